From an optimization exercise on the open Yosys and OpenROAD flow, aimed at small area; shortcuts taken in it are not production practice.
Where RTL was checked, it was by simulation tests only, not by an equivalence proof against the original.
The runs stand in the order in which they began. Some may have run side by side, so a run need not build on the results above it, and the first need not be the original design.
The series may have gaps, and a smaller design here may also do less where the tests do not look.
Only the layout flow was run in runs 2 to 5, 14 and 16 to 21; the RTL was not checked for function there.
Power is estimated from default activity; no workload was simulated.

$ cat config.mk
export PLATFORM = sky130hd
export DESIGN_NAME = floating_point_adder
export DESIGN_NICKNAME = floating_point_adder
export VERILOG_FILES = /design/flow/design.v
export SDC_FILE = /design/flow/constraint.sdc
export NUM_CORES = 4
export LEC_CHECK = 0
export CAP_MARGIN = 20
export CORE_MARGIN = 2
export CORE_UTILIZATION = 40
export SLEW_MARGIN = 20
$ cat constraint.sdc
create_clock -name core_clock -period 6.0 [get_ports {clk}]
set_input_delay 1.2000 -clock core_clock [delete_from_list [all_inputs] [get_ports {clk}]]
set_output_delay 1.2000 -clock core_clock [all_outputs]
set_load 0.01 [all_outputs]
$ cat design.v
module floating_point_adder (f_in1, f_in2, f_out, clk);
input [63:0] f_in1, f_in2;
output reg [63:0] f_out;
input clk;
wire swap = f_in2[62:0] > f_in1[62:0];
wire [63:0] opl = swap ? f_in2 : f_in1;
wire [63:0] ops = swap ? f_in1 : f_in2;
wire [10:0] d = opl[62:52] - ops[62:52];
wire [5:0] shamt = d[5:0] | {6{|d[10:6]}};
reg [51:0] s1_ml, s1_ms;
reg [10:0] s1_el;
reg [5:0] s1_sh;
reg s1_sl, s1_sub;
always @(posedge clk) begin
  s1_ml <= opl[51:0];
  s1_ms <= ops[51:0];
  s1_el <= opl[62:52];
  s1_sh <= shamt;
  s1_sl <= opl[63];
  s1_sub <= opl[63] ^ ops[63];
end
wire [52:0] a = {1'b1, s1_ml};
wire [52:0] b = {1'b1, s1_ms} >> s1_sh;
wire [52:0] bx = b ^ {53{s1_sub}};
wire [54:0] sum = {1'b0, a, s1_sub} + {1'b0, bx, s1_sub};
wire [53:0] r = {sum[54] ^ s1_sub, sum[53:1]};
reg [53:0] s2_r;
reg [10:0] s2_el;
reg s2_sl;
always @(posedge clk) begin
  s2_r <= r;
  s2_el <= s1_el;
  s2_sl <= s1_sl;
end
reg [51:0] mant;
reg [10:0] ex;
always @(*) begin
  if (s2_r[53]) begin
    mant = s2_r[52:1];
    ex = s2_el + 11'd1;
  end else if (s2_r[52]) begin
    mant = s2_r[51:0];
    ex = s2_el;
  end else begin
    mant = {s2_r[50:0], 1'b0};
    ex = s2_el - 11'd1;
  end
end
wire nz = |s2_r;
always @(posedge clk)
  f_out <= {s2_sl & nz, ex & {11{nz}}, mant};
endmodule
$ cat run.sh
#!/bin/bash
# synth_recipe.tcl (not shown) runs the flow's synth.tcl, then flattens the netlist and writes it again
# the make line also repeats each setting of config.mk as NAME=value (left out here)
make -C /OpenROAD-flow-scripts/flow DESIGN_CONFIG=/design/flow/config.mk WORK_HOME=/design/flow/orfs CLKGATE_MAP_FILE= SYNTH_SCRIPT=/design/flow/synth_recipe.tcl finish
==> results of run 1 <==
## through the flow
| stage | hold WS (ns) | std cells | cell area (um^2) | utilization [%] |
|---|---|---|---|---|
| global placement | 0.311 | 2692 | 19700 | 48.3 |
| floorplan | 0.310 | 1954 | 16600 | - |
| global route | 0.331 | 2745 | 20700 | 50.6 |
| CTS | 0.324 | 2743 | 20600 | 50.6 |
| finish | 0.327 | 2745 | 20700 | 50.6 |
| detailed placement | 0.312 | 2692 | 19700 | 48.3 |
## worst paths after layout
kind,start,endpoint,slack [ns]
hold / removal,s1_el[2],s2_el[2],0.33
setup / recovery,s1_sh[3],s2_r[51],0.26
setup reg to reg,s1_sh[3],s2_r[51],0.26
hold reg to reg,s1_el[2],s2_el[2],0.33
## kinds of logic after synthesis
kind of cell | synth area share, %
xor+xnor | 6.44
buf+inv | 4.53
compound gates | 18.6
fa+ha+maj | 8.91
mux | 16.2
flops | 30.5
simple gates | 14.8
## registers in the layout (all words and copies together) (netlist names), 6 cells and up
register,cells
s2_el,11
s1_ms,52
s1_el,11
s2_r,54
s1_sh,6
s1_ml,52
f_out,64
## layout by cell type, fill, tap and decap left out, types with 18 or more instances in the layout
master,instances
a211oi_1,19
a21o_1,41
a21oi_1,125
a31oi_1,18
buf_4,111
clkbuf_16,28
clkdlybuf4s50_1,192
dfxtp_1,246
ha_1,118
inv_1,90
mux2_2,73
mux2i_1,103
mux4_2,30
nand2_1,262
nand3_1,25
nand4_1,22
nor2_1,133
nor3_1,18
nor4_1,19
o21ai_0,180
o22ai_1,23
xnor2_1,47
xor2_1,75
## layer usage
layer  global-route usage [%]  vias up
li1                         -     7462
met2                     39.4      337
met5                        0        -
met4                     7.41        2
met1                     33.2     6889
met3                     2.21       67
## cell type report
cell class	count	area [um^2]
Inverter	93	349
Fill cell	3956	20200
Antenna cell	2	5.00
Timing Repair Buffer	307	2840
Clock inverter	14	180
Sequential cell	253	5080
Clock buffer	37	764
Tap cell	532	666
Multi-Input combinational cell	1507	10800
## power by group
part / total (W) / internal, W / leakage (nW) / switching, W
Combinational: 0.00299 / 0.00148 / 6.43 / 0.00151
Clock: 0.00174 / 0.00103 / 0.450 / 0.000709
Sequential: 0.00265 / 0.00223 / 2.13 / 0.000425
## cells in the mapped netlist (25+ instances only)
| cell type | count |
|---|---|
| mux4_2 | 30 |
| inv_1 | 90 |
| o21ai_0 | 180 |
| dfxtp_1 | 253 |
| nor2_1 | 133 |
| xor2_1 | 75 |
| clkbuf_1 | 68 |
| buf_1 | 28 |
| a21oi_1 | 125 |
| a21o_1 | 41 |
| nand3_1 | 25 |
| mux2i_1 | 103 |
| nand2_1 | 262 |
| mux2_2 | 73 |
| ha_1 | 118 |
| xnor2_1 | 47 |
## repair_timing
action,in CTS,in global routing
gates resized for setup,0,2
setup endpoints to repair,0,3
setup buffers,0,0
## worst register-to-register path, stage by stage, from the launching register on
cell,delay [ns]
dfxtp_1,0.60
clkinv_1,0.52
buf_4,0.33
nand2_1,0.05
o21ai_0,0.08
a21oi_1,0.39
inv_1,0.09
o22ai_1,0.27
xor2_1,0.28
ha_1,0.32
a21oi_1,0.17
o21bai_1,0.10
a211oi_1,0.35
nor3b_1,0.11
a21boi_0,0.14
buf_4,0.16
a211oi_2,0.27
nor4_2,0.09
buf_4,0.15
o22ai_2,0.27
o41ai_4,0.15
a221oi_4,0.36
o21ai_2,0.09
xor2_1,0.28
==> results.sh, run 1 <==
export IMPL_outcome="no timing/DRC/antenna violations"
export IMPL_overflow=0
export IMPL_finalCritPeriodShare_pct=95.6
export IMPL_cts_tree="built"
export IMPL_cts_buffers=28
export IMPL_crit_path_end_kind="flip-flop"
export IMPL_drc=0
export IMPL_cts_root_buf="clkbuf_16"
export IMPL_synth_area_leaders="dfxtp_1 31%, ha_1 8.9%, mux2i_1 6.2%, nand2_1 5.9%, o21ai_0 5.4%"
export IMPL_cap_violations=0
export IMPL_synth_cell_area_mm2=0.0166
export IMPL_rsz0062_at_grt="no"
export IMPL_htree_levels=1
export IMPL_avgSynthCellArea_um2=8.48
export IMPL_critPathMaxStageDelay_ns=0.60
export IMPL_dp_hpwl_um=43800
export IMPL_synth_edf_count=0
export IMPL_syn_to_final_growth_pct=24.6
export IMPL_dr_wl_met3_um=2010
export IMPL_start_util_pct=40.6
export IMPL_synth_distinct_cells=77
export IMPL_worstPathRequired_ns=6.45
export IMPL_nets=2437
export IMPL_io_pins=193
export IMPL_insertion_delay_ns=0.58
export IMPL_cp_arrival_ns=6.19
export IMPL_viasPerCell=5.38
export IMPL_gp_congestion=0.978
export IMPL_fp_dieH_um=208
export IMPL_cts_sinks=253
export IMPL_layout_setup_ws_ns=0.261
export IMPL_tightestPinTransition_ns=1.04
export IMPL_ys_warn_count=1
export IMPL_route_antenna_remaining_nets=0
export IMPL_worstSetupPathType="reg2reg"
export IMPL_die_area_mm2=0.0431
export IMPL_crit_chain="clkinv_1 -> buf_4 -> nand2_1 -> o21ai_0 -> a21oi_1 -> inv_1 -> o22ai_1 -> xor2_1 -> ha_1 -> a21oi_1 -> o21bai_1 -> a211oi_1 -> nor3b_1 -> a21boi_0 -> buf_4 -> a211oi_2 -> nor4_2 -> buf_4 -> o22ai_2 -> o41ai_4 -> a221oi_4 -> o21ai_2 -> xor2_1"
export IMPL_synth_top_area_share_pct=30.5
export IMPL_grt_max_degree=112
export IMPL_hold_buffers=0
export IMPL_fmax_mhz=174
export IMPL_grt_pass1_wl_um=81000
export IMPL_ys_seq_area_share_pct=30.5
export IMPL_p_leak_nw=9.01
export IMPL_std_cell_rows=74
export IMPL_maxSlewHeadroom_pct=30.8
export IMPL_hold_path_class="reg2reg"
export IMPL_highest_layer="met5"
export IMPL_core_area_mm2=0.0408
export IMPL_place_ws_ns=-0.110
export IMPL_antenna_found_initial=3
export IMPL_drive_gt1_share_pct=13.3
export IMPL_syn_inst=1954
export IMPL_ir_drop_uv=207
export IMPL_met2WireLength_um=24600
export IMPL_synth_area_leader_cell="dfxtp_1"
export IMPL_cp_top_family="compound AO/OA/AOI/OAI gates"
export IMPL_grt_usage_pct=23.9
export IMPL_drv_slew=0
export IMPL_setup_viol=0
export IMPL_cp_depth=23
export IMPL_clockBufferDepth=3
export IMPL_grt_pass1_vias=14100
export IMPL_min_period_ns=5.74
export IMPL_clkTransAtPathRegs_ns=0.07
export IMPL_cpMostUsedCell="buf_4"
export IMPL_power_w=0.00738
export IMPL_cp_start_kind="flip-flop"
export IMPL_num_vias=14800
export IMPL_power_density_mw_per_mm2=357
export IMPL_synth_seq_cells=253
export IMPL_crit_fanout=13
export IMPL_fin_skew_ns=0.0421
export IMPL_syn_nets=2201
export IMPL_post_drt_wl_per_cell_um=19.4
export IMPL_finalWirelength_um=53100
export IMPL_hold_viol=0
export IMPL_reg2reg_depth=23
export IMPL_tns_ns=0
export IMPL_drtPass1Iterations=5
export IMPL_min_path_cells=0
export IMPL_met1_length_um=24900
export IMPL_synth_ff_type="dfxtp_1"
export IMPL_die_w_um=208
export IMPL_crit_buf_inv=5
export IMPL_cpMaxStageDelayCell="dfxtp_1"
export IMPL_port_buffers=192
export IMPL_drt_iter0_markers=1067
export IMPL_synthArstFlopShare_pct=0
==> inputs of run 2 (changes only) <==
==> design.v (replaced) <==
module fa_imux (input x0, x1, s, sn, output y);    
  assign y = ~((x0 | s) & (x1 | sn));
endmodule
module fa_mux (input x0, x1, s, sn, output y);     
  assign y = (x0 | s) & (x1 | sn);
endmodule
module fa_nand2 (input a, b, output y);
  assign y = ~(a & b);
endmodule
module fa_nor2 (input a, b, output y);
  assign y = ~(a | b);
endmodule
module fa_xnor2 (input a, b, output y);
  assign y = ~(a ^ b);
endmodule
module fa_xor2 (input a, b, output y);
  assign y = a ^ b;
endmodule
module fa_aoi22 (input a1, a2, b1, b2, output y);
  assign y = ~((a1 & a2) | (b1 & b2));
endmodule
module fa_aoi222 (input a1, a2, b1, b2, c1, c2, output y);
  assign y = ~((a1 & a2) | (b1 & b2) | (c1 & c2));
endmodule
module fa_aoi221 (input a1, a2, b1, b2, c, output y);
  assign y = ~((a1 & a2) | (b1 & b2) | c);
endmodule
module fa_half (input a, b, output s, c);
  assign s = a ^ b;
  assign c = a & b;
endmodule
module fa_full (input a, b, ci, output s, co);
  assign s = a ^ b ^ ci;
  assign co = (a & b) | (ci & (a ^ b));
endmodule
module fa_exp1 (
  input [10:0] e1, e2,
  input s1, s2,
  output gt, gtn,
  output [4:0] s, sn,        
  output sela, selb,         
  output [10:0] el,
  output sl, sub
);
  wire [10:0] g = e1 & ~e2;
  wire [10:0] p = e1 | ~e2;
  wire [10:0] h = ~(e1 ^ e2);
  wire [11:0] c;
  assign c[0] = 1'b0;
  genvar i;
  generate
    for (i = 0; i < 6; i = i + 1) begin : lo
      assign c[i + 1] = g[i] | (p[i] & c[i]);
    end
  endgenerate
  wire g76 = g[7] | (p[7] & g[6]);
  wire p76 = p[7] & p[6];
  wire g98 = g[9] | (p[9] & g[8]);
  wire p98 = p[9] & p[8];
  wire g96 = g98 | (p98 & g76);
  wire p96 = p98 & p76;
  wire g106 = g[10] | (p[10] & g96);
  wire p106 = p[10] & p96;
  wire g10 = g[1] | (p[1] & g[0]);
  wire g32 = g[3] | (p[3] & g[2]);
  wire p32 = p[3] & p[2];
  wire g54 = g[5] | (p[5] & g[4]);
  wire p54 = p[5] & p[4];
  wire g50 = g54 | (p54 & (g32 | (p32 & g10)));
  assign gt = g106 | (p106 & g50);
  assign gtn = ~gt;
  assign c[7] = g[6] | (p[6] & g50);
  generate
    for (i = 7; i < 11; i = i + 1) begin : hi
      assign c[i + 1] = g[i] | (p[i] & c[i]);
    end
  endgenerate
  wire [10:0] dd = (h ^ c[10:0]) ^ {11{gtn}};
  wire sat = |dd[10:6];
  assign s = dd[4:0];
  assign sn = ~dd[4:0];
  assign sela = ~sat & ~dd[5];
  assign selb = ~sat & dd[5];
  assign el = gt ? e1 : e2;
  assign sl = gt ? s1 : s2;
  assign sub = s1 ^ s2;
endmodule
module fa_ctl3 #(parameter NB = 5, parameter [6*8-1:0] LOS = 0) (
  input [52:0] u,
  input [NB-1:0] bc,
  input sub,
  output [NB-1:0] cin,
  output neg, hi, mid, lo, zero
);
  function integer LO;
    input integer j;
    LO = LOS[j * 8 +: 8];
  endfunction
  wire [NB-1:0] ones;
  wire [NB:0] k, c;
  genvar j;
  generate
    for (j = 0; j < NB; j = j + 1) begin : blk
      assign ones[j] = &u[LO(j + 1) - 1:LO(j)];
      assign k[j + 1] = bc[j] | (ones[j] & k[j]);
      assign c[j + 1] = bc[j] | (ones[j] & c[j]);
      assign cin[j] = c[j];
    end
  endgenerate
  assign k[0] = 1'b0;
  assign c[0] = sub & k[NB];
  assign neg = sub & ~k[NB];
  wire r53 = ~sub & k[NB];
  wire t52 = c[NB - 1] & (&u[51:LO(NB - 1)]);
  wire r52 = u[52] ^ t52 ^ neg;
  assign hi = r53;
  assign mid = ~r53 & r52;
  assign lo = ~r53 & ~r52;
  assign zero = sub & (&ones) & ~(|bc);
endmodule
module fa_exp3 (
  input [10:0] el,
  input sl, neg, hi, mid, lo, zero,
  output [11:0] o
);
  wire [10:0] ex = hi ? el + 11'd1 : mid ? el : el - 11'd1;
  assign o = {(sl ^ neg) & ~zero, ex & {11{~zero}}};
endmodule
module floating_point_adder (f_in1, f_in2, f_out, clk);
input [63:0] f_in1, f_in2;
output reg [63:0] f_out;
input clk;
genvar i, j;
localparam NB = 5;
localparam [6*8-1:0] LOS = {8'd53, 8'd43, 8'd33, 8'd22, 8'd11, 8'd0};
function integer LO;
  input integer j;
  LO = LOS[j * 8 +: 8];
endfunction
wire gt, gtn, sela, selb, sl, sub;
wire [4:0] s, sn;
wire [10:0] el;
fa_exp1 ux (.e1(f_in1[62:52]), .e2(f_in2[62:52]), .s1(f_in1[63]), .s2(f_in2[63]),
            .gt(gt), .gtn(gtn), .s(s), .sn(sn), .sela(sela), .selb(selb),
            .el(el), .sl(sl), .sub(sub));
wire [51:0] ml;
generate
  for (i = 0; i < 52; i = i + 1) begin : amux
    fa_mux g (.x0(f_in2[i]), .x1(f_in1[i]), .s(gt), .sn(gtn), .y(ml[i]));
  end
endgenerate
wire [52:0] y0;
assign y0[52] = gt;
fa_nor2 uy51 (.a(gt), .b(f_in1[51]), .y(y0[51]));
generate
  for (i = 0; i < 51; i = i + 1) begin : ymux
    fa_imux g (.x0(f_in1[i]), .x1(f_in2[i + 1]), .s(gt), .sn(gtn), .y(y0[i]));
  end
endgenerate
wire [52:0] y1, y2, y3, y4, y5;
generate
  for (i = 0; i < 53; i = i + 1) begin : shl
    if (i + 1 < 53) begin : a0
      fa_imux g (.x0(y0[i]), .x1(y0[i + 1]), .s(s[0]), .sn(sn[0]), .y(y1[i]));
    end else begin : b0
      fa_nor2 g (.a(s[0]), .b(y0[i]), .y(y1[i]));
    end
    if (i + 2 < 53) begin : a1
      fa_imux g (.x0(y1[i]), .x1(y1[i + 2]), .s(s[1]), .sn(sn[1]), .y(y2[i]));
    end else begin : b1
      fa_nand2 g (.a(sn[1]), .b(y1[i]), .y(y2[i]));
    end
    if (i + 4 < 53) begin : a2
      fa_imux g (.x0(y2[i]), .x1(y2[i + 4]), .s(s[2]), .sn(sn[2]), .y(y3[i]));
    end else begin : b2
      fa_nor2 g (.a(s[2]), .b(y2[i]), .y(y3[i]));
    end
    if (i + 8 < 53) begin : a3
      fa_imux g (.x0(y3[i]), .x1(y3[i + 8]), .s(s[3]), .sn(sn[3]), .y(y4[i]));
    end else begin : b3
      fa_nand2 g (.a(sn[3]), .b(y3[i]), .y(y4[i]));
    end
    if (i + 16 < 53) begin : a4
      fa_imux g (.x0(y4[i]), .x1(y4[i + 16]), .s(s[4]), .sn(sn[4]), .y(y5[i]));
    end else begin : b4
      fa_nor2 g (.a(s[4]), .b(y4[i]), .y(y5[i]));
    end
  end
endgenerate
wire [52:0] bsn;
generate
  for (i = 0; i < 53; i = i + 1) begin : sh5
    if (i + 32 < 53) begin : a
      fa_aoi22 g (.a1(y5[i]), .a2(sela), .b1(y5[i + 32]), .b2(selb), .y(bsn[i]));
    end else begin : b
      fa_nand2 g (.a(y5[i]), .b(sela), .y(bsn[i]));
    end
  end
endgenerate
reg [51:0] s1_ml;
reg [52:0] s1_bsn;
reg [10:0] s1_el;
reg s1_sl, s1_sub;
always @(posedge clk) begin
  s1_ml <= ml;
  s1_bsn <= bsn;
  s1_el <= el;
  s1_sl <= sl;
  s1_sub <= sub;
end
wire [52:0] b;
generate
  for (i = 0; i < 53; i = i + 1) begin : bx
    fa_xnor2 g (.a(s1_bsn[i]), .b(s1_sub), .y(b[i]));
  end
endgenerate
wire [52:0] a = {1'b1, s1_ml};
wire [52:0] u;
wire [53:0] cy;
wire [NB-1:0] bc;
generate
  for (j = 0; j < NB; j = j + 1) begin : blk
    for (i = LO(j); i < LO(j + 1); i = i + 1) begin : ad
      if (i == LO(j)) begin : h
        fa_half g (.a(a[i]), .b(b[i]), .s(u[i]), .c(cy[i + 1]));
      end else begin : f
        fa_full g (.a(a[i]), .b(b[i]), .ci(cy[i]), .s(u[i]), .co(cy[i + 1]));
      end
    end
    assign bc[j] = cy[LO(j + 1)];
  end
endgenerate
reg [52:0] s2_u;
reg [NB-1:0] s2_bc;
reg [10:0] s2_el;
reg s2_sl, s2_sub;
always @(posedge clk) begin
  s2_u <= u;
  s2_bc <= bc;
  s2_el <= s1_el;
  s2_sl <= s1_sl;
  s2_sub <= s1_sub;
end
wire [NB-1:0] cin;
wire neg, hi, mid, lo, zero;
fa_ctl3 #(.NB(NB), .LOS(LOS)) uc (.u(s2_u), .bc(s2_bc), .sub(s2_sub), .cin(cin),
                                  .neg(neg), .hi(hi), .mid(mid), .lo(lo), .zero(zero));
wire [52:0] sm, rn;
wire [52:0] t;
generate
  for (j = 0; j < NB; j = j + 1) begin : inc
    assign t[LO(j)] = cin[j];
    for (i = LO(j); i < LO(j + 1); i = i + 1) begin : b
      if (i + 1 < LO(j + 1)) begin : h
        fa_half g (.a(s2_u[i]), .b(t[i]), .s(sm[i]), .c(t[i + 1]));
      end else begin : e
        fa_xor2 g (.a(s2_u[i]), .b(t[i]), .y(sm[i]));
      end
      fa_xnor2 x (.a(sm[i]), .b(neg), .y(rn[i]));
    end
  end
endgenerate
wire [51:0] mant;
fa_aoi221 um0 (.a1(hi), .a2(rn[1]), .b1(mid), .b2(rn[0]), .c(lo), .y(mant[0]));
generate
  for (i = 1; i < 52; i = i + 1) begin : nrm
    fa_aoi222 g (.a1(hi), .a2(rn[i + 1]), .b1(mid), .b2(rn[i]), .c1(lo), .c2(rn[i - 1]),
                 .y(mant[i]));
  end
endgenerate
wire [11:0] se;
fa_exp3 ue (.el(s2_el), .sl(s2_sl), .neg(neg), .hi(hi), .mid(mid), .lo(lo), .zero(zero), .o(se));
always @(posedge clk)
  f_out <= {se, mant};
endmodule
==> flow/run.sh (new file) <==
#!/bin/bash
# The standard layout (standard.sh), with these changes to how it is made:
#  - every port still gets its own buffer, a small one (buf_1);
#  - optional extra make settings in flow/extra.args (one per line) are passed to make.
set -euo pipefail
cp -r "$FLOW_HOME/scripts" ./scripts_own
cp flow/abc_area.script scripts_own/abc_area.script
extra=()
if [[ -f flow/extra.args ]]; then
  while IFS= read -r line; do [[ -n "$line" ]] && extra+=("$line"); done < flow/extra.args
fi
bash standard.sh SCRIPTS_DIR="$PWD/scripts_own" \
  BUFFER_PORTS_ARGS="-buffer_cell sky130_fd_sc_hd__buf_1" "${extra[@]}" finish \
  > make_finish.log 2>&1
test -s out/final.def
==> flow/abc_area.script (new file) <==
strash
dc2
dch
amap
topo
stime -c
==> standard.sh (new file) <==
#!/bin/bash
# synth_recipe.tcl (not shown) runs the flow's synth.tcl, then flattens the netlist and writes it again
# the make line also repeats each setting of config.mk as NAME=value (left out here)
make -C /OpenROAD-flow-scripts/flow DESIGN_CONFIG=/design/flow/config.mk WORK_HOME=/design/flow/orfs CLKGATE_MAP_FILE= SYNTH_SCRIPT=/design/flow/synth_recipe.tcl "${@:-finish}"
--- a/config.mk
+++ b/config.mk
@@ -5,7 +5,10 @@
 export SDC_FILE = /design/flow/constraint.sdc
 export NUM_CORES = 4
 export LEC_CHECK = 0
+export ABC_AREA = 1
 export CAP_MARGIN = 20
 export CORE_MARGIN = 2
 export CORE_UTILIZATION = 40
+export GPL_TIMING_DRIVEN = 0
 export SLEW_MARGIN = 20
+export SYNTH_HIERARCHICAL = 1
removed: run.sh
==> run 2 against run 1 <==
Net effect: sequential power is 11% lower; core utilization fell by 0.63 points; first-iteration DRC count fell by 18%; global-route usage down 1.3 points; final cell count shrank 30%; clock power is 8% lower; largest power group unchanged; sequential share of layout area is 9.4 points higher; still clean on timing, DRC and antenna; clock skew shrank 0.021 ns; count of clock-buffer cells in the layout is the same; final area fell by 28%; worst hold slack worse by 0.00099 ns.
==> results.sh, run 2 <==
export IMPL_outcome="no timing/DRC/antenna violations"
export IMPL_crit_buf_inv=7
export IMPL_multi_input_area_mm2=0.00717
export IMPL_ys_warn_count=7
export IMPL_drive_gt1_share_pct=6.49
export IMPL_critPathLaunch="f_in2[52]"
export IMPL_regMostFlops="f_out"
export IMPL_syn_nets=1542
export IMPL_viasPerCell=5.86
export IMPL_antenna_found_initial=3
export IMPL_drv_slew=0
export IMPL_drtPass1Iterations=7
export IMPL_cts_sinks=253
export IMPL_yosysMostFrequentCell="o22ai_1"
export IMPL_worstPathRequired_ns=6.42
export IMPL_ff_latch_area_mm2=0.00507
export IMPL_setup_viol=0
export IMPL_synth_cell_area_mm2=0.0122
export IMPL_power_density_mw_per_mm2=441
export IMPL_core_area_mm2=0.0299
export IMPL_rsz0062_at_grt="yes"
export IMPL_finalCritPeriodShare_pct=95.6
export IMPL_cp_depth=32
export IMPL_start_util_pct=40.9
export IMPL_final_common_cell="o22ai_1"
export IMPL_reg2reg_depth=13
export IMPL_r2r_start="s1_sub"
export IMPL_gp_congestion=0.870
export IMPL_maxSlewHeadroom_pct=27.8
export IMPL_crit_fanout=71
export IMPL_cts_buffers=27
export IMPL_syn_to_final_growth_pct=22.2
export IMPL_drc=0
export IMPL_cpMaxStageDelayCell="a22oi_2"
export IMPL_synth_seq_cells=253
export IMPL_finalWirelength_um=37100
export IMPL_avgSynthCellArea_um2=9.53
export IMPL_fmax_mhz=174
export IMPL_cap_violations=0
export IMPL_critPathMaxStageDelay_ns=0.38
export IMPL_route_antenna_remaining_nets=0
export IMPL_fin_skew_ns=0.0214
export IMPL_final_cell_mix="290 x o22ai_1, 252 x dfxtp_1, 192 x buf_1"
export IMPL_tightestPinTransition_ns=1.08
export IMPL_tns_ns=0
export IMPL_p_leak_nw=5.49
export IMPL_clockBufferDepth=3
export IMPL_io_pins=193
export IMPL_post_drt_wl_per_cell_um=19.2
export IMPL_port_buffers=192
export IMPL_met2WireLength_um=16900
export IMPL_dp_hpwl_um=28600
export IMPL_crit_path_end="s1_bsn[16]"
export IMPL_grt_usage_pct=22.6
export IMPL_place_inst=1881
export IMPL_r2r_end="s2_u[32]"
export IMPL_nets=1786
export IMPL_synth_area_leader_cell="dfxtp_1"
export IMPL_ir_drop_uv=229
export IMPL_htree_levels=1
export IMPL_dr_wl_met3_um=2200
export IMPL_grt_pass1_vias=10300
export IMPL_crit_path_end_kind="flip-flop"
export IMPL_largest_reg_flops=64
export IMPL_grt_pass1_wl_um=56000
export IMPL_cpMostUsedCell="nor2_1"
export IMPL_syn_inst=1283
export IMPL_min_period_ns=5.74
export IMPL_fillerInstances=2869
export IMPL_drt_iter0_markers=870
export IMPL_synth_edf_count=0
export IMPL_cts_root_buf="clkbuf_16"
export IMPL_hold_path_class="reg2reg"
export IMPL_synthArstFlopShare_pct=0
export IMPL_std_cell_rows=63
export IMPL_cts_tree="built"
export IMPL_hold_buffers=0
export IMPL_num_vias=11300
export IMPL_cp_start_kind="input pin"
export IMPL_highest_layer="met5"
export IMPL_ys_seq_area_share_pct=41.4
export IMPL_die_area_mm2=0.0320
export IMPL_synth_distinct_cells=29
export IMPL_synth_top_area_share_pct=41.4
export IMPL_cp_arrival_ns=6.16
export IMPL_r2r_setup_slack_ns=0.59
export IMPL_synth_area_leaders="dfxtp_1 41%, o22ai_1 15%, fa_1 9.2%, ha_1 7.6%, nand2_1 4.8%"
export IMPL_met1_length_um=17200
export IMPL_cp_top_family="compound AO/OA/AOI/OAI gates"
export IMPL_synthTopCellsByCount="299 x o22ai_1, 253 x dfxtp_1, 155 x nand2_1"
export IMPL_overflow=0
export IMPL_fp_dieH_um=179
export IMPL_insertion_delay_ns=0.55
export IMPL_synth_ff_type="dfxtp_1"
export IMPL_clkTransAtPathRegs_ns=0.06
export IMPL_fin_cells=1931
export IMPL_grt_max_degree=110
export IMPL_reg_top3="f_out: 64 flops, s1_bsn: 53 flops, s2_u: 53 flops"
export IMPL_worstSetupPathType="in2reg"
export IMPL_hold_viol=0
export IMPL_die_w_um=179
run 2: cell count changes in the layout (fill, tap and decap cells not counted), moves of 73 or more:
cell	delta
mux2i_1	-103
inv_1	-90
mux2_2	-73
nand2_1	-107
buf_4	-103
buf_1	+192
clkdlybuf4s50_1	-192
a21oi_1	-115
o22ai_1	+267
xor2_1	-75
run 2: cell type report:
class	instances	share of cell area (%)
multi-input combinational	980	48.0
sequential	253	33.9
timing repair buffer	215	7.53
clock buffer	37	5.18
tap	390	3.27
inverter	50	1.61
clock inverter	5	0.411
antenna	1	0.0168
run 2: worst min path at each step:
| stage | endpoint | cells after the start | slack (ns) | startpoint |
|---|---|---|---|---|
| 2_1_floorplan | s2_el[0] | 0 | 0.31 | s1_el[0] |
| 3_3_place_gp | s2_el[0] | 0 | 0.31 | s1_el[0] |
| 3_5_place_dp | s2_el[9] | 0 | 0.31 | s1_el[9] |
| 4_1_cts | s2_sl | 0 | 0.33 | s1_sl |
| 5_1_grt | s2_sl | 0 | 0.33 | s1_sl |
| 6_report | s2_el[8] | 0 | 0.33 | s1_el[8] |
run 2: kinds of logic after synthesis:
family          after synthesis  synth area share (%)
simple gates                282                  9.46
other cells                   1                0.0307
buf+inv                      50                  1.54
fa+ha+maj                   130                  16.7
compound gates              567                  30.8
flops                       253                  41.4
run 2: modules after synthesis, one instance, submodules excluded, excerpt:
module,flip-flops and latches,cells
fa_half,0,1
fa_imux,0,1
fa_aoi221,0,1
fa_mux,0,1
fa_nand2,0,1
fa_aoi222,0,1
fa_full,0,1
fa_exp1,0,110
fa_nor2,0,1
fa_exp3,0,66
fa_xor2,0,2
floating_point_adder,253,254
fa_xnor2,0,2
fa_aoi22,0,1
run 2: metal layers:
layer | global-route usage [%] | vias up
li1 | - | 5598
met1 | 31.9 | 5280
met2 | 37.2 | 374
met3 | 2.57 | 57
met4 | 5.22 | 2
met5 | 0 | -
run 2: through the flow:
step / hold WS, ns / instance area, um^2 / total power (W) / setup WS [ns] / util, %
2_1_floorplan: 0.310 / 12300 / 0.00400 / -6.45 / -
3_3_place_gp: 0.310 / 13500 / 0.00482 / -11.30 / 45.1
3_5_place_dp: 0.312 / 13900 / 0.00492 / -1.56 / 46.6
4_1_cts: 0.327 / 14800 / 0.00656 / 0.00217 / 49.7
5_1_grt: 0.328 / 14900 / 0.00702 / -0.0570 / 50.0
6_report: 0.326 / 14900 / 0.00659 / 0.264 / 50.0
run 2: what timing repair did:
| action | in CTS | in global routing |
|---|---|---|
| endpoints found under the hold margin | 0 | 0 |
| endpoints found under the setup margin | 53 | 53 |
| pin swaps | 4 | 1 |
| buffers inserted | 7 | 0 |
| resized for setup | 6 | 16 |
| gates cloned | 0 | 0 |
run 2: report_power, final:
| part | switching (W) | leakage [nW] | internal (W) |
|---|---|---|---|
| Clock | 0.000665 | 0.412 | 0.000933 |
| Sequential | 0.000233 | 2.12 | 0.00213 |
| Combinational | 0.00164 | 2.97 | 0.000985 |
| Total | 0.00254 | 5.49 | 0.00405 |
==> inputs of run 3 (changes only) <==
==> flow/extra.args (new file) <==
CTS_ARGS=-sink_clustering_enable -repair_clock_nets -dont_use_dummy_load -buf_list sky130_fd_sc_hd__clkbuf_8 -sink_clustering_size 14 -sink_clustering_max_diameter 60
--- a/config.mk
+++ b/config.mk
@@ -8,7 +8,7 @@
 export ABC_AREA = 1
 export CAP_MARGIN = 20
 export CORE_MARGIN = 2
-export CORE_UTILIZATION = 40
+export CORE_UTILIZATION = 60
 export GPL_TIMING_DRIVEN = 0
 export SLEW_MARGIN = 20
 export SYNTH_HIERARCHICAL = 1
==> run 3 against run 2 <==
Net effect: die area fell by 33%; synthesized cell count did not move; combinational power rose by 3%; final area is 4.0% lower; total power shrank 10%; largest cell class unchanged; largest power group unchanged.
==> results.sh, run 3 <==
export IMPL_synth_cell_area_mm2=0.0122
export IMPL_viasPerCell=6.57
export IMPL_die_w_um=147
export IMPL_synth_top_family_by_area="compound AO/OA/AOI/OAI gates"
export IMPL_worstSetupPathType="in2reg"
export IMPL_r2r_setup_slack_ns=0.68
export IMPL_min_from="s1_el[3]"
export IMPL_hold_buffers=0
export IMPL_r2r_start="s1_sub"
export IMPL_cts_buffers=22
export IMPL_fin_util_pct=71.3
export IMPL_worstPathRequired_ns=6.35
export IMPL_p_leak_nw=5.27
export IMPL_r2r_end="s2_u[32]"
export IMPL_clkTransAtPathRegs_ns=0.08
export IMPL_io_pins=193
export IMPL_avgSynthCellArea_um2=9.53
export IMPL_syn_nets=1542
export IMPL_finalWirelength_um=36800
export IMPL_nets=1781
export IMPL_hold_viol=0
export IMPL_synthArstFlopShare_pct=0
export IMPL_drt_iter0_markers=1325
export IMPL_timing_hold_ws_ns=0.332
export IMPL_antenna_found_initial=0
export IMPL_port_buffers=192
export IMPL_final_common_cell="o22ai_1"
export IMPL_start_util_pct=60.8
export IMPL_drv_slew=0
export IMPL_min_period_ns=5.67
export IMPL_synth_area_leader_cell="dfxtp_1"
export IMPL_syn_inst=1283
export IMPL_finalCritPeriodShare_pct=94.5
export IMPL_reg2reg_depth=13
export IMPL_yosysMostFrequentCell="o22ai_1"
export IMPL_critPathMaxStageDelay_ns=0.35
export IMPL_post_drt_wl_per_cell_um=20.6
export IMPL_fin_skew_ns=0.0251
export IMPL_ir_drop_uv=214
export IMPL_synth_ff_type="dfxtp_1"
export IMPL_synth_xor_area_share_pct=0
export IMPL_insertion_delay_ns=0.55
export IMPL_overflow=0
export IMPL_cp_start_kind="input pin"
export IMPL_cap_violations=0
export IMPL_synth_area_leaders="dfxtp_1 41%, o22ai_1 15%, fa_1 9.2%, ha_1 7.6%, nand2_1 4.8%"
export IMPL_ys_warn_count=7
export IMPL_fp_dieH_um=147
export IMPL_power_density_mw_per_mm2=413
export IMPL_setup_viol=0
export IMPL_synth_seq_cells=253
export IMPL_fillerInstances=1617
export IMPL_cts_tree="built"
export IMPL_grt_max_degree=110
export IMPL_route_antenna_remaining_nets=0
export IMPL_crit_buf_inv=7
export IMPL_die_area_mm2=0.0215
export IMPL_std_cell_rows=52
export IMPL_synth_edf_count=0
export IMPL_gp_congestion=0.906
export IMPL_num_vias=11800
export IMPL_cpMostUsedCell="nor2_1"
export IMPL_core_area_mm2=0.0201
export IMPL_syn_to_final_growth_pct=17.2
export IMPL_cpMaxStageDelayCell="fa_2"
export IMPL_diodes=0
export IMPL_synth_compound_area_share_pct=30.8
export IMPL_critPathLaunch="f_in2[52]"
export IMPL_drtPass1Iterations=10
export IMPL_outcome="no timing/DRC/antenna violations"
export IMPL_grt_usage_pct=32.7
export IMPL_tightestPinTransition_ns=0.932
export IMPL_crit_path_end_kind="flip-flop"
export IMPL_cts_sinks=253
export IMPL_fmax_mhz=176
export IMPL_synth_distinct_cells=29
export IMPL_cp_arrival_ns=6.01
export IMPL_cp_top_family="simple AND/OR/NAND/NOR gates"
export IMPL_crit_fanout=73
export IMPL_synth_mux_area_share_pct=0
export IMPL_htree_levels=1
export IMPL_largest_reg_flops=64
export IMPL_grt_pass1_vias=10600
export IMPL_power_w=0.00592
export IMPL_min_to="s2_el[3]"
export IMPL_reg_top3="f_out: 64 flops, s1_bsn: 53 flops, s2_u: 53 flops"
export IMPL_grt_pass1_wl_um=55600
export IMPL_synth_simple_area_share_pct=9.46
export IMPL_min_path_cells=0
export IMPL_regMostFlops="f_out"
export IMPL_ys_seq_area_share_pct=41.4
export IMPL_maxSlewHeadroom_pct=37.8
export IMPL_hold_path_class="reg2reg"
export IMPL_clockBufferDepth=3
export IMPL_synthTopCellsByCount="299 x o22ai_1, 253 x dfxtp_1, 155 x nand2_1"
export IMPL_drive_gt1_share_pct=5.79
export IMPL_synth_top_area_share_pct=41.4
export IMPL_drc=0
export IMPL_final_cell_mix="286 x o22ai_1, 252 x dfxtp_1, 192 x buf_1"
export IMPL_dp_hpwl_um=27400
export IMPL_rsz0062_at_grt="yes"
export IMPL_synth_fa_ha_area_share_pct=16.7
export IMPL_cts_root_buf="clkbuf_8"
[run 3: through the flow]
| stage | area (um^2) | TNS, ns | setup WS (ns) | cells |
|---|---|---|---|---|
| floorplan | 12300 | -415.99 | -6.45 | 1283 |
| global placement | 13300 | -831.39 | -10.74 | 1745 |
| detailed placement | 13800 | -79.28 | -1.71 | 1760 |
| CTS | 14200 | 0 | 0.116 | 1788 |
| global route | 14300 | -0.0120 | -0.00447 | 1790 |
| finish | 14300 | 0 | 0.331 | 1790 |
[run 3: per-module statistics from Yosys (local to each module, per instance), excerpt]
module / copies in the design / cell area (um^2) / cells / flip-flops and latches
fa_nand2: 42 / 3.75 / 1 / 0
fa_full: 48 / 20.0 / 1 / 0
fa_nor2: 22 / 3.75 / 1 / 0
fa_xor2: 5 / 8.76 / 2 / 0
fa_aoi222: 51 / 10.0 / 1 / 0
fa_exp3: 1 / 350 / 66 / 0
fa_mux: 52 / 8.76 / 1 / 0
floating_point_adder: 1 / 5070 / 254 / 253
fa_imux: 285 / 6.26 / 1 / 0
fa_aoi221: 1 / 8.76 / 1 / 0
fa_xnor2: 106 / 8.76 / 2 / 0
fa_exp1: 1 / 767 / 110 / 0
fa_half: 53 / 12.5 / 1 / 0
[run 3: worst reg2reg max path, cell delays in order, from the launching register on]
cell     delay (ns)
dfxtp_4        0.54
buf_16         0.30
o21ai_0        0.16
ha_1           0.21
fa_1           0.38
fa_1           0.40
fa_1           0.41
fa_1           0.40
fa_1           0.39
fa_1           0.38
fa_1           0.39
fa_1           0.40
fa_1           0.39
fa_1           0.46
[run 3: worst max-delay path by stage]
stage	endpoint	slack (ns)	depth (start not counted)
final	s1_bsn[7]	0.33	32
after global routing	s1_bsn[16]	-0.004	30
after CTS	s1_bsn[3]	0.12	32
after detailed placement	s1_bsn[3]	-1.71	30
after global placement	s1_bsn[3]	-10.74	28
after floorplan	s1_bsn[14]	-6.45	27
[run 3: logic make-up (layout without fill, tap and decap cells)]
family / after synthesis / count (layout)
and+or+nand+nor: 282 / 282
AOI/OAI and AO/OA: 567 / 569
adders and majority gates: 130 / 130
DFF: 253 / 253
buffers and inverters: 50 / 285
other: 1 / 1
[run 3: report_power, final]
| group | leakage (nW) | internal, W | total [W] | switching (W) |
|---|---|---|---|---|
| clock | 0.158 | 0.000328 | 0.000856 | 0.000528 |
| combinational | 2.99 | 0.00102 | 0.00271 | 0.00169 |
| sequential | 2.12 | 0.00213 | 0.00236 | 0.000235 |
| total | 5.27 | 0.00347 | 0.00592 | 0.00245 |
[run 3: cell type report]
cell class | instances | area, um^2 | area share [%]
clock buffer | 22 | 303 | 2.11
inverter | 50 | 253 | 1.76
multi-input combinational | 982 | 7210 | 50.3
sequential | 253 | 5070 | 35.4
tap | 270 | 338 | 2.36
timing repair buffer | 213 | 1160 | 8.10
[run 3: layer usage]
| layer | vias up | part of all wire [%] | global-route usage (%) |
|---|---|---|---|
| met4 | 0 | 3.1 | 10.4 |
| met5 | - | 0 | 0 |
| met3 | 84 | 8.8 | 5.03 |
| met1 | 5489 | 42 | 45.7 |
| li1 | 5568 | - | - |
| met2 | 615 | 46 | 52.6 |
[run 3: what timing repair did]
action	4_1_cts	5_1_grt
resized for setup	7	21
cloned	2	0
endpoints found under the setup margin	53	50
buffers inserted	4	2
pin swaps	4	3
==> inputs of run 4 (changes only) <==
--- a/config.mk
+++ b/config.mk
@@ -6,9 +6,9 @@
 export NUM_CORES = 4
 export LEC_CHECK = 0
 export ABC_AREA = 1
-export CAP_MARGIN = 20
+export CAP_MARGIN = 0
 export CORE_MARGIN = 2
-export CORE_UTILIZATION = 60
+export CORE_UTILIZATION = 40
 export GPL_TIMING_DRIVEN = 0
-export SLEW_MARGIN = 20
+export SLEW_MARGIN = 0
 export SYNTH_HIERARCHICAL = 1
==> run 4 against run 3 <==
Net effect: first-iteration DRC count is 36% lower; non-clock buffer count is 2 higher; final area increased by 1.1%; sequential share of layout area shrank 0.37 points; synthesized cell count stayed put; core utilization fell by 23 points; sequential power is essentially flat; worst setup slack got worse by 0.041 ns; synthesized area did not move; maximum frequency is 0.71% lower; critical path depth unchanged.
==> results.sh, run 4 <==
export IMPL_globalRouteMet3Util_pct=2.74
export IMPL_hold_viol=0
export IMPL_dp_hpwl_um=28500
export IMPL_cap_violations=0
export IMPL_grt_max_degree=110
export IMPL_place_inst=1879
export IMPL_finalCritPeriodShare_pct=95.2
export IMPL_cpMostUsedCell="nor2_1"
export IMPL_fp_dieH_um=179
export IMPL_cp_top_family="simple AND/OR/NAND/NOR gates"
export IMPL_crit_path_end_kind="flip-flop"
export IMPL_clkTransAtPathRegs_ns=0.08
export IMPL_p_int_w=0.00349
export IMPL_synth_edf_count=0
export IMPL_drv_slew=0
export IMPL_clockBufferDepth=3
export IMPL_final_cell_mix="285 x o22ai_1, 252 x dfxtp_1, 192 x buf_1"
export IMPL_synth_distinct_cells=29
export IMPL_drtPass1Iterations=7
export IMPL_min_period_ns=5.71
export IMPL_yosysMostFrequentCell="o22ai_1"
export IMPL_crit_buf_inv=7
export IMPL_viasPerCell=5.89
export IMPL_synthArstFlopShare_pct=0
export IMPL_reg_top3="f_out: 64 flops, s1_bsn: 53 flops, s2_u: 53 flops"
export IMPL_synth_area_leader_cell="dfxtp_1"
export IMPL_fin_skew_ns=0.0551
export IMPL_grt_usage_pct=22.7
export IMPL_synth_top_area_share_pct=41.4
export IMPL_port_buffers=192
export IMPL_synth_seq_cells=253
export IMPL_overflow=0
export IMPL_io_pins=193
export IMPL_num_vias=11300
export IMPL_cts_root_buf="clkbuf_8"
export IMPL_ys_warn_count=7
export IMPL_grt_pass1_wl_um=56200
export IMPL_core_area_mm2=0.0299
export IMPL_synthTopCellsByCount="299 x o22ai_1, 253 x dfxtp_1, 155 x nand2_1"
export IMPL_die_w_um=179
export IMPL_drt_iter0_markers=851
export IMPL_final_common_cell="o22ai_1"
export IMPL_regMostFlops="f_out"
export IMPL_start_util_pct=40.9
export IMPL_p_switching_w=0.00244
export IMPL_setup_viol=0
export IMPL_cp_arrival_ns=6.17
export IMPL_synth_ff_type="dfxtp_1"
export IMPL_antenna_found_initial=1
export IMPL_tightestPinTransition_ns=1.11
export IMPL_ir_drop_uv=149
export IMPL_syn_to_final_growth_pct=18.5
export IMPL_clockPowerShare_pct=15.5
export IMPL_nets=1785
export IMPL_htree_levels=1
export IMPL_place_ws_ns=-2.44
export IMPL_grt_busiest_layer="met2"
export IMPL_gp_congestion=0.870
export IMPL_syn_inst=1283
export IMPL_critPathMaxStageDelay_ns=0.37
export IMPL_drive_gt1_share_pct=6.10
export IMPL_fmax_mhz=175
export IMPL_cp_start_kind="input pin"
export IMPL_p_leak_nw=5.27
export IMPL_synth_cell_area_mm2=0.0122
export IMPL_largest_reg_flops=64
export IMPL_fin_cells=1915
export IMPL_place_area_mm2=0.0139
export IMPL_cts_tree="built"
export IMPL_cts_buffers=25
export IMPL_worstPathRequired_ns=6.46
export IMPL_maxSlewHeadroom_pct=26.1
export IMPL_worstSetupPathType="in2reg"
export IMPL_finalWirelength_um=37500
export IMPL_crit_fanout=71
export IMPL_syn_nets=1542
export IMPL_std_cell_rows=63
export IMPL_avgSynthCellArea_um2=9.53
export IMPL_hold_path_class="reg2reg"
export IMPL_design_area_mm2=0.0145
export IMPL_route_antenna_remaining_nets=0
export IMPL_synth_area_leaders="dfxtp_1 41%, o22ai_1 15%, fa_1 9.2%, ha_1 7.6%, nand2_1 4.8%"
export IMPL_cts_sinks=253
export IMPL_combPwrFrac_pct=44.6
export IMPL_use_met1_pct=32.2
export IMPL_insertion_delay_ns=0.57
export IMPL_layout_setup_ws_ns=0.290
export IMPL_ys_seq_area_share_pct=41.4
export IMPL_switching_share_pct=41.1
export IMPL_post_drt_wl_per_cell_um=19.6
export IMPL_grt_pass1_vias=10300
export IMPL_power_density_mw_per_mm2=410
export IMPL_cpMaxStageDelayCell="fa_2"
export IMPL_outcome="no timing/DRC/antenna violations"
export IMPL_met2_usage_pct=37.3
export IMPL_seqPwrFrac_pct=39.9
export IMPL_drc=0
export IMPL_die_area_mm2=0.0320
==> run 4: cell counts after synthesis <==
Identical to the previous run, type by type.
==> run 4: cells by family after synthesis <==
logic type	count (synthesis)	share of synthesized area, %
buffers and inverters	50	1.54
other	1	0.0307
and+or+nand+nor	282	9.46
AOI/OAI and AO/OA	567	30.8
DFF	253	41.4
adders and majority gates	130	16.7
==> run 4: repair_timing <==
item,CTS,global route
hold buffers,0,0
gates resized for setup,13,20
buffers inserted,7,1
pin swaps,4,1
endpoints found under the setup margin,53,53
cloned,1,1
==> run 4: power by group through the flow <==
stage,Combinational [W],Clock (W),Sequential [W]
2_1_floorplan,0.00157,0,0.00243
3_3_place_gp,0.00242,0,0.00240
3_5_place_dp,0.00252,0,0.00241
4_1_cts,0.00256,0.000955,0.00237
5_1_grt,0.00293,0.00102,0.00242
6_report,0.00265,0.000918,0.00237
==> run 4: cell type report <==
type                    count  area, um^2
diodes                      1        2.50
clock buffers              25         344
fillers                  2937       15400
inverters                  50         253
multi-input cells         981        7210
flip-flops and latches    253        5070
well taps                 390         488
repair buffers            215        1110
==> run 4: metrics by stage <==
step                total power, W  setup TNS (ns)  hold WS (ns)  util [%]
global placement           0.00482         -931.00         0.310      45.1
CTS                        0.00589               0         0.330      48.0
finish                     0.00593               0         0.326      48.5
floorplan                  0.00400         -415.99         0.310         -
global route               0.00636        -0.00307         0.336      48.5
detailed placement         0.00492         -120.41         0.312      46.5
==> run 4: routing by layer <==
layer	wire, um	share of wire [%]
met1	17700	47
met2	17200	46
met3	2050	5.5
met4	553	1.5
met5	0	0
==> run 4: worst paths after layout <==
| kind | slack, ns | startpoint | depth (start not counted) | endpoint |
|---|---|---|---|---|
| max | 0.29 | f_in2[52] | 32 | s1_bsn[18] |
| min | 0.33 | s1_el[3] | 0 | s2_el[3] |
| max reg2reg | 0.34 | s1_sub | 12 | s2_u[10] |
| min reg2reg | 0.33 | s1_el[3] | 0 | s2_el[3] |
==> run 4: per-module statistics from Yosys, one instance, submodules excluded, a selection <==
module	flip-flops and latches	times used	cells	cell area (um^2)
fa_aoi22	0	21	1	7.51
fa_exp1	0	1	110	767
fa_exp3	0	1	66	350
fa_full	0	48	1	20.0
fa_half	0	53	1	12.5
fa_mux	0	52	1	8.76
fa_nand2	0	42	1	3.75
fa_nor2	0	22	1	3.75
floating_point_adder	253	1	254	5070
==> inputs of run 5 (changes only) <==
--- a/design.v
+++ b/design.v
@@ -39,49 +39,48 @@
   output gt, gtn,
   output [4:0] s, sn,        
   output sela, selb,         
-  output [10:0] el,
   output sl, sub
 );
   wire [10:0] g = e1 & ~e2;
-  wire [10:0] p = e1 | ~e2;
   wire [10:0] h = ~(e1 ^ e2);
   wire [11:0] c;
   assign c[0] = 1'b0;
   genvar i;
   generate
     for (i = 0; i < 6; i = i + 1) begin : lo
-      assign c[i + 1] = g[i] | (p[i] & c[i]);
+      assign c[i + 1] = g[i] | (h[i] & c[i]);
     end
   endgenerate
-  wire g76 = g[7] | (p[7] & g[6]);
-  wire p76 = p[7] & p[6];
-  wire g98 = g[9] | (p[9] & g[8]);
-  wire p98 = p[9] & p[8];
-  wire g96 = g98 | (p98 & g76);
-  wire p96 = p98 & p76;
-  wire g106 = g[10] | (p[10] & g96);
-  wire p106 = p[10] & p96;
-  wire g10 = g[1] | (p[1] & g[0]);
-  wire g32 = g[3] | (p[3] & g[2]);
-  wire p32 = p[3] & p[2];
-  wire g54 = g[5] | (p[5] & g[4]);
-  wire p54 = p[5] & p[4];
-  wire g50 = g54 | (p54 & (g32 | (p32 & g10)));
-  assign gt = g106 | (p106 & g50);
+  wire g10 = g[1] | (h[1] & g[0]);
+  wire h10 = h[1] & h[0];
+  wire g32 = g[3] | (h[3] & g[2]);
+  wire h32 = h[3] & h[2];
+  wire g54 = g[5] | (h[5] & g[4]);
+  wire h54 = h[5] & h[4];
+  wire g76 = g[7] | (h[7] & g[6]);
+  wire h76 = h[7] & h[6];
+  wire g98 = g[9] | (h[9] & g[8]);
+  wire h98 = h[9] & h[8];
+  wire g50 = g54 | (h54 & (g32 | (h32 & g10)));
+  wire g96 = g98 | (h98 & g76);
+  wire h96 = h98 & h76;
+  wire g106 = g[10] | (h[10] & g96);
+  wire h106 = h[10] & h96;
+  assign gt = g106 | (h106 & g50);
   assign gtn = ~gt;
-  assign c[7] = g[6] | (p[6] & g50);
+  assign c[7] = g[6] | (h[6] & g50);
   generate
     for (i = 7; i < 11; i = i + 1) begin : hi
-      assign c[i + 1] = g[i] | (p[i] & c[i]);
+      assign c[i + 1] = g[i] | (h[i] & c[i]);
     end
   endgenerate
-  wire [10:0] dd = (h ^ c[10:0]) ^ {11{gtn}};
-  wire sat = |dd[10:6];
+  wire [10:0] dsum = h ^ c[10:0];           
+  wire [5:0] dd = dsum[5:0] ^ {6{gtn}};
+  wire sat = gt ? |dsum[10:6] : ~&dsum[10:6];
   assign s = dd[4:0];
   assign sn = ~dd[4:0];
   assign sela = ~sat & ~dd[5];
   assign selb = ~sat & dd[5];
-  assign el = gt ? e1 : e2;
   assign sl = gt ? s1 : s2;
   assign sub = s1 ^ s2;
 endmodule
@@ -119,10 +118,11 @@
   assign zero = sub & (&ones) & ~(|bc);
 endmodule
 module fa_exp3 (
-  input [10:0] el,
+  input [10:0] eln,
   input sl, neg, hi, mid, lo, zero,
   output [11:0] o
 );
+  wire [10:0] el = ~eln;
   wire [10:0] ex = hi ? el + 11'd1 : mid ? el : el - 11'd1;
   assign o = {(sl ^ neg) & ~zero, ex & {11{~zero}}};
 endmodule
@@ -139,10 +139,15 @@
 endfunction
 wire gt, gtn, sela, selb, sl, sub;
 wire [4:0] s, sn;
-wire [10:0] el;
 fa_exp1 ux (.e1(f_in1[62:52]), .e2(f_in2[62:52]), .s1(f_in1[63]), .s2(f_in2[63]),
             .gt(gt), .gtn(gtn), .s(s), .sn(sn), .sela(sela), .selb(selb),
-            .el(el), .sl(sl), .sub(sub));
+            .sl(sl), .sub(sub));
+wire [10:0] eln;
+generate
+  for (i = 0; i < 11; i = i + 1) begin : emux
+    fa_imux g (.x0(f_in2[52 + i]), .x1(f_in1[52 + i]), .s(gt), .sn(gtn), .y(eln[i]));
+  end
+endgenerate
 wire [51:0] ml;
 generate
   for (i = 0; i < 52; i = i + 1) begin : amux
@@ -199,12 +204,12 @@
 endgenerate
 reg [51:0] s1_ml;
 reg [52:0] s1_bsn;
-reg [10:0] s1_el;
+reg [10:0] s1_eln;
 reg s1_sl, s1_sub;
 always @(posedge clk) begin
   s1_ml <= ml;
   s1_bsn <= bsn;
-  s1_el <= el;
+  s1_eln <= eln;
   s1_sl <= sl;
   s1_sub <= sub;
 end
@@ -232,12 +237,12 @@
 endgenerate
 reg [52:0] s2_u;
 reg [NB-1:0] s2_bc;
-reg [10:0] s2_el;
+reg [10:0] s2_eln;
 reg s2_sl, s2_sub;
 always @(posedge clk) begin
   s2_u <= u;
   s2_bc <= bc;
-  s2_el <= s1_el;
+  s2_eln <= s1_eln;
   s2_sl <= s1_sl;
   s2_sub <= s1_sub;
 end
@@ -269,7 +274,7 @@
   end
 endgenerate
 wire [11:0] se;
-fa_exp3 ue (.el(s2_el), .sl(s2_sl), .neg(neg), .hi(hi), .mid(mid), .lo(lo), .zero(zero), .o(se));
+fa_exp3 ue (.eln(s2_eln), .sl(s2_sl), .neg(neg), .hi(hi), .mid(mid), .lo(lo), .zero(zero), .o(se));
 always @(posedge clk)
   f_out <= {se, mant};
 endmodule
==> run 5 against run 4 <==
Net effect: synthesized cell count fell by 1.6%; sequential cell count did not move; wire length rose by 2.3%; count of clock-buffer cells in the layout rose by 1; via count rose by 0.73%; die area fell by 1.1%; final cell count fell by 1.1%; critical path type unchanged; largest cell class unchanged.
==> results.sh, run 5 <==
export IMPL_fin_util_pct=48.3
export IMPL_drt_iter0_markers=1047
export IMPL_syn_nets=1513
export IMPL_hold_viol=0
export IMPL_tightestPinTransition_ns=1.17
export IMPL_nets=1756
export IMPL_cts_sinks=253
export IMPL_insertion_delay_ns=0.56
export IMPL_final_common_cell="o22ai_1"
export IMPL_hold_buffers=0
export IMPL_cap_violations=0
export IMPL_die_w_um=178
export IMPL_ys_seq_area_share_pct=41.9
export IMPL_std_cell_rows=63
export IMPL_cts_buffers=26
export IMPL_overflow=0
export IMPL_multi_input_area_mm2=0.00717
export IMPL_syn_to_final_growth_pct=18.8
export IMPL_hold_path_class="reg2reg"
export IMPL_crit_fanout=130
export IMPL_grt_pass1_vias=10400
export IMPL_viasPerCell=6.00
export IMPL_syn_inst=1263
export IMPL_route_antenna_remaining_nets=0
export IMPL_synth_top_area_share_pct=41.9
export IMPL_fmax_mhz=176
export IMPL_cp_start_kind="input pin"
export IMPL_gp_congestion=0.913
export IMPL_post_drt_wl_per_cell_um=20.2
export IMPL_p_leak_nw=5.20
export IMPL_worstPathRequired_ns=6.45
export IMPL_synth_edf_count=0
export IMPL_clockBufferDepth=3
export IMPL_cts_tree="built"
export IMPL_rsz0062_at_grt="no"
export IMPL_grt_pass1_wl_um=58400
export IMPL_grt_max_degree=131
export IMPL_drtPass1Iterations=10
export IMPL_start_util_pct=40.7
export IMPL_drv_slew=0
export IMPL_yosysMostFrequentCell="o22ai_1"
export IMPL_synthArstFlopShare_pct=0
export IMPL_antenna_found_initial=1
export IMPL_cp_arrival_ns=6.14
export IMPL_regMostFlops="f_out"
export IMPL_largest_reg_flops=64
export IMPL_synth_cell_area_mm2=0.0121
export IMPL_ys_warn_count=7
export IMPL_synth_seq_cells=253
export IMPL_core_area_mm2=0.0297
export IMPL_dp_hpwl_um=28700
export IMPL_min_period_ns=5.69
export IMPL_fillerInstances=2880
export IMPL_cts_root_buf="clkbuf_8"
export IMPL_drive_gt1_share_pct=6.85
export IMPL_io_pins=193
export IMPL_crit_path_end_kind="flip-flop"
export IMPL_final_cell_mix="285 x o22ai_1, 252 x dfxtp_1, 191 x buf_1"
export IMPL_reg_top3="f_out: 64 flops, s1_bsn: 53 flops, s2_u: 53 flops"
export IMPL_power_density_mw_per_mm2=415
export IMPL_avgSynthCellArea_um2=9.57
export IMPL_port_buffers=192
export IMPL_htree_levels=1
export IMPL_outcome="no timing/DRC/antenna violations"
export IMPL_fp_dieH_um=178
export IMPL_worstSetupPathType="in2reg"
export IMPL_layout_setup_ws_ns=0.313
export IMPL_power_w=0.00596
export IMPL_clkTransAtPathRegs_ns=0.08
export IMPL_tns_ns=0
export IMPL_synthTopCellsByCount="299 x o22ai_1, 253 x dfxtp_1, 160 x nand2_1"
export IMPL_diodes=0
export IMPL_setup_viol=0
export IMPL_grt_usage_pct=23.8
export IMPL_place_ws_ns=-2.81
export IMPL_synth_area_leader_cell="dfxtp_1"
export IMPL_finalCritPeriodShare_pct=94.8
export IMPL_maxSlewHeadroom_pct=21.7
export IMPL_synth_distinct_cells=31
export IMPL_synth_area_leaders="dfxtp_1 42%, o22ai_1 15%, fa_1 9.3%, ha_1 6.7%, nand2_1 5.0%"
export IMPL_drc=0
export IMPL_num_vias=11400
export IMPL_ir_drop_uv=150
export IMPL_die_area_mm2=0.0316
export IMPL_fin_skew_ns=0.0468
export IMPL_timing_hold_ws_ns=0.332
export IMPL_ff_latch_area_mm2=0.00507
export IMPL_synth_ff_type="dfxtp_1"
export IMPL_finalWirelength_um=38400
[run 5: path summary, 6_finish.rpt]
path	startpoint	slack, ns	endpoint	cells after the start
setup reg to reg	s1_sub	0.35	s2_bc[0]	11
setup / recovery	f_in2[52]	0.31	s1_bsn[6]	26
hold / removal	s1_eln[1]	0.33	s2_eln[1]	0
hold reg to reg	s1_eln[1]	0.33	s2_eln[1]	0
[run 5: per-stage QoR]
stage / cell area (um^2) / instances
after floorplan: 12100 / 1263
after global placement: 13300 / 1845
after detailed placement: 13700 / 1858
after CTS: 14200 / 1892
after global routing: 14400 / 1894
final: 14400 / 1894
[run 5: repair_timing]
item                       in CTS  in global routing
buffers inserted                5                  2
cloned                          3                  0
pin swaps                       4                  3
gates resized for setup        11                 29
setup endpoints to repair      53                 47
[run 5: critical path, cell delays in order]
cell	delay [ns]
clkbuf_2	0.17
clkinv_8	0.06
ha_4	0.16
fa_2	0.39
a21o_1	0.19
a21o_1	0.15
a21o_1	0.15
a21o_1	0.16
a21oi_2	0.16
clkinv_1	0.08
a21oi_1	0.16
nor2_1	0.07
a211oi_2	0.21
nor2_2	0.14
nor2_4	0.18
clkinv_4	0.08
buf_16	0.23
a21oi_4	0.27
buf_6	0.22
buf_16	0.20
o22ai_1	0.13
o22ai_1	0.31
o22ai_1	0.19
o22ai_1	0.29
nor2_1	0.15
a22oi_2	0.30
[run 5: modules after synthesis, one instance, submodules excluded, a selection]
| module | area [um^2] | copies in the design |
|---|---|---|
| fa_exp1 | 562 | 1 |
| fa_exp3 | 353 | 1 |
| fa_aoi222 | 10.0 | 51 |
| fa_aoi221 | 8.76 | 1 |
| fa_full | 20.0 | 48 |
| fa_imux | 6.26 | 296 |
| fa_nand2 | 3.75 | 42 |
| fa_xnor2 | 8.76 | 106 |
| fa_mux | 8.76 | 52 |
| fa_half | 12.5 | 53 |
[run 5: logic make-up (layout without fill, tap and decap cells)]
kind of cell | after synthesis | count (layout) | share of synthesized area, %
other cells | 1 | 1 | 0.0310
simple gates | 276 | 277 | 9.33
fa+ha+maj | 121 | 121 | 16.0
compound gates | 573 | 575 | 31.5
buf+inv | 39 | 277 | 1.21
flops | 253 | 253 | 41.9
[run 5: cell type report]
class / count / area share, %
timing repair buffer: 212 / 7.63
inverter: 39 / 1.32
tap: 390 / 3.40
sequential: 253 / 35.3
multi-input combinational: 974 / 49.9
clock buffer: 26 / 2.49
[run 5: metal layers]
layer	wire (um)	track usage, %	share of wire, %
met5	11	0	0.029
met3	2910	4.16	7.6
met4	697	4.61	1.8
met1	17800	34.7	46
met2	16900	37.0	44
[run 5: power breakdown]
group	switching (W)	leakage (nW)	internal, W
Sequential	0.000214	2.12	0.00212
Clock	0.000544	0.187	0.000383
Combinational	0.00170	2.90	0.000995
==> inputs of run 6 (changes only) <==
--- a/design.v
+++ b/design.v
@@ -1,20 +1,32 @@
 module fa_imux (input x0, x1, s, sn, output y);    
   assign y = ~((x0 | s) & (x1 | sn));
 endmodule
-module fa_mux (input x0, x1, s, sn, output y);     
-  assign y = (x0 | s) & (x1 | sn);
-endmodule
 module fa_nand2 (input a, b, output y);
   assign y = ~(a & b);
 endmodule
 module fa_nor2 (input a, b, output y);
   assign y = ~(a | b);
 endmodule
+module fa_xor2 (input a, b, output y);
+  assign y = a ^ b;
+endmodule
+module fa_inv (input a, output y);
+  assign y = ~a;
+endmodule
+module fa_andn (input a, b, output y);             
+  assign y = a & ~b;
+endmodule
 module fa_xnor2 (input a, b, output y);
   assign y = ~(a ^ b);
 endmodule
-module fa_xor2 (input a, b, output y);
-  assign y = a ^ b;
+module fa_aoi21 (input a1, a2, b, output y);
+  assign y = ~((a1 & a2) | b);
+endmodule
+module fa_oai21 (input a1, a2, b, output y);
+  assign y = ~((a1 | a2) & b);
+endmodule
+module fa_ao21 (input a1, a2, b, output y);
+  assign y = (a1 & a2) | b;
 endmodule
 module fa_aoi22 (input a1, a2, b1, b2, output y);
   assign y = ~((a1 & a2) | (b1 & b2));
@@ -39,50 +51,66 @@
   output gt, gtn,
   output [4:0] s, sn,        
   output sela, selb,         
-  output sl, sub
+  output sl, sub, subn
 );
-  wire [10:0] g = e1 & ~e2;
-  wire [10:0] h = ~(e1 ^ e2);
-  wire [11:0] c;
-  assign c[0] = 1'b0;
   genvar i;
+  wire [10:0] g, h;
   generate
-    for (i = 0; i < 6; i = i + 1) begin : lo
-      assign c[i + 1] = g[i] | (h[i] & c[i]);
+    for (i = 0; i < 11; i = i + 1) begin : lf
+      fa_andn ug (.a(e1[i]), .b(e2[i]), .y(g[i]));
+      fa_xnor2 uh (.a(e1[i]), .b(e2[i]), .y(h[i]));
     end
   endgenerate
-  wire g10 = g[1] | (h[1] & g[0]);
-  wire h10 = h[1] & h[0];
-  wire g32 = g[3] | (h[3] & g[2]);
-  wire h32 = h[3] & h[2];
-  wire g54 = g[5] | (h[5] & g[4]);
-  wire h54 = h[5] & h[4];
-  wire g76 = g[7] | (h[7] & g[6]);
-  wire h76 = h[7] & h[6];
-  wire g98 = g[9] | (h[9] & g[8]);
-  wire h98 = h[9] & h[8];
-  wire g50 = g54 | (h54 & (g32 | (h32 & g10)));
-  wire g96 = g98 | (h98 & g76);
-  wire h96 = h98 & h76;
-  wire g106 = g[10] | (h[10] & g96);
-  wire h106 = h[10] & h96;
-  assign gt = g106 | (h106 & g50);
-  assign gtn = ~gt;
-  assign c[7] = g[6] | (h[6] & g50);
+  wire gn10, hn10, gn32, hn32, gn54, hn54, gn76, hn76, gn98, hn98;
+  fa_aoi21 t0 (.a1(h[1]), .a2(g[0]), .b(g[1]), .y(gn10));
+  fa_nand2 t1 (.a(h[1]), .b(h[0]), .y(hn10));
+  fa_aoi21 t2 (.a1(h[3]), .a2(g[2]), .b(g[3]), .y(gn32));
+  fa_nand2 t3 (.a(h[3]), .b(h[2]), .y(hn32));
+  fa_aoi21 t4 (.a1(h[5]), .a2(g[4]), .b(g[5]), .y(gn54));
+  fa_nand2 t5 (.a(h[5]), .b(h[4]), .y(hn54));
+  fa_aoi21 t6 (.a1(h[7]), .a2(g[6]), .b(g[7]), .y(gn76));
+  fa_nand2 t7 (.a(h[7]), .b(h[6]), .y(hn76));
+  fa_aoi21 t8 (.a1(h[9]), .a2(g[8]), .b(g[9]), .y(gn98));
+  fa_nand2 t9 (.a(h[9]), .b(h[8]), .y(hn98));
+  wire g30, h30, g74, h74, gn70, gn90, g90;
+  fa_oai21 t10 (.a1(hn32), .a2(gn10), .b(gn32), .y(g30));
+  fa_nor2 t11 (.a(hn32), .b(hn10), .y(h30));
+  fa_oai21 t12 (.a1(hn76), .a2(gn54), .b(gn76), .y(g74));
+  fa_nor2 t13 (.a(hn76), .b(hn54), .y(h74));
+  fa_aoi21 t14 (.a1(h74), .a2(g30), .b(g74), .y(gn70));
+  fa_oai21 t15 (.a1(hn98), .a2(gn70), .b(gn98), .y(g90));
+  fa_ao21 t16 (.a1(h[10]), .a2(g90), .b(g[10]), .y(gt));
+  fa_aoi21 t17 (.a1(h[10]), .a2(g90), .b(g[10]), .y(gtn));
+  wire [10:0] c;
+  assign c[1] = g[0];
   generate
-    for (i = 7; i < 11; i = i + 1) begin : hi
-      assign c[i + 1] = g[i] | (h[i] & c[i]);
+    for (i = 1; i < 10; i = i + 1) begin : rc
+      fa_ao21 u (.a1(h[i]), .a2(c[i]), .b(g[i]), .y(c[i + 1]));
     end
   endgenerate
-  wire [10:0] dsum = h ^ c[10:0];           
-  wire [5:0] dd = dsum[5:0] ^ {6{gtn}};
+  wire [10:0] dsum;
+  assign dsum[0] = h[0];
+  generate
+    for (i = 1; i < 11; i = i + 1) begin : ds
+      fa_xor2 u (.a(h[i]), .b(c[i]), .y(dsum[i]));
+    end
+    for (i = 0; i < 5; i = i + 1) begin : sel
+      fa_xnor2 u (.a(dsum[i]), .b(gt), .y(s[i]));
+      fa_inv v (.a(s[i]), .y(sn[i]));
+    end
+  endgenerate
+  fa_exp1s us (.dsum(dsum[10:5]), .gt(gt), .sela(sela), .selb(selb));
+  wire sln;
+  fa_imux usl (.x0(s2), .x1(s1), .s(gt), .sn(gtn), .y(sln));
+  fa_inv usl2 (.a(sln), .y(sl));
+  fa_xor2 usb (.a(s1), .b(s2), .y(sub));
+  fa_xnor2 usbn (.a(s1), .b(s2), .y(subn));
+endmodule
+module fa_exp1s (input [10:5] dsum, input gt, output sela, selb);
+  wire d5 = dsum[5] ^ ~gt;
   wire sat = gt ? |dsum[10:6] : ~&dsum[10:6];
-  assign s = dd[4:0];
-  assign sn = ~dd[4:0];
-  assign sela = ~sat & ~dd[5];
-  assign selb = ~sat & dd[5];
-  assign sl = gt ? s1 : s2;
-  assign sub = s1 ^ s2;
+  assign sela = ~sat & ~d5;
+  assign selb = ~sat & d5;
 endmodule
 module fa_ctl3 #(parameter NB = 5, parameter [6*8-1:0] LOS = 0) (
   input [52:0] u,
@@ -108,10 +136,10 @@
   endgenerate
   assign k[0] = 1'b0;
   assign c[0] = sub & k[NB];
-  assign neg = sub & ~k[NB];
-  wire r53 = ~sub & k[NB];
+  assign neg = sub & k[NB];
+  wire r53 = ~sub & ~k[NB];
   wire t52 = c[NB - 1] & (&u[51:LO(NB - 1)]);
-  wire r52 = u[52] ^ t52 ^ neg;
+  wire r52 = ~(u[52] ^ t52 ^ neg);
   assign hi = r53;
   assign mid = ~r53 & r52;
   assign lo = ~r53 & ~r52;
@@ -137,21 +165,21 @@
   input integer j;
   LO = LOS[j * 8 +: 8];
 endfunction
-wire gt, gtn, sela, selb, sl, sub;
+wire gt, gtn, sela, selb, sl, sub, subn;
 wire [4:0] s, sn;
 fa_exp1 ux (.e1(f_in1[62:52]), .e2(f_in2[62:52]), .s1(f_in1[63]), .s2(f_in2[63]),
             .gt(gt), .gtn(gtn), .s(s), .sn(sn), .sela(sela), .selb(selb),
-            .sl(sl), .sub(sub));
+            .sl(sl), .sub(sub), .subn(subn));
 wire [10:0] eln;
 generate
   for (i = 0; i < 11; i = i + 1) begin : emux
     fa_imux g (.x0(f_in2[52 + i]), .x1(f_in1[52 + i]), .s(gt), .sn(gtn), .y(eln[i]));
   end
 endgenerate
-wire [51:0] ml;
+wire [51:0] mln;
 generate
   for (i = 0; i < 52; i = i + 1) begin : amux
-    fa_mux g (.x0(f_in2[i]), .x1(f_in1[i]), .s(gt), .sn(gtn), .y(ml[i]));
+    fa_imux g (.x0(f_in2[i]), .x1(f_in1[i]), .s(gt), .sn(gtn), .y(mln[i]));
   end
 endgenerate
 wire [52:0] y0;
@@ -202,31 +230,39 @@
     end
   end
 endgenerate
-reg [51:0] s1_ml;
+reg [51:0] s1_mln;
 reg [52:0] s1_bsn;
 reg [10:0] s1_eln;
-reg s1_sl, s1_sub;
+reg s1_sl, s1_sub, s1_subn;
 always @(posedge clk) begin
-  s1_ml <= ml;
+  s1_mln <= mln;
   s1_bsn <= bsn;
   s1_eln <= eln;
   s1_sl <= sl;
   s1_sub <= sub;
+  s1_subn <= subn;
 end
 wire [52:0] b;
 generate
   for (i = 0; i < 53; i = i + 1) begin : bx
-    fa_xnor2 g (.a(s1_bsn[i]), .b(s1_sub), .y(b[i]));
-  end
-endgenerate
-wire [52:0] a = {1'b1, s1_ml};
+    if (i % 2 == 0) begin : e
+      fa_xor2 g (.a(s1_bsn[i]), .b(s1_sub), .y(b[i]));
+    end else begin : o
+      fa_xnor2 g (.a(s1_bsn[i]), .b(s1_subn), .y(b[i]));
+    end
+  end
+endgenerate
+wire [52:0] a = {1'b0, s1_mln};
+wire addc = ~s1_sub;
 wire [52:0] u;
 wire [53:0] cy;
 wire [NB-1:0] bc;
 generate
   for (j = 0; j < NB; j = j + 1) begin : blk
     for (i = LO(j); i < LO(j + 1); i = i + 1) begin : ad
-      if (i == LO(j)) begin : h
+      if (i == 0) begin : c
+        fa_full g (.a(a[i]), .b(b[i]), .ci(addc), .s(u[i]), .co(cy[i + 1]));
+      end else if (i == LO(j)) begin : h
         fa_half g (.a(a[i]), .b(b[i]), .s(u[i]), .c(cy[i + 1]));
       end else begin : f
         fa_full g (.a(a[i]), .b(b[i]), .ci(cy[i]), .s(u[i]), .co(cy[i + 1]));
@@ -261,7 +297,7 @@
       end else begin : e
         fa_xor2 g (.a(s2_u[i]), .b(t[i]), .y(sm[i]));
       end
-      fa_xnor2 x (.a(sm[i]), .b(neg), .y(rn[i]));
+      fa_xor2 x (.a(sm[i]), .b(neg), .y(rn[i]));
     end
   end
 endgenerate
==> run 6 against run 5 <==
Net effect: still clean; die area shrank 0.79%; total power shrank 7.6%; worst setup slack lost 0.052 ns; clock skew grew 0.0032 ns; final cell count grew 1.8%; final area shrank 2.2%; count of clock-buffer cells in the layout shrank 1; synthesized cell count grew 3.1%; sequential share of layout area grew 1.0 points; critical path type is now reg2reg.
==> results.sh, run 6 <==
export IMPL_outcome="no timing/DRC/antenna violations"
export IMPL_maxSlewHeadroom_pct=8.14
export IMPL_drc=0
export IMPL_fin_cells=1929
export IMPL_finalCritPeriodShare_pct=95.6
export IMPL_hold_viol=0
export IMPL_num_vias=11600
export IMPL_crit_chain="o21ai_0 -> ha_1 -> fa_1 -> fa_1 -> fa_1 -> fa_1 -> fa_1 -> fa_1 -> fa_1 -> fa_1 -> fa_1 -> fa_1"
export IMPL_ys_seq_area_share_pct=42.4
export IMPL_synthArstFlopShare_pct=0
export IMPL_gp_congestion=0.940
export IMPL_cp_arrival_ns=6.16
export IMPL_synth_edf_count=0
export IMPL_ir_drop_uv=161
export IMPL_die_w_um=177
export IMPL_syn_to_final_growth_pct=17.1
export IMPL_cpMostUsedCell="fa_1"
export IMPL_drt_iter0_markers=1212
export IMPL_cp_top_family="adder cells"
export IMPL_cts_setup_buffers=0
export IMPL_grt_busiest_layer="met2"
export IMPL_cpMaxStageDelayCell="dfxtp_2"
export IMPL_finalWirelength_um=39000
export IMPL_reg2reg_depth=12
export IMPL_cts_buffers=25
export IMPL_ys_warn_count=7
export IMPL_min_to="s2_eln[6]"
export IMPL_crit_fanout=52
export IMPL_synth_area_leaders="dfxtp_1 42%, o22ai_1 18%, fa_1 8.2%, ha_1 5.6%, nor2_1 4.7%"
export IMPL_worstPathRequired_ns=6.42
export IMPL_synth_cell_area_mm2=0.0120
export IMPL_viasPerCell=6.03
export IMPL_route_antenna_remaining_nets=0
export IMPL_multi_input_area_mm2=0.00692
export IMPL_hold_path_class="reg2reg"
export IMPL_p_leak_nw=5.13
export IMPL_use_met1_pct=35.3
export IMPL_hold_buffers=0
export IMPL_place_ws_ns=-1.07
export IMPL_rsz0062_at_grt="no"
export IMPL_fmax_mhz=174
export IMPL_reg_top3="f_out: 64 flops, s1_bsn: 53 flops, s2_u: 53 flops"
export IMPL_core_area_mm2=0.0296
export IMPL_htree_levels=1
export IMPL_worstSetupPathType="reg2reg"
export IMPL_io_pins=193
export IMPL_min_from="s1_eln[6]"
export IMPL_regMostFlops="f_out"
export IMPL_fillerInstances=2962
export IMPL_cp_start_kind="flip-flop"
export IMPL_place_inst=1900
export IMPL_clkTransAtPathRegs_ns=0.09
export IMPL_met2_usage_pct=37.6
export IMPL_fp_dieH_um=177
export IMPL_synth_area_leader_cell="dfxtp_1"
export IMPL_min_path_cells=0
export IMPL_grt_max_degree=66
export IMPL_synth_top_area_share_pct=42.4
export IMPL_cts_sinks=254
export IMPL_grt_pass1_vias=10400
export IMPL_cts_tree="built"
export IMPL_yosysMostFrequentCell="o22ai_1"
export IMPL_clockBufferDepth=3
export IMPL_syn_nets=1534
export IMPL_drv_slew=0
export IMPL_min_period_ns=5.74
export IMPL_port_buffers=192
export IMPL_overflow=0
export IMPL_synth_seq_cells=254
export IMPL_globalRouteMet3Util_pct=2.32
export IMPL_power_density_mw_per_mm2=392
export IMPL_r2r_start="s1_subn"
export IMPL_dp_hpwl_um=29400
export IMPL_post_drt_wl_per_cell_um=20.2
export IMPL_synth_ff_type="dfxtp_1"
export IMPL_drive_gt1_share_pct=4.68
export IMPL_grt_usage_pct=24.2
export IMPL_drtPass1Iterations=10
export IMPL_critPathMaxStageDelay_ns=0.90
export IMPL_r2r_end="s2_u[21]"
export IMPL_std_cell_rows=63
export IMPL_crit_path_end_kind="flip-flop"
export IMPL_antenna_found_initial=3
export IMPL_nets=1772
export IMPL_cts_root_buf="clkbuf_8"
export IMPL_grt_pass1_wl_um=59000
export IMPL_insertion_delay_ns=0.55
export IMPL_setup_viol=0
export IMPL_final_common_cell="o22ai_1"
export IMPL_cp_depth=12
export IMPL_layout_setup_ws_ns=0.261
export IMPL_die_area_mm2=0.0314
export IMPL_synthTopCellsByCount="351 x o22ai_1, 254 x dfxtp_1, 151 x nor2_1"
export IMPL_synth_distinct_cells=31
export IMPL_largest_reg_flops=64
export IMPL_tightestPinTransition_ns=1.38
export IMPL_ff_latch_area_mm2=0.00510
export IMPL_syn_inst=1302
export IMPL_crit_buf_inv=0
export IMPL_r2r_setup_slack_ns=0.26
export IMPL_avgSynthCellArea_um2=9.21
export IMPL_final_cell_mix="350 x o22ai_1, 245 x dfxtp_1, 192 x buf_1"
export IMPL_fin_skew_ns=0.0501
export IMPL_start_util_pct=40.6
export IMPL_cap_violations=0
export IMPL_power_w=0.00551
-- run 6: cell count changes after synthesis, sizes merged, moves of 9 or more --
cell and change:
clkinv -9, nand2 -62, o22a -52, ha -11, nor2 +75, a21oi +93
o21ai -54, nor2b +12, o22ai +52
-- run 6: Yosys stat by module (local to each module, per instance), a selection --
module    times used  cells inside
fa_andn           11             1
fa_ao21           10             1
fa_aoi21           7             1
fa_aoi22          21             1
fa_exp3            1            69
fa_full           49             1
fa_imux          349             1
fa_inv             6             1
fa_nor2           23             1
fa_oai21           3             1
fa_xor2           96             2
-- run 6: worst register-to-register path, stage by stage, from the launching register on --
cell	delay [ns]
dfxtp_2	0.90
o21ai_0	0.31
ha_1	0.25
fa_1	0.38
fa_1	0.49
fa_1	0.42
fa_1	0.41
fa_1	0.40
fa_1	0.39
fa_1	0.42
fa_1	0.41
fa_1	0.40
fa_1	0.43
-- run 6: worst max-delay path by stage --
stage          slack, ns      start    endpoint
2_1_floorplan      -0.24   s2_u[28]   f_out[59]
3_3_place_gp       -2.51  f_in2[55]   s1_bsn[0]
3_5_place_dp       -1.07  f_in2[55]   s1_bsn[0]
4_1_cts             0.11  f_in2[55]  s1_bsn[17]
5_1_grt             0.03    s1_subn    s2_u[21]
6_report            0.26    s1_subn    s2_u[21]
-- run 6: what timing repair did --
item                       in CTS  in global routing
gates cloned                    2                  0
setup endpoints to repair      49                 16
resized for setup               2                  3
-- run 6: per-layer routing --
layer  vias up  part of all wire (%)
li1       5680                     -
met4         0                   2.7
met1      5392                    46
met2       503                    44
met3        64                   7.2
met5         -                     0
-- run 6: cells by family after synthesis --
kind of cell	synth area share, %
AND/OR/NAND/NOR	10.4
adder cells (fa/ha/maj)	13.8
AO/OA/AOI/OAI	32.3
other	0.0313
flip-flops	42.4
buffers and inverters	1.00
-- run 6: per-stage QoR --
stage	hold WS, ns	TNS [ns]	area [um^2]	utilization, %
2_1_floorplan	0.310	-1.22	12000	-
3_3_place_gp	0.314	-255.58	13300	44.8
3_5_place_dp	0.312	-43.86	13700	46.2
4_1_cts	0.306	0	14000	47.5
5_1_grt	0.315	0	14000	47.5
6_report	0.307	0	14000	47.5
-- run 6: final cells by class --
type | count | share of cell area, %
Inverter | 30 | 0.891
Sequential cell | 254 | 36.3
Timing Repair Buffer | 209 | 7.54
Multi-Input combinational cell | 1019 | 49.3
Buffer | 1 | 0.0534
Tap cell | 390 | 3.47
Antenna cell | 1 | 0.0178
Clock buffer | 25 | 2.45
-- run 6: power breakdown --
part / switching [W] / internal (W) / leakage [nW]
sequential: 0.000214 / 0.00211 / 2.12
combinational: 0.00144 / 0.000837 / 2.82
clock: 0.000535 / 0.000370 / 0.180
total: 0.00219 / 0.00332 / 5.13
==> inputs of run 7 (changes only) <==
--- a/design.v
+++ b/design.v
@@ -9,24 +9,6 @@
 endmodule
 module fa_xor2 (input a, b, output y);
   assign y = a ^ b;
-endmodule
-module fa_inv (input a, output y);
-  assign y = ~a;
-endmodule
-module fa_andn (input a, b, output y);             
-  assign y = a & ~b;
-endmodule
-module fa_xnor2 (input a, b, output y);
-  assign y = ~(a ^ b);
-endmodule
-module fa_aoi21 (input a1, a2, b, output y);
-  assign y = ~((a1 & a2) | b);
-endmodule
-module fa_oai21 (input a1, a2, b, output y);
-  assign y = ~((a1 | a2) & b);
-endmodule
-module fa_ao21 (input a1, a2, b, output y);
-  assign y = (a1 & a2) | b;
 endmodule
 module fa_aoi22 (input a1, a2, b1, b2, output y);
   assign y = ~((a1 & a2) | (b1 & b2));
@@ -51,66 +33,50 @@
   output gt, gtn,
   output [4:0] s, sn,        
   output sela, selb,         
-  output sl, sub, subn
+  output sl, sub
 );
+  wire [10:0] g = e1 & ~e2;
+  wire [10:0] h = ~(e1 ^ e2);
+  wire [11:0] c;
+  assign c[0] = 1'b0;
   genvar i;
-  wire [10:0] g, h;
   generate
-    for (i = 0; i < 11; i = i + 1) begin : lf
-      fa_andn ug (.a(e1[i]), .b(e2[i]), .y(g[i]));
-      fa_xnor2 uh (.a(e1[i]), .b(e2[i]), .y(h[i]));
+    for (i = 0; i < 6; i = i + 1) begin : lo
+      assign c[i + 1] = g[i] | (h[i] & c[i]);
     end
   endgenerate
-  wire gn10, hn10, gn32, hn32, gn54, hn54, gn76, hn76, gn98, hn98;
-  fa_aoi21 t0 (.a1(h[1]), .a2(g[0]), .b(g[1]), .y(gn10));
-  fa_nand2 t1 (.a(h[1]), .b(h[0]), .y(hn10));
-  fa_aoi21 t2 (.a1(h[3]), .a2(g[2]), .b(g[3]), .y(gn32));
-  fa_nand2 t3 (.a(h[3]), .b(h[2]), .y(hn32));
-  fa_aoi21 t4 (.a1(h[5]), .a2(g[4]), .b(g[5]), .y(gn54));
-  fa_nand2 t5 (.a(h[5]), .b(h[4]), .y(hn54));
-  fa_aoi21 t6 (.a1(h[7]), .a2(g[6]), .b(g[7]), .y(gn76));
-  fa_nand2 t7 (.a(h[7]), .b(h[6]), .y(hn76));
-  fa_aoi21 t8 (.a1(h[9]), .a2(g[8]), .b(g[9]), .y(gn98));
-  fa_nand2 t9 (.a(h[9]), .b(h[8]), .y(hn98));
-  wire g30, h30, g74, h74, gn70, gn90, g90;
-  fa_oai21 t10 (.a1(hn32), .a2(gn10), .b(gn32), .y(g30));
-  fa_nor2 t11 (.a(hn32), .b(hn10), .y(h30));
-  fa_oai21 t12 (.a1(hn76), .a2(gn54), .b(gn76), .y(g74));
-  fa_nor2 t13 (.a(hn76), .b(hn54), .y(h74));
-  fa_aoi21 t14 (.a1(h74), .a2(g30), .b(g74), .y(gn70));
-  fa_oai21 t15 (.a1(hn98), .a2(gn70), .b(gn98), .y(g90));
-  fa_ao21 t16 (.a1(h[10]), .a2(g90), .b(g[10]), .y(gt));
-  fa_aoi21 t17 (.a1(h[10]), .a2(g90), .b(g[10]), .y(gtn));
-  wire [10:0] c;
-  assign c[1] = g[0];
+  wire g10 = g[1] | (h[1] & g[0]);
+  wire h10 = h[1] & h[0];
+  wire g32 = g[3] | (h[3] & g[2]);
+  wire h32 = h[3] & h[2];
+  wire g54 = g[5] | (h[5] & g[4]);
+  wire h54 = h[5] & h[4];
+  wire g76 = g[7] | (h[7] & g[6]);
+  wire h76 = h[7] & h[6];
+  wire g98 = g[9] | (h[9] & g[8]);
+  wire h98 = h[9] & h[8];
+  wire g50 = g54 | (h54 & (g32 | (h32 & g10)));
+  wire g96 = g98 | (h98 & g76);
+  wire h96 = h98 & h76;
+  wire g106 = g[10] | (h[10] & g96);
+  wire h106 = h[10] & h96;
+  assign gt = g106 | (h106 & g50);
+  assign gtn = ~gt;
+  assign c[7] = g[6] | (h[6] & g50);
   generate
-    for (i = 1; i < 10; i = i + 1) begin : rc
-      fa_ao21 u (.a1(h[i]), .a2(c[i]), .b(g[i]), .y(c[i + 1]));
+    for (i = 7; i < 11; i = i + 1) begin : hi
+      assign c[i + 1] = g[i] | (h[i] & c[i]);
     end
   endgenerate
-  wire [10:0] dsum;
-  assign dsum[0] = h[0];
-  generate
-    for (i = 1; i < 11; i = i + 1) begin : ds
-      fa_xor2 u (.a(h[i]), .b(c[i]), .y(dsum[i]));
-    end
-    for (i = 0; i < 5; i = i + 1) begin : sel
-      fa_xnor2 u (.a(dsum[i]), .b(gt), .y(s[i]));
-      fa_inv v (.a(s[i]), .y(sn[i]));
-    end
-  endgenerate
-  fa_exp1s us (.dsum(dsum[10:5]), .gt(gt), .sela(sela), .selb(selb));
-  wire sln;
-  fa_imux usl (.x0(s2), .x1(s1), .s(gt), .sn(gtn), .y(sln));
-  fa_inv usl2 (.a(sln), .y(sl));
-  fa_xor2 usb (.a(s1), .b(s2), .y(sub));
-  fa_xnor2 usbn (.a(s1), .b(s2), .y(subn));
-endmodule
-module fa_exp1s (input [10:5] dsum, input gt, output sela, selb);
-  wire d5 = dsum[5] ^ ~gt;
+  wire [10:0] dsum = h ^ c[10:0];           
+  wire [5:0] dd = dsum[5:0] ^ {6{gtn}};
   wire sat = gt ? |dsum[10:6] : ~&dsum[10:6];
-  assign sela = ~sat & ~d5;
-  assign selb = ~sat & d5;
+  assign s = dd[4:0];
+  assign sn = ~dd[4:0];
+  assign sela = ~sat & ~dd[5];
+  assign selb = ~sat & dd[5];
+  assign sl = gt ? s1 : s2;
+  assign sub = s1 ^ s2;
 endmodule
 module fa_ctl3 #(parameter NB = 5, parameter [6*8-1:0] LOS = 0) (
   input [52:0] u,
@@ -165,11 +131,11 @@
   input integer j;
   LO = LOS[j * 8 +: 8];
 endfunction
-wire gt, gtn, sela, selb, sl, sub, subn;
+wire gt, gtn, sela, selb, sl, sub;
 wire [4:0] s, sn;
 fa_exp1 ux (.e1(f_in1[62:52]), .e2(f_in2[62:52]), .s1(f_in1[63]), .s2(f_in2[63]),
             .gt(gt), .gtn(gtn), .s(s), .sn(sn), .sela(sela), .selb(selb),
-            .sl(sl), .sub(sub), .subn(subn));
+            .sl(sl), .sub(sub));
 wire [10:0] eln;
 generate
   for (i = 0; i < 11; i = i + 1) begin : emux
@@ -233,23 +199,18 @@
 reg [51:0] s1_mln;
 reg [52:0] s1_bsn;
 reg [10:0] s1_eln;
-reg s1_sl, s1_sub, s1_subn;
+reg s1_sl, s1_sub;
 always @(posedge clk) begin
   s1_mln <= mln;
   s1_bsn <= bsn;
   s1_eln <= eln;
   s1_sl <= sl;
   s1_sub <= sub;
-  s1_subn <= subn;
 end
 wire [52:0] b;
 generate
   for (i = 0; i < 53; i = i + 1) begin : bx
-    if (i % 2 == 0) begin : e
-      fa_xor2 g (.a(s1_bsn[i]), .b(s1_sub), .y(b[i]));
-    end else begin : o
-      fa_xnor2 g (.a(s1_bsn[i]), .b(s1_subn), .y(b[i]));
-    end
+    fa_xor2 g (.a(s1_bsn[i]), .b(s1_sub), .y(b[i]));
   end
 endgenerate
 wire [52:0] a = {1'b0, s1_mln};
==> run 7 against run 6 <==
Net effect: still clean; non-clock buffer count is 6 higher; register-to-register slack better by 0.26 ns; global-route usage is 0.69 points lower; clock skew is 0.0033 ns lower; core utilization is 0.66 points higher; count of clock-buffer cells in the layout is 1 higher; sequential share of layout area is 0.68 points lower; worst hold slack better by 0.026 ns; maximum frequency is 0.73% lower; die area hardly changed; critical endpoint is now s1_bsn[5].
==> results.sh, run 7 <==
export IMPL_largest_reg_flops=64
export IMPL_port_buffers=192
export IMPL_globalRouteMet3Util_pct=2.88
export IMPL_drv_slew=0
export IMPL_met2_usage_pct=35.8
export IMPL_finalWirelength_um=38500
export IMPL_htree_levels=1
export IMPL_route_antenna_remaining_nets=0
export IMPL_cts_sinks=253
export IMPL_antenna_found_initial=3
export IMPL_insertion_delay_ns=0.58
export IMPL_place_ws_ns=-3.18
export IMPL_synth_seq_cells=253
export IMPL_grt_usage_pct=23.5
export IMPL_place_inst=1864
export IMPL_r2r_start="s1_sub"
export IMPL_syn_nets=1517
export IMPL_overflow=0
export IMPL_std_cell_rows=63
export IMPL_core_area_mm2=0.0296
export IMPL_use_met1_pct=35.4
export IMPL_cp_start_kind="input pin"
export IMPL_power_density_mw_per_mm2=424
export IMPL_power_w=0.00604
export IMPL_syn_inst=1267
export IMPL_min_path_cells=0
export IMPL_syn_to_final_growth_pct=18.8
export IMPL_synth_edf_count=0
export IMPL_dp_hpwl_um=28600
export IMPL_ys_warn_count=7
export IMPL_cts_tree="built"
export IMPL_ys_seq_area_share_pct=42.3
export IMPL_io_pins=193
export IMPL_layout_setup_ws_ns=0.220
export IMPL_critPathLaunch="f_in2[52]"
export IMPL_synth_area_leaders="dfxtp_1 42%, o22ai_1 18%, fa_1 9.5%, ha_1 6.7%, nor2_1 5.7%"
export IMPL_min_to="s2_eln[4]"
export IMPL_crit_buf_inv=7
export IMPL_grt_pass1_vias=10300
export IMPL_final_common_cell="o22ai_1"
export IMPL_crit_fanout=65
export IMPL_setup_viol=0
export IMPL_final_cell_mix="350 x o22ai_1, 251 x dfxtp_1, 192 x buf_1"
export IMPL_fmax_mhz=173
export IMPL_worstPathRequired_ns=6.36
export IMPL_hold_viol=0
export IMPL_start_util_pct=40.6
export IMPL_die_area_mm2=0.0314
export IMPL_critPathMaxStageDelay_ns=0.39
export IMPL_tns_ns=0
export IMPL_cts_root_buf="clkbuf_8"
export IMPL_cts_buffers=26
export IMPL_rsz0062_at_grt="no"
export IMPL_cp_top_family="compound AO/OA/AOI/OAI gates"
export IMPL_regMostFlops="f_out"
export IMPL_clockBufferDepth=3
export IMPL_r2r_end="s2_bc[0]"
export IMPL_hold_path_class="reg2reg"
export IMPL_crit_path_end_kind="flip-flop"
export IMPL_avgSynthCellArea_um2=9.46
export IMPL_post_drt_wl_per_cell_um=20.2
export IMPL_ff_latch_area_mm2=0.00507
export IMPL_outcome="no timing/DRC/antenna violations"
export IMPL_p_leak_nw=5.15
export IMPL_fp_dieH_um=177
export IMPL_grt_max_degree=130
export IMPL_cpMaxStageDelayCell="fa_2"
export IMPL_cp_arrival_ns=6.14
export IMPL_synthArstFlopShare_pct=0
export IMPL_num_vias=11400
export IMPL_finalCritPeriodShare_pct=96.3
export IMPL_min_period_ns=5.78
export IMPL_ir_drop_uv=162
export IMPL_drc=0
export IMPL_reg_top3="f_out: 64 flops, s1_bsn: 53 flops, s2_u: 53 flops"
export IMPL_r2r_setup_slack_ns=0.52
export IMPL_multi_input_area_mm2=0.00695
export IMPL_nets=1763
export IMPL_drt_iter0_markers=1244
export IMPL_die_w_um=177
export IMPL_synth_ff_type="dfxtp_1"
export IMPL_tightestPinTransition_ns=1.03
export IMPL_fin_cells=1902
export IMPL_synthTopCellsByCount="352 x o22ai_1, 253 x dfxtp_1, 183 x nor2_1"
export IMPL_hold_buffers=0
export IMPL_cap_violations=0
export IMPL_gp_congestion=0.936
export IMPL_fin_skew_ns=0.0468
export IMPL_synth_distinct_cells=31
export IMPL_synth_cell_area_mm2=0.0120
export IMPL_grt_pass1_wl_um=57300
export IMPL_min_from="s1_eln[4]"
export IMPL_fillerInstances=2937
export IMPL_worstSetupPathType="in2reg"
export IMPL_grt_busiest_layer="met2"
export IMPL_viasPerCell=6.00
export IMPL_reg2reg_depth=12
export IMPL_yosysMostFrequentCell="o22ai_1"
export IMPL_drtPass1Iterations=9
export IMPL_synth_top_area_share_pct=42.3
export IMPL_drive_gt1_share_pct=5.76
export IMPL_maxSlewHeadroom_pct=31.2
export IMPL_synth_area_leader_cell="dfxtp_1"
export IMPL_timing_hold_ws_ns=0.332
export IMPL_clkTransAtPathRegs_ns=0.08
-- run 7: cell count changes in the layout (fill, tap and decap cells not counted), sizes merged, moves of 11 or more --
cell   delta
o21ai    -52
nand2    -46
nor2     +33
a21oi    +15
nor2b    -11
-- run 7: worst max-delay path by stage --
stage          cells after the start         end
6_report                          27   s1_bsn[5]
5_1_grt                           26  s1_bsn[19]
4_1_cts                           25   s1_bsn[0]
3_5_place_dp                      24   s1_bsn[0]
3_3_place_gp                      24   s1_bsn[5]
2_1_floorplan                     23  s1_bsn[15]
-- run 7: final cells by class --
| class | count | area share [%] |
|---|---|---|
| Antenna cell | 1 | 0.0176 |
| Buffer | 1 | 0.0527 |
| Clock buffer | 26 | 2.51 |
| Inverter | 40 | 1.51 |
| Multi-Input combinational cell | 975 | 48.8 |
| Sequential cell | 253 | 35.6 |
| Tap cell | 390 | 3.43 |
| Timing Repair Buffer | 215 | 8.00 |
| Timing Repair inverter | 1 | 0.0791 |
-- run 7: cell families (layout without fill, tap and decap cells) --
| logic type | after synthesis | in the layout | share of synthesized area [%] |
|---|---|---|---|
| other | 1 | 2 | 0.0313 |
| buffers and inverters | 41 | 283 | 1.32 |
| AO/OA/AOI/OAI | 573 | 574 | 30.7 |
| adder cells (fa/ha/maj) | 121 | 121 | 16.2 |
| flip-flops | 253 | 253 | 42.3 |
| AND/OR/NAND/NOR | 278 | 279 | 9.54 |
-- run 7: metrics by stage --
stage               util [%]  instance area (um^2)
finish                  48.2                 14200
global route            48.2                 14200
detailed placement      46.4                 13700
floorplan                  -                 12100
CTS                     48.0                 14200
global placement        44.9                 13300
-- run 7: Yosys stat by module, one instance, submodules excluded, excerpt --
| module | cells | area, um^2 | copies in the design | flops+latches |
|---|---|---|---|---|
| fa_aoi221 | 1 | 8.76 | 1 | 0 |
| fa_aoi222 | 1 | 10.0 | 51 | 0 |
| fa_exp1 | 79 | 562 | 1 | 0 |
| fa_exp3 | 66 | 353 | 1 | 0 |
| fa_half | 1 | 12.5 | 52 | 0 |
| fa_imux | 1 | 6.26 | 348 | 0 |
| fa_nand2 | 1 | 3.75 | 42 | 0 |
| fa_xor2 | 2 | 8.76 | 111 | 0 |
| floating_point_adder | 255 | 5070 | 1 | 253 |
-- run 7: metal layers --
metal / part of all wire [%] / up-vias
li1: - / 5563
met1: 48 / 5380
met2: 44 / 419
met3: 6.8 / 48
met4: 1.7 / 0
met5: 0 / -
-- run 7: report_power, final --
group	total (W)	internal (W)	leakage [nW]	switching [W]
clock	0.000950	0.000384	0.187	0.000566
combinational	0.00275	0.00101	2.85	0.00174
sequential	0.00234	0.00213	2.12	0.000211
total	0.00604	0.00353	5.15	0.00252
-- run 7: worst register-to-register path: stages, from the launching register on --
cell     delay (ns)
dfxtp_4        0.63
a21oi_1        0.20
fa_1           0.43
fa_1           0.39
fa_1           0.40
fa_1           0.41
fa_1           0.40
fa_1           0.39
fa_1           0.40
fa_1           0.39
fa_1           0.39
fa_1           0.40
fa_1           0.48
-- run 7: repair_timing --
| action | 4_1_cts | 5_1_grt |
|---|---|---|
| gates cloned | 2 | 1 |
| pin swaps | 4 | 2 |
| setup buffers | 6 | 2 |
| resized for setup | 10 | 7 |
| endpoints found under the setup margin | 53 | 31 |
==> inputs of run 8 (changes only) <==
==> design.v: back to that of run 6 <==
==> flow/extra.args (replaced) <==
CTS_ARGS=-sink_clustering_enable -repair_clock_nets -dont_use_dummy_load -buf_list sky130_fd_sc_hd__clkbuf_16 -sink_clustering_size 30 -sink_clustering_max_diameter 100
==> run 8 against run 7 <==
Net effect: still clean on timing, DRC and antenna; combinational power fell by 17%; sequential share of layout area up 0.68 points; final cell count up 0.84%; synthesized cell count rose by 2.8%; core utilization fell by 0.66 points; worst hold slack gained 0.0011 ns; critical path depth down 14; register-to-register slack got worse by 0.23 ns; first-iteration DRC count shrank 2.0%; clock power shrank 4.8%; maximum frequency rose by 1.3%; critical endpoint is now s1_bsn[0]; largest power group is now sequential cells; highest routed layer unchanged.
==> results.sh, run 8 <==
export IMPL_met2_usage_pct=36.7
export IMPL_p_int_w=0.00334
export IMPL_cts_root_buf="clkbuf_16"
export IMPL_num_vias=11600
export IMPL_cts_tree="built"
export IMPL_grt_pass1_wl_um=58300
export IMPL_fin_cells=1918
export IMPL_fin_skew_ns=0.0429
export IMPL_tightestPinTransition_ns=1.16
export IMPL_std_cell_rows=63
export IMPL_largest_reg_flops=64
export IMPL_clkTransAtPathRegs_ns=0.11
export IMPL_drt_iter0_markers=1219
export IMPL_avgSynthCellArea_um2=9.21
export IMPL_finalWirelength_um=39000
export IMPL_clockBufferDepth=3
export IMPL_yosysMostFrequentCell="o22ai_1"
export IMPL_reg_top3="f_out: 64 flops, s1_bsn: 53 flops, s2_u: 53 flops"
export IMPL_synth_cell_area_mm2=0.0120
export IMPL_ys_warn_count=7
export IMPL_synth_seq_cells=254
export IMPL_cts_setup_buffers=0
export IMPL_syn_nets=1534
export IMPL_io_pins=193
export IMPL_cts_buffers=13
export IMPL_synth_mux_area_share_pct=0
export IMPL_synth_top_family_by_area="compound AO/OA/AOI/OAI gates"
export IMPL_power_density_mw_per_mm2=392
export IMPL_cp_start_kind="input pin"
export IMPL_clockPowerShare_pct=16.4
export IMPL_synth_xor_area_share_pct=0
export IMPL_insertion_delay_ns=0.50
export IMPL_ir_drop_uv=172
export IMPL_gp_congestion=0.940
export IMPL_port_buffers=192
export IMPL_syn_inst=1302
export IMPL_crit_fanout=37
export IMPL_nets=1761
export IMPL_viasPerCell=6.06
export IMPL_die_w_um=177
export IMPL_regMostFlops="f_out"
export IMPL_p_leak_nw=5.12
export IMPL_fmax_mhz=175
export IMPL_grt_busiest_layer="met2"
export IMPL_crit_path_end_kind="flip-flop"
export IMPL_rsz0062_at_grt="no"
export IMPL_fillerInstances=2948
export IMPL_core_area_mm2=0.0296
export IMPL_worstSetupPathType="in2reg"
export IMPL_ff_latch_area_mm2=0.00510
export IMPL_place_inst=1900
export IMPL_dp_hpwl_um=29400
export IMPL_globalRouteMet3Util_pct=2.26
export IMPL_final_cell_mix="350 x o22ai_1, 245 x dfxtp_1, 192 x buf_1"
export IMPL_drive_gt1_share_pct=3.99
export IMPL_place_ws_ns=-1.07
export IMPL_r2r_start="s1_subn"
export IMPL_maxSlewHeadroom_pct=22.0
export IMPL_drc=0
export IMPL_use_met1_pct=35.0
export IMPL_antenna_found_initial=3
export IMPL_seqPwrFrac_pct=42.2
export IMPL_die_area_mm2=0.0314
export IMPL_min_from="s1_eln[10]"
export IMPL_combPwrFrac_pct=41.4
export IMPL_switching_share_pct=39.3
export IMPL_grt_usage_pct=23.8
export IMPL_grt_max_degree=66
export IMPL_synth_area_leaders="dfxtp_1 42%, o22ai_1 18%, fa_1 8.2%, ha_1 5.6%, nor2_1 4.7%"
export IMPL_synth_area_leader_cell="dfxtp_1"
export IMPL_synth_fa_ha_area_share_pct=13.8
export IMPL_post_drt_wl_per_cell_um=20.3
export IMPL_design_area_mm2=0.0140
export IMPL_synthArstFlopShare_pct=0
export IMPL_setup_viol=0
export IMPL_hold_viol=0
export IMPL_synth_top_area_share_pct=42.4
export IMPL_finalCritPeriodShare_pct=95.1
export IMPL_place_area_mm2=0.0137
export IMPL_ys_seq_area_share_pct=42.4
export IMPL_route_antenna_remaining_nets=0
export IMPL_drtPass1Iterations=9
export IMPL_synth_compound_area_share_pct=32.3
export IMPL_synth_edf_count=0
export IMPL_drv_slew=0
export IMPL_cts_sinks=254
export IMPL_final_common_cell="o22ai_1"
export IMPL_synthTopCellsByCount="351 x o22ai_1, 254 x dfxtp_1, 151 x nor2_1"
export IMPL_grt_pass1_vias=10300
export IMPL_synth_simple_area_share_pct=10.4
export IMPL_htree_levels=1
export IMPL_overflow=0
export IMPL_cap_violations=0
export IMPL_fp_dieH_um=177
export IMPL_start_util_pct=40.6
export IMPL_synth_ff_type="dfxtp_1"
export IMPL_worstPathRequired_ns=6.26
export IMPL_hold_path_class="reg2reg"
export IMPL_multi_input_area_mm2=0.00692
export IMPL_syn_to_final_growth_pct=17.2
export IMPL_critPathLaunch="f_in2[55]"
export IMPL_p_switching_w=0.00217
export IMPL_layout_setup_ws_ns=0.292
export IMPL_outcome="no timing/DRC/antenna violations"
export IMPL_cp_arrival_ns=5.96
export IMPL_synth_distinct_cells=31
export IMPL_min_period_ns=5.71
## run 8: routing by layer
layer	routed length [um]	vias to the layer above
met2	17500	479
met1	17900	5410
li1	-	5669
met5	0	-
met3	2590	60
met4	1010	0
## run 8: layout make-up
cell class              instances  share of cell area [%]
repair buffers                210                    7.68
plain buffers                   1                  0.0534
inverters                      30                   0.891
flip-flops and latches        254                    36.3
diodes                          1                  0.0178
multi-input cells            1019                    49.3
well taps                     390                    3.47
clock buffers                  13                    2.32
## run 8: worst paths after layout
| check | to | slack (ns) | depth (start not counted) |
|---|---|---|---|
| worst max register to register | s2_u[21] | 0.29 | 12 |
| worst min register to register | s2_eln[10] | 0.33 | 0 |
| worst min-delay path | s2_eln[10] | 0.33 | 0 |
| worst max-delay path | s1_bsn[0] | 0.29 | 13 |
## run 8: through the flow
stage          TNS (ns)  total power (W)  utilization, %  hold WS (ns)
6_report              0          0.00551            47.5         0.333
5_1_grt               0          0.00586            47.5         0.334
4_1_cts               0          0.00550            47.4         0.336
3_5_place_dp     -43.86          0.00458            46.2         0.312
3_3_place_gp    -255.58          0.00449            44.8         0.314
2_1_floorplan     -1.22          0.00376               -         0.310
## run 8: power groups by stage
stage                     Clock [W]  Sequential, W  Combinational, W
after floorplan                   0        0.00241           0.00136
after detailed placement          0        0.00236           0.00221
after CTS                  0.000936        0.00233           0.00224
after global routing       0.000985        0.00236           0.00252
after global placement            0        0.00237           0.00212
final                      0.000904        0.00232           0.00228
## run 8: logic make-up after synthesis
group / after synthesis
adder cells (fa/ha/maj): 103
AND/OR/NAND/NOR: 301
buffers and inverters: 31
other: 1
AO/OA/AOI/OAI: 612
flip-flops: 254
## run 8: Yosys stat by module, one instance, submodules excluded, excerpt
module | flip-flops and latches | cells
fa_full | 0 | 1
fa_xor2 | 0 | 2
fa_exp3 | 0 | 69
fa_aoi22 | 0 | 1
fa_aoi222 | 0 | 1
fa_inv | 0 | 1
fa_aoi21 | 0 | 1
fa_nor2 | 0 | 1
fa_exp1s | 0 | 11
floating_point_adder | 254 | 256
fa_andn | 0 | 1
fa_nand2 | 0 | 1
fa_imux | 0 | 1
fa_ao21 | 0 | 1
fa_xnor2 | 0 | 2
fa_aoi221 | 0 | 1
## run 8: repair_timing
action,4_1_cts,5_1_grt
hold buffers,0,0
resized for setup,4,1
setup endpoints to repair,49,44
cloned,1,1
## run 8: worst max-delay path: stages
cell and delay (ns):
buf_1 0.12, o21ai_0 0.47, nand2_1 0.10, o21ai_0 0.24, a21oi_1 0.13, o21ai_1 0.54, a21o_4 0.53, nand2_1 0.18
o21ai_4 0.29, buf_12 0.27, clkinv_1 0.89, o22ai_1 0.75, a22oi_1 0.21
==> inputs of run 9 (changes only) <==
==> flow/extra.args (replaced) <==
CTS_ARGS=-sink_clustering_enable -repair_clock_nets -dont_use_dummy_load -buf_list sky130_fd_sc_hd__clkbuf_8 -sink_clustering_size 14 -sink_clustering_max_diameter 60
RECOVER_POWER=100
==> run 9 against run 8 <==
Net effect: now fails the layout checks on max-capacitance violations, max-slew violations; clock skew up 0.0090 ns; maximum frequency down 0.83%; wire length about the same; critical path depth unchanged; final cell count up 0.63%; sequential power about the same; total power down 0.23%; die area unchanged; first-iteration DRC count down 4.2%; clock power about the same; synthesized cell count unchanged; combinational power about the same.
==> results.sh, run 9 <==
export IMPL_outcome="complete, but fails checks"
export IMPL_so_violations="max-capacitance violations, max-slew violations"
export IMPL_synth_top_area_share_pct=42.4
export IMPL_syn_nets=1534
export IMPL_synth_area_leaders="dfxtp_1 42%, o22ai_1 18%, fa_1 8.2%, ha_1 5.6%, nor2_1 4.7%"
export IMPL_ys_warn_count=7
export IMPL_clockBufferDepth=3
export IMPL_worstPathRequired_ns=6.33
export IMPL_crit_buf_inv=3
export IMPL_crit_fanout=37
export IMPL_finalWirelength_um=39000
export IMPL_drv_slew=66
export IMPL_grt_pass1_wl_um=59000
export IMPL_cts_sinks=254
export IMPL_rsz0062_at_grt="no"
export IMPL_die_w_um=177
export IMPL_fin_util_pct=47.4
export IMPL_antenna_found_initial=3
export IMPL_io_pins=193
export IMPL_final_common_cell="o22ai_1"
export IMPL_setup_viol=0
export IMPL_hold_viol=0
export IMPL_cpMaxStageDelayCell="clkinv_1"
export IMPL_largest_reg_flops=64
export IMPL_crit_chain="buf_1 -> o21ai_0 -> nand2_1 -> o21ai_0 -> a21oi_1 -> o21ai_1 -> a21o_4 -> nand2_1 -> o21ai_2 -> buf_12 -> clkinv_1 -> o22ai_1 -> a22oi_1"
export IMPL_final_cell_mix="351 x o22ai_1, 246 x dfxtp_1, 192 x buf_1"
export IMPL_reg_top3="f_out: 64 flops, s1_bsn: 53 flops, s2_u: 53 flops"
export IMPL_ys_seq_area_share_pct=42.4
export IMPL_hold_path_class="reg2reg"
export IMPL_worstSetupPathType="in2reg"
export IMPL_synthTopCellsByCount="351 x o22ai_1, 254 x dfxtp_1, 151 x nor2_1"
export IMPL_crit_path_end_kind="flip-flop"
export IMPL_std_cell_rows=63
export IMPL_drc=0
export IMPL_gp_congestion=0.940
export IMPL_route_antenna_remaining_nets=0
export IMPL_yosysMostFrequentCell="o22ai_1"
export IMPL_drive_gt1_share_pct=4.36
export IMPL_post_drt_wl_per_cell_um=20.2
export IMPL_synth_ff_type="dfxtp_1"
export IMPL_synth_cell_area_mm2=0.0120
export IMPL_fin_skew_ns=0.0520
export IMPL_grt_usage_pct=24.2
export IMPL_htree_levels=1
export IMPL_clkTransAtPathRegs_ns=0.08
export IMPL_maxSlewHeadroom_pct=-59.3
export IMPL_cap_violations=1
export IMPL_timing_hold_ws_ns=0.306
export IMPL_fmax_mhz=174
export IMPL_fillerInstances=2972
export IMPL_syn_to_final_growth_pct=16.8
export IMPL_power_density_mw_per_mm2=392
export IMPL_cts_tree="built"
export IMPL_tightestPinTransition_ns=2.39
export IMPL_synth_area_leader_cell="dfxtp_1"
export IMPL_critPathLaunch="f_in2[55]"
export IMPL_critPathMaxStageDelay_ns=0.89
export IMPL_num_vias=11600
export IMPL_fp_dieH_um=177
export IMPL_grt_pass1_vias=10400
export IMPL_drt_iter0_markers=1168
export IMPL_avgSynthCellArea_um2=9.21
export IMPL_ir_drop_uv=162
export IMPL_tns_ns=0
export IMPL_cp_top_family="compound AO/OA/AOI/OAI gates"
export IMPL_drtPass1Iterations=8
export IMPL_synth_distinct_cells=31
export IMPL_insertion_delay_ns=0.55
export IMPL_regMostFlops="f_out"
export IMPL_synthArstFlopShare_pct=0
export IMPL_min_from="s1_eln[6]"
export IMPL_r2r_start="s1_subn"
export IMPL_die_area_mm2=0.0314
export IMPL_viasPerCell=6.02
export IMPL_cts_root_buf="clkbuf_8"
export IMPL_min_period_ns=5.76
export IMPL_dp_hpwl_um=29400
export IMPL_syn_inst=1302
export IMPL_port_buffers=192
export IMPL_cp_start_kind="input pin"
export IMPL_synth_seq_cells=254
export IMPL_cp_arrival_ns=6.08
export IMPL_start_util_pct=40.6
export IMPL_core_area_mm2=0.0296
export IMPL_finalCritPeriodShare_pct=95.9
export IMPL_p_leak_nw=5.11
export IMPL_grt_max_degree=66
export IMPL_overflow=0
export IMPL_nets=1772
export IMPL_cts_buffers=25
export IMPL_synth_edf_count=0
run 9: cell type report:
class	count	area, um^2	share of cell area [%]
Sequential cell	254	5090	36.4
Timing Repair Buffer	209	1040	7.45
Clock buffer	25	344	2.46
Buffer	1	7.51	0.0536
Antenna cell	2	5.00	0.0357
Inverter	30	125	0.894
Multi-Input combinational cell	1019	6890	49.2
Tap cell	390	488	3.48
run 9: report_power, final:
part,switching (W),internal [W],leakage (nW)
sequential,0.000214,0.00211,2.13
clock,0.000537,0.000370,0.180
combinational,0.00144,0.000826,2.81
run 9: cells by family (layout without fill, tap and decap cells):
kind of cell	after synthesis	in the layout	synth area share, %
fa+ha+maj	103	103	13.8
flops	254	254	42.4
other cells	1	3	0.0313
compound gates	612	614	32.3
buf+inv	31	265	1.00
simple gates	301	301	10.4
run 9: what timing repair did:
item,in CTS,in global routing
hold buffers,0,0
buffers inserted,0,0
endpoints found under the setup margin,49,16
cloned,2,0
pin swaps,0,0
gates resized for setup,2,3
run 9: routing by layer:
layer	share of wire, %	global-route usage (%)	routed length [um]
met2	45	37.6	17500
met1	46	35.3	17800
met4	2.5	7.47	976
met5	0	0	0
met3	7.0	2.32	2740
run 9: per-module statistics from Yosys, one instance, submodules excluded, a selection:
module / flops+latches / area [um^2]
fa_aoi22: 0 / 7.51
fa_aoi221: 0 / 8.76
floating_point_adder: 254 / 5090
fa_andn: 0 / 6.26
fa_half: 0 / 12.5
fa_exp3: 0 / 359
fa_ao21: 0 / 7.51
fa_imux: 0 / 6.26
run 9: final timing paths:
kind / slack [ns] / end / depth (start not counted)
max: 0.24 / s1_bsn[0] / 13
min: 0.31 / s2_eln[6] / 0
max reg2reg: 0.27 / s2_u[21] / 12
min reg2reg: 0.31 / s2_eln[6] / 0
run 9: metrics by stage:
stage,instance area [um^2],setup WS [ns],instances,power [W]
3_3_place_gp,13300,-2.51,1884,0.00449
3_5_place_dp,13700,-1.07,1900,0.00458
2_1_floorplan,12000,-0.242,1302,0.00376
5_1_grt,14000,0.0298,1929,0.00585
6_report,14000,0.244,1930,0.00549
4_1_cts,14000,0.106,1927,0.00550
==> inputs of run 10 (changes only) <==
==> flow/extra.args (replaced) <==
CTS_ARGS=-sink_clustering_enable -repair_clock_nets -dont_use_dummy_load -buf_list sky130_fd_sc_hd__clkbuf_8 -sink_clustering_size 14 -sink_clustering_max_diameter 60
DONT_USE_CELLS=sky130_fd_sc_hd__probe_p_8 sky130_fd_sc_hd__probec_p_8 sky130_fd_sc_hd__lpflow_bleeder_1 sky130_fd_sc_hd__lpflow_clkbufkapwr_1 sky130_fd_sc_hd__lpflow_clkbufkapwr_16 sky130_fd_sc_hd__lpflow_clkbufkapwr_2 sky130_fd_sc_hd__lpflow_clkbufkapwr_4 sky130_fd_sc_hd__lpflow_clkbufkapwr_8 sky130_fd_sc_hd__lpflow_clkinvkapwr_1 sky130_fd_sc_hd__lpflow_clkinvkapwr_16 sky130_fd_sc_hd__lpflow_clkinvkapwr_2 sky130_fd_sc_hd__lpflow_clkinvkapwr_4 sky130_fd_sc_hd__lpflow_clkinvkapwr_8 sky130_fd_sc_hd__lpflow_decapkapwr_12 sky130_fd_sc_hd__lpflow_decapkapwr_3 sky130_fd_sc_hd__lpflow_decapkapwr_4 sky130_fd_sc_hd__lpflow_decapkapwr_6 sky130_fd_sc_hd__lpflow_decapkapwr_8 sky130_fd_sc_hd__lpflow_inputiso0n_1 sky130_fd_sc_hd__lpflow_inputiso0p_1 sky130_fd_sc_hd__lpflow_inputiso1n_1 sky130_fd_sc_hd__lpflow_inputiso1p_1 sky130_fd_sc_hd__lpflow_inputisolatch_1 sky130_fd_sc_hd__lpflow_isobufsrc_1 sky130_fd_sc_hd__lpflow_isobufsrc_16 sky130_fd_sc_hd__lpflow_isobufsrc_2 sky130_fd_sc_hd__lpflow_isobufsrc_4 sky130_fd_sc_hd__lpflow_isobufsrc_8 sky130_fd_sc_hd__lpflow_isobufsrckapwr_16 sky130_fd_sc_hd__lpflow_lsbuf_lh_hl_isowell_tap_1 sky130_fd_sc_hd__lpflow_lsbuf_lh_hl_isowell_tap_2 sky130_fd_sc_hd__lpflow_lsbuf_lh_hl_isowell_tap_4 sky130_fd_sc_hd__lpflow_lsbuf_lh_isowell_4 sky130_fd_sc_hd__lpflow_lsbuf_lh_isowell_tap_1 sky130_fd_sc_hd__lpflow_lsbuf_lh_isowell_tap_2 sky130_fd_sc_hd__lpflow_lsbuf_lh_isowell_tap_4 sky130_fd_sc_hd__buf_6 sky130_fd_sc_hd__buf_8 sky130_fd_sc_hd__buf_12 sky130_fd_sc_hd__buf_16 sky130_fd_sc_hd__bufbuf_8 sky130_fd_sc_hd__bufbuf_16 sky130_fd_sc_hd__bufinv_8 sky130_fd_sc_hd__bufinv_16 sky130_fd_sc_hd__clkbuf_16 sky130_fd_sc_hd__inv_6 sky130_fd_sc_hd__inv_8 sky130_fd_sc_hd__inv_12 sky130_fd_sc_hd__inv_16 sky130_fd_sc_hd__clkinv_8 sky130_fd_sc_hd__clkinv_16
==> run 10 against run 9 <==
Net effect: now clean on timing, DRC and antenna; worst hold slack better by 0.014 ns; clock power increased by 3.3%; sequential power about the same; die area did not move; worst setup slack lost 0.0077 ns; total power about the same; wire length rose by 0.28%; critical endpoint is now s2_u[21]; synthesized area stayed put; critical path type is now reg2reg; clock skew decreased by 0.0013 ns; sequential share of layout area up 0.45 points.
==> results.sh, run 10 <==
export IMPL_gp_congestion=0.940
export IMPL_setup_viol=0
export IMPL_crit_path_end_kind="flip-flop"
export IMPL_syn_nets=1534
export IMPL_largest_reg_flops=64
export IMPL_synth_area_leader_cell="dfxtp_1"
export IMPL_place_inst=1899
export IMPL_avgSynthCellArea_um2=9.21
export IMPL_cp_top_family="adder cells"
export IMPL_rsz0062_at_grt="no"
export IMPL_htree_levels=1
export IMPL_num_vias=11500
export IMPL_dp_hpwl_um=29300
export IMPL_drv_slew=0
export IMPL_nets=1771
export IMPL_io_pins=193
export IMPL_fp_dieH_um=177
export IMPL_antenna_found_initial=4
export IMPL_ir_drop_uv=195
export IMPL_regMostFlops="f_out"
export IMPL_min_path_cells=0
export IMPL_crit_path_end="s2_u[21]"
export IMPL_final_cell_mix="350 x o22ai_1, 245 x dfxtp_1, 192 x buf_1"
export IMPL_synth_area_leaders="dfxtp_1 42%, o22ai_1 18%, fa_1 8.2%, ha_1 5.6%, nor2_1 4.7%"
export IMPL_syn_inst=1302
export IMPL_r2r_setup_slack_ns=0.24
export IMPL_worstSetupPathType="reg2reg"
export IMPL_drc=0
export IMPL_finalCritPeriodShare_pct=96.1
export IMPL_ys_seq_area_share_pct=42.4
export IMPL_cp_arrival_ns=6.18
export IMPL_r2r_end="s2_u[21]"
export IMPL_grt_pass1_vias=10500
export IMPL_synth_distinct_cells=31
export IMPL_fin_skew_ns=0.0507
export IMPL_die_area_mm2=0.0314
export IMPL_tns_ns=0
export IMPL_port_buffers=192
export IMPL_reg_top3="f_out: 64 flops, s1_bsn: 53 flops, s2_u: 53 flops"
export IMPL_crit_fanout=52
export IMPL_cts_setup_buffers=0
export IMPL_outcome="no timing/DRC/antenna violations"
export IMPL_critPathMaxStageDelay_ns=0.91
export IMPL_cp_start_kind="flip-flop"
export IMPL_cts_buffers=26
export IMPL_clkTransAtPathRegs_ns=0.09
export IMPL_cts_sinks=254
export IMPL_crit_buf_inv=0
export IMPL_cpMaxStageDelayCell="dfxtp_2"
export IMPL_grt_busiest_layer="met2"
export IMPL_synth_cell_area_mm2=0.0120
export IMPL_syn_to_final_growth_pct=15.4
export IMPL_cpMostUsedCell="fa_1"
export IMPL_cap_violations=0
export IMPL_yosysMostFrequentCell="o22ai_1"
export IMPL_met2_usage_pct=37.3
export IMPL_power_w=0.00549
export IMPL_grt_usage_pct=24.1
export IMPL_grt_pass1_wl_um=59000
export IMPL_finalWirelength_um=39100
export IMPL_tightestPinTransition_ns=1.43
export IMPL_fmax_mhz=174
export IMPL_p_leak_nw=5.05
export IMPL_ys_warn_count=7
export IMPL_cts_root_buf="clkbuf_8"
export IMPL_die_w_um=177
export IMPL_synth_seq_cells=254
export IMPL_start_util_pct=40.6
export IMPL_drtPass1Iterations=9
export IMPL_power_density_mw_per_mm2=397
export IMPL_reg2reg_depth=12
export IMPL_use_met1_pct=35.3
export IMPL_critPathLaunch="s1_subn"
export IMPL_post_drt_wl_per_cell_um=20.3
export IMPL_clockBufferDepth=3
export IMPL_synthArstFlopShare_pct=0
export IMPL_core_area_mm2=0.0296
export IMPL_insertion_delay_ns=0.55
export IMPL_r2r_start="s1_subn"
export IMPL_cp_depth=12
export IMPL_viasPerCell=5.98
export IMPL_hold_path_class="reg2reg"
export IMPL_cts_tree="built"
export IMPL_globalRouteMet3Util_pct=2.62
export IMPL_synth_edf_count=0
export IMPL_grt_max_degree=66
export IMPL_final_common_cell="o22ai_1"
export IMPL_crit_chain="o21ai_0 -> ha_1 -> fa_1 -> fa_1 -> fa_1 -> fa_1 -> fa_1 -> fa_1 -> fa_1 -> fa_1 -> fa_1 -> fa_1"
export IMPL_worstPathRequired_ns=6.42
export IMPL_synthTopCellsByCount="351 x o22ai_1, 254 x dfxtp_1, 151 x nor2_1"
export IMPL_std_cell_rows=63
export IMPL_hold_buffers=0
export IMPL_synth_top_area_share_pct=42.4
export IMPL_drt_iter0_markers=1252
export IMPL_synth_ff_type="dfxtp_1"
export IMPL_hold_viol=0
export IMPL_overflow=0
export IMPL_fin_cells=1930
export IMPL_maxSlewHeadroom_pct=4.71
export IMPL_drive_gt1_share_pct=4.68
export IMPL_min_period_ns=5.76
export IMPL_route_antenna_remaining_nets=0
[run 10: final cells by class]
cell class	instances	area, um^2
well taps	390	488
plain buffers	1	7.51
clock buffers	26	358
flip-flops and latches	254	5100
inverters	30	124
fillers	2968	15700
diodes	3	7.51
multi-input cells	1018	6920
repair buffers	208	838
[run 10: worst min-delay path by stage]
stage / startpoint / to / slack, ns
global route: s1_eln[8] / s2_eln[8] / 0.33
detailed placement: s1_eln[0] / s2_eln[0] / 0.31
floorplan: s1_eln[0] / s2_eln[0] / 0.31
global placement: s1_eln[7] / s2_eln[7] / 0.31
finish: s1_eln[8] / s2_eln[8] / 0.32
CTS: s1_eln[1] / s2_eln[1] / 0.33
[run 10: where the power goes]
group / internal (W) / switching (W) / total, W
Sequential: 0.00211 / 0.000214 / 0.00232
Clock: 0.000383 / 0.000554 / 0.000937
Combinational: 0.000793 / 0.00143 / 0.00223
Total: 0.00329 / 0.00220 / 0.00549
[run 10: logic make-up (layout without fill, tap and decap cells)]
group | after synthesis | after routing | synth area share [%]
fa+ha+maj | 103 | 103 | 13.8
flops | 254 | 254 | 42.4
simple gates | 301 | 301 | 10.4
buf+inv | 31 | 265 | 1.00
other cells | 1 | 4 | 0.0313
compound gates | 612 | 613 | 32.3
[run 10: metal layers]
layer / up-vias / routed length (um)
met5: - / 0
met4: 0 / 977
met3: 63 / 2720
met2: 453 / 17300
met1: 5344 / 18200
li1: 5685 / -
[run 10: worst reg2reg max path, cell delays in order (launching register included)]
cell     delay, ns
dfxtp_2       0.91
o21ai_0       0.31
ha_1          0.26
fa_1          0.38
fa_1          0.49
fa_1          0.42
fa_1          0.41
fa_1          0.40
fa_1          0.39
fa_1          0.43
fa_1          0.41
fa_1          0.40
fa_1          0.43
[run 10: repair_timing]
item / in CTS / in global routing
setup endpoints to repair: 49 / 43
gates cloned: 1 / 0
resized for setup: 3 / 3
[run 10: metrics by stage]
stage / utilization [%] / instance area [um^2] / setup WS [ns] / hold slack (ns)
detailed placement: 45.5 / 13400 / -1.06 / 0.313
CTS: 46.7 / 13800 / 0.118 / 0.326
global placement: 44.8 / 13300 / -2.51 / 0.314
finish: 46.8 / 13800 / 0.236 / 0.319
global route: 46.8 / 13800 / 0.0202 / 0.328
floorplan: - / 12000 / -0.242 / 0.310
[run 10: modules after synthesis, one instance, submodules excluded, excerpt]
module | area [um^2] | copies in the design
fa_andn | 6.26 | 11
fa_ao21 | 7.51 | 10
fa_aoi21 | 5.00 | 7
fa_aoi22 | 7.51 | 21
fa_aoi221 | 8.76 | 1
fa_exp1s | 51.3 | 1
fa_exp3 | 359 | 1
fa_full | 20.0 | 49
fa_half | 12.5 | 52
fa_imux | 6.26 | 349
fa_nand2 | 3.75 | 46
fa_nor2 | 3.75 | 23
fa_oai21 | 5.00 | 3
fa_xnor2 | 8.76 | 43
fa_xor2 | 8.76 | 96
floating_point_adder | 5090 | 1
==> inputs of run 11 (changes only) <==
==> flow/extra.args (replaced) <==
CTS_ARGS=-sink_clustering_enable -repair_clock_nets -dont_use_dummy_load -buf_list sky130_fd_sc_hd__clkbuf_8 -sink_clustering_size 20 -sink_clustering_max_diameter 50
==> run 11 against run 10 <==
Net effect: still clean on timing, DRC and antenna; clock skew is 0.0070 ns higher; final cell count is essentially flat; final area is 1.7% higher; sequential power hardly changed; synthesized cell count unchanged; critical path type unchanged; critical endpoint unchanged.
==> results.sh, run 11 <==
export IMPL_insertion_delay_ns=0.59
export IMPL_overflow=0
export IMPL_synth_area_leader_cell="dfxtp_1"
export IMPL_place_area_mm2=0.0137
export IMPL_synth_cell_area_mm2=0.0120
export IMPL_syn_to_final_growth_pct=17.4
export IMPL_tightestPinTransition_ns=1.37
export IMPL_grt_usage_pct=24.2
export IMPL_grt_pass1_vias=10500
export IMPL_drtPass1Iterations=9
export IMPL_synth_seq_cells=254
export IMPL_io_pins=193
export IMPL_fp_dieH_um=177
export IMPL_drt_iter0_markers=1306
export IMPL_drv_slew=0
export IMPL_synth_ff_type="dfxtp_1"
export IMPL_hold_path_class="reg2reg"
export IMPL_cts_tree="built"
export IMPL_r2r_setup_slack_ns=0.24
export IMPL_maxSlewHeadroom_pct=8.91
export IMPL_synthArstFlopShare_pct=0
export IMPL_post_drt_wl_per_cell_um=20.2
export IMPL_route_antenna_remaining_nets=0
export IMPL_final_cell_mix="350 x o22ai_1, 245 x dfxtp_1, 192 x buf_1"
export IMPL_std_cell_rows=63
export IMPL_htree_levels=1
export IMPL_cts_root_buf="clkbuf_8"
export IMPL_num_vias=11600
export IMPL_die_w_um=177
export IMPL_nets=1774
export IMPL_avgSynthCellArea_um2=9.21
export IMPL_hold_buffers=0
export IMPL_outcome="no timing/DRC/antenna violations"
export IMPL_crit_chain="o21ai_0 -> ha_1 -> fa_1 -> fa_1 -> fa_1 -> fa_1 -> fa_1 -> fa_1 -> fa_1 -> fa_1 -> fa_1 -> fa_1"
export IMPL_place_inst=1900
export IMPL_viasPerCell=6.02
export IMPL_gp_congestion=0.940
export IMPL_regMostFlops="f_out"
export IMPL_dp_hpwl_um=29400
export IMPL_syn_nets=1534
export IMPL_largest_reg_flops=64
export IMPL_cts_sinks=254
export IMPL_clkTransAtPathRegs_ns=0.10
export IMPL_fin_skew_ns=0.0577
export IMPL_finalWirelength_um=39000
export IMPL_ys_seq_area_share_pct=42.4
export IMPL_synth_distinct_cells=31
export IMPL_drc=0
export IMPL_cp_start_kind="flip-flop"
export IMPL_clockBufferDepth=3
export IMPL_p_leak_nw=5.14
export IMPL_cp_top_family="adder cells"
export IMPL_power_density_mw_per_mm2=394
export IMPL_cp_arrival_ns=6.20
export IMPL_ir_drop_uv=151
export IMPL_antenna_found_initial=3
export IMPL_ys_warn_count=7
export IMPL_worstPathRequired_ns=6.44
export IMPL_design_area_mm2=0.0141
export IMPL_cap_violations=0
export IMPL_fin_cells=1931
export IMPL_synth_top_area_share_pct=42.4
export IMPL_cpMaxStageDelayCell="dfxtp_2"
export IMPL_synthTopCellsByCount="351 x o22ai_1, 254 x dfxtp_1, 151 x nor2_1"
export IMPL_finalCritPeriodShare_pct=96.0
export IMPL_fin_util_pct=47.6
export IMPL_hold_viol=0
export IMPL_worstSetupPathType="reg2reg"
export IMPL_synth_edf_count=0
export IMPL_crit_fanout=52
export IMPL_rsz0062_at_grt="no"
export IMPL_grt_max_degree=66
export IMPL_reg_top3="f_out: 64 flops, s1_bsn: 53 flops, s2_u: 53 flops"
export IMPL_fmax_mhz=174
export IMPL_cts_buffers=27
export IMPL_cpMostUsedCell="fa_1"
export IMPL_cts_setup_buffers=0
export IMPL_core_area_mm2=0.0296
export IMPL_drive_gt1_share_pct=4.81
export IMPL_setup_viol=0
export IMPL_die_area_mm2=0.0314
export IMPL_grt_pass1_wl_um=59000
export IMPL_crit_buf_inv=0
export IMPL_port_buffers=192
export IMPL_crit_path_end_kind="flip-flop"
export IMPL_final_common_cell="o22ai_1"
export IMPL_start_util_pct=40.6
export IMPL_synth_area_leaders="dfxtp_1 42%, o22ai_1 18%, fa_1 8.2%, ha_1 5.6%, nor2_1 4.7%"
export IMPL_critPathMaxStageDelay_ns=0.91
export IMPL_min_period_ns=5.76
export IMPL_syn_inst=1302
export IMPL_yosysMostFrequentCell="o22ai_1"
run 11: layout make-up:
| class | instances | area (um^2) |
|---|---|---|
| fill | 2956 | 15500 |
| multi-input combinational | 1019 | 6920 |
| sequential | 254 | 5100 |
| timing repair buffer | 209 | 1060 |
| tap | 390 | 488 |
| clock buffer | 27 | 372 |
| inverter | 30 | 125 |
| buffer | 1 | 7.51 |
| antenna | 1 | 2.50 |
run 11: modules after synthesis (local to each module, per instance), a selection:
module,flip-flops and latches,cell area [um^2]
fa_imux,0,6.26
fa_xnor2,0,8.76
fa_andn,0,6.26
fa_exp1s,0,51.3
fa_nor2,0,3.75
floating_point_adder,254,5090
fa_half,0,12.5
fa_aoi21,0,5.00
fa_ao21,0,7.51
fa_aoi221,0,8.76
fa_aoi222,0,10.0
run 11: where the power goes:
part / switching [W] / internal (W) / total, W
Clock: 0.000540 / 0.000398 / 0.000938
Sequential: 0.000213 / 0.00211 / 0.00232
Combinational: 0.00144 / 0.000838 / 0.00228
run 11: repair_timing:
action / in CTS / in global routing
resized for setup: 2 / 3
pin swaps: 0 / 0
endpoints found under the setup margin: 49 / 15
cloned: 2 / 0
run 11: final timing paths:
| path | end | start | depth (start not counted) |
|---|---|---|---|
| hold reg to reg | s2_eln[6] | s1_eln[6] | 0 |
| setup reg to reg | s2_u[21] | s1_subn | 12 |
| setup / recovery | s2_u[21] | s1_subn | 12 |
| hold / removal | s2_eln[6] | s1_eln[6] | 0 |
run 11: worst register-to-register path: cells and delay by family (launching register included):
| family | cells | cell delay [ns] |
|---|---|---|
| flip-flops | 1 | 0.91 |
| adder cells (fa/ha/maj) | 11 | 4.39 |
| AO/OA/AOI/OAI | 1 | 0.31 |
run 11: cells by family after synthesis:
logic type / count (synthesis) / synth area share, %
AO/OA/AOI/OAI: 612 / 32.3
AND/OR/NAND/NOR: 301 / 10.4
flip-flops: 254 / 42.4
adder cells (fa/ha/maj): 103 / 13.8
buffers and inverters: 31 / 1.00
other: 1 / 0.0313
run 11: routing by layer:
layer	global-route usage [%]	part of all wire, %
met5	0	0
met4	7.20	2.7
met3	2.53	7.1
met2	37.6	45
met1	35.4	46
run 11: metrics by stage:
step           setup TNS [ns]  hold WS [ns]  total power [W]  setup WS, ns
4_1_cts                     0         0.254          0.00554         0.126
5_1_grt                     0         0.260          0.00591        0.0102
2_1_floorplan           -1.22         0.310          0.00376        -0.242
3_3_place_gp          -255.58         0.314          0.00449         -2.51
3_5_place_dp           -43.86         0.312          0.00458         -1.07
6_report                    0         0.255          0.00554         0.243
==> inputs of run 12 (changes only) <==
==> flow/extra.args (replaced) <==
CTS_ARGS=-sink_clustering_enable -repair_clock_nets -dont_use_dummy_load -buf_list sky130_fd_sc_hd__clkbuf_4 -sink_clustering_size 10 -sink_clustering_max_diameter 40
==> run 12 against run 11 <==
Net effect: still clean; sequential cell count stayed put; total power is 1.5% lower; non-clock buffer count stayed put; synthesized area stayed put; critical path type unchanged.
==> results.sh, run 12 <==
export IMPL_critPathLaunch="s1_subn"
export IMPL_seqPwrFrac_pct=42.6
export IMPL_synth_distinct_cells=31
export IMPL_fin_cells=1946
export IMPL_p_switching_w=0.00220
export IMPL_ys_seq_area_share_pct=42.4
export IMPL_power_density_mw_per_mm2=389
export IMPL_avgSynthCellArea_um2=9.21
export IMPL_finalCritPeriodShare_pct=95.8
export IMPL_outcome="no timing/DRC/antenna violations"
export IMPL_grt_max_degree=66
export IMPL_fillerInstances=2974
export IMPL_place_inst=1900
export IMPL_htree_levels=2
export IMPL_drtPass1Iterations=9
export IMPL_place_ws_ns=-1.07
export IMPL_worstSetupPathType="reg2reg"
export IMPL_setup_viol=0
export IMPL_synth_area_leader_cell="dfxtp_1"
export IMPL_synth_edf_count=0
export IMPL_overflow=0
export IMPL_synth_ff_type="dfxtp_1"
export IMPL_syn_nets=1534
export IMPL_core_area_mm2=0.0296
export IMPL_largest_reg_flops=64
export IMPL_drt_iter0_markers=1254
export IMPL_drc=0
export IMPL_maxSlewHeadroom_pct=7.68
export IMPL_cp_start_kind="flip-flop"
export IMPL_hold_viol=0
export IMPL_io_pins=193
export IMPL_crit_path_end="s2_u[21]"
export IMPL_syn_to_final_growth_pct=16.8
export IMPL_ys_warn_count=7
export IMPL_start_util_pct=40.6
export IMPL_min_period_ns=5.75
export IMPL_grt_pass1_vias=10600
export IMPL_tightestPinTransition_ns=1.38
export IMPL_fmax_mhz=174
export IMPL_drv_slew=0
export IMPL_worstPathRequired_ns=6.53
export IMPL_cts_tree="built"
export IMPL_crit_path_end_kind="flip-flop"
export IMPL_grt_pass1_wl_um=58700
export IMPL_synth_cell_area_mm2=0.0120
export IMPL_p_leak_nw=5.13
export IMPL_r2r_setup_slack_ns=0.25
export IMPL_finalWirelength_um=39200
export IMPL_synth_area_leaders="dfxtp_1 42%, o22ai_1 18%, fa_1 8.2%, ha_1 5.6%, nor2_1 4.7%"
export IMPL_drive_gt1_share_pct=5.60
export IMPL_clkTransAtPathRegs_ns=0.10
export IMPL_route_antenna_remaining_nets=0
export IMPL_synthArstFlopShare_pct=0
export IMPL_regMostFlops="f_out"
export IMPL_switching_share_pct=40.4
export IMPL_rsz0062_at_grt="no"
export IMPL_crit_fanout=52
export IMPL_final_common_cell="o22ai_1"
export IMPL_reg_top3="f_out: 64 flops, s1_bsn: 53 flops, s2_u: 53 flops"
export IMPL_r2r_start="s1_subn"
export IMPL_die_w_um=177
export IMPL_combPwrFrac_pct=41.8
export IMPL_yosysMostFrequentCell="o22ai_1"
export IMPL_cts_buffers=40
export IMPL_std_cell_rows=63
export IMPL_num_vias=11800
export IMPL_port_buffers=192
export IMPL_fp_dieH_um=177
export IMPL_synth_seq_cells=254
export IMPL_synthTopCellsByCount="351 x o22ai_1, 254 x dfxtp_1, 151 x nor2_1"
export IMPL_fin_skew_ns=0.112
export IMPL_reg2reg_depth=12
export IMPL_cp_arrival_ns=6.28
export IMPL_antenna_found_initial=4
export IMPL_cts_sinks=254
export IMPL_dp_hpwl_um=29400
export IMPL_layout_setup_ws_ns=0.252
export IMPL_cap_violations=0
export IMPL_gp_congestion=0.940
export IMPL_cts_root_buf="clkbuf_4"
export IMPL_die_area_mm2=0.0314
export IMPL_viasPerCell=6.06
export IMPL_hold_path_class="reg2reg"
export IMPL_clockBufferDepth=3
export IMPL_syn_inst=1302
export IMPL_insertion_delay_ns=0.66
export IMPL_final_cell_mix="350 x o22ai_1, 245 x dfxtp_1, 192 x buf_1"
export IMPL_clockPowerShare_pct=15.7
export IMPL_post_drt_wl_per_cell_um=20.2
export IMPL_p_int_w=0.00325
export IMPL_synth_top_area_share_pct=42.4
export IMPL_nets=1787
export IMPL_grt_usage_pct=24.1
export IMPL_r2r_end="s2_u[21]"
export IMPL_ir_drop_uv=140
-- run 12: cell counts after synthesis --
No cell type changed its count.
-- run 12: layout make-up --
type	instances	area, um^2	share of cell area, %
diodes	3	7.51	0.0536
multi-input cells	1019	6920	49.4
repair buffers	209	1060	7.56
well taps	390	488	3.48
clock buffers	40	300	2.14
flip-flops and latches	254	5100	36.4
inverters	30	125	0.893
plain buffers	1	7.51	0.0536
-- run 12: timing repair --
item | in CTS | in global routing
endpoints found under the setup margin | 48 | 32
hold buffers | 0 | 0
pin swaps | 0 | 0
gates resized for setup | 2 | 3
gates cloned | 1 | 1
buffers inserted | 0 | 0
-- run 12: worst min path at each step --
stage	from	endpoint	cells past startpoint
CTS	s1_eln[6]	s2_eln[6]	0
finish	s1_eln[6]	s2_eln[6]	0
floorplan	s1_eln[0]	s2_eln[0]	0
global placement	s1_eln[7]	s2_eln[7]	0
detailed placement	s1_eln[6]	s2_eln[6]	0
global route	s1_eln[6]	s2_eln[6]	0
-- run 12: critical path: stages, from the launching register on --
cell and delay, ns:
dfxtp_2 0.91, o21ai_0 0.26, ha_1 0.25, fa_1 0.38, fa_1 0.49, fa_1 0.42, fa_1 0.41, fa_1 0.40
fa_1 0.39, fa_1 0.42, fa_1 0.41, fa_1 0.40, fa_1 0.43
-- run 12: through the flow --
stage	util, %	instance area, um^2	hold slack, ns	setup TNS, ns	total power (W)
finish	47.4	14000	0.283	0	0.00545
global route	47.4	14000	0.283	0	0.00582
CTS	47.3	14000	0.266	0	0.00545
detailed placement	46.2	13700	0.312	-43.86	0.00458
global placement	44.8	13300	0.314	-255.58	0.00449
floorplan	-	12000	0.310	-1.22	0.00376
-- run 12: Yosys stat by module, one instance, submodules excluded, a selection --
module,cells,cell area (um^2),times used,flip-flops and latches
floating_point_adder,256,5090,1,254
fa_exp3,69,359,1,0
fa_full,1,20.0,49,0
fa_half,1,12.5,52,0
fa_xnor2,2,8.76,43,0
fa_nor2,1,3.75,23,0
fa_nand2,1,3.75,46,0
-- run 12: cells by family (layout without fill, tap and decap cells) --
logic type / count (synthesis) / count (layout) / synth area share [%]
buf+inv: 31 / 280 / 1.00
compound gates: 612 / 614 / 32.3
flops: 254 / 254 / 42.4
fa+ha+maj: 103 / 103 / 13.8
simple gates: 301 / 301 / 10.4
other cells: 1 / 4 / 0.0313
-- run 12: routing by layer --
layer,wire (um),share of wire (%),GRT usage [%]
met4,1190,3.0,9.19
met3,2700,6.9,2.99
met2,17400,44,36.8
met1,17900,46,34.8
met5,0,0,0
-- run 12: power by group through the flow --
| stage | Clock [W] | Combinational (W) | Sequential, W |
|---|---|---|---|
| 2_1_floorplan | 0 | 0.00136 | 0.00241 |
| 3_3_place_gp | 0 | 0.00212 | 0.00237 |
| 3_5_place_dp | 0 | 0.00221 | 0.00236 |
| 4_1_cts | 0.000894 | 0.00223 | 0.00233 |
| 5_1_grt | 0.000947 | 0.00251 | 0.00236 |
| 6_report | 0.000855 | 0.00228 | 0.00232 |
==> inputs of run 13 (changes only) <==
==> flow/extra.args (replaced) <==
CTS_ARGS=-sink_clustering_enable -repair_clock_nets -dont_use_dummy_load -buf_list sky130_fd_sc_hd__clkbuf_8 -sink_clustering_size 14 -sink_clustering_max_diameter 60
DONT_USE_CELLS=sky130_fd_sc_hd__probe_p_8 sky130_fd_sc_hd__probec_p_8 sky130_fd_sc_hd__lpflow_bleeder_1 sky130_fd_sc_hd__lpflow_clkbufkapwr_1 sky130_fd_sc_hd__lpflow_clkbufkapwr_16 sky130_fd_sc_hd__lpflow_clkbufkapwr_2 sky130_fd_sc_hd__lpflow_clkbufkapwr_4 sky130_fd_sc_hd__lpflow_clkbufkapwr_8 sky130_fd_sc_hd__lpflow_clkinvkapwr_1 sky130_fd_sc_hd__lpflow_clkinvkapwr_16 sky130_fd_sc_hd__lpflow_clkinvkapwr_2 sky130_fd_sc_hd__lpflow_clkinvkapwr_4 sky130_fd_sc_hd__lpflow_clkinvkapwr_8 sky130_fd_sc_hd__lpflow_decapkapwr_12 sky130_fd_sc_hd__lpflow_decapkapwr_3 sky130_fd_sc_hd__lpflow_decapkapwr_4 sky130_fd_sc_hd__lpflow_decapkapwr_6 sky130_fd_sc_hd__lpflow_decapkapwr_8 sky130_fd_sc_hd__lpflow_inputiso0n_1 sky130_fd_sc_hd__lpflow_inputiso0p_1 sky130_fd_sc_hd__lpflow_inputiso1n_1 sky130_fd_sc_hd__lpflow_inputiso1p_1 sky130_fd_sc_hd__lpflow_inputisolatch_1 sky130_fd_sc_hd__lpflow_isobufsrc_1 sky130_fd_sc_hd__lpflow_isobufsrc_16 sky130_fd_sc_hd__lpflow_isobufsrc_2 sky130_fd_sc_hd__lpflow_isobufsrc_4 sky130_fd_sc_hd__lpflow_isobufsrc_8 sky130_fd_sc_hd__lpflow_isobufsrckapwr_16 sky130_fd_sc_hd__lpflow_lsbuf_lh_hl_isowell_tap_1 sky130_fd_sc_hd__lpflow_lsbuf_lh_hl_isowell_tap_2 sky130_fd_sc_hd__lpflow_lsbuf_lh_hl_isowell_tap_4 sky130_fd_sc_hd__lpflow_lsbuf_lh_isowell_4 sky130_fd_sc_hd__lpflow_lsbuf_lh_isowell_tap_1 sky130_fd_sc_hd__lpflow_lsbuf_lh_isowell_tap_2 sky130_fd_sc_hd__lpflow_lsbuf_lh_isowell_tap_4 sky130_fd_sc_hd__buf_6 sky130_fd_sc_hd__buf_8 sky130_fd_sc_hd__buf_12 sky130_fd_sc_hd__buf_16 sky130_fd_sc_hd__bufbuf_8 sky130_fd_sc_hd__bufbuf_16 sky130_fd_sc_hd__bufinv_8 sky130_fd_sc_hd__bufinv_16 sky130_fd_sc_hd__clkbuf_16 sky130_fd_sc_hd__inv_6 sky130_fd_sc_hd__inv_8 sky130_fd_sc_hd__inv_12 sky130_fd_sc_hd__inv_16 sky130_fd_sc_hd__clkinv_8 sky130_fd_sc_hd__clkinv_16
--- a/config.mk
+++ b/config.mk
@@ -8,7 +8,7 @@
 export ABC_AREA = 1
 export CAP_MARGIN = 0
 export CORE_MARGIN = 2
-export CORE_UTILIZATION = 40
+export CORE_UTILIZATION = 50
 export GPL_TIMING_DRIVEN = 0
 export SLEW_MARGIN = 0
 export SYNTH_HIERARCHICAL = 1
==> run 13 against run 12 <==
Net effect: still clean on timing, DRC and antenna; global-route usage is 3.9 points higher; count of clock-buffer cells in the layout shrank 17; wire length shrank 6.5%; first-iteration DRC count rose by 16%; maximum frequency rose by 0.61%; total power down 1.1%; non-clock buffer count decreased by 3; clock skew is 0.052 ns lower; critical path depth is the same; critical path type unchanged; critical endpoint unchanged; largest power group unchanged.
==> results.sh, run 13 <==
export IMPL_outcome="no timing/DRC/antenna violations"
export IMPL_cts_root_buf="clkbuf_8"
export IMPL_die_w_um=159
export IMPL_diodes=0
export IMPL_grt_pass1_vias=10400
export IMPL_fmax_mhz=175
export IMPL_port_buffers=192
export IMPL_min_period_ns=5.71
export IMPL_synth_area_leaders="dfxtp_1 42%, o22ai_1 18%, fa_1 8.2%, ha_1 5.6%, nor2_1 4.7%"
export IMPL_largest_reg_flops=64
export IMPL_drt_iter0_markers=1458
export IMPL_clockBufferDepth=3
export IMPL_syn_to_final_growth_pct=14.2
export IMPL_crit_chain="o21ai_0 -> ha_1 -> fa_1 -> fa_1 -> fa_1 -> fa_1 -> fa_1 -> fa_1 -> fa_1 -> fa_1 -> fa_1 -> fa_1"
export IMPL_met2WireLength_um=16400
export IMPL_drtPass1Iterations=6
export IMPL_drv_slew=0
export IMPL_highest_layer="met4"
export IMPL_io_pins=193
export IMPL_synth_compound_area_share_pct=32.3
export IMPL_layout_setup_ws_ns=0.287
export IMPL_combPwrFrac_pct=40.9
export IMPL_fp_dieH_um=159
export IMPL_fin_skew_ns=0.0600
export IMPL_hold_viol=0
export IMPL_crit_path_end_kind="flip-flop"
export IMPL_post_drt_wl_per_cell_um=19.8
export IMPL_crit_fanout=52
export IMPL_cts_sinks=254
export IMPL_yosysMostFrequentCell="o22ai_1"
export IMPL_synth_xor_area_share_pct=0
export IMPL_maxSlewHeadroom_pct=11.4
export IMPL_final_common_cell="o22ai_1"
export IMPL_antenna_found_initial=0
export IMPL_switching_share_pct=39.9
export IMPL_overflow=0
export IMPL_rsz0062_at_grt="no"
export IMPL_drive_gt1_share_pct=4.44
export IMPL_synth_fa_ha_area_share_pct=13.8
export IMPL_cp_start_kind="flip-flop"
export IMPL_core_area_mm2=0.0235
export IMPL_synthTopCellsByCount="351 x o22ai_1, 254 x dfxtp_1, 151 x nor2_1"
export IMPL_synth_top_area_share_pct=42.4
export IMPL_synth_edf_count=0
export IMPL_cp_depth=12
export IMPL_reg2reg_depth=12
export IMPL_finalCritPeriodShare_pct=95.2
export IMPL_ys_seq_area_share_pct=42.4
export IMPL_syn_inst=1302
export IMPL_htree_levels=1
export IMPL_dr_wl_met3_um=2880
export IMPL_cap_violations=0
export IMPL_drc=0
export IMPL_gp_congestion=0.921
export IMPL_avgSynthCellArea_um2=9.21
export IMPL_synthArstFlopShare_pct=0
export IMPL_std_cell_rows=56
export IMPL_p_int_w=0.00325
export IMPL_p_leak_nw=5.03
export IMPL_cp_arrival_ns=6.15
export IMPL_final_cell_mix="350 x o22ai_1, 245 x dfxtp_1, 192 x buf_1"
export IMPL_hold_path_class="reg2reg"
export IMPL_clkTransAtPathRegs_ns=0.09
export IMPL_nets=1767
export IMPL_route_antenna_remaining_nets=0
export IMPL_power_density_mw_per_mm2=394
export IMPL_ir_drop_uv=172
export IMPL_finalWirelength_um=36700
export IMPL_synth_top_family_by_area="compound AO/OA/AOI/OAI gates"
export IMPL_met1_length_um=16300
export IMPL_design_area_mm2=0.0137
export IMPL_ys_warn_count=7
export IMPL_regMostFlops="f_out"
export IMPL_p_switching_w=0.00215
export IMPL_grt_pass1_wl_um=56500
export IMPL_worstPathRequired_ns=6.44
export IMPL_synth_area_leader_cell="dfxtp_1"
export IMPL_insertion_delay_ns=0.57
export IMPL_synth_distinct_cells=31
export IMPL_synth_mux_area_share_pct=0
export IMPL_start_util_pct=51.1
export IMPL_die_area_mm2=0.0252
export IMPL_cts_setup_buffers=0
export IMPL_place_area_mm2=0.0133
export IMPL_cpMaxStageDelayCell="dfxtp_2"
export IMPL_synth_simple_area_share_pct=10.4
export IMPL_synth_ff_type="dfxtp_1"
export IMPL_dp_hpwl_um=27200
export IMPL_cts_tree="built"
export IMPL_cp_top_family="adder cells"
export IMPL_synth_seq_cells=254
export IMPL_clockPowerShare_pct=16.1
export IMPL_num_vias=11500
export IMPL_critPathMaxStageDelay_ns=0.94
export IMPL_worstSetupPathType="reg2reg"
export IMPL_reg_top3="f_out: 64 flops, s1_bsn: 53 flops, s2_u: 53 flops"
export IMPL_grt_usage_pct=28.1
export IMPL_cts_buffers=23
export IMPL_setup_viol=0
export IMPL_grt_max_degree=66
export IMPL_tightestPinTransition_ns=1.33
export IMPL_min_path_cells=0
export IMPL_seqPwrFrac_pct=43.1
export IMPL_cpMostUsedCell="fa_1"
export IMPL_synth_cell_area_mm2=0.0120
export IMPL_crit_buf_inv=0
export IMPL_syn_nets=1534
export IMPL_place_ws_ns=-0.976
export IMPL_viasPerCell=6.20
-- run 13: cell counts after synthesis --
Identical to the previous run, type by type.
-- run 13: cell families after synthesis --
kind of cell | after synthesis
adder cells (fa/ha/maj) | 103
AND/OR/NAND/NOR | 301
buffers and inverters | 31
flip-flops | 254
other | 1
AO/OA/AOI/OAI | 612
-- run 13: path summary, 6_finish.rpt --
kind / start / end / slack, ns
max: s1_subn / s2_u[21] / 0.29
min: s1_eln[0] / s2_eln[0] / 0.32
max reg2reg: s1_subn / s2_u[21] / 0.29
min reg2reg: s1_eln[0] / s2_eln[0] / 0.32
-- run 13: final cells by class --
class | instances | area, um^2
Multi-Input combinational cell | 1019 | 6920
Tap cell | 319 | 399
Clock buffer | 23 | 317
Fill cell | 2184 | 9780
Buffer | 1 | 7.51
Timing Repair Buffer | 206 | 826
Sequential cell | 254 | 5100
Inverter | 30 | 124
-- run 13: modules after synthesis (local to each module, per instance), a selection --
module	flip-flops and latches	area, um^2
fa_aoi21	0	5.00
fa_aoi221	0	8.76
fa_aoi222	0	10.0
fa_full	0	20.0
fa_exp3	0	359
fa_nand2	0	3.75
fa_nor2	0	3.75
fa_xor2	0	8.76
fa_imux	0	6.26
-- run 13: repair_timing --
item | CTS | global route
hold buffers | 0 | 0
resized for setup | 4 | 2
cloned | 1 | 1
endpoints found under the setup margin | 48 | 42
-- run 13: metrics by stage --
stage / cells / util (%) / total power (W) / TNS (ns) / hold slack, ns
2_1_floorplan: 1302 / - / 0.00376 / -1.22 / 0.310
3_3_place_gp: 1813 / 56.1 / 0.00447 / -217.85 / 0.312
5_1_grt: 1852 / 58.3 / 0.00576 / 0 / 0.336
6_report: 1852 / 58.3 / 0.00540 / 0 / 0.325
3_5_place_dp: 1827 / 56.9 / 0.00449 / -37.25 / 0.312
4_1_cts: 1851 / 58.3 / 0.00538 / 0 / 0.325
-- run 13: routing by layer --
metal	vias up	track usage, %
met4	0	8.14
met2	483	44.6
li1	5672	-
met1	5264	39.3
met5	-	0
met3	71	4.86
-- run 13: power groups by stage --
stage / registers (W) / clock network [W] / logic (W)
after floorplan: 0.00241 / 0 / 0.00136
after global placement: 0.00236 / 0 / 0.00210
after detailed placement: 0.00236 / 0 / 0.00213
after CTS: 0.00233 / 0.000901 / 0.00215
after global routing: 0.00237 / 0.000960 / 0.00244
final: 0.00232 / 0.000868 / 0.00220
==> inputs of run 14 (changes only) <==
--- a/design.v
+++ b/design.v
@@ -112,7 +112,7 @@
   assign sela = ~sat & ~d5;
   assign selb = ~sat & d5;
 endmodule
-module fa_ctl3 #(parameter NB = 5, parameter [6*8-1:0] LOS = 0) (
+module fa_ctl3 #(parameter NB = 5, parameter [6*8-1:0] LOS = {8'd53, 8'd43, 8'd33, 8'd22, 8'd11, 8'd0}) (
   input [52:0] u,
   input [NB-1:0] bc,
   input sub,
==> flow/extra.args (replaced) <==
CTS_ARGS=-sink_clustering_enable -repair_clock_nets -dont_use_dummy_load -buf_list sky130_fd_sc_hd__clkbuf_4 -sink_clustering_size 10 -sink_clustering_max_diameter 40
DONT_USE_CELLS=sky130_fd_sc_hd__probe_p_8 sky130_fd_sc_hd__probec_p_8 sky130_fd_sc_hd__lpflow_bleeder_1 sky130_fd_sc_hd__lpflow_clkbufkapwr_1 sky130_fd_sc_hd__lpflow_clkbufkapwr_16 sky130_fd_sc_hd__lpflow_clkbufkapwr_2 sky130_fd_sc_hd__lpflow_clkbufkapwr_4 sky130_fd_sc_hd__lpflow_clkbufkapwr_8 sky130_fd_sc_hd__lpflow_clkinvkapwr_1 sky130_fd_sc_hd__lpflow_clkinvkapwr_16 sky130_fd_sc_hd__lpflow_clkinvkapwr_2 sky130_fd_sc_hd__lpflow_clkinvkapwr_4 sky130_fd_sc_hd__lpflow_clkinvkapwr_8 sky130_fd_sc_hd__lpflow_decapkapwr_12 sky130_fd_sc_hd__lpflow_decapkapwr_3 sky130_fd_sc_hd__lpflow_decapkapwr_4 sky130_fd_sc_hd__lpflow_decapkapwr_6 sky130_fd_sc_hd__lpflow_decapkapwr_8 sky130_fd_sc_hd__lpflow_inputiso0n_1 sky130_fd_sc_hd__lpflow_inputiso0p_1 sky130_fd_sc_hd__lpflow_inputiso1n_1 sky130_fd_sc_hd__lpflow_inputiso1p_1 sky130_fd_sc_hd__lpflow_inputisolatch_1 sky130_fd_sc_hd__lpflow_isobufsrc_1 sky130_fd_sc_hd__lpflow_isobufsrc_16 sky130_fd_sc_hd__lpflow_isobufsrc_2 sky130_fd_sc_hd__lpflow_isobufsrc_4 sky130_fd_sc_hd__lpflow_isobufsrc_8 sky130_fd_sc_hd__lpflow_isobufsrckapwr_16 sky130_fd_sc_hd__lpflow_lsbuf_lh_hl_isowell_tap_1 sky130_fd_sc_hd__lpflow_lsbuf_lh_hl_isowell_tap_2 sky130_fd_sc_hd__lpflow_lsbuf_lh_hl_isowell_tap_4 sky130_fd_sc_hd__lpflow_lsbuf_lh_isowell_4 sky130_fd_sc_hd__lpflow_lsbuf_lh_isowell_tap_1 sky130_fd_sc_hd__lpflow_lsbuf_lh_isowell_tap_2 sky130_fd_sc_hd__lpflow_lsbuf_lh_isowell_tap_4 sky130_fd_sc_hd__buf_6 sky130_fd_sc_hd__buf_8 sky130_fd_sc_hd__buf_12 sky130_fd_sc_hd__buf_16 sky130_fd_sc_hd__bufbuf_8 sky130_fd_sc_hd__bufbuf_16 sky130_fd_sc_hd__bufinv_8 sky130_fd_sc_hd__bufinv_16 sky130_fd_sc_hd__clkbuf_16 sky130_fd_sc_hd__inv_6 sky130_fd_sc_hd__inv_8 sky130_fd_sc_hd__inv_12 sky130_fd_sc_hd__inv_16 sky130_fd_sc_hd__clkinv_8 sky130_fd_sc_hd__clkinv_16
==> run 14 against run 13 <==
Net effect: still clean; critical path depth stayed put; sequential cell count stayed put; clock skew increased by 0.011 ns.
==> results.sh, run 14 <==
export IMPL_crit_path_end_kind="flip-flop"
export IMPL_crit_chain="o21ai_0 -> ha_1 -> fa_1 -> fa_1 -> fa_1 -> fa_1 -> fa_1 -> fa_1 -> fa_1 -> fa_1 -> fa_1 -> fa_1"
export IMPL_r2r_end="s2_u[21]"
export IMPL_cap_violations=0
export IMPL_overflow=0
export IMPL_synth_xor_area_share_pct=0
export IMPL_synth_distinct_cells=31
export IMPL_core_area_mm2=0.0235
export IMPL_ys_warn_count=7
export IMPL_num_vias=11600
export IMPL_rsz0062_at_grt="no"
export IMPL_synthArstFlopShare_pct=0
export IMPL_syn_inst=1302
export IMPL_synth_area_leaders="dfxtp_1 42%, o22ai_1 18%, fa_1 8.2%, ha_1 5.6%, nor2_1 4.7%"
export IMPL_die_area_mm2=0.0252
export IMPL_gp_congestion=0.921
export IMPL_setup_viol=0
export IMPL_min_path_cells=0
export IMPL_fin_skew_ns=0.0711
export IMPL_min_from="s1_eln[8]"
export IMPL_crit_fanout=52
export IMPL_cp_start_kind="flip-flop"
export IMPL_cts_tree="built"
export IMPL_synth_area_leader_cell="dfxtp_1"
export IMPL_clockBufferDepth=3
export IMPL_largest_reg_flops=64
export IMPL_finalWirelength_um=36700
export IMPL_regMostFlops="f_out"
export IMPL_fmax_mhz=176
export IMPL_maxSlewHeadroom_pct=11.6
export IMPL_finalCritPeriodShare_pct=94.7
export IMPL_grt_pass1_vias=10600
export IMPL_hold_path_class="reg2reg"
export IMPL_timing_hold_ws_ns=0.329
export IMPL_synth_cell_area_mm2=0.0120
export IMPL_min_period_ns=5.68
export IMPL_grt_max_degree=66
export IMPL_antenna_found_initial=1
export IMPL_io_pins=193
export IMPL_cpMaxStageDelayCell="dfxtp_2"
export IMPL_synth_top_area_share_pct=42.4
export IMPL_drt_iter0_markers=1392
export IMPL_reg2reg_depth=12
export IMPL_synth_seq_cells=254
export IMPL_final_common_cell="o22ai_1"
export IMPL_r2r_start="s1_subn"
export IMPL_syn_nets=1534
export IMPL_p_leak_nw=5.04
export IMPL_route_antenna_remaining_nets=0
export IMPL_start_util_pct=51.1
export IMPL_cts_root_buf="clkbuf_4"
export IMPL_synth_compound_area_share_pct=32.3
export IMPL_synth_simple_area_share_pct=10.4
export IMPL_drc=0
export IMPL_drive_gt1_share_pct=5.36
export IMPL_synth_edf_count=0
export IMPL_std_cell_rows=56
export IMPL_outcome="no timing/DRC/antenna violations"
export IMPL_avgSynthCellArea_um2=9.21
export IMPL_dp_hpwl_um=27200
export IMPL_ys_seq_area_share_pct=42.4
export IMPL_cp_arrival_ns=6.22
export IMPL_fp_dieH_um=159
export IMPL_worstPathRequired_ns=6.54
export IMPL_grt_usage_pct=28.2
export IMPL_synth_top_family_by_area="compound AO/OA/AOI/OAI gates"
export IMPL_power_density_mw_per_mm2=392
export IMPL_hold_viol=0
export IMPL_yosysMostFrequentCell="o22ai_1"
export IMPL_synth_mux_area_share_pct=0
export IMPL_htree_levels=2
export IMPL_insertion_delay_ns=0.65
export IMPL_drtPass1Iterations=8
export IMPL_min_to="s2_eln[8]"
export IMPL_synthTopCellsByCount="351 x o22ai_1, 254 x dfxtp_1, 151 x nor2_1"
export IMPL_port_buffers=192
export IMPL_r2r_setup_slack_ns=0.32
export IMPL_tns_ns=0
export IMPL_post_drt_wl_per_cell_um=19.7
export IMPL_synth_fa_ha_area_share_pct=13.8
export IMPL_cts_sinks=254
export IMPL_clkTransAtPathRegs_ns=0.10
export IMPL_critPathMaxStageDelay_ns=0.95
export IMPL_syn_to_final_growth_pct=14.0
export IMPL_reg_top3="f_out: 64 flops, s1_bsn: 53 flops, s2_u: 53 flops"
export IMPL_viasPerCell=6.19
export IMPL_worstSetupPathType="reg2reg"
export IMPL_cpMostUsedCell="fa_1"
export IMPL_die_w_um=159
export IMPL_ir_drop_uv=168
export IMPL_final_cell_mix="350 x o22ai_1, 245 x dfxtp_1, 192 x buf_1"
export IMPL_nets=1782
export IMPL_cts_buffers=38
export IMPL_tightestPinTransition_ns=1.33
export IMPL_grt_pass1_wl_um=56700
export IMPL_synth_ff_type="dfxtp_1"
export IMPL_drv_slew=0
run 14: cell counts after synthesis:
No cell type changed its count.
run 14: how the worst max path moves through the flow:
stage,start,to,slack [ns]
after floorplan,s2_u[28],f_out[59],-0.24
after global placement,f_in2[55],s1_bsn[2],-2.29
after detailed placement,f_in2[55],s1_bsn[3],-0.98
after CTS,f_in2[57],s1_bsn[2],0.04
after global routing,s1_subn,s2_u[21],0.05
final,s1_subn,s2_u[21],0.32
run 14: power by group:
part	internal, W	total [W]	switching [W]	leakage (nW)
Combinational	0.000795	0.00220	0.00140	2.74
Sequential	0.00211	0.00232	0.000215	2.12
Clock	0.000291	0.000829	0.000538	0.175
run 14: cell type report:
| type | count | area (um^2) |
|---|---|---|
| Multi-Input combinational cell | 1019 | 6920 |
| Sequential cell | 254 | 5100 |
| Antenna cell | 2 | 5.00 |
| Inverter | 30 | 125 |
| Fill cell | 2205 | 9800 |
| Clock buffer | 38 | 285 |
| Tap cell | 319 | 399 |
| Buffer | 1 | 7.51 |
| Timing Repair Buffer | 206 | 826 |
run 14: per-module statistics from Yosys (local to each module, per instance), a selection:
module / cell area (um^2) / cells
fa_imux: 6.26 / 1
fa_aoi221: 8.76 / 1
fa_half: 12.5 / 1
fa_oai21: 5.00 / 1
fa_xnor2: 8.76 / 2
fa_inv: 3.75 / 1
fa_aoi22: 7.51 / 1
floating_point_adder: 5090 / 256
fa_nand2: 3.75 / 1
fa_exp1s: 51.3 / 11
fa_xor2: 8.76 / 2
fa_ao21: 7.51 / 1
fa_exp3: 359 / 69
fa_aoi222: 10.0 / 1
fa_aoi21: 5.00 / 1
fa_nor2: 3.75 / 1
run 14: routing by layer:
layer  vias to the layer above  wire length [um]  global-route usage, %
met5                         -                 0                      0
met4                         0              1170                   9.17
met3                        86              2910                   5.12
met2                       481             16400                   44.5
met1                      5267             16300                   39.5
li1                       5736                 -                      -
run 14: kinds of logic after synthesis:
group | after synthesis
compound gates | 612
other cells | 1
simple gates | 301
buf+inv | 31
flops | 254
fa+ha+maj | 103
run 14: what timing repair did:
| item | 4_1_cts | 5_1_grt |
|---|---|---|
| hold buffers | 0 | 0 |
| gates cloned | 1 | 1 |
| endpoints found under the setup margin | 40 | 39 |
| hold endpoints to repair | 0 | 0 |
| resized for setup | 2 | 2 |
| setup buffers | 0 | 0 |
| pin swaps | 0 | 0 |
run 14: stage by stage:
stage	util [%]	area (um^2)	power (W)	setup slack, ns	instances
after floorplan	-	12000	0.00376	-0.242	1302
after global placement	56.1	13200	0.00447	-2.29	1813
after detailed placement	56.9	13300	0.00449	-0.976	1827
after CTS	58.1	13600	0.00533	0.0442	1866
after global routing	58.2	13700	0.00573	0.0472	1868
final	58.2	13700	0.00535	0.317	1869
run 14: critical path: cells and delay by family (launching register included):
kind	cells	cell delay (ns)
compound gates	1	0.22
fa+ha+maj	11	4.38
flops	1	0.95
==> inputs of run 15 (changes only) <==
--- a/design.v
+++ b/design.v
@@ -112,7 +112,7 @@
   assign sela = ~sat & ~d5;
   assign selb = ~sat & d5;
 endmodule
-module fa_ctl3 #(parameter NB = 5, parameter [6*8-1:0] LOS = {8'd53, 8'd43, 8'd33, 8'd22, 8'd11, 8'd0}) (
+module fa_ctl3 #(parameter NB = 5, parameter [6*8-1:0] LOS = 0) (
   input [52:0] u,
   input [NB-1:0] bc,
   input sub,
--- a/config.mk
+++ b/config.mk
@@ -8,7 +8,7 @@
 export ABC_AREA = 1
 export CAP_MARGIN = 0
 export CORE_MARGIN = 2
-export CORE_UTILIZATION = 50
+export CORE_UTILIZATION = 40
 export GPL_TIMING_DRIVEN = 0
 export SLEW_MARGIN = 0
 export SYNTH_HIERARCHICAL = 1
==> run 15 against run 14 <==
Net effect: clock power is 2.9% higher; synthesized area is the same; register-to-register slack got worse by 0.09 ns; critical path depth is the same; clock skew grew 0.022 ns; count of clock-buffer cells in the layout is 2 higher; global-route usage decreased by 3.7 points; first-iteration DRC count decreased by 10%; critical endpoint unchanged; wire length rose by 7.1%; die area increased by 24%; sequential cell count stayed put.
==> results.sh, run 15 <==
export IMPL_synth_ff_type="dfxtp_1"
export IMPL_place_area_mm2=0.0134
export IMPL_layout_setup_ws_ns=0.229
export IMPL_gp_congestion=0.940
export IMPL_clockBufferDepth=3
export IMPL_synth_area_leader_cell="dfxtp_1"
export IMPL_regMostFlops="f_out"
export IMPL_ys_seq_area_share_pct=42.4
export IMPL_synth_seq_cells=254
export IMPL_worstPathRequired_ns=6.53
export IMPL_synth_cell_area_mm2=0.0120
export IMPL_syn_to_final_growth_pct=15.0
export IMPL_htree_levels=2
export IMPL_crit_chain="o21ai_0 -> ha_1 -> fa_1 -> fa_1 -> fa_1 -> fa_1 -> fa_1 -> fa_1 -> fa_1 -> fa_1 -> fa_1 -> fa_1"
export IMPL_die_area_mm2=0.0314
export IMPL_antenna_found_initial=5
export IMPL_rsz0062_at_grt="no"
export IMPL_fmax_mhz=173
export IMPL_design_area_mm2=0.0138
export IMPL_r2r_start="s1_subn"
export IMPL_synth_area_leaders="dfxtp_1 42%, o22ai_1 18%, fa_1 8.2%, ha_1 5.6%, nor2_1 4.7%"
export IMPL_grt_max_degree=66
export IMPL_largest_reg_flops=64
export IMPL_cts_buffers=40
export IMPL_min_from="s1_eln[8]"
export IMPL_clkTransAtPathRegs_ns=0.10
export IMPL_overflow=0
export IMPL_reg2reg_depth=12
export IMPL_synth_edf_count=0
export IMPL_hold_path_class="reg2reg"
export IMPL_io_pins=193
export IMPL_cts_sinks=254
export IMPL_dp_hpwl_um=29300
export IMPL_drtPass1Iterations=9
export IMPL_insertion_delay_ns=0.67
export IMPL_crit_fanout=52
export IMPL_fillerInstances=3006
export IMPL_num_vias=11700
export IMPL_power_density_mw_per_mm2=392
export IMPL_cp_start_kind="flip-flop"
export IMPL_ys_warn_count=7
export IMPL_avgSynthCellArea_um2=9.21
export IMPL_cts_tree="built"
export IMPL_r2r_setup_slack_ns=0.23
export IMPL_core_area_mm2=0.0296
export IMPL_drt_iter0_markers=1246
export IMPL_syn_inst=1302
export IMPL_synth_distinct_cells=31
export IMPL_finalWirelength_um=39300
export IMPL_drv_slew=0
export IMPL_viasPerCell=6.03
export IMPL_route_antenna_remaining_nets=0
export IMPL_crit_buf_inv=0
export IMPL_min_to="s2_eln[8]"
export IMPL_r2r_end="s2_u[21]"
export IMPL_multi_input_area_mm2=0.00693
export IMPL_cp_arrival_ns=6.31
export IMPL_min_period_ns=5.77
export IMPL_min_path_cells=0
export IMPL_place_ws_ns=-1.06
export IMPL_p_leak_nw=5.05
export IMPL_synthArstFlopShare_pct=0
export IMPL_yosysMostFrequentCell="o22ai_1"
export IMPL_crit_path_end_kind="flip-flop"
export IMPL_maxSlewHeadroom_pct=10.6
export IMPL_worstSetupPathType="reg2reg"
export IMPL_ir_drop_uv=124
export IMPL_fin_skew_ns=0.0935
export IMPL_port_buffers=192
export IMPL_cp_top_family="adder cells"
export IMPL_die_w_um=177
export IMPL_hold_buffers=0
export IMPL_syn_nets=1534
export IMPL_drive_gt1_share_pct=5.61
export IMPL_drc=0
export IMPL_outcome="no timing/DRC/antenna violations"
export IMPL_hold_viol=0
export IMPL_cts_root_buf="clkbuf_4"
export IMPL_nets=1785
export IMPL_cpMaxStageDelayCell="dfxtp_2"
export IMPL_synthTopCellsByCount="351 x o22ai_1, 254 x dfxtp_1, 151 x nor2_1"
export IMPL_critPathMaxStageDelay_ns=0.92
export IMPL_cp_depth=12
export IMPL_cap_violations=0
export IMPL_tightestPinTransition_ns=1.34
export IMPL_grt_pass1_vias=10700
export IMPL_fp_dieH_um=177
export IMPL_finalCritPeriodShare_pct=96.2
export IMPL_std_cell_rows=63
export IMPL_grt_pass1_wl_um=59600
export IMPL_final_common_cell="o22ai_1"
export IMPL_cpMostUsedCell="fa_1"
export IMPL_final_cell_mix="350 x o22ai_1, 245 x dfxtp_1, 192 x buf_1"
export IMPL_grt_usage_pct=24.5
export IMPL_reg_top3="f_out: 64 flops, s1_bsn: 53 flops, s2_u: 53 flops"
export IMPL_start_util_pct=40.6
export IMPL_post_drt_wl_per_cell_um=20.2
export IMPL_ff_latch_area_mm2=0.00510
export IMPL_synth_top_area_share_pct=42.4
export IMPL_setup_viol=0
export IMPL_timing_hold_ws_ns=0.255
==> run 15: cell counts after synthesis <==
Identical to the previous run, type by type.
==> run 15: routing by layer <==
layer / GRT usage [%] / vias up / share of wire (%)
met3: 3.33 / 73 / 7.3
met2: 37.9 / 497 / 44
met1: 35.4 / 5427 / 46
met5: 0 / - / 0
li1: - / 5735 / -
met4: 7.78 / 0 / 2.5
==> run 15: how the worst max path moves through the flow <==
stage                     startpoint   endpoint  slack [ns]
after floorplan             s2_u[28]  f_out[59]       -0.24
final                        s1_subn   s2_u[21]        0.23
after global placement     f_in2[55]  s1_bsn[0]       -2.51
after CTS                  f_in2[55]  s1_bsn[2]        0.17
after detailed placement   f_in2[55]  s1_bsn[0]       -1.06
after global routing         s1_subn   s2_u[21]        0.03
==> run 15: cell families after synthesis <==
logic type	count (synthesis)	synth area share, %
AO/OA/AOI/OAI	612	32.3
AND/OR/NAND/NOR	301	10.4
flip-flops	254	42.4
adder cells (fa/ha/maj)	103	13.8
buffers and inverters	31	1.00
other	1	0.0313
==> run 15: timing repair <==
action / CTS / global route
endpoints found under the setup margin: 47 / 35
pin swaps: 0 / 0
gates cloned: 2 / 0
gates resized for setup: 2 / 3
setup buffers: 0 / 0
==> run 15: per-stage QoR <==
step | util [%] | cells | TNS, ns | total power (W)
floorplan | - | 1302 | -1.22 | 0.00376
global placement | 44.8 | 1884 | -255.58 | 0.00449
detailed placement | 45.5 | 1899 | -41.59 | 0.00452
CTS | 46.6 | 1941 | 0 | 0.00540
global route | 46.6 | 1944 | 0 | 0.00579
finish | 46.6 | 1945 | 0 | 0.00541
==> run 15: worst reg2reg max path: cells and delay by family (launching register included) <==
| family | cells | cell delay (ns) |
|---|---|---|
| flip-flops | 1 | 0.92 |
| AO/OA/AOI/OAI | 1 | 0.31 |
| adder cells (fa/ha/maj) | 11 | 4.40 |
==> run 15: per-module statistics from Yosys, one instance, submodules excluded, excerpt <==
| module | cells | copies in the design | flip-flops and latches | area [um^2] |
|---|---|---|---|---|
| fa_ao21 | 1 | 10 | 0 | 7.51 |
| fa_aoi21 | 1 | 7 | 0 | 5.00 |
| fa_aoi22 | 1 | 21 | 0 | 7.51 |
| fa_aoi221 | 1 | 1 | 0 | 8.76 |
| fa_aoi222 | 1 | 51 | 0 | 10.0 |
| fa_exp1s | 11 | 1 | 0 | 51.3 |
| fa_exp3 | 69 | 1 | 0 | 359 |
| fa_full | 1 | 49 | 0 | 20.0 |
| fa_imux | 1 | 349 | 0 | 6.26 |
| fa_nand2 | 1 | 46 | 0 | 3.75 |
| fa_nor2 | 1 | 23 | 0 | 3.75 |
| fa_oai21 | 1 | 3 | 0 | 5.00 |
| fa_xnor2 | 2 | 43 | 0 | 8.76 |
| fa_xor2 | 2 | 96 | 0 | 8.76 |
| floating_point_adder | 256 | 1 | 254 | 5090 |
==> run 15: power by group <==
part,internal (W),switching [W],leakage (nW)
clock network,0.000306,0.000547,0.184
logic,0.000794,0.00144,2.74
registers,0.00211,0.000214,2.12
==> run 15: layout make-up <==
class	count	area share, %
flip-flops and latches	254	37.0
well taps	390	3.54
multi-input cells	1019	50.3
diodes	4	0.0726
repair buffers	207	6.04
plain buffers	1	0.0544
inverters	30	0.898
clock buffers	40	2.18
==> inputs of run 16 (changes only) <==
--- a/design.v
+++ b/design.v
@@ -112,7 +112,7 @@
   assign sela = ~sat & ~d5;
   assign selb = ~sat & d5;
 endmodule
-module fa_ctl3 #(parameter NB = 5, parameter [6*8-1:0] LOS = 0) (
+module fa_ctl3 #(parameter NB = 5, parameter [6*8-1:0] LOS = {8'd53, 8'd43, 8'd33, 8'd22, 8'd11, 8'd0}) (
   input [52:0] u,
   input [NB-1:0] bc,
   input sub,
--- a/config.mk
+++ b/config.mk
@@ -8,7 +8,8 @@
 export ABC_AREA = 1
 export CAP_MARGIN = 0
 export CORE_MARGIN = 2
-export CORE_UTILIZATION = 40
+export CORE_UTILIZATION = 50
 export GPL_TIMING_DRIVEN = 0
+export PLACE_DENSITY = 0.75
 export SLEW_MARGIN = 0
 export SYNTH_HIERARCHICAL = 1
==> run 16 against run 15 <==
Net effect: still clean on timing, DRC and antenna; sequential power is essentially flat; die area is 20% lower; sequential cell count unchanged; register-to-register slack better by 0.24 ns; global-route usage rose by 4.3 points; sequential share of layout area rose by 0.26 points; count of clock-buffer cells in the layout unchanged; largest power group unchanged; highest routed layer unchanged.
==> results.sh, run 16 <==
export IMPL_min_period_ns=5.72
export IMPL_switching_share_pct=40.5
export IMPL_syn_nets=1534
export IMPL_yosysMostFrequentCell="o22ai_1"
export IMPL_p_leak_nw=5.05
export IMPL_cts_root_buf="clkbuf_4"
export IMPL_die_w_um=159
export IMPL_drc=0
export IMPL_combPwrFrac_pct=41.2
export IMPL_finalCritPeriodShare_pct=95.4
export IMPL_synth_cell_area_mm2=0.0120
export IMPL_final_cell_mix="350 x o22ai_1, 245 x dfxtp_1, 192 x buf_1"
export IMPL_cpMostUsedCell="o22ai_1"
export IMPL_fp_dieH_um=159
export IMPL_design_area_mm2=0.0137
export IMPL_place_ws_ns=-1.35
export IMPL_core_area_mm2=0.0235
export IMPL_nets=1785
export IMPL_grt_pass1_wl_um=58200
export IMPL_critPathMaxStageDelay_ns=0.60
export IMPL_layout_setup_ws_ns=0.277
export IMPL_synth_area_leader_cell="dfxtp_1"
export IMPL_cts_setup_buffers=0
export IMPL_cp_start_kind="input pin"
export IMPL_grt_max_degree=66
export IMPL_synth_seq_cells=254
export IMPL_seqPwrFrac_pct=43.0
export IMPL_power_density_mw_per_mm2=393
export IMPL_htree_levels=2
export IMPL_finalWirelength_um=37800
export IMPL_overflow=0
export IMPL_syn_to_final_growth_pct=14.2
export IMPL_synthArstFlopShare_pct=0
export IMPL_gp_congestion=0.931
export IMPL_port_buffers=192
export IMPL_dp_hpwl_um=28100
export IMPL_worstPathRequired_ns=6.41
export IMPL_multi_input_area_mm2=0.00692
export IMPL_insertion_delay_ns=0.66
export IMPL_clockPowerShare_pct=15.8
export IMPL_fillerInstances=2159
export IMPL_synth_ff_type="dfxtp_1"
export IMPL_ff_latch_area_mm2=0.00510
export IMPL_cap_violations=0
export IMPL_ir_drop_uv=155
export IMPL_ys_warn_count=7
export IMPL_synth_edf_count=0
export IMPL_drv_slew=0
export IMPL_synthTopCellsByCount="351 x o22ai_1, 254 x dfxtp_1, 151 x nor2_1"
export IMPL_num_vias=11800
export IMPL_cp_top_family="compound AO/OA/AOI/OAI gates"
export IMPL_clockBufferDepth=3
export IMPL_drive_gt1_share_pct=5.54
export IMPL_hold_path_class="reg2reg"
export IMPL_worstSetupPathType="in2reg"
export IMPL_avgSynthCellArea_um2=9.21
export IMPL_post_drt_wl_per_cell_um=20.2
export IMPL_synth_area_leaders="dfxtp_1 42%, o22ai_1 18%, fa_1 8.2%, ha_1 5.6%, nor2_1 4.7%"
export IMPL_tightestPinTransition_ns=1.13
export IMPL_route_antenna_remaining_nets=0
export IMPL_grt_pass1_vias=10800
export IMPL_p_int_w=0.00320
export IMPL_crit_path_end_kind="flip-flop"
export IMPL_die_area_mm2=0.0252
export IMPL_grt_usage_pct=28.9
export IMPL_reg_top3="f_out: 64 flops, s1_bsn: 53 flops, s2_u: 53 flops"
export IMPL_fin_skew_ns=0.0856
export IMPL_hold_viol=0
export IMPL_crit_chain="buf_1 -> o21ai_0 -> nand2_1 -> o21ai_0 -> a21oi_1 -> o21ai_1 -> a21o_4 -> nand2_1 -> o21ai_4 -> buf_4 -> clkinv_2 -> o22ai_1 -> o22ai_1 -> o22ai_1 -> a22oi_1"
export IMPL_drtPass1Iterations=8
export IMPL_regMostFlops="f_out"
export IMPL_ys_seq_area_share_pct=42.4
export IMPL_cp_arrival_ns=6.14
export IMPL_cts_tree="built"
export IMPL_place_area_mm2=0.0134
export IMPL_viasPerCell=6.30
export IMPL_cpMaxStageDelayCell="clkinv_2"
export IMPL_final_common_cell="o22ai_1"
export IMPL_std_cell_rows=56
export IMPL_crit_buf_inv=3
export IMPL_p_switching_w=0.00218
export IMPL_largest_reg_flops=64
export IMPL_maxSlewHeadroom_pct=24.1
export IMPL_syn_inst=1302
export IMPL_cts_buffers=40
export IMPL_setup_viol=0
export IMPL_io_pins=193
export IMPL_crit_fanout=49
export IMPL_cts_sinks=254
export IMPL_synth_top_area_share_pct=42.4
export IMPL_clkTransAtPathRegs_ns=0.09
export IMPL_start_util_pct=51.1
export IMPL_synth_distinct_cells=31
export IMPL_fmax_mhz=175
export IMPL_antenna_found_initial=3
export IMPL_rsz0062_at_grt="no"
export IMPL_outcome="no timing/DRC/antenna violations"
export IMPL_drt_iter0_markers=1543
export IMPL_timing_hold_ws_ns=0.312
## run 16: cell counts after synthesis
No cell type changed its count.
## run 16: metal layers
layer / part of all wire [%] / wire, um / global-route usage [%]
met1: 44 / 16700 / 41.0
met2: 45 / 17000 / 45.6
met3: 8.2 / 3120 / 4.00
met4: 2.8 / 1050 / 9.42
met5: 0 / 0 / 0
## run 16: through the flow
step	total power [W]	std cells	setup TNS, ns	util [%]
finish	0.00538	1871	0	58.3
CTS	0.00534	1868	0	58.2
detailed placement	0.00448	1827	-55.41	56.9
floorplan	0.00376	1302	-1.22	-
global placement	0.00444	1813	-229.65	56.1
global route	0.00574	1871	0	58.3
## run 16: per-module statistics from Yosys, one instance, submodules excluded, a selection
module	times used	cells
fa_andn	11	1
fa_nand2	46	1
fa_imux	349	1
fa_nor2	23	1
fa_oai21	3	1
fa_aoi21	7	1
fa_xnor2	43	2
fa_aoi221	1	1
fa_half	52	1
floating_point_adder	1	256
fa_full	49	1
fa_inv	6	1
fa_aoi222	51	1
fa_xor2	96	2
## run 16: what timing repair did
item                                    CTS  global route
endpoints found under the setup margin   49            44
gates resized for setup                   3             3
hold buffers                              0             0
gates cloned                              1             1
endpoints found under the hold margin     0             0
## run 16: final timing paths
kind	from	depth (start not counted)	slack, ns	endpoint
worst max-delay path	f_in2[55]	15	0.28	s1_bsn[0]
worst min-delay path	s1_eln[9]	0	0.31	s2_eln[9]
worst max register to register	s1_subn	11	0.47	s2_u[10]
worst min register to register	s1_eln[9]	0	0.31	s2_eln[9]
## run 16: cell families (layout without fill, tap and decap cells)
| group | Yosys count | count (layout) | share of synthesized area [%] |
|---|---|---|---|
| AOI/OAI and AO/OA | 612 | 614 | 32.3 |
| and+or+nand+nor | 301 | 301 | 10.4 |
| DFF | 254 | 254 | 42.4 |
| adders and majority gates | 103 | 103 | 13.8 |
| buffers and inverters | 31 | 278 | 1.00 |
| other | 1 | 2 | 0.0313 |
## run 16: power groups by stage
stage | Combinational (W) | Sequential (W) | Clock (W)
after detailed placement | 0.00213 | 0.00235 | 0
after CTS | 0.00215 | 0.00231 | 0.000871
final | 0.00222 | 0.00231 | 0.000851
after global placement | 0.00209 | 0.00235 | 0
after global routing | 0.00243 | 0.00236 | 0.000947
after floorplan | 0.00136 | 0.00241 | 0
## run 16: cell type report
class / instances / share of cell area (%)
diodes: 1 / 0.0183
repair buffers: 207 / 6.13
inverters: 30 / 0.905
well taps: 319 / 2.91
flip-flops and latches: 254 / 37.2
clock buffers: 40 / 2.19
multi-input cells: 1019 / 50.6
plain buffers: 1 / 0.0548
==> inputs of run 17 (changes only) <==
==> flow/extra.args (replaced) <==
CTS_ARGS=-sink_clustering_enable -repair_clock_nets -dont_use_dummy_load -buf_list sky130_fd_sc_hd__clkbuf_4 -sink_clustering_size 13 -sink_clustering_max_diameter 45
DONT_USE_CELLS=sky130_fd_sc_hd__probe_p_8 sky130_fd_sc_hd__probec_p_8 sky130_fd_sc_hd__lpflow_bleeder_1 sky130_fd_sc_hd__lpflow_clkbufkapwr_1 sky130_fd_sc_hd__lpflow_clkbufkapwr_16 sky130_fd_sc_hd__lpflow_clkbufkapwr_2 sky130_fd_sc_hd__lpflow_clkbufkapwr_4 sky130_fd_sc_hd__lpflow_clkbufkapwr_8 sky130_fd_sc_hd__lpflow_clkinvkapwr_1 sky130_fd_sc_hd__lpflow_clkinvkapwr_16 sky130_fd_sc_hd__lpflow_clkinvkapwr_2 sky130_fd_sc_hd__lpflow_clkinvkapwr_4 sky130_fd_sc_hd__lpflow_clkinvkapwr_8 sky130_fd_sc_hd__lpflow_decapkapwr_12 sky130_fd_sc_hd__lpflow_decapkapwr_3 sky130_fd_sc_hd__lpflow_decapkapwr_4 sky130_fd_sc_hd__lpflow_decapkapwr_6 sky130_fd_sc_hd__lpflow_decapkapwr_8 sky130_fd_sc_hd__lpflow_inputiso0n_1 sky130_fd_sc_hd__lpflow_inputiso0p_1 sky130_fd_sc_hd__lpflow_inputiso1n_1 sky130_fd_sc_hd__lpflow_inputiso1p_1 sky130_fd_sc_hd__lpflow_inputisolatch_1 sky130_fd_sc_hd__lpflow_isobufsrc_1 sky130_fd_sc_hd__lpflow_isobufsrc_16 sky130_fd_sc_hd__lpflow_isobufsrc_2 sky130_fd_sc_hd__lpflow_isobufsrc_4 sky130_fd_sc_hd__lpflow_isobufsrc_8 sky130_fd_sc_hd__lpflow_isobufsrckapwr_16 sky130_fd_sc_hd__lpflow_lsbuf_lh_hl_isowell_tap_1 sky130_fd_sc_hd__lpflow_lsbuf_lh_hl_isowell_tap_2 sky130_fd_sc_hd__lpflow_lsbuf_lh_hl_isowell_tap_4 sky130_fd_sc_hd__lpflow_lsbuf_lh_isowell_4 sky130_fd_sc_hd__lpflow_lsbuf_lh_isowell_tap_1 sky130_fd_sc_hd__lpflow_lsbuf_lh_isowell_tap_2 sky130_fd_sc_hd__lpflow_lsbuf_lh_isowell_tap_4 sky130_fd_sc_hd__buf_6 sky130_fd_sc_hd__buf_8 sky130_fd_sc_hd__buf_12 sky130_fd_sc_hd__buf_16 sky130_fd_sc_hd__bufbuf_8 sky130_fd_sc_hd__bufbuf_16 sky130_fd_sc_hd__bufinv_8 sky130_fd_sc_hd__bufinv_16 sky130_fd_sc_hd__clkbuf_16 sky130_fd_sc_hd__inv_6 sky130_fd_sc_hd__inv_8 sky130_fd_sc_hd__inv_12 sky130_fd_sc_hd__inv_16 sky130_fd_sc_hd__clkinv_8 sky130_fd_sc_hd__clkinv_16
--- a/config.mk
+++ b/config.mk
@@ -10,6 +10,5 @@
 export CORE_MARGIN = 2
 export CORE_UTILIZATION = 50
 export GPL_TIMING_DRIVEN = 0
-export PLACE_DENSITY = 0.75
 export SLEW_MARGIN = 0
 export SYNTH_HIERARCHICAL = 1
==> run 17 against run 16 <==
Net effect: synthesized cell count unchanged; sequential power about the same; critical path type is now reg2reg; critical endpoint is now s2_u[21]; count of clock-buffer cells in the layout decreased by 10; still clean; largest cell class unchanged.
==> results.sh, run 17 <==
export IMPL_regMostFlops="f_out"
export IMPL_gp_congestion=0.921
export IMPL_cts_sinks=254
export IMPL_nets=1773
export IMPL_post_drt_wl_per_cell_um=19.6
export IMPL_avgSynthCellArea_um2=9.21
export IMPL_min_to="s2_eln[10]"
export IMPL_min_path_cells=0
export IMPL_syn_to_final_growth_pct=13.4
export IMPL_rsz0062_at_grt="no"
export IMPL_fmax_mhz=177
export IMPL_crit_fanout=52
export IMPL_worstSetupPathType="reg2reg"
export IMPL_r2r_setup_slack_ns=0.34
export IMPL_cts_root_buf="clkbuf_4"
export IMPL_p_leak_nw=4.99
export IMPL_crit_path_end_kind="flip-flop"
export IMPL_grt_usage_pct=28.0
export IMPL_place_area_mm2=0.0133
export IMPL_fin_util_pct=57.9
export IMPL_grt_pass1_vias=10500
export IMPL_synth_area_leaders="dfxtp_1 42%, o22ai_1 18%, fa_1 8.2%, ha_1 5.6%, nor2_1 4.7%"
export IMPL_r2r_end="s2_u[21]"
export IMPL_design_area_mm2=0.0136
export IMPL_largest_reg_flops=64
export IMPL_fin_skew_ns=0.0866
export IMPL_io_pins=193
export IMPL_r2r_start="s1_subn"
export IMPL_hold_path_class="reg2reg"
export IMPL_drc=0
export IMPL_reg_top3="f_out: 64 flops, s1_bsn: 53 flops, s2_u: 53 flops"
export IMPL_highest_layer="met4"
export IMPL_synthTopCellsByCount="351 x o22ai_1, 254 x dfxtp_1, 151 x nor2_1"
export IMPL_dr_wl_met3_um=2690
export IMPL_start_util_pct=51.1
export IMPL_synth_distinct_cells=31
export IMPL_cts_buffers=30
export IMPL_reg2reg_depth=12
export IMPL_outcome="no timing/DRC/antenna violations"
export IMPL_antenna_found_initial=1
export IMPL_setup_viol=0
export IMPL_final_cell_mix="350 x o22ai_1, 245 x dfxtp_1, 192 x buf_1"
export IMPL_htree_levels=1
export IMPL_port_buffers=192
export IMPL_insertion_delay_ns=0.73
export IMPL_die_area_mm2=0.0252
export IMPL_die_w_um=159
export IMPL_synthArstFlopShare_pct=0
export IMPL_overflow=0
export IMPL_ir_drop_uv=169
export IMPL_grt_pass1_wl_um=56600
export IMPL_dp_hpwl_um=27200
export IMPL_synth_ff_type="dfxtp_1"
export IMPL_hold_buffers=0
export IMPL_num_vias=11500
export IMPL_synth_area_leader_cell="dfxtp_1"
export IMPL_drtPass1Iterations=8
export IMPL_cp_start_kind="flip-flop"
export IMPL_drv_slew=0
export IMPL_core_area_mm2=0.0235
export IMPL_synth_seq_cells=254
export IMPL_finalCritPeriodShare_pct=94.4
export IMPL_std_cell_rows=56
export IMPL_syn_inst=1302
export IMPL_route_antenna_remaining_nets=0
export IMPL_worstPathRequired_ns=6.62
export IMPL_hold_viol=0
export IMPL_finalWirelength_um=36500
export IMPL_synth_cell_area_mm2=0.0120
export IMPL_min_period_ns=5.66
export IMPL_yosysMostFrequentCell="o22ai_1"
export IMPL_grt_max_degree=66
export IMPL_viasPerCell=6.20
export IMPL_min_from="s1_eln[10]"
export IMPL_fp_dieH_um=159
export IMPL_clockBufferDepth=3
export IMPL_synth_top_area_share_pct=42.4
export IMPL_ys_seq_area_share_pct=42.4
export IMPL_maxSlewHeadroom_pct=12.1
export IMPL_drt_iter0_markers=1383
export IMPL_syn_nets=1534
export IMPL_cap_violations=0
export IMPL_met1_length_um=16500
export IMPL_final_common_cell="o22ai_1"
export IMPL_cp_arrival_ns=6.28
export IMPL_power_density_mw_per_mm2=387
export IMPL_tightestPinTransition_ns=1.32
export IMPL_cts_tree="built"
export IMPL_synth_edf_count=0
export IMPL_clkTransAtPathRegs_ns=0.12
export IMPL_ys_warn_count=7
export IMPL_timing_hold_ws_ns=0.321
export IMPL_met2WireLength_um=16100
export IMPL_drive_gt1_share_pct=4.81
==> run 17: area by class of cell <==
class / instances / area, um^2
Buffer: 1 / 7.51
Fill cell: 2205 / 9880
Antenna cell: 1 / 2.50
Clock buffer: 30 / 225
Timing Repair Buffer: 206 / 826
Tap cell: 319 / 399
Multi-Input combinational cell: 1018 / 6920
Sequential cell: 254 / 5100
Inverter: 30 / 123
==> run 17: kinds of logic (layout without fill, tap and decap cells) <==
family | Yosys count | count (layout) | synth area share [%]
flops | 254 | 254 | 42.4
compound gates | 612 | 613 | 32.3
fa+ha+maj | 103 | 103 | 13.8
simple gates | 301 | 301 | 10.4
buf+inv | 31 | 267 | 1.00
other cells | 1 | 2 | 0.0313
==> run 17: worst max-delay path, cell delays in order, from the launching register on <==
cell and delay, ns:
dfxtp_2 0.94, o21ai_0 0.22, ha_1 0.24, fa_1 0.38, fa_1 0.48, fa_1 0.43
fa_1 0.39, fa_1 0.41, fa_1 0.40, fa_1 0.41, fa_1 0.41, fa_1 0.40
fa_1 0.44
==> run 17: repair_timing <==
item / 4_1_cts / 5_1_grt
endpoints found under the setup margin: 20 / 50
gates cloned: 1 / 0
resized for setup: 1 / 3
setup buffers: 0 / 0
==> run 17: report_power, final <==
part	total [W]	leakage, nW	switching [W]	internal [W]
Combinational	0.00219	2.73	0.00140	0.000795
Sequential	0.00232	2.12	0.000216	0.00211
Clock	0.000744	0.138	0.000516	0.000228
==> run 17: through the flow <==
| stage | std cells | power, W | setup slack, ns | TNS (ns) |
|---|---|---|---|---|
| after floorplan | 1302 | 0.00376 | -0.242 | -1.22 |
| after global placement | 1813 | 0.00447 | -2.29 | -217.85 |
| after detailed placement | 1827 | 0.00449 | -0.976 | -37.25 |
| after CTS | 1858 | 0.00525 | 0.0350 | 0 |
| after global routing | 1859 | 0.00564 | 0.0299 | 0 |
| final | 1859 | 0.00526 | 0.339 | 0 |
==> run 17: per-layer routing <==
metal  global-route usage, %  up-vias
li1                        -     5702
met5                       0        -
met4                    8.31        0
met2                    44.3      491
met3                    5.04       82
met1                    39.4     5252
==> run 17: how the worst max path moves through the flow <==
stage | from | to | slack [ns] | cells past startpoint
2_1_floorplan | s2_u[28] | f_out[59] | -0.24 | 26
3_3_place_gp | f_in2[55] | s1_bsn[2] | -2.29 | 14
3_5_place_dp | f_in2[55] | s1_bsn[3] | -0.98 | 14
4_1_cts | f_in2[57] | s1_bsn[2] | 0.04 | 16
5_1_grt | f_in2[57] | s1_bsn[14] | 0.03 | 16
6_report | s1_subn | s2_u[21] | 0.34 | 12
==> run 17: Yosys stat by module (local to each module, per instance), a selection <==
module / cell area [um^2] / flops+latches
fa_full: 20.0 / 0
fa_imux: 6.26 / 0
fa_xor2: 8.76 / 0
fa_andn: 6.26 / 0
fa_aoi222: 10.0 / 0
fa_nand2: 3.75 / 0
fa_exp3: 359 / 0
fa_oai21: 5.00 / 0
fa_xnor2: 8.76 / 0
fa_aoi221: 8.76 / 0
fa_ao21: 7.51 / 0
fa_inv: 3.75 / 0
fa_half: 12.5 / 0
fa_aoi22: 7.51 / 0
==> inputs of run 18 (changes only) <==
--- a/design.v
+++ b/design.v
@@ -51,7 +51,7 @@
   output gt, gtn,
   output [4:0] s, sn,        
   output sela, selb,         
-  output sl, sub, subn
+  output sl, sub
 );
   genvar i;
   wire [10:0] g, h;
@@ -104,7 +104,6 @@
   fa_imux usl (.x0(s2), .x1(s1), .s(gt), .sn(gtn), .y(sln));
   fa_inv usl2 (.a(sln), .y(sl));
   fa_xor2 usb (.a(s1), .b(s2), .y(sub));
-  fa_xnor2 usbn (.a(s1), .b(s2), .y(subn));
 endmodule
 module fa_exp1s (input [10:5] dsum, input gt, output sela, selb);
   wire d5 = dsum[5] ^ ~gt;
@@ -165,11 +164,11 @@
   input integer j;
   LO = LOS[j * 8 +: 8];
 endfunction
-wire gt, gtn, sela, selb, sl, sub, subn;
+wire gt, gtn, sela, selb, sl, sub;
 wire [4:0] s, sn;
 fa_exp1 ux (.e1(f_in1[62:52]), .e2(f_in2[62:52]), .s1(f_in1[63]), .s2(f_in2[63]),
             .gt(gt), .gtn(gtn), .s(s), .sn(sn), .sela(sela), .selb(selb),
-            .sl(sl), .sub(sub), .subn(subn));
+            .sl(sl), .sub(sub));
 wire [10:0] eln;
 generate
   for (i = 0; i < 11; i = i + 1) begin : emux
@@ -233,23 +232,18 @@
 reg [51:0] s1_mln;
 reg [52:0] s1_bsn;
 reg [10:0] s1_eln;
-reg s1_sl, s1_sub, s1_subn;
+reg s1_sl, s1_sub;
 always @(posedge clk) begin
   s1_mln <= mln;
   s1_bsn <= bsn;
   s1_eln <= eln;
   s1_sl <= sl;
   s1_sub <= sub;
-  s1_subn <= subn;
 end
 wire [52:0] b;
 generate
   for (i = 0; i < 53; i = i + 1) begin : bx
-    if (i % 2 == 0) begin : e
-      fa_xor2 g (.a(s1_bsn[i]), .b(s1_sub), .y(b[i]));
-    end else begin : o
-      fa_xnor2 g (.a(s1_bsn[i]), .b(s1_subn), .y(b[i]));
-    end
+    fa_xor2 g (.a(s1_bsn[i]), .b(s1_sub), .y(b[i]));
   end
 endgenerate
 wire [52:0] a = {1'b0, s1_mln};
@@ -264,6 +258,8 @@
         fa_full g (.a(a[i]), .b(b[i]), .ci(addc), .s(u[i]), .co(cy[i + 1]));
       end else if (i == LO(j)) begin : h
         fa_half g (.a(a[i]), .b(b[i]), .s(u[i]), .c(cy[i + 1]));
+      end else if (i == 52) begin : t       
+        fa_half g (.a(b[i]), .b(cy[i]), .s(u[i]), .c(cy[i + 1]));
       end else begin : f
         fa_full g (.a(a[i]), .b(b[i]), .ci(cy[i]), .s(u[i]), .co(cy[i + 1]));
       end
==> flow/extra.args (replaced) <==
CTS_ARGS=-sink_clustering_enable -repair_clock_nets -dont_use_dummy_load -buf_list sky130_fd_sc_hd__clkbuf_4 -sink_clustering_size 11 -sink_clustering_max_diameter 42
DONT_USE_CELLS=sky130_fd_sc_hd__probe_p_8 sky130_fd_sc_hd__probec_p_8 sky130_fd_sc_hd__lpflow_bleeder_1 sky130_fd_sc_hd__lpflow_clkbufkapwr_1 sky130_fd_sc_hd__lpflow_clkbufkapwr_16 sky130_fd_sc_hd__lpflow_clkbufkapwr_2 sky130_fd_sc_hd__lpflow_clkbufkapwr_4 sky130_fd_sc_hd__lpflow_clkbufkapwr_8 sky130_fd_sc_hd__lpflow_clkinvkapwr_1 sky130_fd_sc_hd__lpflow_clkinvkapwr_16 sky130_fd_sc_hd__lpflow_clkinvkapwr_2 sky130_fd_sc_hd__lpflow_clkinvkapwr_4 sky130_fd_sc_hd__lpflow_clkinvkapwr_8 sky130_fd_sc_hd__lpflow_decapkapwr_12 sky130_fd_sc_hd__lpflow_decapkapwr_3 sky130_fd_sc_hd__lpflow_decapkapwr_4 sky130_fd_sc_hd__lpflow_decapkapwr_6 sky130_fd_sc_hd__lpflow_decapkapwr_8 sky130_fd_sc_hd__lpflow_inputiso0n_1 sky130_fd_sc_hd__lpflow_inputiso0p_1 sky130_fd_sc_hd__lpflow_inputiso1n_1 sky130_fd_sc_hd__lpflow_inputiso1p_1 sky130_fd_sc_hd__lpflow_inputisolatch_1 sky130_fd_sc_hd__lpflow_isobufsrc_1 sky130_fd_sc_hd__lpflow_isobufsrc_16 sky130_fd_sc_hd__lpflow_isobufsrc_2 sky130_fd_sc_hd__lpflow_isobufsrc_4 sky130_fd_sc_hd__lpflow_isobufsrc_8 sky130_fd_sc_hd__lpflow_isobufsrckapwr_16 sky130_fd_sc_hd__lpflow_lsbuf_lh_hl_isowell_tap_1 sky130_fd_sc_hd__lpflow_lsbuf_lh_hl_isowell_tap_2 sky130_fd_sc_hd__lpflow_lsbuf_lh_hl_isowell_tap_4 sky130_fd_sc_hd__lpflow_lsbuf_lh_isowell_4 sky130_fd_sc_hd__lpflow_lsbuf_lh_isowell_tap_1 sky130_fd_sc_hd__lpflow_lsbuf_lh_isowell_tap_2 sky130_fd_sc_hd__lpflow_lsbuf_lh_isowell_tap_4 sky130_fd_sc_hd__buf_6 sky130_fd_sc_hd__buf_8 sky130_fd_sc_hd__buf_12 sky130_fd_sc_hd__buf_16 sky130_fd_sc_hd__bufbuf_8 sky130_fd_sc_hd__bufbuf_16 sky130_fd_sc_hd__bufinv_8 sky130_fd_sc_hd__bufinv_16 sky130_fd_sc_hd__clkbuf_16 sky130_fd_sc_hd__inv_6 sky130_fd_sc_hd__inv_8 sky130_fd_sc_hd__inv_12 sky130_fd_sc_hd__inv_16 sky130_fd_sc_hd__clkinv_8 sky130_fd_sc_hd__clkinv_16
==> run 18 against run 17 <==
Net effect: still clean on timing, DRC and antenna; first-iteration DRC count is 5.9% higher; clock skew is 0.026 ns higher; core utilization is 0.18 points higher; die area is 0.33% lower; largest cell class unchanged; largest power group unchanged.
==> results.sh, run 18 <==
export IMPL_cts_root_buf="clkbuf_4"
export IMPL_syn_inst=1298
export IMPL_fp_dieH_um=159
export IMPL_synth_seq_cells=253
export IMPL_drt_iter0_markers=1465
export IMPL_grt_pass1_wl_um=55000
export IMPL_worstPathRequired_ns=6.53
export IMPL_drive_gt1_share_pct=5.31
export IMPL_synth_xor_area_share_pct=0
export IMPL_num_vias=11600
export IMPL_p_leak_nw=5.00
export IMPL_largest_reg_flops=64
export IMPL_overflow=0
export IMPL_nets=1778
export IMPL_drc=0
export IMPL_hold_path_class="reg2reg"
export IMPL_insertion_delay_ns=0.66
export IMPL_antenna_found_initial=4
export IMPL_maxSlewHeadroom_pct=12.2
export IMPL_r2r_start="s1_sub"
export IMPL_synth_mux_area_share_pct=0
export IMPL_grt_max_degree=80
export IMPL_drv_slew=0
export IMPL_synth_distinct_cells=30
export IMPL_fin_skew_ns=0.112
export IMPL_multi_input_area_mm2=0.00691
export IMPL_grt_pass1_vias=10400
export IMPL_core_area_mm2=0.0235
export IMPL_synth_area_leaders="dfxtp_1 42%, o22ai_1 18%, fa_1 8.0%, ha_1 5.8%, a21oi_1 5.7%"
export IMPL_ys_warn_count=7
export IMPL_synth_top_family_by_area="compound AO/OA/AOI/OAI gates"
export IMPL_start_util_pct=50.9
export IMPL_finalWirelength_um=36600
export IMPL_drtPass1Iterations=6
export IMPL_critPathMaxStageDelay_ns=0.64
export IMPL_r2r_end="s2_u[32]"
export IMPL_post_drt_wl_per_cell_um=19.6
export IMPL_fin_cells=1869
export IMPL_die_w_um=159
export IMPL_cpMostUsedCell="fa_1"
export IMPL_grt_usage_pct=28.4
export IMPL_cp_top_family="adder cells"
export IMPL_final_common_cell="o22ai_1"
export IMPL_min_period_ns=5.71
export IMPL_outcome="no timing/DRC/antenna violations"
export IMPL_cap_violations=0
export IMPL_htree_levels=2
export IMPL_regMostFlops="f_out"
export IMPL_cp_start_kind="flip-flop"
export IMPL_crit_buf_inv=1
export IMPL_yosysMostFrequentCell="o22ai_1"
export IMPL_reg2reg_depth=13
export IMPL_cp_arrival_ns=6.24
export IMPL_fin_util_pct=58.1
export IMPL_syn_nets=1530
export IMPL_crit_fanout=79
export IMPL_rsz0062_at_grt="no"
export IMPL_cts_tree="built"
export IMPL_ff_latch_area_mm2=0.00508
export IMPL_tightestPinTransition_ns=1.32
export IMPL_hold_buffers=0
export IMPL_synth_cell_area_mm2=0.0120
export IMPL_io_pins=193
export IMPL_cpMaxStageDelayCell="buf_4"
export IMPL_min_from="s1_eln[10]"
export IMPL_synth_top_area_share_pct=42.4
export IMPL_worstSetupPathType="reg2reg"
export IMPL_synth_compound_area_share_pct=32.4
export IMPL_reg_top3="f_out: 64 flops, s1_bsn: 53 flops, s2_u: 53 flops"
export IMPL_synth_ff_type="dfxtp_1"
export IMPL_synth_fa_ha_area_share_pct=13.8
export IMPL_hold_viol=0
export IMPL_std_cell_rows=56
export IMPL_crit_chain="buf_4 -> a21oi_1 -> ha_1 -> fa_1 -> fa_1 -> fa_1 -> fa_1 -> fa_1 -> fa_1 -> fa_1 -> fa_1 -> fa_1 -> fa_1"
export IMPL_fillerInstances=2213
export IMPL_ir_drop_uv=197
export IMPL_viasPerCell=6.22
export IMPL_gp_congestion=0.991
export IMPL_power_density_mw_per_mm2=384
export IMPL_die_area_mm2=0.0252
export IMPL_port_buffers=192
export IMPL_synth_area_leader_cell="dfxtp_1"
export IMPL_place_inst=1823
export IMPL_cts_sinks=253
export IMPL_fmax_mhz=175
export IMPL_route_antenna_remaining_nets=0
export IMPL_syn_to_final_growth_pct=14.1
export IMPL_min_to="s2_eln[10]"
export IMPL_dp_hpwl_um=27000
export IMPL_r2r_setup_slack_ns=0.29
export IMPL_synth_simple_area_share_pct=10.4
export IMPL_final_cell_mix="350 x o22ai_1, 245 x dfxtp_1, 192 x buf_1"
export IMPL_min_path_cells=0
export IMPL_ys_seq_area_share_pct=42.4
export IMPL_synthTopCellsByCount="351 x o22ai_1, 253 x dfxtp_1, 177 x nor2_1"
export IMPL_synthArstFlopShare_pct=0
export IMPL_setup_viol=0
export IMPL_clockBufferDepth=3
export IMPL_crit_path_end_kind="flip-flop"
export IMPL_cts_buffers=37
export IMPL_avgSynthCellArea_um2=9.21
export IMPL_finalCritPeriodShare_pct=95.2
export IMPL_clkTransAtPathRegs_ns=0.10
export IMPL_synth_edf_count=0
run 18: how the worst max path moves through the flow:
stage	end	depth (start not counted)	startpoint
global placement	s1_bsn[0]	14	f_in2[55]
finish	s2_u[32]	13	s1_sub
detailed placement	s1_bsn[0]	15	f_in2[55]
floorplan	f_out[61]	26	s2_u[28]
CTS	s1_bsn[0]	16	f_in2[53]
global route	s2_u[32]	13	s1_sub
run 18: kinds of logic after synthesis:
logic type,Yosys count
AND/OR/NAND/NOR,300
flip-flops,253
adder cells (fa/ha/maj),103
AO/OA/AOI/OAI,611
buffers and inverters,31
run 18: cell type report:
type | count | area share (%)
diodes | 6 | 0.110
plain buffers | 1 | 0.0551
clock buffers | 37 | 2.04
inverters | 30 | 0.908
multi-input cells | 1017 | 50.7
flip-flops and latches | 253 | 37.2
well taps | 319 | 2.93
repair buffers | 206 | 6.06
run 18: per-layer routing:
layer,vias to the layer above,routed length (um),track usage (%)
met3,83,2780,4.55
met5,-,0,0
met2,493,16700,45.3
met1,5330,16000,39.8
met4,0,1060,8.41
li1,5721,-,-
run 18: timing repair:
action,CTS,global route
pin swaps,0,1
gates resized for setup,2,4
cloned,1,2
endpoints found under the setup margin,49,49
buffers inserted,0,0
run 18: per-stage QoR:
stage	instance area (um^2)	TNS (ns)	setup WS [ns]	power [W]	hold slack [ns]
2_1_floorplan	12000	-1.24	-0.265	0.00368	0.310
3_3_place_gp	13100	-222.13	-2.27	0.00436	0.313
3_5_place_dp	13300	-50.87	-1.23	0.00438	0.313
4_1_cts	13600	0	0.112	0.00520	0.336
5_1_grt	13600	0	0.0502	0.00562	0.341
6_report	13600	0	0.290	0.00523	0.338
run 18: report_power, final:
group | switching, W | internal (W) | leakage, nW
registers | 0.000211 | 0.00209 | 2.12
logic | 0.00135 | 0.000764 | 2.71
clock network | 0.000526 | 0.000284 | 0.170
total | 0.00209 | 0.00314 | 5.00
run 18: per-module statistics from Yosys, one instance, submodules excluded, a selection:
module                cell area [um^2]  cells inside  flip-flops and latches  times used
fa_nor2                           3.75             1                       0          23
fa_aoi21                          5.00             1                       0           7
fa_aoi22                          7.51             1                       0          21
fa_inv                            3.75             1                       0           6
fa_xnor2                          8.76             2                       0          16
fa_oai21                          5.00             1                       0           3
fa_exp1s                          51.3            11                       0           1
floating_point_adder              5070           254                     253           1
fa_nand2                          3.75             1                       0          46
fa_aoi221                         8.76             1                       0           1
fa_half                           12.5             1                       0          53
fa_imux                           6.26             1                       0         349
fa_andn                           6.26             1                       0          11
fa_xor2                           8.76             2                       0         122
fa_ao21                           7.51             1                       0          10
==> inputs of run 19 (changes only) <==
==> flow/extra.args (replaced) <==
CTS_ARGS=-sink_clustering_enable -repair_clock_nets -dont_use_dummy_load -buf_list sky130_fd_sc_hd__clkbuf_4 -sink_clustering_size 12 -sink_clustering_max_diameter 38
DONT_USE_CELLS=sky130_fd_sc_hd__probe_p_8 sky130_fd_sc_hd__probec_p_8 sky130_fd_sc_hd__lpflow_bleeder_1 sky130_fd_sc_hd__lpflow_clkbufkapwr_1 sky130_fd_sc_hd__lpflow_clkbufkapwr_16 sky130_fd_sc_hd__lpflow_clkbufkapwr_2 sky130_fd_sc_hd__lpflow_clkbufkapwr_4 sky130_fd_sc_hd__lpflow_clkbufkapwr_8 sky130_fd_sc_hd__lpflow_clkinvkapwr_1 sky130_fd_sc_hd__lpflow_clkinvkapwr_16 sky130_fd_sc_hd__lpflow_clkinvkapwr_2 sky130_fd_sc_hd__lpflow_clkinvkapwr_4 sky130_fd_sc_hd__lpflow_clkinvkapwr_8 sky130_fd_sc_hd__lpflow_decapkapwr_12 sky130_fd_sc_hd__lpflow_decapkapwr_3 sky130_fd_sc_hd__lpflow_decapkapwr_4 sky130_fd_sc_hd__lpflow_decapkapwr_6 sky130_fd_sc_hd__lpflow_decapkapwr_8 sky130_fd_sc_hd__lpflow_inputiso0n_1 sky130_fd_sc_hd__lpflow_inputiso0p_1 sky130_fd_sc_hd__lpflow_inputiso1n_1 sky130_fd_sc_hd__lpflow_inputiso1p_1 sky130_fd_sc_hd__lpflow_inputisolatch_1 sky130_fd_sc_hd__lpflow_isobufsrc_1 sky130_fd_sc_hd__lpflow_isobufsrc_16 sky130_fd_sc_hd__lpflow_isobufsrc_2 sky130_fd_sc_hd__lpflow_isobufsrc_4 sky130_fd_sc_hd__lpflow_isobufsrc_8 sky130_fd_sc_hd__lpflow_isobufsrckapwr_16 sky130_fd_sc_hd__lpflow_lsbuf_lh_hl_isowell_tap_1 sky130_fd_sc_hd__lpflow_lsbuf_lh_hl_isowell_tap_2 sky130_fd_sc_hd__lpflow_lsbuf_lh_hl_isowell_tap_4 sky130_fd_sc_hd__lpflow_lsbuf_lh_isowell_4 sky130_fd_sc_hd__lpflow_lsbuf_lh_isowell_tap_1 sky130_fd_sc_hd__lpflow_lsbuf_lh_isowell_tap_2 sky130_fd_sc_hd__lpflow_lsbuf_lh_isowell_tap_4 sky130_fd_sc_hd__buf_6 sky130_fd_sc_hd__buf_8 sky130_fd_sc_hd__buf_12 sky130_fd_sc_hd__buf_16 sky130_fd_sc_hd__bufbuf_8 sky130_fd_sc_hd__bufbuf_16 sky130_fd_sc_hd__bufinv_8 sky130_fd_sc_hd__bufinv_16 sky130_fd_sc_hd__clkbuf_16 sky130_fd_sc_hd__inv_6 sky130_fd_sc_hd__inv_8 sky130_fd_sc_hd__inv_12 sky130_fd_sc_hd__inv_16 sky130_fd_sc_hd__clkinv_8 sky130_fd_sc_hd__clkinv_16
==> run 19 against run 18 <==
Net effect: count of clock-buffer cells in the layout up 1; sequential share of layout area about the same; sequential cell count unchanged; register-to-register slack worse by 0.02 ns; critical path depth unchanged; global-route usage up 0.13 points; synthesized cell count unchanged; worst setup slack worse by 0.015 ns; total power up 0.26%; die area unchanged; final cell count about the same; maximum frequency down 0.27%.
==> results.sh, run 19 <==
export IMPL_outcome="no timing/DRC/antenna violations"
export IMPL_cp_arrival_ns=6.24
export IMPL_largest_reg_flops=64
export IMPL_clkTransAtPathRegs_ns=0.11
export IMPL_synth_distinct_cells=30
export IMPL_crit_path_end_kind="flip-flop"
export IMPL_avgSynthCellArea_um2=9.21
export IMPL_cts_tree="built"
export IMPL_synth_edf_count=0
export IMPL_worstSetupPathType="reg2reg"
export IMPL_power_density_mw_per_mm2=385
export IMPL_synthArstFlopShare_pct=0
export IMPL_syn_to_final_growth_pct=14.1
export IMPL_synth_xor_area_share_pct=0
export IMPL_synth_simple_area_share_pct=10.4
export IMPL_synth_fa_ha_area_share_pct=13.8
export IMPL_post_drt_wl_per_cell_um=19.6
export IMPL_rsz0062_at_grt="no"
export IMPL_fmax_mhz=175
export IMPL_grt_max_degree=80
export IMPL_synth_compound_area_share_pct=32.4
export IMPL_cap_violations=0
export IMPL_synth_ff_type="dfxtp_1"
export IMPL_antenna_found_initial=4
export IMPL_synth_seq_cells=253
export IMPL_ys_seq_area_share_pct=42.4
export IMPL_regMostFlops="f_out"
export IMPL_synth_area_leader_cell="dfxtp_1"
export IMPL_setup_viol=0
export IMPL_gp_congestion=0.991
export IMPL_final_cell_mix="350 x o22ai_1, 245 x dfxtp_1, 192 x buf_1"
export IMPL_overflow=0
export IMPL_ir_drop_uv=167
export IMPL_synth_top_area_share_pct=42.4
export IMPL_start_util_pct=50.9
export IMPL_synth_mux_area_share_pct=0
export IMPL_syn_nets=1530
export IMPL_nets=1779
export IMPL_drive_gt1_share_pct=5.31
export IMPL_p_leak_nw=5.00
export IMPL_fin_util_pct=58.1
export IMPL_timing_hold_ws_ns=0.324
export IMPL_drv_slew=0
export IMPL_grt_pass1_wl_um=55300
export IMPL_fillerInstances=2208
export IMPL_port_buffers=192
export IMPL_ys_warn_count=7
export IMPL_cts_buffers=38
export IMPL_yosysMostFrequentCell="o22ai_1"
export IMPL_insertion_delay_ns=0.66
export IMPL_crit_fanout=79
export IMPL_hold_viol=0
export IMPL_tightestPinTransition_ns=1.34
export IMPL_synth_area_leaders="dfxtp_1 42%, o22ai_1 18%, fa_1 8.0%, ha_1 5.8%, a21oi_1 5.7%"
export IMPL_route_antenna_remaining_nets=0
export IMPL_min_period_ns=5.73
export IMPL_std_cell_rows=56
export IMPL_finalCritPeriodShare_pct=95.4
export IMPL_cp_start_kind="flip-flop"
export IMPL_htree_levels=2
export IMPL_maxSlewHeadroom_pct=10.7
export IMPL_drtPass1Iterations=9
export IMPL_hold_buffers=0
export IMPL_fp_dieH_um=159
export IMPL_core_area_mm2=0.0235
export IMPL_cts_sinks=253
export IMPL_die_area_mm2=0.0252
export IMPL_syn_inst=1298
export IMPL_drc=0
export IMPL_synth_top_family_by_area="compound AO/OA/AOI/OAI gates"
export IMPL_synth_cell_area_mm2=0.0120
export IMPL_hold_path_class="reg2reg"
export IMPL_synthTopCellsByCount="351 x o22ai_1, 253 x dfxtp_1, 177 x nor2_1"
export IMPL_dp_hpwl_um=27000
export IMPL_clockBufferDepth=3
export IMPL_reg2reg_depth=13
export IMPL_fin_skew_ns=0.0668
export IMPL_drt_iter0_markers=1441
export IMPL_worstPathRequired_ns=6.51
export IMPL_viasPerCell=6.19
export IMPL_finalWirelength_um=36600
export IMPL_grt_usage_pct=28.5
export IMPL_num_vias=11600
export IMPL_final_common_cell="o22ai_1"
export IMPL_io_pins=193
export IMPL_reg_top3="f_out: 64 flops, s1_bsn: 53 flops, s2_u: 53 flops"
export IMPL_cts_root_buf="clkbuf_4"
export IMPL_grt_pass1_vias=10400
export IMPL_min_path_cells=0
export IMPL_die_w_um=159
## run 19: stage by stage
step           instances  power, W  worst slack (ns)  area [um^2]  setup TNS [ns]
2_1_floorplan       1298   0.00368            -0.265        12000           -1.24
3_3_place_gp        1809   0.00436             -2.27        13100         -222.13
3_5_place_dp        1823   0.00438             -1.23        13300          -50.87
4_1_cts             1862   0.00521            0.0832        13600               0
5_1_grt             1868   0.00563            0.0451        13600               0
6_report            1868   0.00524             0.274        13600               0
## run 19: kinds of logic (layout without fill, tap and decap cells)
logic type	after synthesis	after routing
other	0	4
AO/OA/AOI/OAI	611	613
buffers and inverters	31	275
adder cells (fa/ha/maj)	103	103
flip-flops	253	253
AND/OR/NAND/NOR	300	301
## run 19: path summary, 6_finish.rpt
path / to / slack [ns] / startpoint
worst max register to register: s2_u[32] / 0.27 / s1_sub
worst min-delay path: s2_sl / 0.32 / s1_sl
worst min register to register: s2_sl / 0.32 / s1_sl
worst max-delay path: s2_u[32] / 0.27 / s1_sub
## run 19: final cells by class
cell class                      instances  area, um^2  area share (%)
Multi-Input combinational cell       1017        6910            50.7
Sequential cell                       253        5080            37.2
Timing Repair Buffer                  206         826            6.06
Inverter                               30         120           0.881
Clock buffer                           38         285            2.09
Buffer                                  1        7.51          0.0551
Antenna cell                            4        10.0          0.0734
Tap cell                              319         399            2.93
## run 19: report_power, final
group | total [W] | switching [W] | internal, W
clock network | 0.000825 | 0.000533 | 0.000292
logic | 0.00211 | 0.00135 | 0.000764
registers | 0.00231 | 0.000212 | 0.00209
total | 0.00524 | 0.00209 | 0.00315
## run 19: worst max-delay path, cell delays in order, from the launching register on
cell and delay [ns]:
dfxtp_4 0.56, buf_4 0.63, a21oi_1 0.15, ha_1 0.23
fa_1 0.37, fa_1 0.41, fa_1 0.39, fa_1 0.38
fa_1 0.38, fa_1 0.38, fa_1 0.39, fa_1 0.40
fa_1 0.40, fa_1 0.47
## run 19: what timing repair did
action,CTS,global route
pin swaps,0,1
endpoints found under the setup margin,49,49
resized for setup,2,3
cloned,1,2
setup buffers,0,0
## run 19: Yosys stat by module, one instance, submodules excluded, excerpt
module | times used | flops+latches
fa_oai21 | 3 | 0
fa_exp1s | 1 | 0
fa_half | 53 | 0
fa_xor2 | 122 | 0
fa_aoi222 | 51 | 0
fa_aoi22 | 21 | 0
fa_full | 48 | 0
fa_ao21 | 10 | 0
fa_imux | 349 | 0
## run 19: layer usage
metal	GRT usage (%)	up-vias	wire length, um
met3	5.39	82	2970
met1	39.5	5265	15900
met5	0	-	0
met2	45.4	508	16600
li1	-	5712	-
met4	8.75	0	1110
==> inputs of run 20 (changes only) <==
--- a/design.v
+++ b/design.v
@@ -28,6 +28,21 @@
 module fa_ao21 (input a1, a2, b, output y);
   assign y = (a1 & a2) | b;
 endmodule
+module fa_and2 (input a, b, output y);
+  assign y = a & b;
+endmodule
+module fa_nand3 (input a, b, c, output y);
+  assign y = ~(a & b & c);
+endmodule
+module fa_nand4 (input a, b, c, d, output y);
+  assign y = ~(a & b & c & d);
+endmodule
+module fa_nor3 (input a, b, c, output y);
+  assign y = ~(a | b | c);
+endmodule
+module fa_nor4 (input a, b, c, d, output y);
+  assign y = ~(a | b | c | d);
+endmodule
 module fa_aoi22 (input a1, a2, b1, b2, output y);
   assign y = ~((a1 & a2) | (b1 & b2));
 endmodule
@@ -111,38 +126,66 @@
   assign sela = ~sat & ~d5;
   assign selb = ~sat & d5;
 endmodule
-module fa_ctl3 #(parameter NB = 5, parameter [6*8-1:0] LOS = {8'd53, 8'd43, 8'd33, 8'd22, 8'd11, 8'd0}) (
+module fa_ctl3 (
   input [52:0] u,
-  input [NB-1:0] bc,
+  input [4:0] bc,
   input sub,
-  output [NB-1:0] cin,
+  output [4:0] cin,
   output neg, hi, mid, lo, zero
 );
-  function integer LO;
-    input integer j;
-    LO = LOS[j * 8 +: 8];
-  endfunction
-  wire [NB-1:0] ones;
-  wire [NB:0] k, c;
-  genvar j;
-  generate
-    for (j = 0; j < NB; j = j + 1) begin : blk
-      assign ones[j] = &u[LO(j + 1) - 1:LO(j)];
-      assign k[j + 1] = bc[j] | (ones[j] & k[j]);
-      assign c[j + 1] = bc[j] | (ones[j] & c[j]);
-      assign cin[j] = c[j];
-    end
-  endgenerate
-  assign k[0] = 1'b0;
-  assign c[0] = sub & k[NB];
-  assign neg = sub & k[NB];
-  wire r53 = ~sub & ~k[NB];
-  wire t52 = c[NB - 1] & (&u[51:LO(NB - 1)]);
-  wire r52 = ~(u[52] ^ t52 ^ neg);
+  wire [4:0] ones;
+  wire [13:0] n;
+  fa_nand4 a0 (.a(u[0]), .b(u[1]), .c(u[2]), .d(u[3]), .y(n[0]));
+  fa_nand4 a1 (.a(u[4]), .b(u[5]), .c(u[6]), .d(u[7]), .y(n[1]));
+  fa_nand3 a2 (.a(u[8]), .b(u[9]), .c(u[10]), .y(n[2]));
+  fa_nor3 o0 (.a(n[0]), .b(n[1]), .c(n[2]), .y(ones[0]));
+  fa_nand4 a3 (.a(u[11]), .b(u[12]), .c(u[13]), .d(u[14]), .y(n[3]));
+  fa_nand4 a4 (.a(u[15]), .b(u[16]), .c(u[17]), .d(u[18]), .y(n[4]));
+  fa_nand3 a5 (.a(u[19]), .b(u[20]), .c(u[21]), .y(n[5]));
+  fa_nor3 o1 (.a(n[3]), .b(n[4]), .c(n[5]), .y(ones[1]));
+  fa_nand4 a6 (.a(u[22]), .b(u[23]), .c(u[24]), .d(u[25]), .y(n[6]));
+  fa_nand4 a7 (.a(u[26]), .b(u[27]), .c(u[28]), .d(u[29]), .y(n[7]));
+  fa_nand3 a8 (.a(u[30]), .b(u[31]), .c(u[32]), .y(n[8]));
+  fa_nor3 o2 (.a(n[6]), .b(n[7]), .c(n[8]), .y(ones[2]));
+  fa_nand4 a9 (.a(u[33]), .b(u[34]), .c(u[35]), .d(u[36]), .y(n[9]));
+  fa_nand3 a10 (.a(u[37]), .b(u[38]), .c(u[39]), .y(n[10]));
+  fa_nand3 a11 (.a(u[40]), .b(u[41]), .c(u[42]), .y(n[11]));
+  fa_nor3 o3 (.a(n[9]), .b(n[10]), .c(n[11]), .y(ones[3]));
+  fa_nand4 a12 (.a(u[43]), .b(u[44]), .c(u[45]), .d(u[46]), .y(n[12]));
+  fa_nand4 a13 (.a(u[47]), .b(u[48]), .c(u[49]), .d(u[50]), .y(n[13]));
+  wire n5152, n51c;
+  fa_nand2 a14 (.a(u[51]), .b(u[52]), .y(n5152));
+  fa_nor3 o4 (.a(n[12]), .b(n[13]), .c(n5152), .y(ones[4]));
+  wire [5:1] k;
+  wire [4:0] c;
+  assign k[1] = bc[0];
+  fa_ao21 k2 (.a1(ones[1]), .a2(k[1]), .b(bc[1]), .y(k[2]));
+  fa_ao21 k3 (.a1(ones[2]), .a2(k[2]), .b(bc[2]), .y(k[3]));
+  fa_ao21 k4 (.a1(ones[3]), .a2(k[3]), .b(bc[3]), .y(k[4]));
+  fa_ao21 k5 (.a1(ones[4]), .a2(k[4]), .b(bc[4]), .y(k[5]));
+  fa_and2 c0 (.a(sub), .b(k[5]), .y(c[0]));
+  fa_ao21 c1 (.a1(ones[0]), .a2(c[0]), .b(bc[0]), .y(c[1]));
+  fa_ao21 c2 (.a1(ones[1]), .a2(c[1]), .b(bc[1]), .y(c[2]));
+  fa_ao21 c3 (.a1(ones[2]), .a2(c[2]), .b(bc[2]), .y(c[3]));
+  fa_ao21 c4 (.a1(ones[3]), .a2(c[3]), .b(bc[3]), .y(c[4]));
+  assign cin = c;
+  assign neg = c[0];
+  wire r53, t52, x52, r52n, r52;
+  fa_nor2 h0 (.a(sub), .b(k[5]), .y(r53));
+  fa_nand2 t0 (.a(u[51]), .b(c[4]), .y(n51c));
+  fa_nor3 t1 (.a(n[12]), .b(n[13]), .c(n51c), .y(t52));
+  fa_xor2 x0 (.a(u[52]), .b(t52), .y(x52));
+  fa_xor2 x1 (.a(x52), .b(neg), .y(r52n));
+  fa_inv x2 (.a(r52n), .y(r52));
   assign hi = r53;
-  assign mid = ~r53 & r52;
-  assign lo = ~r53 & ~r52;
-  assign zero = sub & (&ones) & ~(|bc);
+  fa_nor2 m0 (.a(r53), .b(r52n), .y(mid));
+  fa_nor2 l0 (.a(r53), .b(r52), .y(lo));
+  wire za, zb, zc, zd;
+  fa_nand3 z0 (.a(ones[0]), .b(ones[1]), .c(ones[2]), .y(za));
+  fa_nand3 z1 (.a(ones[3]), .b(ones[4]), .c(sub), .y(zb));
+  fa_nor4 z2 (.a(za), .b(zb), .c(bc[0]), .d(bc[1]), .y(zc));
+  fa_nor3 z3 (.a(bc[2]), .b(bc[3]), .c(bc[4]), .y(zd));
+  fa_and2 z4 (.a(zc), .b(zd), .y(zero));
 endmodule
 module fa_exp3 (
   input [10:0] eln,
@@ -280,7 +323,7 @@
 end
 wire [NB-1:0] cin;
 wire neg, hi, mid, lo, zero;
-fa_ctl3 #(.NB(NB), .LOS(LOS)) uc (.u(s2_u), .bc(s2_bc), .sub(s2_sub), .cin(cin),
+fa_ctl3 uc (.u(s2_u), .bc(s2_bc), .sub(s2_sub), .cin(cin),
                                   .neg(neg), .hi(hi), .mid(mid), .lo(lo), .zero(zero));
 wire [52:0] sm, rn;
 wire [52:0] t;
==> flow/extra.args (replaced) <==
CTS_ARGS=-sink_clustering_enable -repair_clock_nets -dont_use_dummy_load -buf_list sky130_fd_sc_hd__clkbuf_4 -sink_clustering_size 11 -sink_clustering_max_diameter 42
DONT_USE_CELLS=sky130_fd_sc_hd__probe_p_8 sky130_fd_sc_hd__probec_p_8 sky130_fd_sc_hd__lpflow_bleeder_1 sky130_fd_sc_hd__lpflow_clkbufkapwr_1 sky130_fd_sc_hd__lpflow_clkbufkapwr_16 sky130_fd_sc_hd__lpflow_clkbufkapwr_2 sky130_fd_sc_hd__lpflow_clkbufkapwr_4 sky130_fd_sc_hd__lpflow_clkbufkapwr_8 sky130_fd_sc_hd__lpflow_clkinvkapwr_1 sky130_fd_sc_hd__lpflow_clkinvkapwr_16 sky130_fd_sc_hd__lpflow_clkinvkapwr_2 sky130_fd_sc_hd__lpflow_clkinvkapwr_4 sky130_fd_sc_hd__lpflow_clkinvkapwr_8 sky130_fd_sc_hd__lpflow_decapkapwr_12 sky130_fd_sc_hd__lpflow_decapkapwr_3 sky130_fd_sc_hd__lpflow_decapkapwr_4 sky130_fd_sc_hd__lpflow_decapkapwr_6 sky130_fd_sc_hd__lpflow_decapkapwr_8 sky130_fd_sc_hd__lpflow_inputiso0n_1 sky130_fd_sc_hd__lpflow_inputiso0p_1 sky130_fd_sc_hd__lpflow_inputiso1n_1 sky130_fd_sc_hd__lpflow_inputiso1p_1 sky130_fd_sc_hd__lpflow_inputisolatch_1 sky130_fd_sc_hd__lpflow_isobufsrc_1 sky130_fd_sc_hd__lpflow_isobufsrc_16 sky130_fd_sc_hd__lpflow_isobufsrc_2 sky130_fd_sc_hd__lpflow_isobufsrc_4 sky130_fd_sc_hd__lpflow_isobufsrc_8 sky130_fd_sc_hd__lpflow_isobufsrckapwr_16 sky130_fd_sc_hd__lpflow_lsbuf_lh_hl_isowell_tap_1 sky130_fd_sc_hd__lpflow_lsbuf_lh_hl_isowell_tap_2 sky130_fd_sc_hd__lpflow_lsbuf_lh_hl_isowell_tap_4 sky130_fd_sc_hd__lpflow_lsbuf_lh_isowell_4 sky130_fd_sc_hd__lpflow_lsbuf_lh_isowell_tap_1 sky130_fd_sc_hd__lpflow_lsbuf_lh_isowell_tap_2 sky130_fd_sc_hd__lpflow_lsbuf_lh_isowell_tap_4 sky130_fd_sc_hd__buf_6 sky130_fd_sc_hd__buf_8 sky130_fd_sc_hd__buf_12 sky130_fd_sc_hd__buf_16 sky130_fd_sc_hd__bufbuf_8 sky130_fd_sc_hd__bufbuf_16 sky130_fd_sc_hd__bufinv_8 sky130_fd_sc_hd__bufinv_16 sky130_fd_sc_hd__clkbuf_16 sky130_fd_sc_hd__inv_6 sky130_fd_sc_hd__inv_8 sky130_fd_sc_hd__inv_12 sky130_fd_sc_hd__inv_16 sky130_fd_sc_hd__clkinv_8 sky130_fd_sc_hd__clkinv_16
==> run 20 against run 19 <==
Net effect: sequential power about the same; total power decreased by 0.50%; first-iteration DRC count decreased by 5.1%; largest cell class unchanged; die area decreased by 0.40%; register-to-register slack improved by 0.04 ns; still clean on timing, DRC and antenna; via count increased by 0.48%; critical path type unchanged; core utilization decreased by 0.077 points; critical endpoint is now s2_bc[0].
==> results.sh, run 20 <==
export IMPL_synth_distinct_cells=27
export IMPL_route_antenna_remaining_nets=0
export IMPL_viasPerCell=6.28
export IMPL_antenna_found_initial=2
export IMPL_dp_hpwl_um=26600
export IMPL_critPathMaxStageDelay_ns=0.50
export IMPL_cp_top_family="adder cells"
export IMPL_synth_top_area_share_pct=42.6
export IMPL_nets=1763
export IMPL_clockBufferDepth=3
export IMPL_largest_reg_flops=64
export IMPL_syn_inst=1284
export IMPL_hold_buffers=0
export IMPL_synth_edf_count=0
export IMPL_gp_congestion=0.929
export IMPL_ys_seq_area_share_pct=42.6
export IMPL_cp_start_kind="flip-flop"
export IMPL_maxSlewHeadroom_pct=8.70
export IMPL_design_area_mm2=0.0136
export IMPL_crit_buf_inv=1
export IMPL_timing_hold_ws_ns=0.295
export IMPL_cap_violations=0
export IMPL_rsz0062_at_grt="no"
export IMPL_worstPathRequired_ns=6.52
export IMPL_overflow=0
export IMPL_insertion_delay_ns=0.65
export IMPL_synth_seq_cells=253
export IMPL_cpMostUsedCell="fa_1"
export IMPL_die_area_mm2=0.0251
export IMPL_grt_pass1_wl_um=55900
export IMPL_setup_viol=0
export IMPL_synthArstFlopShare_pct=0
export IMPL_place_area_mm2=0.0132
export IMPL_avgSynthCellArea_um2=9.27
export IMPL_finalCritPeriodShare_pct=94.8
export IMPL_cts_sinks=253
export IMPL_port_buffers=192
export IMPL_crit_path_end_kind="flip-flop"
export IMPL_fin_skew_ns=0.107
export IMPL_drt_iter0_markers=1367
export IMPL_ys_warn_count=7
export IMPL_syn_nets=1516
export IMPL_syn_to_final_growth_pct=14.1
export IMPL_htree_levels=2
export IMPL_drc=0
export IMPL_fmax_mhz=176
export IMPL_min_period_ns=5.69
export IMPL_finalWirelength_um=37300
export IMPL_std_cell_rows=56
export IMPL_io_pins=193
export IMPL_hold_path_class="reg2reg"
export IMPL_grt_usage_pct=28.8
export IMPL_outcome="no timing/DRC/antenna violations"
export IMPL_hold_viol=0
export IMPL_post_drt_wl_per_cell_um=20.1
export IMPL_die_w_um=158
export IMPL_cts_buffers=36
export IMPL_num_vias=11600
export IMPL_drive_gt1_share_pct=4.84
export IMPL_crit_chain="clkbuf_8 -> a21oi_1 -> fa_1 -> fa_1 -> fa_1 -> fa_1 -> fa_1 -> fa_1 -> fa_1 -> fa_1 -> fa_1 -> fa_1 -> fa_1"
export IMPL_regMostFlops="f_out"
export IMPL_core_area_mm2=0.0234
export IMPL_grt_max_degree=113
export IMPL_drtPass1Iterations=9
export IMPL_start_util_pct=50.9
export IMPL_final_cell_mix="349 x o22ai_1, 252 x dfxtp_1, 192 x buf_1"
export IMPL_cts_root_buf="clkbuf_4"
export IMPL_cpMaxStageDelayCell="clkbuf_8"
export IMPL_fp_dieH_um=158
export IMPL_cp_arrival_ns=6.20
export IMPL_fillerInstances=2229
export IMPL_synth_cell_area_mm2=0.0119
export IMPL_synthTopCellsByCount="349 x o22ai_1, 253 x dfxtp_1, 164 x nor2_1"
export IMPL_drv_slew=0
export IMPL_power_density_mw_per_mm2=384
export IMPL_clkTransAtPathRegs_ns=0.11
export IMPL_reg_top3="f_out: 64 flops, s1_bsn: 53 flops, s2_u: 53 flops"
export IMPL_grt_pass1_vias=10300
export IMPL_final_common_cell="o22ai_1"
export IMPL_crit_fanout=108
export IMPL_ir_drop_uv=209
export IMPL_p_leak_nw=5.01
export IMPL_cts_setup_buffers=0
export IMPL_yosysMostFrequentCell="o22ai_1"
export IMPL_cts_tree="built"
export IMPL_tightestPinTransition_ns=1.36
export IMPL_synth_ff_type="dfxtp_1"
export IMPL_worstSetupPathType="reg2reg"
export IMPL_synth_area_leaders="dfxtp_1 43%, o22ai_1 18%, fa_1 8.1%, ha_1 5.8%, a21oi_1 5.7%"
export IMPL_synth_area_leader_cell="dfxtp_1"
## run 20: cell count changes after synthesis, moves of 2 or more
cell	previous run	this run
nand3_1	7	10
or2_0	4	1
a21o_1	10	18
or4_1	3	0
nor3_1	9	13
o22ai_1	351	349
nor2b_1	14	12
and2_0	0	2
nor2_1	177	164
clkinv_1	30	24
## run 20: cell families (layout without fill, tap and decap cells)
family	after synthesis	after routing	share of synthesized area [%]
AO/OA/AOI/OAI	617	619	32.9
flip-flops	253	253	42.6
buffers and inverters	25	266	0.820
other	0	4	0
adder cells (fa/ha/maj)	103	103	13.9
AND/OR/NAND/NOR	286	288	9.85
## run 20: layer usage
layer / vias up / part of all wire [%] / global-route usage [%]
met2: 533 / 43 / 42.4
met1: 5361 / 46 / 43.0
met4: 0 / 1.9 / 7.59
met5: - / 0 / 0
li1: 5672 / - / -
met3: 57 / 9.3 / 6.21
## run 20: worst register-to-register path, delay by kind of cell (launching register included)
kind / cells / cell delay, ns
compound gates: 1 / 0.23
flops: 1 / 0.35
fa+ha+maj: 11 / 4.48
buf+inv: 1 / 0.50
## run 20: layout make-up
cell class	count	area [um^2]	area share, %
antenna	4	10.0	0.0737
buffer	1	7.51	0.0553
clock buffer	36	270	1.99
inverter	24	103	0.756
multi-input combinational	1010	6890	50.8
sequential	253	5070	37.3
tap	319	399	2.94
timing repair buffer	205	825	6.07
## run 20: metrics by stage
step | TNS, ns | total power (W) | instances | utilization, % | setup slack, ns
floorplan | 0 | 0.00368 | 1284 | - | 0.00330
global placement | -227.54 | 0.00435 | 1795 | 55.8 | -2.59
detailed placement | -59.91 | 0.00437 | 1808 | 56.5 | -1.42
CTS | 0 | 0.00519 | 1845 | 57.8 | 0.00943
global route | 0 | 0.00560 | 1851 | 58.0 | 0.00859
finish | 0 | 0.00522 | 1852 | 58.0 | 0.312
## run 20: modules after synthesis, one instance, submodules excluded, a selection
module	copies in the design	area [um^2]	cells	flip-flops and latches
floating_point_adder	1	5070	254	253
fa_full	48	20.0	1	0
fa_xor2	124	8.76	2	0
fa_nor4	1	6.26	1	0
fa_andn	11	6.26	1	0
fa_imux	349	6.26	1	0
fa_nor3	7	5.00	1	0
fa_nand2	48	3.75	1	0
fa_nor2	26	3.75	1	0
## run 20: path summary, 6_finish.rpt
kind	from	cells after the start	end	slack, ns
setup / recovery	s1_sub	13	s2_bc[0]	0.31
hold / removal	s1_eln[7]	0	s2_eln[7]	0.29
setup reg to reg	s1_sub	13	s2_bc[0]	0.31
hold reg to reg	s1_eln[7]	0	s2_eln[7]	0.29
## run 20: what timing repair did
| item | in CTS | in global routing |
|---|---|---|
| pin swaps | 0 | 0 |
| cloned | 1 | 3 |
| endpoints found under the setup margin | 49 | 58 |
| gates resized for setup | 3 | 5 |
## run 20: where the power goes
part | switching (W) | internal [W] | leakage [nW]
Sequential | 0.000185 | 0.00209 | 2.12
Clock | 0.000525 | 0.000277 | 0.166
Combinational | 0.00138 | 0.000760 | 2.72
Total | 0.00209 | 0.00313 | 5.01
==> inputs of run 21 (changes only) <==
==> flow/extra.args (replaced) <==
CTS_ARGS=-sink_clustering_enable -repair_clock_nets -dont_use_dummy_load -buf_list sky130_fd_sc_hd__clkbuf_2 sky130_fd_sc_hd__clkbuf_4 -sink_clustering_size 8 -sink_clustering_max_diameter 35
DONT_USE_CELLS=sky130_fd_sc_hd__probe_p_8 sky130_fd_sc_hd__probec_p_8 sky130_fd_sc_hd__lpflow_bleeder_1 sky130_fd_sc_hd__lpflow_clkbufkapwr_1 sky130_fd_sc_hd__lpflow_clkbufkapwr_16 sky130_fd_sc_hd__lpflow_clkbufkapwr_2 sky130_fd_sc_hd__lpflow_clkbufkapwr_4 sky130_fd_sc_hd__lpflow_clkbufkapwr_8 sky130_fd_sc_hd__lpflow_clkinvkapwr_1 sky130_fd_sc_hd__lpflow_clkinvkapwr_16 sky130_fd_sc_hd__lpflow_clkinvkapwr_2 sky130_fd_sc_hd__lpflow_clkinvkapwr_4 sky130_fd_sc_hd__lpflow_clkinvkapwr_8 sky130_fd_sc_hd__lpflow_decapkapwr_12 sky130_fd_sc_hd__lpflow_decapkapwr_3 sky130_fd_sc_hd__lpflow_decapkapwr_4 sky130_fd_sc_hd__lpflow_decapkapwr_6 sky130_fd_sc_hd__lpflow_decapkapwr_8 sky130_fd_sc_hd__lpflow_inputiso0n_1 sky130_fd_sc_hd__lpflow_inputiso0p_1 sky130_fd_sc_hd__lpflow_inputiso1n_1 sky130_fd_sc_hd__lpflow_inputiso1p_1 sky130_fd_sc_hd__lpflow_inputisolatch_1 sky130_fd_sc_hd__lpflow_isobufsrc_1 sky130_fd_sc_hd__lpflow_isobufsrc_16 sky130_fd_sc_hd__lpflow_isobufsrc_2 sky130_fd_sc_hd__lpflow_isobufsrc_4 sky130_fd_sc_hd__lpflow_isobufsrc_8 sky130_fd_sc_hd__lpflow_isobufsrckapwr_16 sky130_fd_sc_hd__lpflow_lsbuf_lh_hl_isowell_tap_1 sky130_fd_sc_hd__lpflow_lsbuf_lh_hl_isowell_tap_2 sky130_fd_sc_hd__lpflow_lsbuf_lh_hl_isowell_tap_4 sky130_fd_sc_hd__lpflow_lsbuf_lh_isowell_4 sky130_fd_sc_hd__lpflow_lsbuf_lh_isowell_tap_1 sky130_fd_sc_hd__lpflow_lsbuf_lh_isowell_tap_2 sky130_fd_sc_hd__lpflow_lsbuf_lh_isowell_tap_4 sky130_fd_sc_hd__buf_6 sky130_fd_sc_hd__buf_8 sky130_fd_sc_hd__buf_12 sky130_fd_sc_hd__buf_16 sky130_fd_sc_hd__bufbuf_8 sky130_fd_sc_hd__bufbuf_16 sky130_fd_sc_hd__bufinv_8 sky130_fd_sc_hd__bufinv_16 sky130_fd_sc_hd__clkbuf_16 sky130_fd_sc_hd__inv_6 sky130_fd_sc_hd__inv_8 sky130_fd_sc_hd__inv_12 sky130_fd_sc_hd__inv_16 sky130_fd_sc_hd__clkinv_8 sky130_fd_sc_hd__clkinv_16
==> run 21 against run 20 <==
Net effect: the flow now stops in 4_1_cts; synthesized area unchanged; synthesized cell count unchanged.
==> results.sh, run 21 <==
export IMPL_syn_inst=1284
export IMPL_std_cell_rows=56
export IMPL_die_w_um=158
export IMPL_synthTopCellsByCount="349 x o22ai_1, 253 x dfxtp_1, 164 x nor2_1"
export IMPL_fp_dieH_um=158
export IMPL_port_buffers=192
export IMPL_dp_hpwl_um=26600
export IMPL_yosysMostFrequentCell="o22ai_1"
export IMPL_synth_top_area_share_pct=42.6
export IMPL_syn_nets=1516
export IMPL_avgSynthCellArea_um2=9.27
export IMPL_synth_ff_type="dfxtp_1"
export IMPL_synth_edf_count=0
export IMPL_io_pins=193
export IMPL_failed_stage="4_1_cts"
export IMPL_synth_area_leaders="dfxtp_1 43%, o22ai_1 18%, fa_1 8.1%, ha_1 5.8%, a21oi_1 5.7%"
export IMPL_synth_cell_area_mm2=0.0119
export IMPL_synthArstFlopShare_pct=0
export IMPL_ys_warn_count=7
export IMPL_synth_area_leader_cell="dfxtp_1"
export IMPL_synth_distinct_cells=27
export IMPL_ys_seq_area_share_pct=42.6
export IMPL_start_util_pct=50.9
export IMPL_outcome="did not finish"
export IMPL_synth_seq_cells=253
export IMPL_gp_congestion=0.929
export IMPL_firstError="[ERROR STA-0564] clock_tree_synthesis positional arguments not supported."
## run 21: cell counts after synthesis
Identical to the previous run, type by type.
## run 21: kinds of logic after synthesis
kind of cell | share of synthesized area, %
compound gates | 32.9
flops | 42.6
buf+inv | 0.820
simple gates | 9.85
fa+ha+maj | 13.9
## run 21: worst max path at each step
| stage | from | to | slack (ns) | depth (start not counted) |
|---|---|---|---|---|
| 2_1_floorplan | f_in1[55] | s1_bsn[0] | 0.003 | 14 |
| 3_3_place_gp | f_in2[53] | s1_bsn[0] | -2.59 | 14 |
| 3_5_place_dp | f_in2[55] | s1_bsn[0] | -1.42 | 15 |
## run 21: power by group through the flow
stage          combinational [W]  clock, W  sequential, W
3_5_place_dp             0.00205         0        0.00231
3_3_place_gp             0.00202         0        0.00233
2_1_floorplan            0.00130         0        0.00239
## run 21: per-module statistics from Yosys (local to each module, per instance), a selection
| module | cells | times used | area, um^2 | flops+latches |
|---|---|---|---|---|
| floating_point_adder | 254 | 1 | 5070 | 253 |
| fa_exp1s | 11 | 1 | 51.3 | 0 |
| fa_xnor2 | 2 | 16 | 8.76 | 0 |
| fa_xor2 | 2 | 124 | 8.76 | 0 |
| fa_oai21 | 1 | 3 | 5.00 | 0 |
| fa_nand3 | 1 | 7 | 5.00 | 0 |
| fa_inv | 1 | 7 | 3.75 | 0 |
| fa_nor2 | 1 | 26 | 3.75 | 0 |
## run 21: metrics by stage
stage / util (%) / area [um^2] / setup slack (ns) / setup TNS [ns] / std cells
global placement: 55.8 / 13100 / -2.59 / -227.54 / 1795
detailed placement: 56.5 / 13200 / -1.42 / -59.91 / 1808
floorplan: - / 11900 / 0.00330 / 0 / 1284
==> inputs of run 22 (changes only) <==
--- a/design.v
+++ b/design.v
@@ -324,7 +324,7 @@
 wire [NB-1:0] cin;
 wire neg, hi, mid, lo, zero;
 fa_ctl3 uc (.u(s2_u), .bc(s2_bc), .sub(s2_sub), .cin(cin),
-                                  .neg(neg), .hi(hi), .mid(mid), .lo(lo), .zero(zero));
+            .neg(neg), .hi(hi), .mid(mid), .lo(lo), .zero(zero));
 wire [52:0] sm, rn;
 wire [52:0] t;
 generate
--- a/flow/run.sh
+++ b/flow/run.sh
@@ -1,7 +1,11 @@
 #!/bin/bash
 # The standard layout (standard.sh), with these changes to how it is made:
 #  - every port still gets its own buffer, a small one (buf_1);
-#  - optional extra make settings in flow/extra.args (one per line) are passed to make.
+#  - extra make settings in flow/extra.args, one per line, are passed to make:
+#    CTS_ARGS (small clkbuf_4 clusters, no dummy loads) and DONT_USE_CELLS (the
+#    platform's list plus the largest buffers and inverters, so that repair
+#    builds fanout trees from small buffers). The standard flow writes each
+#    tool's log under orfs/logs; make's own output goes to make_finish.log.
 set -euo pipefail
 cp -r "$FLOW_HOME/scripts" ./scripts_own
 cp flow/abc_area.script scripts_own/abc_area.script
==> flow/extra.args (replaced) <==
CTS_ARGS=-sink_clustering_enable -repair_clock_nets -dont_use_dummy_load -buf_list sky130_fd_sc_hd__clkbuf_4 -sink_clustering_size 11 -sink_clustering_max_diameter 42
DONT_USE_CELLS=sky130_fd_sc_hd__probe_p_8 sky130_fd_sc_hd__probec_p_8 sky130_fd_sc_hd__lpflow_bleeder_1 sky130_fd_sc_hd__lpflow_clkbufkapwr_1 sky130_fd_sc_hd__lpflow_clkbufkapwr_16 sky130_fd_sc_hd__lpflow_clkbufkapwr_2 sky130_fd_sc_hd__lpflow_clkbufkapwr_4 sky130_fd_sc_hd__lpflow_clkbufkapwr_8 sky130_fd_sc_hd__lpflow_clkinvkapwr_1 sky130_fd_sc_hd__lpflow_clkinvkapwr_16 sky130_fd_sc_hd__lpflow_clkinvkapwr_2 sky130_fd_sc_hd__lpflow_clkinvkapwr_4 sky130_fd_sc_hd__lpflow_clkinvkapwr_8 sky130_fd_sc_hd__lpflow_decapkapwr_12 sky130_fd_sc_hd__lpflow_decapkapwr_3 sky130_fd_sc_hd__lpflow_decapkapwr_4 sky130_fd_sc_hd__lpflow_decapkapwr_6 sky130_fd_sc_hd__lpflow_decapkapwr_8 sky130_fd_sc_hd__lpflow_inputiso0n_1 sky130_fd_sc_hd__lpflow_inputiso0p_1 sky130_fd_sc_hd__lpflow_inputiso1n_1 sky130_fd_sc_hd__lpflow_inputiso1p_1 sky130_fd_sc_hd__lpflow_inputisolatch_1 sky130_fd_sc_hd__lpflow_isobufsrc_1 sky130_fd_sc_hd__lpflow_isobufsrc_16 sky130_fd_sc_hd__lpflow_isobufsrc_2 sky130_fd_sc_hd__lpflow_isobufsrc_4 sky130_fd_sc_hd__lpflow_isobufsrc_8 sky130_fd_sc_hd__lpflow_isobufsrckapwr_16 sky130_fd_sc_hd__lpflow_lsbuf_lh_hl_isowell_tap_1 sky130_fd_sc_hd__lpflow_lsbuf_lh_hl_isowell_tap_2 sky130_fd_sc_hd__lpflow_lsbuf_lh_hl_isowell_tap_4 sky130_fd_sc_hd__lpflow_lsbuf_lh_isowell_4 sky130_fd_sc_hd__lpflow_lsbuf_lh_isowell_tap_1 sky130_fd_sc_hd__lpflow_lsbuf_lh_isowell_tap_2 sky130_fd_sc_hd__lpflow_lsbuf_lh_isowell_tap_4 sky130_fd_sc_hd__buf_6 sky130_fd_sc_hd__buf_8 sky130_fd_sc_hd__buf_12 sky130_fd_sc_hd__buf_16 sky130_fd_sc_hd__bufbuf_8 sky130_fd_sc_hd__bufbuf_16 sky130_fd_sc_hd__bufinv_8 sky130_fd_sc_hd__bufinv_16 sky130_fd_sc_hd__clkbuf_16 sky130_fd_sc_hd__inv_6 sky130_fd_sc_hd__inv_8 sky130_fd_sc_hd__inv_12 sky130_fd_sc_hd__inv_16 sky130_fd_sc_hd__clkinv_8 sky130_fd_sc_hd__clkinv_16
==> run 22 against run 21 <==
Net effect: now clean on timing, DRC and antenna; synthesized cell count unchanged; synthesized area unchanged.
==> results.sh, run 22 <==
export IMPL_fillerInstances=2229
export IMPL_htree_levels=2
export IMPL_hold_buffers=0
export IMPL_timing_hold_ws_ns=0.295
export IMPL_clkTransAtPathRegs_ns=0.11
export IMPL_cp_start_kind="flip-flop"
export IMPL_cp_arrival_ns=6.20
export IMPL_drtPass1Iterations=9
export IMPL_reg_top3="f_out: 64 flops, s1_bsn: 53 flops, s2_u: 53 flops"
export IMPL_hold_viol=0
export IMPL_rsz0062_at_grt="no"
export IMPL_worstSetupPathType="reg2reg"
export IMPL_fin_skew_ns=0.107
export IMPL_fp_dieH_um=158
export IMPL_cpMostUsedCell="fa_1"
export IMPL_outcome="no timing/DRC/antenna violations"
export IMPL_fin_util_pct=58.0
export IMPL_maxSlewHeadroom_pct=8.70
export IMPL_tns_ns=0
export IMPL_regMostFlops="f_out"
export IMPL_dp_hpwl_um=26600
export IMPL_io_pins=193
export IMPL_final_common_cell="o22ai_1"
export IMPL_nets=1763
export IMPL_fmax_mhz=176
export IMPL_yosysMostFrequentCell="o22ai_1"
export IMPL_cts_tree="built"
export IMPL_start_util_pct=50.9
export IMPL_route_antenna_remaining_nets=0
export IMPL_synthArstFlopShare_pct=0
export IMPL_synth_seq_cells=253
export IMPL_cts_buffers=36
export IMPL_insertion_delay_ns=0.65
export IMPL_tightestPinTransition_ns=1.36
export IMPL_overflow=0
export IMPL_cts_sinks=253
export IMPL_syn_inst=1284
export IMPL_drc=0
export IMPL_viasPerCell=6.28
export IMPL_synth_cell_area_mm2=0.0119
export IMPL_die_area_mm2=0.0251
export IMPL_clockBufferDepth=3
export IMPL_synth_area_leader_cell="dfxtp_1"
export IMPL_setup_viol=0
export IMPL_std_cell_rows=56
export IMPL_hold_path_class="reg2reg"
export IMPL_grt_usage_pct=28.8
export IMPL_cap_violations=0
export IMPL_power_w=0.00522
export IMPL_finalCritPeriodShare_pct=94.8
export IMPL_drv_slew=0
export IMPL_critPathMaxStageDelay_ns=0.50
export IMPL_avgSynthCellArea_um2=9.27
export IMPL_crit_chain="clkbuf_8 -> a21oi_1 -> fa_1 -> fa_1 -> fa_1 -> fa_1 -> fa_1 -> fa_1 -> fa_1 -> fa_1 -> fa_1 -> fa_1 -> fa_1"
export IMPL_largest_reg_flops=64
export IMPL_antenna_found_initial=2
export IMPL_ys_warn_count=7
export IMPL_cts_root_buf="clkbuf_4"
export IMPL_synth_area_leaders="dfxtp_1 43%, o22ai_1 18%, fa_1 8.1%, ha_1 5.8%, a21oi_1 5.7%"
export IMPL_grt_pass1_vias=10300
export IMPL_synthTopCellsByCount="349 x o22ai_1, 253 x dfxtp_1, 164 x nor2_1"
export IMPL_core_area_mm2=0.0234
export IMPL_crit_fanout=108
export IMPL_drt_iter0_markers=1367
export IMPL_grt_pass1_wl_um=55900
export IMPL_synth_edf_count=0
export IMPL_synth_ff_type="dfxtp_1"
export IMPL_syn_nets=1516
export IMPL_final_cell_mix="349 x o22ai_1, 252 x dfxtp_1, 192 x buf_1"
export IMPL_ys_seq_area_share_pct=42.6
export IMPL_synth_distinct_cells=27
export IMPL_crit_path_end_kind="flip-flop"
export IMPL_synth_top_area_share_pct=42.6
export IMPL_num_vias=11600
export IMPL_worstPathRequired_ns=6.52
export IMPL_finalWirelength_um=37300
export IMPL_power_density_mw_per_mm2=384
export IMPL_ir_drop_uv=209
export IMPL_p_leak_nw=5.01
export IMPL_post_drt_wl_per_cell_um=20.1
export IMPL_min_period_ns=5.69
export IMPL_grt_max_degree=113
export IMPL_gp_congestion=0.929
export IMPL_syn_to_final_growth_pct=14.1
export IMPL_die_w_um=158
export IMPL_port_buffers=192
export IMPL_cpMaxStageDelayCell="clkbuf_8"
export IMPL_drive_gt1_share_pct=4.84
-- run 22: repair_timing --
item                                    4_1_cts  5_1_grt
endpoints found under the setup margin       49       58
cloned                                        1        3
gates resized for setup                       3        5
buffers inserted                              0        0
-- run 22: kinds of logic (layout without fill, tap and decap cells) --
kind of cell / Yosys count / after routing / synth area share, %
other: 0 / 4 / 0
and+or+nand+nor: 286 / 288 / 9.85
buffers and inverters: 25 / 266 / 0.820
AOI/OAI and AO/OA: 617 / 619 / 32.9
DFF: 253 / 253 / 42.6
adders and majority gates: 103 / 103 / 13.9
-- run 22: Yosys stat by module (local to each module, per instance), excerpt --
module / copies in the design / cell area, um^2 / cells inside / flip-flops and latches
fa_nor3: 7 / 5.00 / 1 / 0
fa_xor2: 124 / 8.76 / 2 / 0
fa_xnor2: 16 / 8.76 / 2 / 0
fa_full: 48 / 20.0 / 1 / 0
fa_aoi222: 51 / 10.0 / 1 / 0
fa_nor4: 1 / 6.26 / 1 / 0
fa_inv: 7 / 3.75 / 1 / 0
fa_exp3: 1 / 359 / 69 / 0
fa_and2: 2 / 6.26 / 1 / 0
fa_ao21: 18 / 7.51 / 1 / 0
fa_nand4: 9 / 6.26 / 1 / 0
fa_aoi21: 7 / 5.00 / 1 / 0
fa_nor2: 26 / 3.75 / 1 / 0
floating_point_adder: 1 / 5070 / 254 / 253
fa_half: 53 / 12.5 / 1 / 0
-- run 22: through the flow --
stage               setup WS [ns]  instance area (um^2)  cells
floorplan                 0.00330                 11900   1284
global placement            -2.59                 13100   1795
detailed placement          -1.42                 13200   1808
CTS                       0.00943                 13500   1845
global route              0.00859                 13600   1851
finish                      0.312                 13600   1852
-- run 22: path summary, 6_finish.rpt --
check / cells past startpoint / slack (ns) / from / endpoint
worst max-delay path: 13 / 0.31 / s1_sub / s2_bc[0]
worst min register to register: 0 / 0.29 / s1_eln[7] / s2_eln[7]
worst min-delay path: 0 / 0.29 / s1_eln[7] / s2_eln[7]
worst max register to register: 13 / 0.31 / s1_sub / s2_bc[0]
-- run 22: power by group --
part           switching [W]  leakage [nW]  internal (W)  total, W
Clock               0.000525         0.166      0.000277  0.000801
Sequential          0.000185          2.12       0.00209   0.00228
Combinational        0.00138          2.72      0.000760   0.00214
Total                0.00209          5.01       0.00313   0.00522
-- run 22: layout make-up --
cell class / instances / area, um^2 / share of cell area [%]
antenna: 4 / 10.0 / 0.0737
buffer: 1 / 7.51 / 0.0553
clock buffer: 36 / 270 / 1.99
inverter: 24 / 103 / 0.756
multi-input combinational: 1010 / 6890 / 50.8
sequential: 253 / 5070 / 37.3
tap: 319 / 399 / 2.94
timing repair buffer: 205 / 825 / 6.07
-- run 22: metal layers --
metal | part of all wire [%] | track usage, %
met1 | 46 | 43.0
met2 | 43 | 42.4
met3 | 9.3 | 6.21
met4 | 1.9 | 7.59
met5 | 0 | 0
-- run 22: worst max-delay path, delay by kind of cell (launching register included) --
| family | cells | cell delay [ns] |
|---|---|---|
| adders and majority gates | 11 | 4.48 |
| buffers and inverters | 1 | 0.50 |
| DFF | 1 | 0.35 |
| AOI/OAI and AO/OA | 1 | 0.18 |
==> inputs of run 23 (changes only) <==
--- a/config.mk
+++ b/config.mk
@@ -8,7 +8,7 @@
 export ABC_AREA = 1
 export CAP_MARGIN = 0
 export CORE_MARGIN = 2
-export CORE_UTILIZATION = 50
+export CORE_UTILIZATION = 56
 export GPL_TIMING_DRIVEN = 0
 export SLEW_MARGIN = 0
 export SYNTH_HIERARCHICAL = 1
==> run 23 against run 22 <==
Net effect: highest routed layer unchanged; clock power fell by 2%; final cell count down 2.6%; global-route usage up 2.8 points; sequential power about the same; count of clock-buffer cells in the layout shrank 2; still clean on timing, DRC and antenna.
==> results.sh, run 23 <==
export IMPL_crit_path_end="s2_u[32]"
export IMPL_met1_length_um=16300
export IMPL_cts_sinks=253
export IMPL_drv_slew=0
export IMPL_hold_path_class="reg2reg"
export IMPL_ys_seq_area_share_pct=42.6
export IMPL_cp_arrival_ns=6.28
export IMPL_clockBufferDepth=3
export IMPL_io_pins=193
export IMPL_finalWirelength_um=36800
export IMPL_syn_to_final_growth_pct=13.2
export IMPL_dp_hpwl_um=26200
export IMPL_synth_area_leaders="dfxtp_1 43%, o22ai_1 18%, fa_1 8.1%, ha_1 5.8%, a21oi_1 5.7%"
export IMPL_min_path_cells=0
export IMPL_core_area_mm2=0.0210
export IMPL_post_drt_wl_per_cell_um=20.4
export IMPL_std_cell_rows=53
export IMPL_synth_mux_area_share_pct=0
export IMPL_crit_path_end_kind="flip-flop"
export IMPL_power_density_mw_per_mm2=387
export IMPL_reg_top3="f_out: 64 flops, s1_bsn: 53 flops, s2_u: 53 flops"
export IMPL_worstSetupPathType="reg2reg"
export IMPL_regMostFlops="f_out"
export IMPL_drive_gt1_share_pct=4.52
export IMPL_rsz0062_at_grt="no"
export IMPL_hold_viol=0
export IMPL_largest_reg_flops=64
export IMPL_synth_simple_area_share_pct=9.85
export IMPL_final_common_cell="o22ai_1"
export IMPL_final_cell_mix="349 x o22ai_1, 252 x dfxtp_1, 192 x buf_1"
export IMPL_syn_inst=1284
export IMPL_clkTransAtPathRegs_ns=0.11
export IMPL_p_leak_nw=4.99
export IMPL_cap_violations=0
export IMPL_hold_buffers=0
export IMPL_synth_fa_ha_area_share_pct=13.9
export IMPL_grt_max_degree=113
export IMPL_synth_xor_area_share_pct=0
export IMPL_antenna_found_initial=1
export IMPL_num_vias=11700
export IMPL_port_buffers=192
export IMPL_r2r_end="s2_u[32]"
export IMPL_fp_dieH_um=150
export IMPL_cp_start_kind="flip-flop"
export IMPL_synth_distinct_cells=27
export IMPL_synthTopCellsByCount="349 x o22ai_1, 253 x dfxtp_1, 164 x nor2_1"
export IMPL_drt_iter0_markers=1373
export IMPL_overflow=0
export IMPL_die_area_mm2=0.0224
export IMPL_ys_warn_count=7
export IMPL_maxSlewHeadroom_pct=9.60
export IMPL_cts_root_buf="clkbuf_4"
export IMPL_cts_buffers=34
export IMPL_fin_skew_ns=0.0602
export IMPL_avgSynthCellArea_um2=9.27
export IMPL_r2r_setup_slack_ns=0.23
export IMPL_cts_tree="built"
export IMPL_synth_seq_cells=253
export IMPL_outcome="no timing/DRC/antenna violations"
export IMPL_yosysMostFrequentCell="o22ai_1"
export IMPL_ir_drop_uv=193
export IMPL_dr_wl_met3_um=3530
export IMPL_place_inst=1763
export IMPL_worstPathRequired_ns=6.51
export IMPL_insertion_delay_ns=0.62
export IMPL_min_period_ns=5.77
export IMPL_synth_edf_count=0
export IMPL_gp_congestion=0.943
export IMPL_synth_top_area_share_pct=42.6
export IMPL_viasPerCell=6.50
export IMPL_drc=0
export IMPL_fmax_mhz=173
export IMPL_met2WireLength_um=16000
export IMPL_setup_viol=0
export IMPL_grt_pass1_vias=10500
export IMPL_route_antenna_remaining_nets=0
export IMPL_fin_cells=1803
export IMPL_synth_area_leader_cell="dfxtp_1"
export IMPL_start_util_pct=56.8
export IMPL_synth_compound_area_share_pct=32.9
export IMPL_place_ws_ns=-1.31
export IMPL_reg2reg_depth=13
export IMPL_critPathLaunch="s1_sub"
export IMPL_nets=1760
export IMPL_synthArstFlopShare_pct=0
export IMPL_drtPass1Iterations=9
export IMPL_syn_nets=1516
export IMPL_grt_pass1_wl_um=55200
export IMPL_finalCritPeriodShare_pct=96.2
export IMPL_highest_layer="met4"
export IMPL_r2r_start="s1_sub"
export IMPL_layout_setup_ws_ns=0.228
export IMPL_fillerInstances=1936
export IMPL_grt_usage_pct=31.6
export IMPL_crit_fanout=68
export IMPL_synth_ff_type="dfxtp_1"
export IMPL_tightestPinTransition_ns=1.36
export IMPL_die_w_um=150
export IMPL_synth_cell_area_mm2=0.0119
export IMPL_synth_top_family_by_area="compound AO/OA/AOI/OAI gates"
export IMPL_htree_levels=2
run 23: worst min path at each step:
stage | from | to | slack (ns)
2_1_floorplan | s1_eln[0] | s2_eln[0] | 0.31
3_3_place_gp | s1_eln[9] | s2_eln[9] | 0.31
3_5_place_dp | s1_eln[9] | s2_eln[9] | 0.31
4_1_cts | s1_eln[4] | s2_eln[4] | 0.33
5_1_grt | s1_eln[4] | s2_eln[4] | 0.33
6_report | s1_eln[4] | s2_eln[4] | 0.33
run 23: critical path, stage by stage (launching register included):
cell	delay, ns
dfxtp_4	0.63
buf_4	0.58
a21oi_1	0.17
ha_1	0.24
fa_1	0.38
fa_1	0.39
fa_1	0.39
fa_1	0.39
fa_1	0.40
fa_1	0.39
fa_1	0.40
fa_1	0.41
fa_1	0.41
fa_1	0.44
run 23: metal layers:
| layer | global-route usage (%) | vias up |
|---|---|---|
| met3 | 6.13 | 79 |
| li1 | - | 5644 |
| met5 | 0 | - |
| met4 | 8.07 | 0 |
| met1 | 45.7 | 5391 |
| met2 | 49.0 | 612 |
run 23: per-stage QoR:
stage	setup TNS [ns]	total power, W	hold slack, ns	cell area (um^2)	util [%]
after floorplan	0	0.00368	0.310	11900	-
after global placement	-188.00	0.00432	0.310	13000	62.0
after detailed placement	-54.69	0.00437	0.315	13200	62.9
after CTS	0	0.00517	0.331	13400	64.2
after global routing	0	0.00557	0.335	13500	64.3
final	0	0.00521	0.325	13500	64.3
run 23: repair_timing:
item,CTS,global route
setup endpoints to repair,49,56
buffers inserted,0,0
gates resized for setup,2,1
gates cloned,2,2
run 23: cell type report:
type                    instances  area (um^2)  area share (%)
inverters                      24         95.1           0.706
multi-input cells            1010         6880            51.1
plain buffers                   1         7.51          0.0557
clock buffers                  34          255            1.90
diodes                          2         5.00          0.0372
well taps                     275          344            2.56
repair buffers                204          811            6.02
flip-flops and latches        253         5070            37.6
run 23: cell families after synthesis:
group                      after synthesis
and+or+nand+nor                        286
AOI/OAI and AO/OA                      617
DFF                                    253
buffers and inverters                   25
adders and majority gates              103
run 23: power by group:
group | switching, W | internal, W
sequential | 0.000203 | 0.00209
clock | 0.000522 | 0.000262
combinational | 0.00137 | 0.000759
total | 0.00210 | 0.00311
run 23: Yosys stat by module (local to each module, per instance), excerpt:
module | times used | cells inside
floating_point_adder | 1 | 254
fa_exp1s | 1 | 11
fa_full | 48 | 1
fa_xor2 | 124 | 2
fa_andn | 11 | 1
fa_oai21 | 3 | 1
==> inputs of run 24 (changes only) <==
--- a/config.mk
+++ b/config.mk
@@ -8,7 +8,7 @@
 export ABC_AREA = 1
 export CAP_MARGIN = 0
 export CORE_MARGIN = 2
-export CORE_UTILIZATION = 56
+export CORE_UTILIZATION = 68
 export GPL_TIMING_DRIVEN = 0
 export SLEW_MARGIN = 0
 export SYNTH_HIERARCHICAL = 1
==> run 24 against run 23 <==
Net effect: critical endpoint unchanged; critical path depth stayed put; largest power group unchanged; sequential share of layout area is 0.21 points higher; final area is 0.57% lower; final cell count is 3.0% lower; largest cell class unchanged; worst setup slack better by 0.13 ns; via count is 4.9% higher; total power is 0.85% higher; clock power is 3.1% lower; core utilization is 14 points higher; still clean on timing, DRC and antenna; critical path type unchanged.
==> results.sh, run 24 <==
export IMPL_outcome="no timing/DRC/antenna violations"
export IMPL_synth_ff_type="dfxtp_1"
export IMPL_htree_levels=1
export IMPL_drive_gt1_share_pct=4.40
export IMPL_cp_arrival_ns=6.20
export IMPL_drtPass1Iterations=8
export IMPL_syn_inst=1284
export IMPL_grt_max_degree=113
export IMPL_critPathMaxStageDelay_ns=0.51
export IMPL_ir_drop_uv=246
export IMPL_cts_root_buf="clkbuf_4"
export IMPL_hold_viol=0
export IMPL_finalCritPeriodShare_pct=94.1
export IMPL_ys_warn_count=7
export IMPL_worstPathRequired_ns=6.56
export IMPL_ys_seq_area_share_pct=42.6
export IMPL_drc=0
export IMPL_insertion_delay_ns=0.74
export IMPL_finalWirelength_um=37800
export IMPL_reg_top3="f_out: 64 flops, s1_bsn: 53 flops, s2_u: 53 flops"
export IMPL_setup_viol=0
export IMPL_num_vias=12300
export IMPL_io_pins=193
export IMPL_die_w_um=136
export IMPL_post_drt_wl_per_cell_um=21.6
export IMPL_std_cell_rows=48
export IMPL_yosysMostFrequentCell="o22ai_1"
export IMPL_hold_path_class="reg2reg"
export IMPL_power_density_mw_per_mm2=392
export IMPL_synth_area_leaders="dfxtp_1 43%, o22ai_1 18%, fa_1 8.1%, ha_1 5.8%, a21oi_1 5.7%"
export IMPL_die_area_mm2=0.0186
export IMPL_avgSynthCellArea_um2=9.27
export IMPL_start_util_pct=69.3
export IMPL_syn_nets=1516
export IMPL_viasPerCell=7.04
export IMPL_tns_ns=0
export IMPL_cts_setup_buffers=0
export IMPL_drv_slew=0
export IMPL_synth_seq_cells=253
export IMPL_nets=1757
export IMPL_worstSetupPathType="reg2reg"
export IMPL_fmax_mhz=177
export IMPL_fp_dieH_um=136
export IMPL_antenna_found_initial=1
export IMPL_core_area_mm2=0.0172
export IMPL_route_antenna_remaining_nets=0
export IMPL_grt_usage_pct=38.6
export IMPL_synth_edf_count=0
export IMPL_p_leak_nw=4.98
export IMPL_cts_sinks=253
export IMPL_dp_hpwl_um=26900
export IMPL_largest_reg_flops=64
export IMPL_cp_start_kind="flip-flop"
export IMPL_synthArstFlopShare_pct=0
export IMPL_hold_buffers=0
export IMPL_cts_buffers=31
export IMPL_drt_iter0_markers=1990
export IMPL_grt_pass1_wl_um=55700
export IMPL_synth_distinct_cells=27
export IMPL_cap_violations=0
export IMPL_cts_tree="built"
export IMPL_overflow=0
export IMPL_fillerInstances=1205
export IMPL_grt_pass1_vias=10700
export IMPL_synthTopCellsByCount="349 x o22ai_1, 253 x dfxtp_1, 164 x nor2_1"
export IMPL_final_common_cell="o22ai_1"
export IMPL_final_cell_mix="349 x o22ai_1, 252 x dfxtp_1, 192 x buf_1"
export IMPL_synth_area_leader_cell="dfxtp_1"
export IMPL_synth_cell_area_mm2=0.0119
export IMPL_tightestPinTransition_ns=1.35
export IMPL_gp_congestion=1.06
export IMPL_clockBufferDepth=3
export IMPL_fin_util_pct=78.0
export IMPL_cpMostUsedCell="fa_1"
export IMPL_crit_fanout=95
export IMPL_maxSlewHeadroom_pct=10.2
export IMPL_synth_top_area_share_pct=42.6
export IMPL_port_buffers=192
export IMPL_regMostFlops="f_out"
export IMPL_crit_chain="clkbuf_8 -> a21oi_1 -> ha_1 -> fa_1 -> fa_1 -> fa_1 -> fa_1 -> fa_1 -> fa_1 -> fa_1 -> fa_1 -> fa_1 -> fa_1"
export IMPL_fin_skew_ns=0.0963
export IMPL_cpMaxStageDelayCell="clkbuf_8"
export IMPL_syn_to_final_growth_pct=12.5
export IMPL_crit_path_end_kind="flip-flop"
export IMPL_min_period_ns=5.64
export IMPL_clkTransAtPathRegs_ns=0.11
export IMPL_rsz0062_at_grt="no"
run 24: cell counts after synthesis:
No cell type changed its count.
run 24: repair_timing:
| action | CTS | global route |
|---|---|---|
| resized for setup | 2 | 4 |
| endpoints found under the setup margin | 49 | 62 |
| gates cloned | 1 | 3 |
run 24: power breakdown:
group / leakage (nW) / switching [W] / internal, W
registers: 2.12 / 0.000214 / 0.00209
clock network: 0.143 / 0.000525 / 0.000236
logic: 2.72 / 0.00141 / 0.000774
run 24: area by class of cell:
class	instances	area (um^2)	area share (%)
antenna	1	2.50	0.0187
buffer	1	7.51	0.0561
clock buffer	31	233	1.74
inverter	24	100	0.748
multi-input combinational	1010	6880	51.4
sequential	253	5070	37.9
tap	225	282	2.10
timing repair buffer	204	817	6.10
run 24: kinds of logic after synthesis:
family | synth area share (%)
AO/OA/AOI/OAI | 32.9
AND/OR/NAND/NOR | 9.85
flip-flops | 42.6
adder cells (fa/ha/maj) | 13.9
buffers and inverters | 0.820
run 24: worst paths after layout:
| check | depth (start not counted) | slack (ns) | endpoint | start |
|---|---|---|---|---|
| worst min register to register | 0 | 0.34 | s2_eln[4] | s1_eln[4] |
| worst min-delay path | 0 | 0.34 | s2_eln[4] | s1_eln[4] |
| worst max-delay path | 13 | 0.36 | s2_u[32] | s1_sub |
| worst max register to register | 13 | 0.36 | s2_u[32] | s1_sub |
run 24: metal layers:
layer	global-route usage (%)	share of wire [%]	vias to the layer above
li1	-	-	5661
met1	52.1	39	5605
met2	63.0	46	892
met3	6.26	11	147
met4	14.0	4.2	0
met5	0	0	-
run 24: per-stage QoR:
step           area, um^2  power [W]  hold WS, ns  worst slack [ns]  instances
2_1_floorplan       11900    0.00368        0.310           0.00330       1284
3_3_place_gp        12900    0.00428        0.312             -2.11       1701
3_5_place_dp        13100    0.00440        0.312             -1.26       1713
4_1_cts             13400    0.00515        0.330            0.0389       1745
5_1_grt             13400    0.00552        0.327             0.176       1749
6_report            13400    0.00525        0.338             0.355       1749
run 24: worst max-delay path: cells and delay by family (launching register included):
kind / cells / cell delay [ns]
compound gates: 1 / 0.14
flops: 1 / 0.46
fa+ha+maj: 11 / 4.31
buf+inv: 1 / 0.51
run 24: Yosys stat by module, one instance, submodules excluded, excerpt:
module,flip-flops and latches,copies in the design
fa_exp3,0,1
fa_exp1s,0,1
fa_nand4,0,9
fa_nor4,0,1
fa_aoi21,0,7
fa_nand2,0,48
==> inputs of run 25 (changes only) <==
--- a/config.mk
+++ b/config.mk
@@ -8,7 +8,7 @@
 export ABC_AREA = 1
 export CAP_MARGIN = 0
 export CORE_MARGIN = 2
-export CORE_UTILIZATION = 68
+export CORE_UTILIZATION = 62
 export GPL_TIMING_DRIVEN = 0
 export SLEW_MARGIN = 0
 export SYNTH_HIERARCHICAL = 1
==> run 25 against run 24 <==
Net effect: register-to-register slack better by 0.09 ns; global-route usage is 5.0 points lower; final area hardly changed; synthesized cell count stayed put; worst hold slack worse by 0.047 ns; total power is 1.5% lower; die area is 9.4% higher; count of clock-buffer cells in the layout is 1 lower; sequential power hardly changed; critical path depth is 1 higher; worst setup slack worse by 0.025 ns; largest cell class unchanged; largest power group unchanged.
==> results.sh, run 25 <==
export IMPL_worstPathRequired_ns=6.57
export IMPL_fin_skew_ns=0.107
export IMPL_synth_top_family_by_area="compound AO/OA/AOI/OAI gates"
export IMPL_outcome="no timing/DRC/antenna violations"
export IMPL_start_util_pct=63.4
export IMPL_synth_simple_area_share_pct=9.85
export IMPL_p_switching_w=0.00210
export IMPL_worstSetupPathType="in2reg"
export IMPL_crit_path_end_kind="flip-flop"
export IMPL_reg2reg_depth=12
export IMPL_hold_viol=0
export IMPL_synth_fa_ha_area_share_pct=13.9
export IMPL_largest_reg_flops=64
export IMPL_fin_util_pct=71.4
export IMPL_drtPass1Iterations=7
export IMPL_syn_nets=1516
export IMPL_yosysMostFrequentCell="o22ai_1"
export IMPL_drt_iter0_markers=1568
export IMPL_drv_slew=0
export IMPL_synth_seq_cells=253
export IMPL_clockPowerShare_pct=14.4
export IMPL_num_vias=11900
export IMPL_die_w_um=143
export IMPL_fp_dieH_um=143
export IMPL_synth_cell_area_mm2=0.0119
export IMPL_core_area_mm2=0.0188
export IMPL_finalWirelength_um=36900
export IMPL_antenna_found_initial=2
export IMPL_cp_start_kind="input pin"
export IMPL_synth_area_leader_cell="dfxtp_1"
export IMPL_dp_hpwl_um=26100
export IMPL_synthArstFlopShare_pct=0
export IMPL_power_density_mw_per_mm2=386
export IMPL_std_cell_rows=50
export IMPL_p_leak_nw=4.97
export IMPL_combPwrFrac_pct=41.4
export IMPL_r2r_start="s1_sub"
export IMPL_grt_pass1_wl_um=53900
export IMPL_synth_xor_area_share_pct=0
export IMPL_avgSynthCellArea_um2=9.27
export IMPL_gp_congestion=0.969
export IMPL_final_common_cell="o22ai_1"
export IMPL_insertion_delay_ns=0.72
export IMPL_synth_compound_area_share_pct=32.9
export IMPL_tightestPinTransition_ns=1.42
export IMPL_ys_warn_count=7
export IMPL_setup_viol=0
export IMPL_timing_hold_ws_ns=0.290
export IMPL_synth_ff_type="dfxtp_1"
export IMPL_cts_tree="built"
export IMPL_port_buffers=192
export IMPL_grt_usage_pct=33.7
export IMPL_grt_pass1_vias=10300
export IMPL_cts_root_buf="clkbuf_4"
export IMPL_critPathLaunch="f_in2[53]"
export IMPL_r2r_end="s2_u[10]"
export IMPL_min_period_ns=5.67
export IMPL_reg_top3="f_out: 64 flops, s1_bsn: 53 flops, s2_u: 53 flops"
export IMPL_switching_share_pct=40.5
export IMPL_synth_top_area_share_pct=42.6
export IMPL_overflow=0
export IMPL_synth_edf_count=0
export IMPL_drc=0
export IMPL_hold_path_class="reg2reg"
export IMPL_viasPerCell=6.76
export IMPL_r2r_setup_slack_ns=0.45
export IMPL_synthTopCellsByCount="349 x o22ai_1, 253 x dfxtp_1, 164 x nor2_1"
export IMPL_cap_violations=0
export IMPL_ir_drop_uv=209
export IMPL_ys_seq_area_share_pct=42.6
export IMPL_nets=1756
export IMPL_synth_mux_area_share_pct=0
export IMPL_io_pins=193
export IMPL_clockBufferDepth=3
export IMPL_clkTransAtPathRegs_ns=0.11
export IMPL_grt_max_degree=131
export IMPL_regMostFlops="f_out"
export IMPL_final_cell_mix="349 x o22ai_1, 252 x dfxtp_1, 192 x buf_1"
export IMPL_route_antenna_remaining_nets=0
export IMPL_cts_buffers=30
export IMPL_fmax_mhz=176
export IMPL_htree_levels=1
export IMPL_syn_inst=1284
export IMPL_seqPwrFrac_pct=44.2
export IMPL_cp_arrival_ns=6.24
export IMPL_synth_area_leaders="dfxtp_1 43%, o22ai_1 18%, fa_1 8.1%, ha_1 5.8%, a21oi_1 5.7%"
export IMPL_rsz0062_at_grt="no"
export IMPL_post_drt_wl_per_cell_um=21.0
export IMPL_cts_sinks=253
export IMPL_crit_path_end="s1_bsn[19]"
export IMPL_drive_gt1_share_pct=4.34
export IMPL_crit_fanout=53
export IMPL_finalCritPeriodShare_pct=94.5
export IMPL_synth_distinct_cells=27
export IMPL_maxSlewHeadroom_pct=5.29
export IMPL_p_int_w=0.00308
export IMPL_die_area_mm2=0.0203
export IMPL_syn_to_final_growth_pct=12.5
[run 25: power groups by stage]
stage	clock network [W]	registers (W)	logic [W]
finish	0.000745	0.00229	0.00214
global route	0.000819	0.00233	0.00235
CTS	0.000749	0.00229	0.00204
detailed placement	0	0.00233	0.00203
global placement	0	0.00232	0.00197
floorplan	0	0.00239	0.00130
[run 25: cells by family (layout without fill, tap and decap cells)]
kind of cell    after synthesis  in the layout
flops                       253            253
compound gates              617            619
simple gates                286            288
other cells                   0              2
buf+inv                      25            259
fa+ha+maj                   103            103
[run 25: worst min-delay path by stage]
stage	cells after the start	slack, ns	startpoint	to
2_1_floorplan	0	0.31	s1_eln[0]	s2_eln[0]
3_3_place_gp	0	0.31	s1_eln[9]	s2_eln[9]
3_5_place_dp	0	0.31	s1_sl	s2_sl
4_1_cts	0	0.28	s1_eln[5]	s2_eln[5]
5_1_grt	0	0.26	s1_eln[5]	s2_eln[5]
6_report	0	0.29	s1_eln[5]	s2_eln[5]
[run 25: worst max-delay path: stages]
cell and delay, ns:
buf_1 0.11, o21ai_0 0.37, a21oi_1 0.14, o21ai_0 0.25
a21oi_1 0.13, o21ai_0 0.92, a21o_4 0.56, nand2_1 0.18
o21ai_4 0.23, buf_4 0.41, clkinv_2 0.64, o22ai_1 0.50
o22ai_1 0.11, a22oi_1 0.46
[run 25: metal layers]
layer / wire length, um / vias to the layer above / part of all wire, % / GRT usage [%]
li1: - / 5653 / - / -
met1: 15800 / 5418 / 43 / 50.3
met2: 16400 / 727 / 45 / 51.9
met3: 3680 / 85 / 10 / 4.88
met4: 932 / 0 / 2.5 / 7.76
met5: 0 / - / 0 / 0
[run 25: per-stage QoR]
| step | worst slack (ns) | area (um^2) | total power [W] | TNS (ns) | std cells |
|---|---|---|---|---|---|
| 3_3_place_gp | -2.13 | 12900 | 0.00429 | -166.42 | 1710 |
| 5_1_grt | 0.0901 | 13400 | 0.00550 | 0 | 1757 |
| 6_report | 0.330 | 13400 | 0.00518 | 0 | 1758 |
| 4_1_cts | 0.0886 | 13300 | 0.00509 | 0 | 1751 |
| 3_5_place_dp | -0.944 | 13100 | 0.00436 | -39.40 | 1721 |
| 2_1_floorplan | 0.00330 | 11900 | 0.00368 | 0 | 1284 |
[run 25: what timing repair did]
item | 4_1_cts | 5_1_grt
endpoints found under the setup margin | 33 | 63
setup buffers | 0 | 1
hold buffers | 0 | 0
gates resized for setup | 2 | 3
cloned | 0 | 4
[run 25: modules after synthesis (local to each module, per instance), a selection]
module	cells	times used	cell area [um^2]
fa_aoi221	1	1	8.76
fa_nand2	1	48	3.75
fa_ao21	1	18	7.51
fa_nor2	1	26	3.75
fa_full	1	48	20.0
fa_inv	1	7	3.75
fa_aoi22	1	21	7.51
fa_nor3	1	7	5.00
[run 25: final cells by class]
cell class              count  area, um^2
multi-input cells        1010        6880
fillers                  1499        5380
flip-flops and latches    253        5070
repair buffers            204         811
well taps                 234         293
clock buffers              30         225
inverters                  24         101
plain buffers               1        7.51
diodes                      2        5.00

-- separate check: timing with driven ports --
The results above use ideal ports. As a check the final layouts listed here were re-extracted and re-timed, cells and wires unchanged.
Step 1 (the two cells are an assumption about what drives the block):
set clk [get_ports {clk}]
set_driving_cell -lib_cell sky130_fd_sc_hd__clkbuf_16 $clk
set_driving_cell -lib_cell sky130_fd_sc_hd__buf_2 [delete_from_list [all_inputs] $clk]
Step 2 times the ports against the registers' clock, not the clock port: input delays grow and output delays shrink by t, the midpoint of the rising clock arrivals with the driver on.
Slacks: no drivers / after step 1 / after step 2; pairs: no drivers / after step 1.
run	shift t [ns]	setup WS [ns]	hold slack, ns	worst data-port slew with drivers (ns)	pins driven straight from the clock port
run 1	0.607	0.261 / 0.261 / -0.101	0.327 / 0.327 / 0.327	0.09	1
run 2	0.583	0.264 / 0.283 / -0.300	0.326 / 0.326 / 0.326	0.06	1
run 3	0.580	0.331 / 0.354 / -0.226	0.332 / 0.332 / 0.332	0.06	1
run 4	0.589	0.290 / 0.306 / -0.283	0.326 / 0.326 / 0.326	0.06	1
run 5	0.586	0.313 / 0.322 / -0.263	0.332 / 0.332 / 0.332	0.07	1
run 6	0.570	0.261 / 0.261 / -0.228	0.307 / 0.307 / 0.307	0.07	1
run 7	0.601	0.220 / 0.218 / -0.383	0.332 / 0.332 / 0.332	0.08	1
run 8	0.526	0.292 / 0.292 / -0.207	0.333 / 0.333 / 0.333	0.07	1
run 9	0.574	0.244 / 0.265 / -0.307	0.306 / 0.306 / 0.306	0.07	1
run 10	0.579	0.236 / 0.236 / -0.249	0.319 / 0.319 / 0.319	0.07	1
run 11	0.602	0.243 / 0.243 / -0.220	0.255 / 0.255 / 0.255	0.07	1
run 12	0.648	0.252 / 0.252 / -0.138	0.283 / 0.283 / 0.283	0.07	1
run 13	0.585	0.287 / 0.287 / 0.001	0.325 / 0.325 / 0.325	0.07	1
run 14	0.663	0.317 / 0.317 / -0.284	0.329 / 0.329 / 0.329	0.08	1
run 15	0.667	0.229 / 0.229 / -0.257	0.255 / 0.255 / 0.255	0.08	1
run 16	0.656	0.277 / 0.298 / -0.358	0.312 / 0.312 / 0.312	0.07	1
run 17	0.740	0.339 / 0.339 / -0.358	0.321 / 0.321 / 0.321	0.07	1
run 18	0.659	0.290 / 0.290 / -0.146	0.338 / 0.338 / 0.338	0.08	1
run 19	0.665	0.274 / 0.274 / -0.166	0.324 / 0.324 / 0.324	0.08	1
run 20	0.640	0.312 / 0.312 / -0.263	0.295 / 0.295 / 0.295	0.06	1
run 22	0.640	0.312 / 0.312 / -0.263	0.295 / 0.295 / 0.295	0.06	1
run 23	0.639	0.228 / 0.228 / -0.295	0.325 / 0.325 / 0.325	0.07	1
run 24	0.725	0.355 / 0.355 / -0.314	0.338 / 0.338 / 0.338	0.07	1
run 25	0.709	0.330 / 0.346 / -0.363	0.290 / 0.290 / 0.290	0.06	1
The setup slack of run 17, which loses most, moves by 0.000 ns with the drivers and by -0.697 ns with both steps.
